Context: an optimization exercise on an open-source flow, tuned for small area, a short achievable clock period and few clock cycles. The choices shown serve that exercise and are no tape-out recipe.
RTL that was checked went through simulation tests only; none was proved equivalent to the original.
Runs are listed by start time; runs that overlapped did not see each other's results, and the first one shown may already differ from the original design.
Not every run is shown, and edits may drop behaviour that the tests do not exercise.
Function not checked in runs 4 to 12, 18, 22 to 25, 29, 30 and 32: the RTL went through the layout flow alone.

==> flow/design.v <==
module grayscale(
  input clk,
  input rst,
  input en,
  input [23:0] d,
  output reg [7:0] q
  );
wire [11:0] r;
wire [11:0] g;
wire [11:0] b;
assign r = { 4'b0000, d[7:0] };
assign g = { 4'b0000, d[15:8] };
assign b = { 4'b0000, d[23:16]};
wire [11:0] y_r;
wire [11:0] y_g;
wire [11:0] y_b;
assign y_r=(r<<2)+r;
assign y_g = (g<<3) + g;
assign y_b = (b << 1);
wire [11:0] total;
assign total = y_r + y_g + y_b;
always @(posedge rst or posedge clk)begin
  if(rst) q <= 8'b0;
  else begin
    if(en)
      q <= total[11:4];
  end
end
endmodule
module err_dif(clk, rst, ld, en, addr, d, q);
input                             clk;
input                             rst;
input                             ld;      
input                             en;
input  [2:0]                      addr;
input  [8-1:0]      d;
output   [8-1:0]    q;
reg [8+4-1:0] error1, error3, error5, error7;
reg addsub;
reg [8-1:0] q;
reg [8-1:0]   Out_C_pixel,Out_R_pixel,Out_LL_pixel,Out_LC_pixel,Out_LR_pixel;
always @(posedge clk or posedge rst) begin
        if(rst)begin
                Out_C_pixel <= 8'b0;
                Out_R_pixel <= 8'b0;
                Out_LL_pixel <= 8'b0;
                Out_LC_pixel <= 8'b0;
                Out_LR_pixel <= 8'b0;
                error1 <= 12'b0;
                error3 <= 12'b0;
                error5 <= 12'b0;
                error7 <= 12'b0;
                addsub <= 1'b0;
        end
        else if(ld && (en==0))begin
          case(addr)
            3'b000:begin
                   if(d[8-1]==1)begin
                     Out_C_pixel <= 8'd255;
                     error1 <= (12'b111111111111&(8'b11111111-d));
                     error3 <= (12'b111111111111&(8'b11111111-d)*3);
                     error5 <= (12'b111111111111&(8'b11111111-d)*5);
                     error7 <= (12'b111111111111&(8'b11111111-d)*7);
                     addsub <= 1'b1;
                   end
                   else begin
                     Out_C_pixel <= 8'b0;
                     error1 <= (12'b111111111111&d);
                     error3 <= (12'b111111111111&(d*3));
                     error5 <= (12'b111111111111&(d*5));
                     error7 <= (12'b111111111111&(d*7));
                     addsub <= 1'b0;
                   end
                   end
            3'b001:begin
                   if(addsub)begin
                     if(d>error7[11:4])Out_R_pixel<=d-error7[11:4];
                     else Out_R_pixel<=8'b00000000;
                   end
                   else begin
                     if({1'b0,d}+{1'b0,error7[11:4]}<255)Out_R_pixel<=d+error7[11:4];
                     else Out_R_pixel<=8'b11111111;
                   end
                   end
            3'b010:begin
                   if(addsub)begin
                     if(d>error3[11:4])Out_LL_pixel<=d-error3[11:4];
                     else Out_LL_pixel<=8'b00000000;
                   end
                   else begin
                     if({1'b0,d}+{1'b0,error3[11:4]}<255)Out_LL_pixel<=d+error3[11:4];
                     else Out_LL_pixel<=8'b11111111;
                   end
                   end
            3'b011:begin
                   if(addsub)begin
                     if(d>error5[11:4])Out_LC_pixel<=d-error5[11:4];
                     else Out_LC_pixel<=8'b00000000;
                   end
                   else begin
                     if({1'b0,d}+{1'b0,error5[11:4]}<255)Out_LC_pixel<=d+error5[11:4];
                     else Out_LC_pixel<=8'b11111111;
                   end
                   end
            3'b100:begin
                   if(addsub)begin
                     if(d>error1[11:4])Out_LR_pixel<=d-error1[11:4];
                     else Out_LR_pixel<=8'b00000000;
                   end
                   else begin
                     if({1'b0,d}+{1'b0,error1[11:4]}<255)Out_LR_pixel<=d+error1[11:4];
                     else Out_LR_pixel<=8'b11111111;
                   end
                   end
            default:begin
                   end
          endcase
        end
end
always @(*) begin
  case(addr)
    3'b000:q = Out_C_pixel;
    3'b001:q = Out_R_pixel;
    3'b010:q = Out_LL_pixel;
    3'b011:q = Out_LC_pixel;
    3'b100:q = Out_LR_pixel;
    default:q = 8'b0;
  endcase
end
endmodule
module controller(clk,
                  rst,
                  en_in_mem,
                  in_mem_addr,
                  en_gray,
                  mux_sel,
                  en_out_mem,
                  out_mem_read,
                  out_mem_write,
                  out_mem_addr,
                  en_err_dif,
                  ld_err_dif,
                  err_dif_addr,
                  done
                  );
  input         clk;
  input         rst;
  output        en_in_mem;
  output [31:0] in_mem_addr;
  output        en_gray;
  output        mux_sel;
  output        en_out_mem;
  output        out_mem_read;
  output        out_mem_write;
  output [31:0] out_mem_addr;
  output        en_err_dif;
  output        ld_err_dif;
  output [2:0]  err_dif_addr;
  output        done;
  reg           en_in_mem;
  reg [31:0]    in_mem_addr;
  reg           en_gray;
  reg           mux_sel;
  reg           en_out_mem;
  reg           out_mem_read;
  reg           out_mem_write;
  reg [31:0]    out_mem_addr;
  reg           en_err_dif;
  reg           ld_err_dif;
  reg [2:0]     err_dif_addr;
  reg           done;
  reg [3:0] cstate;
  reg [3:0] nstate;
  reg [31:0]  in_mem_addr_next;  
  parameter S_reset = 4'b0000,
          S_in_mem = 4'b0001,
          S_grayscale = 4'b0010,
          S_writeback = 4'b0011,
          S_branch1 = 4'b0100,
          S_FS_read = 4'b0101,
          S_err_dif = 4'b0110,
          S_FS_writeback = 4'b0111,
          S_branch2 = 4'b1000,
          S_done = 4'b1001;
  reg [31:0] Center;
  reg [31:0]  errdif5[4:0];      
  reg [4:0]   inside5;           
  reg [31:0]    dirty;   
  wire          at_right;
  wire          at_left;
  wire          at_top;
always @(posedge clk or posedge rst) begin
    if (rst)
      cstate <= S_reset;
    else
      cstate <= nstate;
end
always @(posedge clk or posedge rst)begin
        if(rst)begin
        in_mem_addr <= 0;
        in_mem_addr_next <= 0;
        end
        else if (cstate == S_writeback)begin
        in_mem_addr_next <= in_mem_addr;
        end
        else if (cstate == S_branch1)begin
        in_mem_addr <= in_mem_addr_next + 1;
        end
end
always @(posedge clk or posedge rst)begin
        if(rst)begin
        err_dif_addr <= 0;
        end
        else if (cstate == S_FS_read)begin
        err_dif_addr <=(err_dif_addr < 4)?(err_dif_addr + 1):0;
        end
        else if (cstate == S_FS_writeback)begin
        err_dif_addr <=(err_dif_addr < 4)?(err_dif_addr + 1):0;
        end
end
always @(posedge clk or posedge rst)begin
        if(rst)begin
        Center <= 479200;  
        end
        else if(cstate == S_branch2)begin
        Center <= ((Center % 800) == 799)?(Center - 1599): Center + 1;   
        end
end
assign at_right = ((Center % 800) == 799);
assign at_left  = ((Center % 800) == 0);
assign at_top   = (Center < 800);
always @(*)begin
        dirty = 799;
        errdif5[0] = Center;
        errdif5[1] = at_right?dirty:(Center+1);
        errdif5[2] = (at_top || at_left)?dirty:(Center - 800 -1) ;
        errdif5[3] = at_top? dirty:(Center -800);
        errdif5[4] = (at_top || at_right)?dirty:(Center -800 +1);
        inside5[0] = 1'b1;
        inside5[1] = !at_right;
        inside5[2] = !(at_top || at_left);
        inside5[3] = !at_top;
        inside5[4] = !(at_top || at_right);
end
always @(*) begin
    en_in_mem = 0;
    en_gray = 0;
    en_out_mem = 0;
    out_mem_read = 0;
    out_mem_write = 0;
    en_err_dif = 0;
    ld_err_dif = 0;
    mux_sel = 0;
    done = 0;
    out_mem_addr = 0;
    nstate = cstate;
    case (cstate)
      S_reset:
      begin
        nstate = S_in_mem;
      end
      S_in_mem:
      begin
        en_in_mem = 1;
        nstate = S_grayscale;
      end
      S_grayscale:
      begin
        en_gray = 1;
        nstate = S_writeback;
      end
      S_writeback:
      begin
        en_out_mem = 1;
        out_mem_write = 1;
        nstate = S_branch1;
        out_mem_addr = in_mem_addr;
      end
      S_branch1:
      begin
        nstate = (in_mem_addr>= 32'd479999)?S_FS_read:S_in_mem;
      end
      S_FS_read:
      begin
        en_in_mem = 1;
        en_out_mem = 1;
        out_mem_read = 1;
        ld_err_dif = 1;
        mux_sel = 1;
        out_mem_addr = errdif5[err_dif_addr];
        nstate = (err_dif_addr == 4)?S_FS_writeback:S_FS_read;
      end
      S_FS_writeback:
      begin
        en_out_mem = inside5[err_dif_addr];
        out_mem_write = inside5[err_dif_addr];
        en_err_dif = 1;
        mux_sel = 1;
        out_mem_addr = errdif5[err_dif_addr];
        nstate = (err_dif_addr ==4)?S_branch2:S_FS_writeback;
      end
      S_branch2:
      begin
        mux_sel = 1;
        nstate = (Center==799)?S_done:S_FS_read;
      end
      S_done:
      begin
        mux_sel = 1;
        done = 1;
        nstate = S_done;
      end
      default:
      begin
        nstate = S_reset;
      end
    endcase
end
endmodule
module top(clk,
           rst,
           done,
           in_mem_data,
           out_mem_data,
           mux_data,
           en_in_mem,
           in_mem_addr,
           en_out_mem,
           out_mem_addr,
           out_mem_read,
           out_mem_write
           );
  input  clk;
  input  rst;
  input  [23:0]  in_mem_data;
  input  [7:0]   out_mem_data;
  output [7:0]   mux_data;
  output         en_in_mem;
  output [31:0]  in_mem_addr;
  output         en_out_mem;
  output [31:0]  out_mem_addr;
  output         out_mem_read;
  output         out_mem_write;
  output done;
  wire [7:0]   gray_data;
  wire [7:0]   err_dif_data;
  wire         en_gray;
  wire         mux_sel;
  wire         en_err_dif;
  wire         ld_err_dif;
  wire [2:0]   err_dif_addr;
  wire         done;
assign mux_data=(mux_sel)?err_dif_data:gray_data;
  grayscale gray(.clk(clk),
                 .rst(rst),
                 .en(en_gray),
                 .d(in_mem_data),
                 .q(gray_data)
                 );
  err_dif ed(.clk(clk),
             .rst(rst),
             .ld(ld_err_dif),
             .en(en_err_dif),
             .addr(err_dif_addr),
             .d(out_mem_data),
             .q(err_dif_data)
             );
  controller ctrl(.clk(clk),
                  .rst(rst),
                  .en_in_mem(en_in_mem),
                  .in_mem_addr(in_mem_addr),
                  .en_gray(en_gray),
                  .mux_sel(mux_sel),
                  .en_out_mem(en_out_mem),
                  .out_mem_read(out_mem_read),
                  .out_mem_write(out_mem_write),
                  .out_mem_addr(out_mem_addr),
                  .en_err_dif(en_err_dif),
                  .ld_err_dif(ld_err_dif),
                  .err_dif_addr(err_dif_addr),
                  .done(done)
                  );
endmodule
==> flow/run.sh <==
#!/bin/bash
# synth_recipe.tcl (not shown) runs the flow's synth.tcl, then flattens the netlist and writes it again
# the make line also repeats each setting of config.mk as NAME=value (left out here)
make -C /OpenROAD-flow-scripts/flow DESIGN_CONFIG=/design/flow/config.mk WORK_HOME=/design/flow/orfs CLKGATE_MAP_FILE= SYNTH_SCRIPT=/design/flow/synth_recipe.tcl finish
==> flow/config.mk <==
export PLATFORM = sky130hd
export DESIGN_NAME = top
export DESIGN_NICKNAME = top
export VERILOG_FILES = /design/flow/design.v
export SDC_FILE = /design/flow/constraint.sdc
export NUM_CORES = 4
export LEC_CHECK = 0
export CAP_MARGIN = 20
export CORE_MARGIN = 2
export CORE_UTILIZATION = 40
export SLEW_MARGIN = 20
==> flow/constraint.sdc <==
create_clock -name core_clock -period 24.0 [get_ports {clk}]
set_input_delay 4.8000 -clock core_clock [delete_from_list [all_inputs] [get_ports {clk}]]
set_output_delay 4.8000 -clock core_clock [all_outputs]
set_load 0.01 [all_outputs]
==> flow_summary.json, run 1 <==
{
  "status": "complete, no violations",
  "final_core_util": 0.457,
  "die_w_um": 240,
  "start_util": 0.404,
  "synth_cell_types": 132,
  "grt_pass1_vias": 21500,
  "vias": 22600,
  "max_stage_delay_ns": 0.78,
  "fin_crit_sh": 0.972,
  "gp_congestion": 1.01,
  "fmax_mhz": 42.9,
  "cts_inserted_buffers": 17,
  "cap_violations": 0,
  "ys_ff_latch": 167,
  "hp-class": "register to register",
  "pin_count": 111,
  "dieHeight_um": 240,
  "ys.flop_type": "dfrtp_1",
  "synthArstFlopShare": 1.00,
  "cts_hold_buf": 0,
  "ys_seq_area_frac": 0.188,
  "crit_path_top_delay_cell": "nor4_1",
  "max_slew_margin": 0.229,
  "dr.pass1.iters": 6,
  "overflow": 0,
  "fp-row-count": 86,
  "drive_above_1_share": 0.0969,
  "crit_fanout": 22,
  "die_area_mm2": 0.0576,
  "hpwlAfterDp_um": 54400,
  "antenna_left": 0,
  "nNetsFinal": 3208,
  "grt_pass1_wl_um": 115000,
  "worstMarginPinSlew_ns": 1.15,
  "core_mm2": 0.0551,
  "crit_type": "register to output port",
  "insertion_delay_ns": 0.47,
  "finalClockSkew_ns": 0.0152,
  "crit_required_ns": 19.20,
  "finalSetupViolCount": 0,
  "grt_max_degree": 64,
  "worst_setup_path_start_kind": "register",
  "clkTransAtPathRegs_ns": 0.08,
  "syn_area_mm2": 0.0223,
  "fillers": 5570,
  "synth_warnings": 4,
  "cts_buffer_depth": 2,
  "synthCells": 2988,
  "clock_sinks": 167,
  "routed_wl_um": 72100,
  "endpoint_kind": "output port",
  "tritoncts": "yes",
  "drtIter0Drc": 1844,
  "antenna_found_initial": 0,
  "via_per_inst": 5.99,
  "grt_usage": 0.245,
  "hold_slack_ns": 0.485,
  "min_period_ns": 23.33,
  "worstPathArrival_ns": 18.53,
  "wl_per_cell_um": 19.1,
  "area_growth_pct": 13.1,
  "clockRootBuffer": "clkbuf_16",
  "port_buffers": 110,
  "avgSynthCellArea_um2": 7.45,
  "htreeDepth": 4,
  "drcViolationCount": 0,
  "slew_violations": 0,
  "synth_edf_count": 0,
  "final-hold-violation-count": 0
}
## layout by cell type, fill, tap and decap left out, types with 20 or more instances in the layout
master | Yosys | layout
buf_4 | 7 | 65
nand2_1 | 330 | 329
fa_1 | 33 | 33
inv_1 | 129 | 128
nor3_1 | 87 | 84
a31oi_1 | 36 | 36
nand2b_1 | 28 | 28
a211oi_1 | 35 | 31
nor2_1 | 278 | 274
nand4_1 | 27 | 27
nand3_1 | 93 | 93
and3_1 | 48 | 48
and2_1 | 21 | 21
o211ai_1 | 26 | 26
a21o_1 | 55 | 54
dfrtp_1 | 156 | 156
or2_2 | 23 | 23
nor4_1 | 38 | 34
a21oi_1 | 235 | 233
xnor2_1 | 169 | 167
nor2b_1 | 20 | 20
ha_1 | 130 | 130
o21ai_0 | 173 | 171
or3_1 | 24 | 21
clkdlybuf4s50_1 | 0 | 110
o21ai_1 | 73 | 72
xor2_1 | 75 | 74
## stage by stage
step                      instances  cell area (um2)  worst slack (ns)  TNS, ns
after floorplan                2988            22300              3.52        0
after global placement         3714            23900             0.910        0
after detailed placement       3714            23900             0.335        0
after CTS                      3746            24500            0.0996        0
after global routing           3772            25200            -0.200    -2.07
final                          3773            25200             0.672        0
## kinds of logic (layout without fill, tap and decap cells)
group,Yosys count,after routing,share of synthesized area
AND/OR/NAND/NOR,1103,1104,0.241
AO/OA/AOI/OAI,940,940,0.285
buffers and inverters,314,348,0.0565
XOR/XNOR,248,249,0.0992
flip-flops,167,167,0.188
adder cells (fa/ha/maj),166,166,0.104
multiplexers,50,50,0.0256
other,0,1,0
## critical path, delay by kind of cell, from the launching register on
family	cells	cell delay, ns
flops	1	0.53
compound gates	28	7.47
simple gates	19	6.82
mux	6	2.24
buf+inv	2	0.83
xor+xnor	1	0.16
## sequential cells by signal, indices dropped and copies added, names as in the netlist
name,count
ctrl.cstate,4
ed.Out_R_pixel,8
ed.error5,7
ed.Out_LL_pixel,8
ed.Out_LC_pixel,8
ctrl.Center,32
ed.error3,6
ctrl.err_dif_addr,3
ed.Out_LR_pixel,8
ctrl.in_mem_addr_next,32
gray.q,8
ed.Out_C_pixel,1
ed.error1,3
ctrl.in_mem_addr,32
ed.error7,7
## worst paths after layout
kind	from	endpoint	slack, ns	cells after the start
min reg2reg	ed.Out_LR_pixel[1]	ed.Out_LR_pixel[1]	0.48	2
max in group asynchronous	rst	ctrl.Center[12]	17.32	4
max reg2reg	ctrl.Center[8]	ctrl.Center[22]	6.03	57
min in group asynchronous	rst	ctrl.in_mem_addr[4]	4.78	2
max	ctrl.Center[8]	out_mem_addr[0]	0.67	56
min	ed.Out_LR_pixel[1]	ed.Out_LR_pixel[1]	0.48	2
## metal layers
metal  vias to the layer above  global-route usage  routed length, um
met2                       779               0.425              35100
met3                       164              0.0305               3510
met1                     10800               0.310              30900
met4                         0              0.0945               2620
li1                      10900                   -                  -
met5                         -                   0                  0
## layout make-up
| cell class | instances | area, um2 | area share |
|---|---|---|---|
| flip-flops and latches | 167 | 4190 | 0.166 |
| multi-input cells | 2509 | 17300 | 0.687 |
| well taps | 748 | 936 | 0.0371 |
| repair buffers | 177 | 1620 | 0.0643 |
| diodes | 1 | 2.50 | 0.0000993 |
| clock buffers | 19 | 453 | 0.0180 |
| inverters | 139 | 534 | 0.0212 |
| clock inverters | 13 | 154 | 0.00611 |
## what timing repair did
action / in CTS / in global routing
pin swaps: 0 / 13
setup endpoints to repair: 18 / 34
resized for setup: 3 / 75
buffers inserted: 0 / 24
hold endpoints to repair: 0 / 0
cloned: 0 / 2
## Yosys cell counts (9+ instances only)
cell      count  share of area
a31oi_1      36          0.010
o21ai_1      73          0.016
fa_1         33          0.030
or2_1         9         0.0025
o31a_1       10         0.0039
and2_1       21         0.0059
o21bai_1     14         0.0047
a22o_1       12         0.0047
nand4_1      27         0.0076
dfrtp_1     156           0.18
inv_1       129          0.022
nand2_1     330          0.056
a21oi_1     235          0.053
nor3_1       87          0.020
o22ai_1      19         0.0053
xnor2_1     169          0.066
a22oi_1      17         0.0057
o21a_1       18         0.0061
o221ai_1     20         0.0079
o311ai_0      9         0.0035
nand2b_1     28         0.0079
a211oi_1     35          0.012
or4_1        12         0.0040
and3_1       48          0.013
mux2_2       19         0.0096
ha_1        130          0.073
a211o_1       9         0.0035
or3_1        24         0.0067
or2_2        23         0.0065
nor4_1       38          0.011
o31ai_1      19         0.0064
buf_2        24         0.0054
clkbuf_1    132          0.022
dfstp_2      11          0.013
buf_1         9         0.0015
nor2_1      278          0.047
a32oi_1      11         0.0043
a21o_1       55          0.019
o211ai_1     26         0.0088
xor2_1       75          0.029
nand3_1      93          0.021
nor2b_1      20         0.0056
a221oi_1     14         0.0055
o21ai_0     173          0.039
mux2i_1      23          0.010
Testbench counts, summed over its fixed seeds: cycles 28,800,008.
Power of run 1 is not shown: the default activity estimate is doubtful for this run.
==> inputs of run 2 (changes only) <==
==> flow/design.v (replaced) <==
module grayscale(
  input  [23:0] d,
  output [7:0]  q
  );
wire [11:0] r = {4'b0000, d[7:0]};
wire [11:0] g = {4'b0000, d[15:8]};
wire [11:0] b = {4'b0000, d[23:16]};
wire [11:0] total = (r << 2) + r + (g << 3) + g + (b << 1);
assign q = total[11:4];
endmodule
module sat_add(
  input  [7:0] a,
  input  [7:0] m,
  input        neg,
  output [7:0] q
  );
wire [8:0] r = {1'b0, a} + {1'b0, m ^ {8{neg}}} + {8'b0, neg};
wire       ovf = r[8] ^ neg;
assign q = ovf ? {8{~neg}} : r[7:0];
endmodule
module err_dif(
  input  [7:0] a,
  input  [6:0] c7,
  input  [6:0] ep,
  input        sp,
  input        m3,
  output [7:0] v,
  output       s,
  output [6:0] e,
  output [5:0] d7
  );
wire [8:0] ep3 = {2'b00, ep} + {1'b0, ep, 1'b0};
wire [4:0] d3  = m3 ? ep3[8:4] : 5'd0;
wire [7:0] t;
sat_add u_t(.a(a), .m({3'b000, d3}), .neg(sp), .q(t));
sat_add u_v(.a(t), .m({2'b00, c7[5:0]}), .neg(c7[6]), .q(v));
assign s  = v[7];
assign e  = v[6:0] ^ {7{v[7]}};
wire [9:0] e7 = {e, 3'b000} - {3'b000, e};
assign d7 = e7[9:4];
endmodule
module controller #(
  parameter W  = 800,
  parameter H  = 600,
  parameter K  = 4,
  parameter AW = 19
  ) (
  input               clk,
  input               rst,
  output reg [CW-1:0] c,
  output reg [XW-1:0] xo,
  output reg [AW-1:0] oa,
  output reg [AW-1:0] ia,
  output reg          rd,
  output reg          wr,
  output reg          en_o,
  output reg          en_i,
  output reg          done
  );
function integer lg2;
  input integer n;
  integer i;
  begin
    lg2 = 0;
    for (i = n - 1; i > 0; i = i >> 1)
      lg2 = lg2 + 1;
  end
endfunction
localparam integer NB  = H / K;
localparam integer CW  = lg2(K + 2);
localparam integer XW  = lg2(W);
localparam integer BW  = lg2(NB + 2);
localparam integer WK1 = W * (K + 1);
localparam [AW-1:0] D_RD   = W * K + K + 2;
localparam [AW-1:0] D_RDW  = W * K + K + 2 - WK1;
localparam [AW-1:0] D_L0   = -1;
localparam [AW-1:0] D_L0W  = WK1 - 1;
localparam [AW-1:0] D_LN   = -W - 1;
localparam [AW-1:0] D_LNW  = WK1 - W - 1;
localparam [AW-1:0] I_L2   = -2 * W - 2;
localparam [AW-1:0] I_L2W  = WK1 - 2 * W - 2;
localparam [AW-1:0] I_L3   = -3 * W - 2;
localparam [AW-1:0] I_L3W  = WK1 - 3 * W - 2;
localparam [AW-1:0] I_L0   = W * (K - 1) + K + 1;
localparam [AW-1:0] I_L0W  = W * (K - 1) + K + 1 - WK1;
localparam [AW-1:0] OA0    = W * (H - 1) + W - 3 - K;
localparam [XW-1:0] XO0    = W - 3 - K;
reg [BW-1:0] bo;
reg [CW-1:0] c_n;
reg [XW-1:0] xo_n;
reg [BW-1:0] bo_n;
reg [AW-1:0] doa, dia;
reg [XW:0]   xs;
reg          rd_n, wr_n, done_n;
always @(*) begin
  c_n = (c == K + 1) ? {CW{1'b0}} : c + 1'b1;
  xs  = {1'b0, xo} + (K + 2);
  bo_n = bo;
  if (c == 0) begin
    if (xs >= W) begin
      xo_n = xs - W;
      doa  = D_RDW;
      bo_n = bo + 1'b1;
    end else begin
      xo_n = xs[XW-1:0];
      doa  = D_RD;
    end
  end else begin
    if (xo == 0) begin
      xo_n = W - 1;
      doa  = (c == 1) ? D_L0W : D_LNW;
      bo_n = bo - 1'b1;
    end else begin
      xo_n = xo - 1'b1;
      doa  = (c == 1) ? D_L0 : D_LN;
    end
  end
  if (c_n == 1)
    dia = (xo_n < 2) ? I_L2W : I_L2;
  else if (c_n == 0 || c_n == K + 1)
    dia = ({1'b0, xo_n} + (K + 1) >= W) ? I_L0W : I_L0;
  else
    dia = (xo_n < 2) ? I_L3W : I_L3;
  done_n = done || (c == K + 1 && bo == NB && xo == W - 1);
  rd_n = 1'b0;
  wr_n = 1'b0;
  if (c_n == 1)
    rd_n = (bo_n >= 2 && bo_n <= NB);
  else if (c_n == 0)
    wr_n = (bo_n >= 1 && bo_n <= NB - 1);
  else
    wr_n = (bo_n >= 1 && bo_n <= NB);
  rd_n = rd_n && !done_n;
  wr_n = wr_n && !done_n;
end
always @(posedge clk or posedge rst) begin
  if (rst) begin
    c    <= 0;
    xo   <= XO0;
    bo   <= 0;
    oa   <= OA0;
    ia   <= 0;
    rd   <= 1'b0;
    wr   <= 1'b0;
    en_o <= 1'b0;
    en_i <= 1'b0;
    done <= 1'b0;
  end else begin
    c    <= c_n;
    xo   <= xo_n;
    bo   <= bo_n;
    oa   <= oa + doa;
    ia   <= oa + doa + dia;
    rd   <= rd_n;
    wr   <= wr_n;
    en_o <= rd_n || wr_n;
    en_i <= !done_n;
    done <= done_n;
  end
end
endmodule
module sipu_core #(
  parameter W  = 800,
  parameter H  = 600,
  parameter K  = 4,
  parameter AW = 19
  ) (
  input           clk,
  input           rst,
  input  [23:0]   in_mem_data,
  input  [7:0]    out_mem_data,
  output reg [7:0] mux_data,
  output          en_in_mem,
  output [AW-1:0] in_mem_addr,
  output          en_out_mem,
  output [AW-1:0] out_mem_addr,
  output          out_mem_read,
  output          out_mem_write,
  output          done
  );
function integer lg2;
  input integer n;
  integer i;
  begin
    lg2 = 0;
    for (i = n - 1; i > 0; i = i >> 1)
      lg2 = lg2 + 1;
  end
endfunction
localparam integer CW = lg2(K + 2);
localparam integer XW = lg2(W);
localparam integer RW = 19;
wire [CW-1:0] c;
wire [XW-1:0] xo;
controller #(.W(W), .H(H), .K(K), .AW(AW)) ctrl(
  .clk(clk), .rst(rst), .c(c), .xo(xo), .oa(out_mem_addr), .ia(in_mem_addr),
  .rd(out_mem_read), .wr(out_mem_write), .en_o(en_out_mem), .en_i(en_in_mem),
  .done(done));
reg [RW*(K+2)-1:0] ring;
reg [23:0]         in_q;
reg [6:0]          e_q;
reg                s_q;
wire [RW-1:0] head = ring[RW-1:0];
wire [7:0]    a    = head[7:0];
wire [3:0]    d1   = head[11:8];
wire [6:0]    c7   = head[18:12];
wire lane0 = (c == 1);
wire laneK = (c == K + 1);
wire x_last = (xo == 0);        
wire x_next_last = (xo == W - 1);
wire [7:0] v;
wire       s;
wire [6:0] e;
wire [5:0] d7;
wire m3 = !lane0 && !x_last;
err_dif ed(.a(a), .c7(c7), .ep(e_q), .sp(s_q && m3), .m3(m3),
           .v(v), .s(s), .e(e), .d7(d7));
wire [9:0] ep5 = {3'b000, e_q} + {1'b0, e_q, 2'b00};
wire [5:0] d5  = lane0 ? 6'd0 : ep5[9:4];
wire [2:0] d1n = (lane0 || x_next_last) ? 3'd0 : e_q[6:4];
wire [7:0] g, g1, a_calc;
grayscale gray(.d(in_q), .q(g));
sat_add u_g1(.a(g), .m({5'b00000, d1[2:0]}), .neg(d1[3]), .q(g1));
sat_add u_g5(.a(g1), .m({2'b00, d5}), .neg(s_q && !lane0), .q(a_calc));
wire [7:0] a_n  = (lane0 && out_mem_read) ? out_mem_data : a_calc;
wire [6:0] c7_n = (x_last || laneK) ? 7'd0 : {s, d7};
wire [3:0] d1_n = {s_q && !lane0 && !x_next_last, d1n};
always @(posedge clk) begin
  ring     <= {c7_n, d1_n, a_n, ring[RW*(K+2)-1:RW]};
  in_q     <= in_mem_data;
  e_q      <= e;
  s_q      <= s;
  mux_data <= laneK ? v : {8{s}};
end
endmodule
module top(clk,
           rst,
           done,
           in_mem_data,
           out_mem_data,
           mux_data,
           en_in_mem,
           in_mem_addr,
           en_out_mem,
           out_mem_addr,
           out_mem_read,
           out_mem_write
           );
  input  clk;
  input  rst;
  input  [23:0]  in_mem_data;
  input  [7:0]   out_mem_data;
  output [7:0]   mux_data;
  output         en_in_mem;
  output [31:0]  in_mem_addr;
  output         en_out_mem;
  output [31:0]  out_mem_addr;
  output         out_mem_read;
  output         out_mem_write;
  output done;
  wire [18:0] in_addr;
  wire [18:0] out_addr;
  assign in_mem_addr  = {13'd0, in_addr};
  assign out_mem_addr = {13'd0, out_addr};
  sipu_core #(.W(800), .H(600), .K(4), .AW(19)) core(
    .clk(clk), .rst(rst),
    .in_mem_data(in_mem_data), .out_mem_data(out_mem_data),
    .mux_data(mux_data),
    .en_in_mem(en_in_mem), .in_mem_addr(in_addr),
    .en_out_mem(en_out_mem), .out_mem_addr(out_addr),
    .out_mem_read(out_mem_read), .out_mem_write(out_mem_write),
    .done(done));
endmodule
==> run 2 against run 1 <==
  * Still clean on timing, DRC and antenna
  * Flip-flop and latch count up 50
  * Cell area decreased by 46%
  * Register-to-register slack better by 10 ns
  * Worst hold slack worse by 0.17 ns
  * Maximum frequency rose to 3.1 times the previous value
  * Synthesized cell count decreased by 60%
  * Highest routed layer unchanged
==> flow_summary.json, run 2 <==
{
  "antenna_left": 0,
  "synth.top_cells.by_count": "dfxtp_1, ha_1, inv_1",
  "ys_ff_latch": 217,
  "max_stage_delay_ns": 0.84,
  "synth_top_area_frac": 0.264,
  "die_w_um": 174,
  "insertion_delay_ns": 0.52,
  "dr.pass1.iters": 5,
  "drtIter0Drc": 319,
  "synth_area_leaders": "dfxtp_1, ha_1, dfrtp_1",
  "fin_cells": 1675,
  "fp-row-count": 62,
  "area_growth_pct": 16.3,
  "finalClockSkew_ns": 0.0168,
  "synth_cell_types": 88,
  "antenna_found_initial": 0,
  "routed_wl_um": 23500,
  "clock_sinks": 217,
  "dieHeight_um": 174,
  "drive_above_1_share": 0.0720,
  "overflow": 0,
  "cts_hold_buf": 0,
  "worst_setup_path_start_kind": "register",
  "ys.flop_type": "dfxtp_1",
  "worstMarginPinSlew_ns": 0.947,
  "synth_edf_count": 0,
  "cts_buffer_depth": 3,
  "synthCells": 1192,
  "max_slew_margin": 0.364,
  "clkTransAtPathRegs_ns": 0.06,
  "nNetsFinal": 1433,
  "final-hold-violation-count": 0,
  "largest_reg_flops": 114,
  "avgSynthCellArea_um2": 9.73,
  "port_buffers": 84,
  "crit_path_top_delay_cell": "xnor2_1",
  "hp-class": "register to register",
  "yosysTopAreaCell": "dfxtp_1",
  "pin_count": 111,
  "final_common_cell": "dfxtp_1",
  "reg_top3": "core.ring (114), core.in_q (24)",
  "cap_violations": 0,
  "post-cts-setup-buffer-count": 0,
  "final_cell_mix": "dfxtp_1, ha_1, inv_1, nand2_1, nor2_1",
  "wl_per_cell_um": 14.0,
  "gp_congestion": 0.868,
  "crit_type": "register to register",
  "start_util": 0.405,
  "vias": 8241,
  "finalSetupViolCount": 0,
  "fin_crit_sh": 0.313,
  "synthMostInstantiatedCell": "dfxtp_1",
  "rsz0062_at_grt": "false",
  "endpoint_kind": "register",
  "fin_setup_tns_ns": 0,
  "htreeDepth": 1,
  "cts_inserted_buffers": 24,
  "crit_required_ns": 24.45,
  "cts_resized": 0,
  "finalInstanceArea_mm2": 0.0135,
  "grt_max_degree": 65,
  "regMostFlops": "core.ring",
  "drcViolationCount": 0,
  "n_antenna_cell": 0,
  "fmax_mhz": 133,
  "placed_area_mm2": 0.0127,
  "synth_warnings": 2,
  "core_mm2": 0.0286,
  "hpwlAfterDp_um": 17900,
  "via_per_inst": 4.92,
  "clockRootBuffer": "clkbuf_16",
  "dp_cells": 1633,
  "synthArstFlopShare": 0.295,
  "ys_seq_area_frac": 0.404,
  "grt_usage": 0.155,
  "tritoncts": "yes",
  "min_period_ns": 7.50,
  "crit_fanout": 12,
  "syn_area_mm2": 0.0116,
  "grt_pass1_vias": 8032,
  "slew_violations": 0,
  "grt_pass1_wl_um": 39200,
  "worstPathArrival_ns": 7.95,
  "status": "complete, no violations",
  "cpMostUsedCell": "nor2_1",
  "die_area_mm2": 0.0304
}
[run 2: worst paths after layout]
kind	start	endpoint	slack (ns)	cells after the start
min	core.ring[46]	core.ring[27]	0.32	0
min in group asynchronous	rst	core.ctrl.ia[5]	4.84	3
max in group asynchronous	rst	core.ctrl.bo[6]	18.61	3
max	core.ctrl.xo[1]	core.ring[112]	16.50	27
max reg2reg	core.ctrl.xo[1]	core.ring[112]	16.50	27
min reg2reg	core.ring[46]	core.ring[27]	0.32	0
[run 2: per-stage QoR]
| stage | util | worst slack [ns] | hold WS [ns] |
|---|---|---|---|
| after global routing | 0.471 | 15.80 | 0.327 |
| final | 0.471 | 16.50 | 0.319 |
| after global placement | 0.443 | 16.70 | 0.310 |
| after CTS | 0.471 | 16.54 | 0.320 |
| after detailed placement | 0.443 | 16.58 | 0.312 |
| after floorplan | - | 17.49 | 0.310 |
[run 2: layout make-up]
cell class | instances | area [um2]
timing repair buffer | 86 | 856
inverter | 101 | 379
clock buffer | 25 | 626
multi-input combinational | 845 | 6280
clock inverter | 17 | 169
fill | 2685 | 15100
sequential | 217 | 4690
tap | 384 | 480
[run 2: worst max-delay path: cells and delay by family, from the launching register on]
family / cells / cell delay [ns]
AO/OA/AOI/OAI: 9 / 2.06
AND/OR/NAND/NOR: 10 / 2.02
adder cells (fa/ha/maj): 5 / 1.71
buffers and inverters: 2 / 0.33
XOR/XNOR: 1 / 0.84
flip-flops: 1 / 0.47
[run 2: kinds of logic (layout without fill, tap and decap cells)]
kind of cell             Yosys count  in the layout  synth area share
AO/OA/AOI/OAI                    247            247             0.146
multiplexers                       6              6           0.00529
other                              1             26          0.000323
adder cells (fa/ha/maj)          137            137             0.162
buffers and inverters            155            229            0.0619
AND/OR/NAND/NOR                  314            314             0.130
XOR/XNOR                         115            115            0.0908
flip-flops                       217            217             0.404
[run 2: metal layers]
| metal | track usage | vias to the layer above | wire (um) |
|---|---|---|---|
| li1 | - | 4216 | - |
| met5 | 0 | - | 0 |
| met3 | 0.0308 | 41 | 1180 |
| met4 | 0.0483 | 0 | 554 |
| met1 | 0.209 | 3807 | 11000 |
| met2 | 0.249 | 177 | 10700 |
Testbench counts for the RTL of run 2, summed over its fixed seeds: cycles 2,880,124.
Power of run 2 is not shown: the default activity estimate is doubtful for this run.
==> inputs of run 3 (changes only) <==
--- a/flow/design.v
+++ b/flow/design.v
@@ -262,7 +262,7 @@
   wire [18:0] out_addr;
   assign in_mem_addr  = {13'd0, in_addr};
   assign out_mem_addr = {13'd0, out_addr};
-  sipu_core #(.W(800), .H(600), .K(4), .AW(19)) core(
+  sipu_core #(.W(800), .H(600), .K(6), .AW(19)) core(
     .clk(clk), .rst(rst),
     .in_mem_data(in_mem_data), .out_mem_data(out_mem_data),
     .mux_data(mux_data),
==> run 3 against run 2 <==
  * Clock skew decreased by 0.0027 ns
  * Still clean
  * Setup slack improved by 0.18 ns
  * Wire length decreased by 0.79%
  * Largest cell class unchanged
  * Die area increased by 5.2%
  * Flip-flop and latch count increased by 37
  * Maximum frequency increased by 2.5%
  * Critical path type unchanged
  * Core utilization increased by 0.90 points
  * Sequential share of layout area increased by 3.1 points
  * Critical endpoint is now core.ring[150]
  * Non-clock buffer count increased by 1
==> flow_summary.json, run 3 <==
{
  "yosysTopAreaCell": "dfxtp_1",
  "crit_required_ns": 24.47,
  "grt_pass1_wl_um": 38100,
  "hpwlAfterDp_um": 17500,
  "cts_inserted_buffers": 27,
  "finalClockSkew_ns": 0.0140,
  "vias": 8274,
  "fmax_mhz": 137,
  "dp_cells": 1660,
  "synth_area_leaders": "dfxtp_1, ha_1, dfrtp_1",
  "min_period_ns": 7.32,
  "worstPathArrival_ns": 7.79,
  "routed_wl_um": 23300,
  "clkTransAtPathRegs_ns": 0.07,
  "gp_congestion": 0.852,
  "antenna_found_initial": 0,
  "pin_count": 111,
  "dr.pass1.iters": 4,
  "avgSynthCellArea_um2": 10.1,
  "ys.flop_type": "dfxtp_1",
  "synth.top_cells.by_count": "dfxtp_1, inv_1, ha_1",
  "syn_area_mm2": 0.0122,
  "drcViolationCount": 0,
  "insertion_delay_ns": 0.54,
  "die_area_mm2": 0.0320,
  "pre_cts_ws_ns": 16.68,
  "crit_fanout": 13,
  "synth_warnings": 2,
  "synth_top_area_frac": 0.313,
  "antenna_left": 0,
  "port_buffers": 84,
  "cts_buffer_depth": 3,
  "finalSetupViolCount": 0,
  "post-cts-setup-buffer-count": 0,
  "crit_path_top_delay_cell": "a21boi_1",
  "final_cell_mix": "dfxtp_1, inv_1, ha_1, nor2_1, clkdlybuf4s50_1",
  "grt_usage": 0.147,
  "cts_hold_buf": 0,
  "synth_edf_count": 0,
  "worstMarginPinSlew_ns": 0.936,
  "clockRootBuffer": "clkbuf_16",
  "tritoncts": "yes",
  "n_antenna_cell": 0,
  "dieHeight_um": 179,
  "grt_max_degree": 64,
  "max_slew_margin": 0.374,
  "whs_path_depth": 0,
  "wl_per_cell_um": 13.6,
  "slew_violations": 0,
  "worst_setup_path_start_kind": "register",
  "synthCells": 1207,
  "cp_cell_sequence": "nor4_1 > and3_1 > clkinv_1 > ha_1 > inv_1 > nor2_1 > fa_1 > a211oi_2 > o211ai_1 > a21oi_4 > a21oi_1 > ha_1 > a21o_1 > a21oi_1 > nand2_1 > a21boi_1 > nor2_1 > o32ai_1 > o21ai_1 > o21bai_2 > o2111ai_2 > a2111oi_4 > mux2i_1",
  "fp-row-count": 63,
  "fin_ws_ns": 16.68,
  "fin_setup_tns_ns": 0,
  "start_util": 0.409,
  "final_common_cell": "dfxtp_1",
  "status": "complete, no violations",
  "fin_crit_sh": 0.305,
  "rsz0062_at_grt": "false",
  "endpoint_kind": "register",
  "fin_cells": 1709,
  "synthMostInstantiatedCell": "dfxtp_1",
  "regMostFlops": "core.ring",
  "hp-class": "register to register",
  "ys_seq_area_frac": 0.444,
  "nNetsFinal": 1460,
  "area_growth_pct": 17.4,
  "synth_cell_types": 92,
  "ys_ff_latch": 254,
  "synthArstFlopShare": 0.248,
  "htreeDepth": 1,
  "grt_pass1_vias": 8077,
  "crit_type": "register to register",
  "overflow": 0,
  "reg2regPathDepth": 23,
  "cap_violations": 0,
  "max_stage_delay_ns": 0.74,
  "via_per_inst": 4.84,
  "final-hold-violation-count": 0,
  "cts_resized": 0,
  "largest_reg_flops": 152,
  "clock_sinks": 254,
  "drive_above_1_share": 0.0766,
  "core_mm2": 0.0299,
  "hold_slack_ns": 0.316,
  "reg_top3": "core.ring (152), core.in_q (24)",
  "die_w_um": 179,
  "drtIter0Drc": 375
}
[run 3: worst paths after layout]
path	startpoint	endpoint	slack, ns
min	core.ring[103]	core.ring[84]	0.32
min reg2reg	core.ring[103]	core.ring[84]	0.32
max reg2reg	core.ctrl.xo[3]	core.ring[150]	16.68
max	core.ctrl.xo[3]	core.ring[150]	16.68
max in group asynchronous	rst	core.ctrl.ia[4]	18.66
min in group asynchronous	rst	core.ctrl.ia[17]	4.81
[run 3: cells by family (layout without fill, tap and decap cells)]
kind of cell / count (synthesis) / after routing / share of synthesized area
buffers and inverters: 157 / 244 / 0.0571
multiplexers: 4 / 4 / 0.00338
AND/OR/NAND/NOR: 303 / 303 / 0.122
AO/OA/AOI/OAI: 244 / 244 / 0.139
XOR/XNOR: 106 / 106 / 0.0783
flip-flops: 254 / 254 / 0.444
adder cells (fa/ha/maj): 138 / 138 / 0.155
other: 1 / 26 / 0.000307
[run 3: layer usage]
layer  up-vias  global-route usage  wire (um)
li1       4262                   -          -
met1      3846               0.191      10900
met2       133               0.244      10600
met3        33              0.0373       1320
met4         0              0.0403        463
met5         -                   0          0
[run 3: cell type report]
type / instances / area (um2)
Clock buffer: 34 / 752
Clock inverter: 15 / 216
Fill cell: 2743 / 15500
Inverter: 108 / 405
Multi-Input combinational cell: 821 / 6190
Sequential cell: 254 / 5420
Tap cell: 390 / 488
Timing Repair Buffer: 87 / 863
[run 3: stage by stage]
step | instance area [um2] | util
floorplan | 12300 | -
global placement | 13400 | 0.448
detailed placement | 13400 | 0.448
CTS | 14300 | 0.480
global route | 14300 | 0.480
finish | 14300 | 0.480
[run 3: worst max-delay path, delay by kind of cell, from the launching register on]
family                   cells  cell delay [ns]
AO/OA/AOI/OAI               12             3.42
buffers and inverters        2             0.49
AND/OR/NAND/NOR              5             1.46
adder cells (fa/ha/maj)      3             1.23
multiplexers                 1             0.21
flip-flops                   1             0.46
Testbench counts for the RTL of run 3, summed over its fixed seeds: cycles 2,560,228.
Power of run 3 is not shown: the default activity estimate is doubtful for this run.
==> inputs of run 4 (changes only) <==
--- a/flow/design.v
+++ b/flow/design.v
@@ -20,24 +20,22 @@
 endmodule
 module err_dif(
   input  [7:0] a,
-  input  [6:0] c7,
+  input  [7:0] c7,
   input  [6:0] ep,
   input        sp,
   input        m3,
   output [7:0] v,
   output       s,
-  output [6:0] e,
-  output [5:0] d7
+  output [6:0] e
   );
 wire [8:0] ep3 = {2'b00, ep} + {1'b0, ep, 1'b0};
 wire [4:0] d3  = m3 ? ep3[8:4] : 5'd0;
+wire [9:0] e7  = {c7[6:0], 3'b000} - {3'b000, c7[6:0]};
 wire [7:0] t;
 sat_add u_t(.a(a), .m({3'b000, d3}), .neg(sp), .q(t));
-sat_add u_v(.a(t), .m({2'b00, c7[5:0]}), .neg(c7[6]), .q(v));
+sat_add u_v(.a(t), .m({2'b00, e7[9:4]}), .neg(c7[7]), .q(v));
 assign s  = v[7];
 assign e  = v[6:0] ^ {7{v[7]}};
-wire [9:0] e7 = {e, 3'b000} - {3'b000, e};
-assign d7 = e7[9:4];
 endmodule
 module controller #(
   parameter W  = 800,
@@ -54,8 +52,11 @@
   output reg          rd,
   output reg          wr,
   output reg          en_o,
-  output reg          en_i,
-  output reg          done
+  output reg          done,
+  output reg          idle,      
+  output reg          lane_k,    
+  output reg          x_last,    
+  output reg          x_nlast    
   );
 function integer lg2;
   input integer n;
@@ -133,29 +134,35 @@
   rd_n = rd_n && !done_n;
   wr_n = wr_n && !done_n;
 end
+always @(posedge clk)
+  ia <= oa + doa + dia;
 always @(posedge clk or posedge rst) begin
   if (rst) begin
     c    <= 0;
     xo   <= XO0;
     bo   <= 0;
     oa   <= OA0;
-    ia   <= 0;
     rd   <= 1'b0;
     wr   <= 1'b0;
     en_o <= 1'b0;
-    en_i <= 1'b0;
     done <= 1'b0;
+    idle <= 1'b1;
+    lane_k <= 1'b0;
+    x_last <= 1'b0;
+    x_nlast <= 1'b0;
   end else begin
     c    <= c_n;
     xo   <= xo_n;
     bo   <= bo_n;
     oa   <= oa + doa;
-    ia   <= oa + doa + dia;
     rd   <= rd_n;
     wr   <= wr_n;
     en_o <= rd_n || wr_n;
-    en_i <= !done_n;
     done <= done_n;
+    idle <= (c_n == 0);
+    lane_k <= (c_n == K + 1);
+    x_last <= (xo_n == 0);
+    x_nlast <= (xo_n == W - 1);
   end
 end
 endmodule
@@ -178,59 +185,41 @@
   output          out_mem_write,
   output          done
   );
-function integer lg2;
-  input integer n;
-  integer i;
-  begin
-    lg2 = 0;
-    for (i = n - 1; i > 0; i = i >> 1)
-      lg2 = lg2 + 1;
-  end
-endfunction
-localparam integer CW = lg2(K + 2);
-localparam integer XW = lg2(W);
-localparam integer RW = 19;
-wire [CW-1:0] c;
-wire [XW-1:0] xo;
+localparam integer RW = 20;
+wire idle, lane_k, x_last, x_nlast;
 controller #(.W(W), .H(H), .K(K), .AW(AW)) ctrl(
-  .clk(clk), .rst(rst), .c(c), .xo(xo), .oa(out_mem_addr), .ia(in_mem_addr),
-  .rd(out_mem_read), .wr(out_mem_write), .en_o(en_out_mem), .en_i(en_in_mem),
-  .done(done));
+  .clk(clk), .rst(rst), .c(), .xo(), .oa(out_mem_addr), .ia(in_mem_addr),
+  .rd(out_mem_read), .wr(out_mem_write), .en_o(en_out_mem), .done(done),
+  .idle(idle), .lane_k(lane_k), .x_last(x_last), .x_nlast(x_nlast));
+assign en_in_mem = 1'b1;
 reg [RW*(K+2)-1:0] ring;
 reg [23:0]         in_q;
-reg [6:0]          e_q;
-reg                s_q;
+reg [6:0]          e_q;      
+reg                s_q;      
 wire [RW-1:0] head = ring[RW-1:0];
 wire [7:0]    a    = head[7:0];
 wire [3:0]    d1   = head[11:8];
-wire [6:0]    c7   = head[18:12];
-wire lane0 = (c == 1);
-wire laneK = (c == K + 1);
-wire x_last = (xo == 0);        
-wire x_next_last = (xo == W - 1);
+wire [7:0]    c7   = head[19:12];
 wire [7:0] v;
 wire       s;
 wire [6:0] e;
-wire [5:0] d7;
-wire m3 = !lane0 && !x_last;
-err_dif ed(.a(a), .c7(c7), .ep(e_q), .sp(s_q && m3), .m3(m3),
-           .v(v), .s(s), .e(e), .d7(d7));
+err_dif ed(.a(a), .c7(c7), .ep(e_q), .sp(s_q), .m3(!x_last),
+           .v(v), .s(s), .e(e));
 wire [9:0] ep5 = {3'b000, e_q} + {1'b0, e_q, 2'b00};
-wire [5:0] d5  = lane0 ? 6'd0 : ep5[9:4];
-wire [2:0] d1n = (lane0 || x_next_last) ? 3'd0 : e_q[6:4];
+wire [2:0] d1n = x_nlast ? 3'd0 : e_q[6:4];
 wire [7:0] g, g1, a_calc;
 grayscale gray(.d(in_q), .q(g));
 sat_add u_g1(.a(g), .m({5'b00000, d1[2:0]}), .neg(d1[3]), .q(g1));
-sat_add u_g5(.a(g1), .m({2'b00, d5}), .neg(s_q && !lane0), .q(a_calc));
-wire [7:0] a_n  = (lane0 && out_mem_read) ? out_mem_data : a_calc;
-wire [6:0] c7_n = (x_last || laneK) ? 7'd0 : {s, d7};
-wire [3:0] d1_n = {s_q && !lane0 && !x_next_last, d1n};
+sat_add u_g5(.a(g1), .m({2'b00, ep5[9:4]}), .neg(s_q), .q(a_calc));
+wire [7:0] a_n  = out_mem_read ? out_mem_data : a_calc;
+wire [7:0] c7_n = (x_last || lane_k) ? 8'd0 : {s, e};
+wire [3:0] d1_n = {s_q && !x_nlast, d1n};
 always @(posedge clk) begin
   ring     <= {c7_n, d1_n, a_n, ring[RW*(K+2)-1:RW]};
   in_q     <= in_mem_data;
-  e_q      <= e;
-  s_q      <= s;
-  mux_data <= laneK ? v : {8{s}};
+  e_q      <= idle ? 7'd0 : e;
+  s_q      <= s && !idle;
+  mux_data <= lane_k ? v : {8{s}};
 end
 endmodule
 module top(clk,
==> run 4 against run 3 <==
  * Still clean
  * Clock skew grew 0.031 ns
  * Non-clock buffer count rose by 1
  * Setup slack worse by 0.17 ns
  * Core utilization is 0.69 points lower
  * Synthesized cell count grew 0.17%
  * Cell count increased by 0.47%
  * Global-route usage shrank 0.11 points
  * Worst hold slack got worse by 0.028 ns
  * Critical path depth increased by 7
  * Largest cell class unchanged
==> flow_summary.json, run 4 <==
{
  "synth.top_cells.by_count": "dfxtp_1, inv_1, ha_1",
  "status": "complete, no violations",
  "insertion_delay_ns": 0.57,
  "grt_max_degree": 48,
  "synth_top_area_frac": 0.356,
  "tritoncts": "yes",
  "ys_seq_area_frac": 0.453,
  "largest_reg_flops": 160,
  "final_cell_mix": "dfxtp_1, inv_1, ha_1, nor2_1, clkdlybuf4s50_1",
  "finalClockSkew_ns": 0.0445,
  "die_area_mm2": 0.0322,
  "clockRootBuffer": "clkbuf_16",
  "wl_per_cell_um": 13.8,
  "via_per_inst": 4.83,
  "fillers": 2904,
  "synth_cell_types": 87,
  "overflow": 0,
  "fp-row-count": 64,
  "max_slew_margin": 0.578,
  "reg_top3": "core.ring (160), core.in_q (24)",
  "cts_buffer_depth": 3,
  "vias": 8300,
  "r2r_slack_ns": 16.51,
  "worstPathArrival_ns": 7.88,
  "crit_path_top_delay_cell": "fa_1",
  "worstMarginPinSlew_ns": 0.617,
  "ys.flop_type": "dfxtp_1",
  "drtIter0Drc": 344,
  "n_antenna_cell": 0,
  "clkTransAtPathRegs_ns": 0.06,
  "crit_fanout": 9,
  "cpMostUsedCell": "a21oi_1",
  "fin_cells": 1717,
  "avgSynthCellArea_um2": 10.2,
  "final-hold-violation-count": 0,
  "synthMostInstantiatedCell": "dfxtp_1",
  "grt_usage": 0.146,
  "drive_above_1_share": 0.0840,
  "antenna_left": 0,
  "slew_violations": 0,
  "cp_top_family": "adder cells",
  "die_w_um": 179,
  "nNetsFinal": 1462,
  "clock_sinks": 266,
  "endpoint_kind": "register",
  "final_common_cell": "dfxtp_1",
  "cts_hold_buf": 0,
  "cts_resized": 0,
  "synth_warnings": 2,
  "pre_cts_ws_ns": 16.47,
  "synth_edf_count": 0,
  "finalSetupViolCount": 0,
  "dieHeight_um": 179,
  "hpwlAfterDp_um": 17400,
  "htreeDepth": 1,
  "grt_pass1_vias": 8355,
  "synthCells": 1209,
  "area_growth_pct": 16.8,
  "fin_ws_ns": 16.51,
  "port_buffers": 83,
  "core_mm2": 0.0304,
  "routed_wl_um": 23600,
  "cts_inserted_buffers": 28,
  "gp_congestion": 0.812,
  "worst_setup_path_start_kind": "register",
  "drcViolationCount": 0,
  "synth_area_leaders": "dfxtp_1, ha_1, dfrtp_1",
  "syn_area_mm2": 0.0123,
  "cap_violations": 0,
  "fmax_mhz": 134,
  "synthArstFlopShare": 0.177,
  "cp_num_buf_inv": 3,
  "yosysTopAreaCell": "dfxtp_1",
  "antenna_found_initial": 0,
  "pin_count": 111,
  "fin_crit_sh": 0.312,
  "start_util": 0.405,
  "dp_cells": 1666,
  "fin_setup_tns_ns": 0,
  "rsz0062_at_grt": "false",
  "dr.pass1.iters": 4,
  "crit_required_ns": 24.39,
  "hp-class": "register to register",
  "regMostFlops": "core.ring",
  "ys_ff_latch": 266,
  "grt_pass1_wl_um": 39900,
  "min_period_ns": 7.49,
  "post-cts-setup-buffer-count": 0,
  "max_stage_delay_ns": 0.53,
  "crit_type": "register to register"
}
-- run 4: cells by family after synthesis --
group	Yosys count	synth area share
XOR/XNOR	107	0.0782
adder cells (fa/ha/maj)	138	0.154
multiplexers	5	0.00437
flip-flops	266	0.453
other	2	0.000610
buffers and inverters	161	0.0592
AND/OR/NAND/NOR	302	0.126
AO/OA/AOI/OAI	228	0.125
-- run 4: layer usage --
layer	GRT usage	vias to the layer above	routed length (um)
li1	-	4246	-
met1	0.195	3870	11100
met4	0.0413	0	563
met2	0.241	140	10900
met5	0	-	0
met3	0.0298	44	1050
-- run 4: path summary, 6_finish.rpt --
check / start / end / cells past startpoint
worst max-delay path: core.in_q[1] / core.ring[147] / 30
worst min-delay path: core.ring[102] / core.ring[82] / 0
worst max register to register: core.in_q[1] / core.ring[147] / 30
worst min register to register: core.ring[102] / core.ring[82] / 0
max in group asynchronous: rst / core.ctrl.xo[3] / 3
min in group asynchronous: rst / core.ctrl.wr / 3
-- run 4: cell type report --
type	count	area, um2	area share
clock buffers	37	795	0.0552
flip-flops and latches	266	5590	0.388
inverters	109	409	0.0284
multi-input cells	807	6100	0.424
clock inverters	14	144	0.0100
well taps	396	495	0.0344
repair buffers	88	868	0.0603
-- run 4: metrics by stage --
step                hold slack [ns]  area [um2]   util
detailed placement            0.312       13500  0.442
global placement              0.309       13500  0.442
global route                  0.310       14400  0.473
finish                        0.288       14400  0.473
CTS                           0.292       14400  0.473
floorplan                     0.310       12400      -
Power of run 4 is not shown: the default activity estimate is doubtful for this run.
==> inputs of run 5 (changes only) <==
--- a/flow/config.mk
+++ b/flow/config.mk
@@ -5,6 +5,7 @@
 export SDC_FILE = /design/flow/constraint.sdc
 export NUM_CORES = 4
 export LEC_CHECK = 0
+export ABC_AREA = 1
 export CAP_MARGIN = 20
 export CORE_MARGIN = 2
 export CORE_UTILIZATION = 40
==> run 5 against run 4 <==
  * Non-clock buffer count down 5
  * Cell area is 1.6% higher
  * Flip-flop and latch count is the same
  * Via count increased by 8.7%
  * Area after synthesis increased by 1.8%
  * Wire length grew 5.3%
  * Critical endpoint is now core.ring[146]
==> flow_summary.json, run 5 <==
{
  "status": "complete, no violations",
  "dieHeight_um": 181,
  "synth_top_area_frac": 0.350,
  "synthCells": 1416,
  "clockRootBuffer": "clkbuf_16",
  "port_buffers": 83,
  "htreeDepth": 1,
  "cp_top_family": "adder cells",
  "clkTransAtPathRegs_ns": 0.06,
  "antenna_found_initial": 0,
  "die_area_mm2": 0.0328,
  "grtUsageMet2": 0.261,
  "grt_usage": 0.149,
  "largest_reg_flops": 160,
  "cts_inserted_buffers": 27,
  "avgSynthCellArea_um2": 8.86,
  "synth_area_leaders": "dfxtp_1, ha_1, nand2_1",
  "final-hold-violation-count": 0,
  "routed_wl_um": 24900,
  "slew_violations": 0,
  "antenna_left": 0,
  "synth_warnings": 2,
  "rsz0062_at_grt": "false",
  "ys_ff_latch": 266,
  "grt_pass1_wl_um": 40600,
  "core_mm2": 0.0307,
  "reg_top3": "core.ring (160), core.in_q (24)",
  "synth_edf_count": 0,
  "fin_crit_sh": 0.278,
  "ys_seq_area_frac": 0.445,
  "hpwlAfterDp_um": 19000,
  "overflow": 0,
  "cts_resized": 0,
  "insertion_delay_ns": 0.54,
  "dr.pass1.iters": 5,
  "synthArstFlopShare": 0.177,
  "regMostFlops": "core.ring",
  "crit_required_ns": 24.43,
  "via_per_inst": 4.68,
  "worstMarginPinSlew_ns": 0.890,
  "met1_usage": 0.188,
  "synthMostInstantiatedCell": "nand2_1",
  "max_slew_margin": 0.405,
  "finalClockSkew_ns": 0.0105,
  "drcViolationCount": 0,
  "wl_per_cell_um": 12.9,
  "die_w_um": 181,
  "vias": 9019,
  "tritoncts": "yes",
  "cp_num_buf_inv": 6,
  "fin_setup_tns_ns": 0,
  "start_util": 0.408,
  "post-cts-setup-buffer-count": 0,
  "worst_setup_path_start_kind": "register",
  "syn_area_mm2": 0.0125,
  "cts_hold_buf": 0,
  "worstPathArrival_ns": 7.10,
  "hp-class": "register to register",
  "pin_count": 111,
  "yosysTopAreaCell": "dfxtp_1",
  "grt_max_degree": 48,
  "endpoint_kind": "register",
  "drive_above_1_share": 0.0737,
  "drtIter0Drc": 344,
  "final_cell_mix": "nand2_1, dfxtp_1, inv_1, ha_1, a21oi_1",
  "crit_fanout": 7,
  "crit_path_top_delay_cell": "fa_1",
  "synth_cell_types": 51,
  "ys.flop_type": "dfxtp_1",
  "synth.top_cells.by_count": "nand2_1, dfxtp_1, inv_1",
  "crit_type": "register to register",
  "finalSetupViolCount": 0,
  "clock_sinks": 266,
  "final_common_cell": "nand2_1",
  "gp_congestion": 0.908,
  "fmax_mhz": 150,
  "max_stage_delay_ns": 0.53,
  "grt_pass1_vias": 8769,
  "fp-row-count": 64,
  "area_growth_pct": 16.7,
  "nNetsFinal": 1675,
  "min_period_ns": 6.67,
  "cts_buffer_depth": 3,
  "met3_usage": 0.0294,
  "busiest_layer": "met2",
  "n_antenna_cell": 0,
  "cpMostUsedCell": "inv_1",
  "cap_violations": 0
}
-- run 5: cell types whose count changed in the layout (fill, tap and decap cells not counted), moves of 11 or more --
cell | before | now
a21o_1 | 21 | 10
nand2_1 | 58 | 231
nand4_1 | 6 | 17
inv_1 | 107 | 214
xnor2_1 | 57 | 24
nand3_1 | 20 | 54
o21a_1 | 15 | 2
nand2b_1 | 15 | 0
nor2b_1 | 15 | 0
nand2_2 | 1 | 12
xor2_1 | 48 | 72
nor3_1 | 31 | 12
a21oi_1 | 64 | 100
or3_1 | 11 | 0
-- run 5: cell type report --
class	instances	area (um2)
clock inverter	11	130
sequential	266	5590
clock buffer	38	810
fill	3006	16100
inverter	223	838
timing repair buffer	83	831
tap	396	495
multi-input combinational	912	5940
-- run 5: cell families (layout without fill, tap and decap cells) --
family | count (synthesis) | count (layout) | share of synthesized area
and+or+nand+nor | 450 | 450 | 0.160
DFF | 266 | 266 | 0.445
buffers and inverters | 263 | 355 | 0.0883
AOI/OAI and AO/OA | 210 | 210 | 0.0930
adders and majority gates | 128 | 128 | 0.143
xor gates and xnor gates | 97 | 97 | 0.0692
other | 2 | 27 | 0.000599
-- run 5: path summary, 6_finish.rpt --
check                                   start              end  slack [ns]  cells past startpoint
worst max register to register   core.in_q[1]   core.ring[146]       17.33                     35
max in group asynchronous                 rst  core.ctrl.oa[3]       18.74                      2
worst min-delay path            core.ring[60]    core.ring[40]        0.32                      0
min in group asynchronous                 rst     core.ctrl.wr        4.73                      2
worst max-delay path             core.in_q[1]   core.ring[146]       17.33                     35
worst min register to register  core.ring[60]    core.ring[40]        0.32                      0
-- run 5: metrics by stage --
stage          instances  hold slack (ns)  worst slack [ns]   util  instance area [um2]
6_report            1929            0.319             17.33  0.476                14600
5_1_grt             1929            0.326             16.73  0.476                14600
4_1_cts             1929            0.314             17.29  0.476                14600
3_5_place_dp        1880            0.312             17.32  0.445                13700
3_3_place_gp        1880            0.310             17.46  0.445                13700
2_1_floorplan       1441            0.310             17.96      -                12600
-- run 5: per-layer routing --
metal | wire length (um) | share of wire | vias to the layer above
met3 | 1010 | 0.041 | 46
met2 | 11800 | 0.47 | 133
met5 | 0 | 0 | -
li1 | - | - | 4668
met1 | 11500 | 0.46 | 4172
met4 | 595 | 0.024 | 0
Power of run 5 is not shown: the default activity estimate is doubtful for this run.
==> inputs of run 6 (changes only) <==
--- a/flow/design.v
+++ b/flow/design.v
@@ -2,10 +2,21 @@
   input  [23:0] d,
   output [7:0]  q
   );
-wire [11:0] r = {4'b0000, d[7:0]};
-wire [11:0] g = {4'b0000, d[15:8]};
-wire [11:0] b = {4'b0000, d[23:16]};
-wire [11:0] total = (r << 2) + r + (g << 3) + g + (b << 1);
+wire [11:0] r  = {4'b0000, d[7:0]};
+wire [11:0] g  = {4'b0000, d[15:8]};
+wire [11:0] b  = {4'b0000, d[23:16]};
+wire [11:0] t0 = r;
+wire [11:0] t1 = r << 2;
+wire [11:0] t2 = g;
+wire [11:0] t3 = g << 3;
+wire [11:0] t4 = b << 1;
+wire [11:0] s1 = t0 ^ t1 ^ t2;
+wire [11:0] c1 = ((t0 & t1) | (t0 & t2) | (t1 & t2)) << 1;
+wire [11:0] s2 = s1 ^ c1 ^ t3;
+wire [11:0] c2 = ((s1 & c1) | (s1 & t3) | (c1 & t3)) << 1;
+wire [11:0] s3 = s2 ^ c2 ^ t4;
+wire [11:0] c3 = ((s2 & c2) | (s2 & t4) | (c2 & t4)) << 1;
+wire [11:0] total = s3 + c3;
 assign q = total[11:4];
 endmodule
 module sat_add(
@@ -78,12 +89,12 @@
 localparam [AW-1:0] D_L0W  = WK1 - 1;
 localparam [AW-1:0] D_LN   = -W - 1;
 localparam [AW-1:0] D_LNW  = WK1 - W - 1;
-localparam [AW-1:0] I_L2   = -2 * W - 2;
-localparam [AW-1:0] I_L2W  = WK1 - 2 * W - 2;
-localparam [AW-1:0] I_L3   = -3 * W - 2;
-localparam [AW-1:0] I_L3W  = WK1 - 3 * W - 2;
-localparam [AW-1:0] I_L0   = W * (K - 1) + K + 1;
-localparam [AW-1:0] I_L0W  = W * (K - 1) + K + 1 - WK1;
+localparam [AW-1:0] I_L3   = -3 * W - 3;
+localparam [AW-1:0] I_L3W  = WK1 - 3 * W - 3;
+localparam [AW-1:0] I_L4   = -4 * W - 3;
+localparam [AW-1:0] I_L4W  = WK1 - 4 * W - 3;
+localparam [AW-1:0] I_L0   = W * (K - 2) + K;
+localparam [AW-1:0] I_L0W  = W * (K - 2) + K - WK1;
 localparam [AW-1:0] OA0    = W * (H - 1) + W - 3 - K;
 localparam [XW-1:0] XO0    = W - 3 - K;
 reg [BW-1:0] bo;
@@ -116,12 +127,12 @@
       doa  = (c == 1) ? D_L0 : D_LN;
     end
   end
-  if (c_n == 1)
-    dia = (xo_n < 2) ? I_L2W : I_L2;
-  else if (c_n == 0 || c_n == K + 1)
-    dia = ({1'b0, xo_n} + (K + 1) >= W) ? I_L0W : I_L0;
+  if (c_n == 0 || c_n == K || c_n == K + 1)
+    dia = ({1'b0, xo_n} + K >= W) ? I_L0W : I_L0;
+  else if (c_n == 1)
+    dia = (xo_n < 3) ? I_L3W : I_L3;
   else
-    dia = (xo_n < 2) ? I_L3W : I_L3;
+    dia = (xo_n < 3) ? I_L4W : I_L4;
   done_n = done || (c == K + 1 && bo == NB && xo == W - 1);
   rd_n = 1'b0;
   wr_n = 1'b0;
@@ -194,11 +205,11 @@
 assign en_in_mem = 1'b1;
 reg [RW*(K+2)-1:0] ring;
 reg [23:0]         in_q;
+reg [7:0]          g1_q;     
 reg [6:0]          e_q;      
 reg                s_q;      
 wire [RW-1:0] head = ring[RW-1:0];
 wire [7:0]    a    = head[7:0];
-wire [3:0]    d1   = head[11:8];
 wire [7:0]    c7   = head[19:12];
 wire [7:0] v;
 wire       s;
@@ -207,16 +218,18 @@
            .v(v), .s(s), .e(e));
 wire [9:0] ep5 = {3'b000, e_q} + {1'b0, e_q, 2'b00};
 wire [2:0] d1n = x_nlast ? 3'd0 : e_q[6:4];
+wire [3:0] d1_nx = ring[2*RW-9:2*RW-12];
 wire [7:0] g, g1, a_calc;
 grayscale gray(.d(in_q), .q(g));
-sat_add u_g1(.a(g), .m({5'b00000, d1[2:0]}), .neg(d1[3]), .q(g1));
-sat_add u_g5(.a(g1), .m({2'b00, ep5[9:4]}), .neg(s_q), .q(a_calc));
+sat_add u_g1(.a(g), .m({5'b00000, d1_nx[2:0]}), .neg(d1_nx[3]), .q(g1));
+sat_add u_g5(.a(g1_q), .m({2'b00, ep5[9:4]}), .neg(s_q), .q(a_calc));
 wire [7:0] a_n  = out_mem_read ? out_mem_data : a_calc;
 wire [7:0] c7_n = (x_last || lane_k) ? 8'd0 : {s, e};
 wire [3:0] d1_n = {s_q && !x_nlast, d1n};
 always @(posedge clk) begin
   ring     <= {c7_n, d1_n, a_n, ring[RW*(K+2)-1:RW]};
   in_q     <= in_mem_data;
+  g1_q     <= g1;
   e_q      <= idle ? 7'd0 : e;
   s_q      <= s && !idle;
   mux_data <= lane_k ? v : {8{s}};
--- a/flow/config.mk
+++ b/flow/config.mk
@@ -5,7 +5,6 @@
 export SDC_FILE = /design/flow/constraint.sdc
 export NUM_CORES = 4
 export LEC_CHECK = 0
-export ABC_AREA = 1
 export CAP_MARGIN = 20
 export CORE_MARGIN = 2
 export CORE_UTILIZATION = 40
==> run 6 against run 5 <==
  * First-iteration DRC count increased by 27%
  * Wire length shrank 7.8%
  * Clock skew grew 0.0060 ns
  * Register-to-register slack improved by 0.39 ns
  * Die area decreased by 3.0%
  * Cell count shrank 14%
  * Maximum frequency increased by 0.62%
  * Non-clock buffer count is 4 higher
  * Core utilization is 0.39 points higher
==> flow_summary.json, run 6 <==
{
  "status": "complete, no violations",
  "synth_area_leaders": "dfxtp_1, ha_1, dfrtp_1",
  "reg_top3": "core.ring (156), core.in_q (24)",
  "final_core_util": 0.480,
  "n_antenna_cell": 0,
  "worst_setup_path_start_kind": "register",
  "antenna_left": 0,
  "synth_cell_types": 78,
  "fin_crit_sh": 0.276,
  "die_w_um": 178,
  "hold_end": "core.ring[118]",
  "synthMostInstantiatedCell": "dfxtp_1",
  "whs_path_depth": 0,
  "cp_cell_sequence": "clkdlybuf4s50_1",
  "grt_usage": 0.148,
  "cts_buffer_depth": 3,
  "min_period_ns": 6.62,
  "routed_wl_um": 23000,
  "hold_slack_ns": 0.320,
  "reg2reg_to": "core.ring[152]",
  "finalSetupViolCount": 0,
  "post-cts-setup-buffer-count": 0,
  "cts_resized": 0,
  "vias": 8068,
  "finalInstanceArea_mm2": 0.0143,
  "core_mm2": 0.0298,
  "yosysTopAreaCell": "dfxtp_1",
  "endpoint_kind": "output port",
  "htreeDepth": 1,
  "drtIter0Drc": 438,
  "hpwlAfterDp_um": 17300,
  "via_per_inst": 4.85,
  "crit_fanout": 15,
  "hp-class": "register to register",
  "cp_top_family": "flip-flops",
  "drive_above_1_share": 0.0839,
  "slew_violations": 0,
  "cts_hold_buf": 0,
  "max_slew_margin": 0.424,
  "final-hold-violation-count": 0,
  "r2r-start": "core.e_q[2]",
  "grt_max_degree": 48,
  "clkTransAtPathRegs_ns": 0.06,
  "reg2regPathDepth": 28,
  "dieHeight_um": 178,
  "wl_per_cell_um": 13.8,
  "cts_inserted_buffers": 28,
  "synthArstFlopShare": 0.174,
  "syn_area_mm2": 0.0122,
  "grt_pass1_wl_um": 38600,
  "ys.flop_type": "dfxtp_1",
  "final_cell_mix": "dfxtp_1, ha_1, nor2_1, clkdlybuf4s50_1, xnor2_1",
  "clockRootBuffer": "clkbuf_16",
  "nNetsFinal": 1420,
  "placed_area_mm2": 0.0133,
  "overflow": 0,
  "synth_edf_count": 0,
  "fp-row-count": 63,
  "synth_warnings": 2,
  "worstMarginPinSlew_ns": 0.862,
  "gp_congestion": 0.833,
  "ys_ff_latch": 270,
  "cap_violations": 0,
  "regMostFlops": "core.ring",
  "fmax_mhz": 151,
  "start_util": 0.408,
  "r2r_slack_ns": 17.72,
  "worstPathArrival_ns": 1.82,
  "ys_seq_area_frac": 0.466,
  "die_area_mm2": 0.0318,
  "crit_required_ns": 19.20,
  "fillers": 2764,
  "crit_type": "register to output port",
  "final_common_cell": "dfxtp_1",
  "dr.pass1.iters": 5,
  "rsz0062_at_grt": "false",
  "tritoncts": "yes",
  "crit_path_top_delay_cell": "dfrtp_1",
  "synth_top_area_frac": 0.367,
  "synth.top_cells.by_count": "dfxtp_1, ha_1, nor2_1",
  "port_buffers": 83,
  "pin_count": 111,
  "antenna_found_initial": 0,
  "insertion_delay_ns": 0.54,
  "clock_sinks": 270,
  "drcViolationCount": 0,
  "hp-start": "core.ring[138]",
  "largest_reg_flops": 156,
  "fin_setup_tns_ns": 0,
  "max_stage_delay_ns": 0.65,
  "synthCells": 1158,
  "area_growth_pct": 17.6,
  "cp_num_buf_inv": 1,
  "avgSynthCellArea_um2": 10.5,
  "grt_pass1_vias": 8095,
  "finalClockSkew_ns": 0.0165
}
==> run 6: changes by cell type in the layout (fill, tap and decap cells not counted), moves of 21 or more <==
cell / previous run / this run
nand2_1: 231 / 60
nand3_1: 54 / 18
a21oi_1: 100 / 66
xnor2_1: 24 / 67
o21ai_0: 57 / 36
xor2_1: 72 / 36
inv_1: 214 / 62
==> run 6: worst max-delay path by stage <==
stage            startpoint              end  depth (start not counted)
2_1_floorplan           rst  core.ctrl.bo[0]                          1
3_3_place_gp    core.e_q[2]   core.ring[152]                         28
3_5_place_dp    core.e_q[2]   core.ring[152]                         28
4_1_cts        core.ctrl.rd     out_mem_read                          1
5_1_grt         core.e_q[2]   core.ring[152]                         28
6_report       core.ctrl.rd     out_mem_read                          1
==> run 6: cell families (layout without fill, tap and decap cells) <==
group	Yosys count	in the layout	share of synthesized area
AOI/OAI and AO/OA	226	226	0.124
xor gates and xnor gates	104	104	0.0761
adders and majority gates	146	146	0.163
buffers and inverters	112	204	0.0443
DFF	270	270	0.466
muxes	9	9	0.00772
other	2	27	0.000618
and+or+nand+nor	289	289	0.118
==> run 6: area by class of cell <==
type                            count  area (um2)  share of cell area
Inverter                           65         244              0.0171
Multi-Input combinational cell    801        6050               0.423
Timing Repair Buffer               87         861              0.0602
Tap cell                          390         488              0.0341
Sequential cell                   270        5670               0.396
Clock inverter                     19         250              0.0175
Clock buffer                       33         739              0.0517
==> run 6: per-layer routing <==
| metal | GRT usage | share of wire | vias to the layer above |
|---|---|---|---|
| li1 | - | - | 4148 |
| met1 | 0.203 | 0.48 | 3754 |
| met2 | 0.243 | 0.46 | 134 |
| met3 | 0.0239 | 0.037 | 32 |
| met4 | 0.0410 | 0.019 | 0 |
| met5 | 0 | 0 | - |
==> run 6: through the flow <==
| step | setup WS (ns) | std cells |
|---|---|---|
| after floorplan | 18.12 | 1183 |
| after global placement | 17.95 | 1613 |
| after detailed placement | 17.76 | 1613 |
| after CTS | 17.35 | 1665 |
| after global routing | 17.08 | 1665 |
| final | 17.38 | 1665 |
Power of run 6 is not shown: the default activity estimate is doubtful for this run.
==> inputs of run 7 (changes only) <==
--- a/flow/config.mk
+++ b/flow/config.mk
@@ -5,6 +5,7 @@
 export SDC_FILE = /design/flow/constraint.sdc
 export NUM_CORES = 4
 export LEC_CHECK = 0
+export ABC_AREA = 1
 export CAP_MARGIN = 20
 export CORE_MARGIN = 2
 export CORE_UTILIZATION = 40
==> run 7 against run 6 <==
  * Clock skew is 0.0034 ns lower
  * Via count is 11% higher
  * Wire length up 7.4%
  * Highest routed layer unchanged
  * Clock-buffer cell count stayed put
  * Flip-flop and latch count unchanged
  * Cell count is 13% higher
  * Setup slack improved by 0.084 ns
  * Register-to-register slack gained 0.46 ns
  * Critical path type unchanged
==> flow_summary.json, run 7 <==
{
  "status": "complete, no violations",
  "whs_path_depth": 0,
  "grt_max_degree": 48,
  "hold_slack_ns": 0.317,
  "ys_ff_latch": 270,
  "max_stage_delay_ns": 0.65,
  "antenna_left": 0,
  "reg_top3": "core.ring (156), core.in_q (24)",
  "routed_wl_um": 24700,
  "synthArstFlopShare": 0.174,
  "largest_reg_flops": 156,
  "finalClockSkew_ns": 0.0131,
  "crit_type": "register to output port",
  "reg2reg_to": "core.ring[157]",
  "crit_path_top_delay_cell": "clkdlybuf4s50_1",
  "cts_inserted_buffers": 29,
  "synth.top_cells.by_count": "nand2_1, dfxtp_1, inv_1",
  "overflow": 0,
  "clock_sinks": 270,
  "worstMarginPinSlew_ns": 0.841,
  "pin_count": 111,
  "synth_warnings": 2,
  "wl_per_cell_um": 13.1,
  "yosysTopAreaCell": "dfxtp_1",
  "synth_cell_types": 54,
  "endpoint_kind": "output port",
  "ys_seq_area_frac": 0.455,
  "cp_num_buf_inv": 1,
  "finalSetupViolCount": 0,
  "syn_area_mm2": 0.0125,
  "cp_cell_sequence": "clkdlybuf4s50_1",
  "crit_required_ns": 19.20,
  "hpwlAfterDp_um": 18700,
  "clkTransAtPathRegs_ns": 0.07,
  "r2r-start": "core.e_q[2]",
  "max_slew_margin": 0.434,
  "crit_fanout": 10,
  "start_util": 0.406,
  "rsz0062_at_grt": "false",
  "htreeDepth": 1,
  "via_per_inst": 4.72,
  "regMostFlops": "core.ring",
  "fp-row-count": 64,
  "cap_violations": 0,
  "final_common_cell": "nand2_1",
  "insertion_delay_ns": 0.55,
  "area_growth_pct": 17.4,
  "avgSynthCellArea_um2": 9.11,
  "hp-class": "register to register",
  "grt_pass1_wl_um": 41800,
  "vias": 8917,
  "r2r_slack_ns": 18.18,
  "synth_area_leaders": "dfxtp_1, ha_1, nand2_1",
  "hp-start": "core.ring[144]",
  "cp_top_family": "buffers and inverters",
  "clockRootBuffer": "clkbuf_16",
  "drive_above_1_share": 0.0851,
  "reg2regPathDepth": 37,
  "ys.flop_type": "dfxtp_1",
  "drtIter0Drc": 402,
  "cts_hold_buf": 0,
  "final_cell_mix": "nand2_1, dfxtp_1, inv_1, ha_1, nor2_1",
  "n_antenna_cell": 0,
  "synthMostInstantiatedCell": "nand2_1",
  "post-cts-setup-buffer-count": 0,
  "fin_setup_tns_ns": 0,
  "fin_crit_sh": 0.273,
  "nNetsFinal": 1636,
  "synth_top_area_frac": 0.358,
  "finalInstanceArea_mm2": 0.0146,
  "cts_resized": 0,
  "core_mm2": 0.0307,
  "antenna_found_initial": 1,
  "grt_pass1_vias": 8942,
  "die_w_um": 180,
  "min_period_ns": 6.54,
  "synthCells": 1367,
  "dr.pass1.iters": 5,
  "worst_setup_path_start_kind": "register",
  "die_area_mm2": 0.0326,
  "tritoncts": "yes",
  "hold_end": "core.ring[124]",
  "cts_buffer_depth": 3,
  "dieHeight_um": 180,
  "drcViolationCount": 0,
  "placed_area_mm2": 0.0136,
  "gp_congestion": 0.864,
  "grt_usage": 0.153,
  "worstPathArrival_ns": 1.74,
  "slew_violations": 0,
  "final-hold-violation-count": 0,
  "fmax_mhz": 153,
  "port_buffers": 83,
  "synth_edf_count": 0
}
run 7: cell count changes after synthesis, moves of 11 or more:
cell	delta
a21o_1	-13
inv_1	+115
maj3_1	-13
nand2_1	+172
nand2_2	+11
nand3_1	+44
nand4_1	+15
nor2b_1	-15
nor3_1	-21
o21a_1	-17
o21ai_0	+32
xnor2_1	-37
xor2_1	+24
run 7: how the worst max path moves through the flow:
stage | from | to | cells after the start
after floorplan | rst | core.ctrl.bo[0] | 1
after global placement | core.ctrl.rd | out_mem_read | 1
after detailed placement | core.ctrl.rd | out_mem_read | 1
after CTS | core.ctrl.rd | out_mem_read | 1
after global routing | core.ctrl.rd | out_mem_read | 1
final | core.ctrl.rd | out_mem_read | 1
run 7: kinds of logic (layout without fill, tap and decap cells):
logic type               after synthesis  in the layout  synth area share
AO/OA/AOI/OAI                        181            181            0.0823
adder cells (fa/ha/maj)              133            133             0.149
AND/OR/NAND/NOR                      465            465             0.169
other                                  2             27          0.000603
XOR/XNOR                              91             91            0.0646
flip-flops                           270            270             0.455
buffers and inverters                225            325            0.0805
run 7: per-layer routing:
| layer | part of all wire | routed length [um] | global-route usage |
|---|---|---|---|
| met4 | 0.022 | 544 | 0.0445 |
| met1 | 0.45 | 11100 | 0.188 |
| met3 | 0.053 | 1300 | 0.0354 |
| met2 | 0.47 | 11700 | 0.266 |
| met5 | 0 | 0 | 0 |
run 7: area by class of cell:
class	instances	area [um2]
clock buffer	33	751
clock inverter	21	262
fill	2879	16000
inverter	186	724
multi-input combinational	897	5880
sequential	270	5670
tap	396	495
timing repair buffer	85	846
run 7: metrics by stage:
step / worst slack [ns] / cells / util
floorplan: 18.12 / 1392 / -
global placement: 18.04 / 1834 / 0.444
detailed placement: 18.02 / 1834 / 0.444
CTS: 17.42 / 1888 / 0.477
global route: 17.37 / 1888 / 0.477
finish: 17.46 / 1888 / 0.477
Power of run 7 is not shown: the default activity estimate is doubtful for this run.
==> inputs of run 8 (changes only) <==
--- a/flow/design.v
+++ b/flow/design.v
@@ -39,12 +39,24 @@
   output       s,
   output [6:0] e
   );
-wire [8:0] ep3 = {2'b00, ep} + {1'b0, ep, 1'b0};
-wire [4:0] d3  = m3 ? ep3[8:4] : 5'd0;
-wire [9:0] e7  = {c7[6:0], 3'b000} - {3'b000, c7[6:0]};
-wire [7:0] t;
-sat_add u_t(.a(a), .m({3'b000, d3}), .neg(sp), .q(t));
-sat_add u_v(.a(t), .m({2'b00, e7[9:4]}), .neg(c7[7]), .q(v));
+wire [9:0]  e7  = {c7[6:0], 3'b000} - {3'b000, c7[6:0]};
+wire [5:0]  d7  = e7[9:4];
+wire        n7  = c7[7];
+wire [6:0]  epm = m3 ? ep : 7'd0;
+wire [13:0] sx  = {14{sp}};
+wire [13:0] nx  = {2'b00, a, 4'b0000} + ({7'b0, epm} ^ sx) + ({6'b0, epm, 1'b0} ^ sx)
+                  + (sp ? 14'd17 : 14'd0);
+wire [13:0] nz  = nx + ({4'b0000, d7, 4'b0000} ^ {14{n7}}) + {13'b0, n7};
+wire [9:0]  x   = nx[13:4];
+wire [9:0]  z   = nz[13:4];
+wire x_lo = x[9];
+wire x_hi = !x[9] && x[8];
+wire z_lo = z[9];
+wire z_hi = !z[9] && z[8];
+assign v = x_lo ? (n7 ? 8'd0 : {2'b00, d7}) :
+           x_hi ? (n7 ? ~{2'b00, d7} : 8'd255) :
+           z_lo ? 8'd0 :
+           z_hi ? 8'd255 : z[7:0];
 assign s  = v[7];
 assign e  = v[6:0] ^ {7{v[7]}};
 endmodule
==> flow/flow/run.sh (new file) <==
#!/bin/bash
set -o pipefail
export BUFFER_PORTS_ARGS="-buffer_cell sky130_fd_sc_hd__buf_2"
export CTS_ARGS="-sink_clustering_enable -repair_clock_nets -dont_use_dummy_load -buf_list {sky130_fd_sc_hd__clkbuf_4 sky130_fd_sc_hd__clkbuf_8}"
bash standard.sh > standard.log 2>&1
==> flow/standard.sh (new file) <==
#!/bin/bash
# synth_recipe.tcl (not shown) runs the flow's synth.tcl, then flattens the netlist and writes it again
# the make line also repeats each setting of config.mk as NAME=value (left out here)
make -C /OpenROAD-flow-scripts/flow DESIGN_CONFIG=/design/flow/config.mk WORK_HOME=/design/flow/orfs CLKGATE_MAP_FILE= SYNTH_SCRIPT=/design/flow/synth_recipe.tcl "${@:-finish}"
--- a/flow/config.mk
+++ b/flow/config.mk
@@ -5,7 +5,6 @@
 export SDC_FILE = /design/flow/constraint.sdc
 export NUM_CORES = 4
 export LEC_CHECK = 0
-export ABC_AREA = 1
 export CAP_MARGIN = 20
 export CORE_MARGIN = 2
 export CORE_UTILIZATION = 40
removed: flow/run.sh
==> run 8 against run 7 <==
  * Core utilization is 2.8 points lower
  * Area after synthesis grew 7.2%
  * Still clean on timing, DRC and antenna
  * Sequential share of layout area down 0.13 points
  * Non-clock buffer count up 2
  * Cell area increased by 0.33%
  * Flip-flop and latch count unchanged
  * Largest cell class unchanged
  * Wire length up 3.7%
  * Global-route usage decreased by 0.51 points
==> flow_summary.json, run 8 <==
{
  "regMostFlops": "core.ring",
  "worstPathArrival_ns": 1.38,
  "synth_edf_count": 0,
  "nNetsFinal": 1591,
  "dr_wl_met3_um": 1390,
  "dr_wl_met2_um": 11700,
  "finalInstanceArea_mm2": 0.0147,
  "ys_seq_area_frac": 0.424,
  "overflow": 0,
  "grt_pass1_wl_um": 43300,
  "cts_hold_buf": 0,
  "crit_required_ns": 19.20,
  "grt_max_degree": 48,
  "synth_area_leaders": "dfxtp_1, ha_1, dfrtp_1",
  "status": "complete, no violations",
  "cts_buffer_depth": 3,
  "gp_congestion": 0.855,
  "port_buffers": 83,
  "ys_ff_latch": 270,
  "cp_cell_sequence": "buf_2",
  "synth.top_cells.by_count": "dfxtp_1, ha_1, nor2_1",
  "wl_per_cell_um": 13.9,
  "synth_cell_types": 100,
  "rsz0062_at_grt": "false",
  "routed_wl_um": 25600,
  "via_per_inst": 4.98,
  "final_common_cell": "dfxtp_1",
  "r2r_slack_ns": 17.86,
  "top_layer_used": "met4",
  "placed_area_mm2": 0.0141,
  "insertion_delay_ns": 0.52,
  "fp-row-count": 66,
  "dieHeight_um": 187,
  "hpwlAfterDp_um": 19100,
  "antenna_left": 0,
  "grt_pass1_vias": 9083,
  "cp_num_buf_inv": 1,
  "clkTransAtPathRegs_ns": 0.05,
  "htreeDepth": 2,
  "worst_setup_path_start_kind": "register",
  "die_w_um": 187,
  "drtIter0Drc": 395,
  "cts_inserted_buffers": 43,
  "tritoncts": "yes",
  "crit_type": "register to output port",
  "n_antenna_cell": 0,
  "clock_sinks": 270,
  "endpoint_kind": "output port",
  "pin_count": 111,
  "post-cts-setup-buffer-count": 0,
  "cp_top_family": "flip-flops",
  "slew_violations": 0,
  "wl_met1_um": 11800,
  "antenna_found_initial": 0,
  "die_area_mm2": 0.0349,
  "avgSynthCellArea_um2": 10.3,
  "hold_slack_ns": 0.314,
  "synth_warnings": 2,
  "max_stage_delay_ns": 0.65,
  "grt_usage": 0.148,
  "synthArstFlopShare": 0.174,
  "fin_crit_sh": 0.258,
  "ys.flop_type": "dfxtp_1",
  "drcViolationCount": 0,
  "dr.pass1.iters": 5,
  "min_period_ns": 6.18,
  "final_core_util": 0.449,
  "syn_area_mm2": 0.0134,
  "area_growth_pct": 9.86,
  "yosysTopAreaCell": "dfxtp_1",
  "largest_reg_flops": 156,
  "vias": 9146,
  "synthMostInstantiatedCell": "dfxtp_1",
  "reg_top3": "core.ring (156), core.in_q (24)",
  "fmax_mhz": 162,
  "core_mm2": 0.0327,
  "finalSetupViolCount": 0,
  "final_cell_mix": "dfxtp_1, ha_1, nor2_1, buf_2, inv_1",
  "fin_setup_tns_ns": 0,
  "synth_top_area_frac": 0.334,
  "crit_fanout": 15,
  "max_slew_margin": 0.470,
  "finalClockSkew_ns": 0.0206,
  "hp-class": "register to register",
  "crit_path_top_delay_cell": "dfrtp_1",
  "synthCells": 1300,
  "cts_resized": 0,
  "final-hold-violation-count": 0,
  "cap_violations": 0,
  "clockRootBuffer": "clkbuf_8",
  "drive_above_1_share": 0.148,
  "start_util": 0.409,
  "worstMarginPinSlew_ns": 0.793
}
[run 8: cell types whose count changed in the layout (fill, tap and decap cells not counted), sizes merged, moves of 17 or more]
cell and change:
nor3 +33, and2 +21, o21a +17, nand3 -45, nor2b +18, o21ai -35, inv -110, nand2 -187
xnor2 +38, ha +26, clkdlybuf4s50 -83, xor2 -33, buf +85
[run 8: logic make-up (layout without fill, tap and decap cells)]
group,Yosys count,after routing,share of synthesized area
AO/OA/AOI/OAI,258,258,0.138
XOR/XNOR,96,96,0.0629
adder cells (fa/ha/maj),171,171,0.173
buffers and inverters,145,214,0.0511
flip-flops,270,270,0.424
multiplexers,11,11,0.00890
other,2,27,0.000562
AND/OR/NAND/NOR,347,347,0.141
[run 8: cell type report]
type                    instances  area (um2)
flip-flops and latches        270        5670
fillers                      3160       18000
inverters                      84         317
repair buffers                 87         445
multi-input cells             910        7100
well taps                     442         553
clock buffers                  43         592
[run 8: metrics by stage]
| step | setup slack [ns] | cells |
|---|---|---|
| final | 17.82 | 1836 |
| after global routing | 17.35 | 1836 |
| after CTS | 17.78 | 1836 |
| after detailed placement | 17.95 | 1793 |
| after global placement | 17.99 | 1793 |
| after floorplan | 18.07 | 1325 |
[run 8: layer usage]
layer	track usage	vias to the layer above
met5	0	-
met4	0.0595	0
met3	0.0333	50
met2	0.238	204
met1	0.192	4216
li1	-	4676
[run 8: final timing paths]
path | to | cells past startpoint | start
setup / recovery | out_mem_read | 1 | core.ctrl.rd
hold / removal | core.ring[50] | 0 | core.ring[70]
setup reg to reg | core.ctrl.ia[18] | 22 | core.ctrl.xo[3]
hold reg to reg | core.ring[50] | 0 | core.ring[70]
max in group asynchronous | core.ctrl.xo[7] | 2 | rst
min in group asynchronous | core.ctrl.oa[15] | 2 | rst
Power of run 8 is not shown: the default activity estimate is doubtful for this run.
==> inputs of run 9 (changes only) <==
--- a/flow/design.v
+++ b/flow/design.v
@@ -31,7 +31,7 @@
 endmodule
 module err_dif(
   input  [7:0] a,
-  input  [7:0] c7,
+  input  [6:0] c7,
   input  [6:0] ep,
   input        sp,
   input        m3,
@@ -39,24 +39,11 @@
   output       s,
   output [6:0] e
   );
-wire [9:0]  e7  = {c7[6:0], 3'b000} - {3'b000, c7[6:0]};
-wire [5:0]  d7  = e7[9:4];
-wire        n7  = c7[7];
-wire [6:0]  epm = m3 ? ep : 7'd0;
-wire [13:0] sx  = {14{sp}};
-wire [13:0] nx  = {2'b00, a, 4'b0000} + ({7'b0, epm} ^ sx) + ({6'b0, epm, 1'b0} ^ sx)
-                  + (sp ? 14'd17 : 14'd0);
-wire [13:0] nz  = nx + ({4'b0000, d7, 4'b0000} ^ {14{n7}}) + {13'b0, n7};
-wire [9:0]  x   = nx[13:4];
-wire [9:0]  z   = nz[13:4];
-wire x_lo = x[9];
-wire x_hi = !x[9] && x[8];
-wire z_lo = z[9];
-wire z_hi = !z[9] && z[8];
-assign v = x_lo ? (n7 ? 8'd0 : {2'b00, d7}) :
-           x_hi ? (n7 ? ~{2'b00, d7} : 8'd255) :
-           z_lo ? 8'd0 :
-           z_hi ? 8'd255 : z[7:0];
+wire [8:0] ep3 = {2'b00, ep} + {1'b0, ep, 1'b0};
+wire [4:0] d3  = m3 ? ep3[8:4] : 5'd0;
+wire [7:0] t;
+sat_add u_t(.a(a), .m({3'b000, d3}), .neg(sp), .q(t));
+sat_add u_v(.a(t), .m({2'b00, c7[5:0]}), .neg(c7[6]), .q(v));
 assign s  = v[7];
 assign e  = v[6:0] ^ {7{v[7]}};
 endmodule
@@ -93,7 +80,6 @@
 localparam integer NB  = H / K;
 localparam integer CW  = lg2(K + 2);
 localparam integer XW  = lg2(W);
-localparam integer BW  = lg2(NB + 2);
 localparam integer WK1 = W * (K + 1);
 localparam [AW-1:0] D_RD   = W * K + K + 2;
 localparam [AW-1:0] D_RDW  = W * K + K + 2 - WK1;
@@ -109,22 +95,21 @@
 localparam [AW-1:0] I_L0W  = W * (K - 2) + K - WK1;
 localparam [AW-1:0] OA0    = W * (H - 1) + W - 3 - K;
 localparam [XW-1:0] XO0    = W - 3 - K;
-reg [BW-1:0] bo;
+localparam [AW-1:0] N_PIX  = W * H;         
+localparam [AW-1:0] N_RD   = W * (H - K);   
+localparam [AW-1:0] LAST   = W - 1;         
 reg [CW-1:0] c_n;
 reg [XW-1:0] xo_n;
-reg [BW-1:0] bo_n;
-reg [AW-1:0] doa, dia;
+reg [AW-1:0] doa, dia, oa_n;
 reg [XW:0]   xs;
 reg          rd_n, wr_n, done_n;
 always @(*) begin
   c_n = (c == K + 1) ? {CW{1'b0}} : c + 1'b1;
   xs  = {1'b0, xo} + (K + 2);
-  bo_n = bo;
   if (c == 0) begin
     if (xs >= W) begin
       xo_n = xs - W;
       doa  = D_RDW;
-      bo_n = bo + 1'b1;
     end else begin
       xo_n = xs[XW-1:0];
       doa  = D_RD;
@@ -133,7 +118,6 @@
     if (xo == 0) begin
       xo_n = W - 1;
       doa  = (c == 1) ? D_L0W : D_LNW;
-      bo_n = bo - 1'b1;
     end else begin
       xo_n = xo - 1'b1;
       doa  = (c == 1) ? D_L0 : D_LN;
@@ -145,47 +129,35 @@
     dia = (xo_n < 3) ? I_L3W : I_L3;
   else
     dia = (xo_n < 3) ? I_L4W : I_L4;
-  done_n = done || (c == K + 1 && bo == NB && xo == W - 1);
-  rd_n = 1'b0;
-  wr_n = 1'b0;
-  if (c_n == 1)
-    rd_n = (bo_n >= 2 && bo_n <= NB);
-  else if (c_n == 0)
-    wr_n = (bo_n >= 1 && bo_n <= NB - 1);
-  else
-    wr_n = (bo_n >= 1 && bo_n <= NB);
-  rd_n = rd_n && !done_n;
-  wr_n = wr_n && !done_n;
-end
-always @(posedge clk)
-  ia <= oa + doa + dia;
+  oa_n = oa + doa;
+  done_n = done || (wr && oa == LAST);
+  rd_n = (c_n == 1) && (oa_n < N_RD) && !done_n;
+  wr_n = (c_n != 1) && (oa_n < N_PIX) && !done_n;
+end
+always @(posedge clk) begin
+  ia      <= oa_n + dia;
+  idle    <= (c_n == 0);
+  lane_k  <= (c_n == K + 1);
+  x_last  <= (xo_n == 0);
+  x_nlast <= (xo_n == W - 1);
+end
 always @(posedge clk or posedge rst) begin
   if (rst) begin
     c    <= 0;
     xo   <= XO0;
-    bo   <= 0;
     oa   <= OA0;
     rd   <= 1'b0;
     wr   <= 1'b0;
     en_o <= 1'b0;
     done <= 1'b0;
-    idle <= 1'b1;
-    lane_k <= 1'b0;
-    x_last <= 1'b0;
-    x_nlast <= 1'b0;
   end else begin
     c    <= c_n;
     xo   <= xo_n;
-    bo   <= bo_n;
-    oa   <= oa + doa;
+    oa   <= oa_n;
     rd   <= rd_n;
     wr   <= wr_n;
     en_o <= rd_n || wr_n;
     done <= done_n;
-    idle <= (c_n == 0);
-    lane_k <= (c_n == K + 1);
-    x_last <= (xo_n == 0);
-    x_nlast <= (xo_n == W - 1);
   end
 end
 endmodule
@@ -208,21 +180,22 @@
   output          out_mem_write,
   output          done
   );
-localparam integer RW = 20;
+localparam integer RW = 19;     
 wire idle, lane_k, x_last, x_nlast;
 controller #(.W(W), .H(H), .K(K), .AW(AW)) ctrl(
   .clk(clk), .rst(rst), .c(), .xo(), .oa(out_mem_addr), .ia(in_mem_addr),
   .rd(out_mem_read), .wr(out_mem_write), .en_o(en_out_mem), .done(done),
   .idle(idle), .lane_k(lane_k), .x_last(x_last), .x_nlast(x_nlast));
 assign en_in_mem = 1'b1;
-reg [RW*(K+2)-1:0] ring;
+reg [RW*(K+1)-1:0] ring;
+reg [RW:0]         tail;
 reg [23:0]         in_q;
 reg [7:0]          g1_q;     
 reg [6:0]          e_q;      
 reg                s_q;      
 wire [RW-1:0] head = ring[RW-1:0];
 wire [7:0]    a    = head[7:0];
-wire [7:0]    c7   = head[19:12];
+wire [6:0]    c7   = head[18:12];
 wire [7:0] v;
 wire       s;
 wire [6:0] e;
@@ -230,7 +203,7 @@
            .v(v), .s(s), .e(e));
 wire [9:0] ep5 = {3'b000, e_q} + {1'b0, e_q, 2'b00};
 wire [2:0] d1n = x_nlast ? 3'd0 : e_q[6:4];
-wire [3:0] d1_nx = ring[2*RW-9:2*RW-12];
+wire [3:0] d1_nx = ring[2*RW-8:2*RW-11];
 wire [7:0] g, g1, a_calc;
 grayscale gray(.d(in_q), .q(g));
 sat_add u_g1(.a(g), .m({5'b00000, d1_nx[2:0]}), .neg(d1_nx[3]), .q(g1));
@@ -238,8 +211,10 @@
 wire [7:0] a_n  = out_mem_read ? out_mem_data : a_calc;
 wire [7:0] c7_n = (x_last || lane_k) ? 8'd0 : {s, e};
 wire [3:0] d1_n = {s_q && !x_nlast, d1n};
+wire [9:0] t7 = {tail[18:12], 3'b000} - {3'b000, tail[18:12]};
 always @(posedge clk) begin
-  ring     <= {c7_n, d1_n, a_n, ring[RW*(K+2)-1:RW]};
+  tail     <= {c7_n, d1_n, a_n};
+  ring     <= {tail[19], t7[9:4], tail[11:0], ring[RW*(K+1)-1:RW]};
   in_q     <= in_mem_data;
   g1_q     <= g1;
   e_q      <= idle ? 7'd0 : e;
==> run 9 against run 8 <==
  * Register-to-register slack gained 0.04 ns
  * Cell area decreased by 11%
  * Via count shrank 14%
  * Area after synthesis decreased by 12%
  * Cell count down 13%
  * Synthesized cell count shrank 15%
  * Non-clock buffer count stayed put
  * Flip-flop and latch count is 14 lower
  * Sequential share of layout area grew 2.3 points
==> flow_summary.json, run 9 <==
{
  "status": "complete, no violations",
  "die_w_um": 175,
  "ys.flop_type": "dfxtp_1",
  "fp-row-count": 62,
  "tritoncts": "yes",
  "fillers": 2677,
  "final_cell_mix": "dfxtp_1, ha_1, buf_2, nor2_1, inv_1",
  "crit_fanout": 15,
  "nNetsFinal": 1390,
  "core_mm2": 0.0288,
  "cap_violations": 0,
  "finalClockSkew_ns": 0.0791,
  "finalSetupViolCount": 0,
  "overflow": 0,
  "cts_hold_buf": 0,
  "regMostFlops": "core.ring",
  "pin_count": 111,
  "grt_pass1_vias": 7777,
  "worst_setup_path_start_kind": "register",
  "worstMarginPinSlew_ns": 1.01,
  "synthMostInstantiatedCell": "dfxtp_1",
  "start_util": 0.407,
  "cts_resized": 0,
  "dr.pass1.iters": 5,
  "synth.top_cells.by_count": "dfxtp_1, ha_1, nor2_1",
  "grt_usage": 0.149,
  "syn_area_mm2": 0.0117,
  "fin_crit_sh": 0.259,
  "synthCells": 1111,
  "synthArstFlopShare": 0.141,
  "clockRootBuffer": "clkbuf_8",
  "via_per_inst": 4.88,
  "synth_cell_types": 76,
  "yosysTopAreaCell": "dfxtp_1",
  "max_slew_margin": 0.312,
  "die_area_mm2": 0.0306,
  "grt_pass1_wl_um": 37200,
  "antenna_left": 0,
  "ys_seq_area_frac": 0.455,
  "routed_wl_um": 22600,
  "htreeDepth": 2,
  "reg_top3": "core.ring (129), core.in_q (24), core.tail (20)",
  "max_stage_delay_ns": 0.68,
  "synth_area_leaders": "dfxtp_1, ha_1, xnor2_1",
  "synth_top_area_frac": 0.376,
  "fmax_mhz": 161,
  "avgSynthCellArea_um2": 10.5,
  "vias": 7841,
  "hpwlAfterDp_um": 16800,
  "clock_sinks": 256,
  "crit_path_top_delay_cell": "dfrtp_1",
  "cp_cell_sequence": "buf_2",
  "n_antenna_cell": 0,
  "drtIter0Drc": 351,
  "insertion_delay_ns": 0.57,
  "ys_ff_latch": 256,
  "endpoint_kind": "output port",
  "grt_max_degree": 37,
  "cts_inserted_buffers": 43,
  "synth_edf_count": 0,
  "min_period_ns": 6.21,
  "final_common_cell": "dfxtp_1",
  "slew_violations": 0,
  "largest_reg_flops": 129,
  "port_buffers": 83,
  "clkTransAtPathRegs_ns": 0.06,
  "final-hold-violation-count": 0,
  "synth_warnings": 2,
  "fin_setup_tns_ns": 0,
  "crit_required_ns": 19.20,
  "drcViolationCount": 0,
  "cp_num_buf_inv": 1,
  "hp-class": "register to register",
  "crit_type": "register to output port",
  "rsz0062_at_grt": "false",
  "worstPathArrival_ns": 1.41,
  "antenna_found_initial": 0,
  "gp_congestion": 0.819,
  "dieHeight_um": 175,
  "drive_above_1_share": 0.142,
  "cp_top_family": "flip-flops",
  "post-cts-setup-buffer-count": 0,
  "area_growth_pct": 11.2,
  "cts_buffer_depth": 3,
  "wl_per_cell_um": 14.1
}
==> run 9: layer usage <==
layer	wire length, um	vias to the layer above	GRT usage
met5	0	-	0
met4	542	0	0.0573
met1	10300	3644	0.187
li1	-	4005	-
met3	1020	43	0.0309
met2	10700	149	0.252
==> run 9: path summary, 6_finish.rpt <==
path                                      from                to  slack, ns  depth (start not counted)
worst max register to register  core.ctrl.c[0]  core.ctrl.ia[18]      17.90                         22
worst min-delay path             core.ring[95]     core.ring[76]       0.25                          0
min in group asynchronous                  rst    core.ctrl.en_o       4.36                          3
worst max-delay path              core.ctrl.rd      out_mem_read      17.79                          1
max in group asynchronous                  rst   core.ctrl.xo[8]      19.21                          3
worst min register to register   core.ring[95]     core.ring[76]       0.25                          0
==> run 9: kinds of logic (layout without fill, tap and decap cells) <==
logic type	Yosys count	in the layout	synth area share
and+or+nand+nor	245	245	0.107
DFF	256	256	0.455
adders and majority gates	151	151	0.173
other	2	27	0.000642
AOI/OAI and AO/OA	227	227	0.128
buffers and inverters	119	205	0.0498
muxes	12	12	0.0106
xor gates and xnor gates	99	99	0.0752
==> run 9: cell type report <==
type | count | area (um2) | area share
Timing Repair Buffer | 87 | 445 | 0.0342
Multi-Input combinational cell | 761 | 5890 | 0.452
Inverter | 75 | 287 | 0.0220
Tap cell | 384 | 480 | 0.0369
Sequential cell | 256 | 5330 | 0.409
Clock buffer | 43 | 592 | 0.0455
==> run 9: stage by stage <==
| stage | setup WS (ns) | util | hold slack [ns] | cells | instance area [um2] |
|---|---|---|---|---|---|
| 6_report | 17.79 | 0.452 | 0.249 | 1606 | 13000 |
| 3_5_place_dp | 17.80 | 0.432 | 0.312 | 1563 | 12400 |
| 2_1_floorplan | 18.43 | - | 0.310 | 1136 | 11800 |
| 5_1_grt | 17.28 | 0.452 | 0.250 | 1606 | 13000 |
| 4_1_cts | 17.72 | 0.452 | 0.241 | 1606 | 13000 |
| 3_3_place_gp | 18.05 | 0.432 | 0.310 | 1563 | 12400 |
Power of run 9 is not shown: the default activity estimate is doubtful for this run.
==> inputs of run 10 (changes only) <==
==> flow/flow/run.sh (replaced) <==
#!/bin/bash
set -o pipefail
export BUFFER_PORTS_ARGS="-buffer_cell sky130_fd_sc_hd__buf_2"
export CTS_ARGS="-sink_clustering_enable -repair_clock_nets -dont_use_dummy_load -buf_list {sky130_fd_sc_hd__clkbuf_4 sky130_fd_sc_hd__clkbuf_8}"
export SETUP_SLACK_MARGIN=17.5
bash standard.sh > standard.log 2>&1
==> run 10 against run 9 <==
  * Maximum frequency is essentially flat
  * Global-route usage is the same
  * Flip-flop and latch count is the same
  * Die area is the same
  * Critical endpoint unchanged
  * Highest routed layer unchanged
==> flow_summary.json, run 10 <==
{
  "status": "complete, no violations",
  "dr.pass1.iters": 4,
  "crit_path_top_delay_cell": "dfrtp_1",
  "cap_violations": 0,
  "avgSynthCellArea_um2": 10.5,
  "start_util": 0.407,
  "synthMostInstantiatedCell": "dfxtp_1",
  "finalClockSkew_ns": 0.0786,
  "clock_sinks": 256,
  "fp-row-count": 62,
  "finalInstanceArea_mm2": 0.0130,
  "via_per_inst": 4.88,
  "htreeDepth": 2,
  "rsz0062_at_grt": "true",
  "cp_top_family": "flip-flops",
  "crit_fanout": 15,
  "clockRootBuffer": "clkbuf_8",
  "overflow": 0,
  "ys_ff_latch": 256,
  "max_slew_margin": 0.459,
  "finalSetupViolCount": 0,
  "cp_cell_sequence": "buf_2",
  "antenna_found_initial": 0,
  "die_w_um": 175,
  "clkTransAtPathRegs_ns": 0.06,
  "final_cell_mix": "dfxtp_1, ha_1, buf_2, nor2_1, inv_1",
  "max_stage_delay_ns": 0.68,
  "regMostFlops": "core.ring",
  "ys_seq_area_frac": 0.455,
  "area_growth_pct": 11.3,
  "insertion_delay_ns": 0.57,
  "final_core_util": 0.453,
  "crit_required_ns": 19.20,
  "synth_warnings": 2,
  "antenna_left": 0,
  "slew_violations": 0,
  "register_area_mm2": 0.00533,
  "synthArstFlopShare": 0.141,
  "grt_pass1_wl_um": 37200,
  "tritoncts": "yes",
  "fmax_mhz": 161,
  "port_buffers": 83,
  "min_period_ns": 6.21,
  "synth.top_cells.by_count": "dfxtp_1, ha_1, nor2_1",
  "grt_pass1_vias": 7777,
  "n_antenna_cell": 0,
  "fin_crit_sh": 0.259,
  "worst_setup_path_start_kind": "register",
  "drive_above_1_share": 0.144,
  "gp_congestion": 0.819,
  "synth_edf_count": 0,
  "final-hold-violation-count": 0,
  "hp-class": "register to register",
  "cts_hold_buf": 0,
  "cts_buffer_depth": 3,
  "wl_per_cell_um": 14.0,
  "endpoint_kind": "output port",
  "cp_num_buf_inv": 1,
  "r2r_slack_ns": 17.99,
  "synthCells": 1111,
  "drcViolationCount": 0,
  "synth_area_leaders": "dfxtp_1, ha_1, xnor2_1",
  "crit_type": "register to output port",
  "placed_area_mm2": 0.0124,
  "fillers": 2678,
  "final_common_cell": "dfxtp_1",
  "synth_top_area_frac": 0.376,
  "nNetsFinal": 1390,
  "largest_reg_flops": 129,
  "multi_input_area_mm2": 0.00590,
  "dieHeight_um": 175,
  "cts_inserted_buffers": 43,
  "worstMarginPinSlew_ns": 0.805,
  "pin_count": 111,
  "synth_cell_types": 76,
  "reg_top3": "core.ring (129), core.in_q (24), core.tail (20)",
  "routed_wl_um": 22500,
  "core_mm2": 0.0288,
  "hpwlAfterDp_um": 16800,
  "drtIter0Drc": 314,
  "grt_max_degree": 37,
  "fin_setup_tns_ns": 0,
  "grt_usage": 0.149,
  "ys.flop_type": "dfxtp_1",
  "vias": 7843,
  "die_area_mm2": 0.0306,
  "syn_area_mm2": 0.0117,
  "yosysTopAreaCell": "dfxtp_1",
  "worstPathArrival_ns": 1.41
}
run 10: cell counts after synthesis:
No cell type changed its count.
run 10: worst paths after layout:
kind	from	to	depth (start not counted)
worst max-delay path	core.ctrl.rd	out_mem_read	1
worst min-delay path	core.ring[95]	core.ring[76]	0
worst max register to register	core.ctrl.c[0]	core.ctrl.ia[18]	23
worst min register to register	core.ring[95]	core.ring[76]	0
max in group asynchronous	rst	core.ctrl.xo[8]	3
min in group asynchronous	rst	core.ctrl.done	3
run 10: final cells by class:
| type | count | area share |
|---|---|---|
| Tap cell | 384 | 0.0369 |
| Sequential cell | 256 | 0.409 |
| Multi-Input combinational cell | 761 | 0.453 |
| Timing Repair Buffer | 87 | 0.0342 |
| Clock buffer | 43 | 0.0454 |
| Inverter | 75 | 0.0220 |
run 10: what timing repair did:
action / in CTS / in global routing
setup endpoints to repair: 0 / 5
resized for setup: 0 / 3
setup buffers: 0 / 0
run 10: per-stage QoR:
step                      setup WS [ns]  hold slack (ns)  cells
after floorplan                   18.43            0.310   1136
after global placement            18.05            0.310   1563
after detailed placement          17.80            0.312   1563
after CTS                         17.72            0.241   1606
after global routing              17.49            0.250   1606
final                             17.79            0.250   1606
run 10: routing by layer:
metal	routed length [um]	GRT usage	part of all wire	vias to the layer above
met2	10600	0.252	0.47	146
li1	-	-	-	4003
met1	10300	0.187	0.46	3647
met4	580	0.0573	0.026	0
met3	1030	0.0309	0.046	47
met5	0	0	0	-
run 10: logic make-up after synthesis:
group	after synthesis	share of synthesized area
other	2	0.000642
buffers and inverters	119	0.0498
flip-flops	256	0.455
AO/OA/AOI/OAI	227	0.128
adder cells (fa/ha/maj)	151	0.173
XOR/XNOR	99	0.0752
AND/OR/NAND/NOR	245	0.107
multiplexers	12	0.0106
Power of run 10 is not shown: the default activity estimate is doubtful for this run.
==> inputs of run 11 (changes only) <==
==> flow/flow/run.sh (replaced) <==
#!/bin/bash
set -o pipefail
export BUFFER_PORTS_ARGS="-buffer_cell sky130_fd_sc_hd__buf_2"
export CTS_ARGS="-sink_clustering_enable -repair_clock_nets -dont_use_dummy_load -buf_list {sky130_fd_sc_hd__clkbuf_4 sky130_fd_sc_hd__clkbuf_8}"
export SETUP_SLACK_MARGIN=18.2
bash standard.sh > standard.log 2>&1
==> run 11 against run 10 <==
  * Register-to-register slack gained 0.41 ns
  * Sequential share of layout area is 1.5 points lower
  * Worst hold slack is essentially flat
  * Clock-buffer cell count unchanged
  * Core utilization rose by 2.0 points
==> flow_summary.json, run 11 <==
{
  "clkTransAtPathRegs_ns": 0.06,
  "final-hold-violation-count": 0,
  "r2r-start": "core.ctrl.xo[4]",
  "hold_slack_ns": 0.250,
  "fillers": 2642,
  "drtIter0Drc": 390,
  "crit_type": "register to output port",
  "min_period_ns": 6.04,
  "register_area_mm2": 0.00535,
  "finalSetupViolCount": 0,
  "die_w_um": 175,
  "synthCells": 1111,
  "via_per_inst": 4.89,
  "cts_hold_buf": 0,
  "final_common_cell": "dfxtp_1",
  "ys_seq_area_frac": 0.455,
  "wl_per_cell_um": 14.4,
  "synthArstFlopShare": 0.141,
  "endpoint": "out_mem_addr[2]",
  "hp-class": "register to register",
  "crit_path_top_delay_cell": "dfstp_2",
  "core_mm2": 0.0288,
  "fin_cells": 1638,
  "fin_setup_tns_ns": 0,
  "pin_count": 111,
  "synth_edf_count": 0,
  "regMostFlops": "core.ring",
  "r2r_slack_ns": 18.40,
  "cp_top_family": "flip-flops",
  "endpoint_kind": "output port",
  "routed_wl_um": 23500,
  "dr.pass1.iters": 5,
  "synth_top_area_frac": 0.376,
  "fp-row-count": 62,
  "max_stage_delay_ns": 0.58,
  "max_slew_margin": 0.496,
  "cp_num_buf_inv": 1,
  "clock_sinks": 256,
  "reg2reg_to": "core.ctrl.ia[18]",
  "overflow": 0,
  "slew_violations": 0,
  "synth_warnings": 2,
  "vias": 8016,
  "synthMostInstantiatedCell": "dfxtp_1",
  "cts_inserted_buffers": 43,
  "port_buffers": 83,
  "ys_ff_latch": 256,
  "avgSynthCellArea_um2": 10.5,
  "die_area_mm2": 0.0306,
  "drive_above_1_share": 0.197,
  "reg_top3": "core.ring (129), core.in_q (24), core.tail (20)",
  "tritoncts": "yes",
  "insertion_delay_ns": 0.57,
  "hpwlAfterDp_um": 16800,
  "dieHeight_um": 175,
  "synth.top_cells.by_count": "dfxtp_1, ha_1, nor2_1",
  "synth_area_leaders": "dfxtp_1, ha_1, xnor2_1",
  "cap_violations": 0,
  "start_util": 0.407,
  "final_cell_mix": "dfxtp_1, ha_1, nor2_1, inv_1, xnor2_1",
  "crit_required_ns": 19.20,
  "gp_congestion": 0.819,
  "worstPathArrival_ns": 1.24,
  "nNetsFinal": 1422,
  "cp_cell_sequence": "buf_6",
  "syn_area_mm2": 0.0117,
  "dp_cells": 1563,
  "reg2regPathDepth": 21,
  "path_depth": 1,
  "grt_pass1_vias": 7933,
  "rsz0062_at_grt": "true",
  "yosysTopAreaCell": "dfxtp_1",
  "finalClockSkew_ns": 0.0793,
  "antenna_left": 0,
  "n_antenna_cell": 0,
  "grt_usage": 0.154,
  "fin_crit_sh": 0.252,
  "largest_reg_flops": 129,
  "multi_input_area_mm2": 0.00600,
  "drcViolationCount": 0,
  "synth_cell_types": 76,
  "startpoint": "core.ctrl.oa[2]",
  "crit_fanout": 2,
  "worstMarginPinSlew_ns": 0.754,
  "clockRootBuffer": "clkbuf_8",
  "htreeDepth": 2,
  "grt_max_degree": 37,
  "area_growth_pct": 16.2,
  "worst_setup_path_start_kind": "register",
  "grt_pass1_wl_um": 38300,
  "fmax_mhz": 166,
  "cts_buffer_depth": 3,
  "antenna_found_initial": 0,
  "status": "complete, no violations",
  "ys.flop_type": "dfxtp_1"
}
==> run 11: cell counts after synthesis <==
Identical to the previous run, type by type.
==> run 11: kinds of logic (layout without fill, tap and decap cells) <==
family | after synthesis | in the layout | synth area share
flops | 256 | 256 | 0.455
buf+inv | 119 | 237 | 0.0498
fa+ha+maj | 151 | 151 | 0.173
other cells | 2 | 27 | 0.000642
xor+xnor | 99 | 99 | 0.0752
simple gates | 245 | 245 | 0.107
mux | 12 | 12 | 0.0106
compound gates | 227 | 227 | 0.128
==> run 11: worst min-delay path by stage <==
stage,start,end,cells after the start
6_report,core.ring[95],core.ring[76],0
5_1_grt,core.ring[95],core.ring[76],0
4_1_cts,core.ring[95],core.ring[76],0
3_5_place_dp,core.ring[19],core.ring[0],0
3_3_place_gp,core.ring[132],core.ring[113],0
2_1_floorplan,core.ring[19],core.ring[0],0
==> run 11: metrics by stage <==
step                      cell area (um2)  setup WS [ns]   util
after floorplan                     11800          18.43      -
after global placement              12400          18.05  0.432
after detailed placement            12400          17.80  0.432
after CTS                           13300          17.93  0.462
after global routing                13600          17.91  0.472
final                               13600          17.96  0.472
==> run 11: timing repair <==
| item | 4_1_cts | 5_1_grt |
|---|---|---|
| pin swaps | 2 | 10 |
| gates resized for setup | 29 | 54 |
| setup buffers | 20 | 12 |
| setup endpoints to repair | 50 | 74 |
==> run 11: final cells by class <==
cell class | instances | share of cell area
inverters | 75 | 0.0212
flip-flops and latches | 256 | 0.393
clock buffers | 43 | 0.0435
well taps | 384 | 0.0353
repair buffers | 119 | 0.0650
multi-input cells | 761 | 0.442
==> run 11: per-layer routing <==
layer,global-route usage,wire [um],vias to the layer above,part of all wire
li1,-,-,4067,-
met1,0.194,10600,3730,0.45
met5,0,0,-,0
met2,0.259,11000,170,0.47
met3,0.0335,1270,49,0.054
met4,0.0583,601,0,0.026
Power of run 11 is not shown: the default activity estimate is doubtful for this run.
==> inputs of run 12 (changes only) <==
==> flow/flow/run.sh (replaced) <==
#!/bin/bash
set -o pipefail
export BUFFER_PORTS_ARGS="-buffer_cell sky130_fd_sc_hd__buf_2"
export CTS_ARGS="-sink_clustering_enable -repair_clock_nets -dont_use_dummy_load -buf_list {sky130_fd_sc_hd__clkbuf_4 sky130_fd_sc_hd__clkbuf_8}"
export SETUP_SLACK_MARGIN=18.6
bash standard.sh > standard.log 2>&1
==> run 12 against run 11 <==
  * Flip-flop and latch count unchanged
  * Synthesized cell count unchanged
  * Core utilization increased by 2.8 points
  * Cell area increased by 5.8%
  * Via count increased by 2.8%
  * Global-route usage increased by 0.39 points
  * Cell count increased by 2.0%
  * Sequential share of layout area decreased by 2.1 points
  * Critical path depth unchanged
==> flow_summary.json, run 12 <==
{
  "die_w_um": 175,
  "wl_per_cell_um": 14.7,
  "synth.top_cells.by_count": "dfxtp_1, ha_1, nor2_1",
  "core_mm2": 0.0288,
  "top_layer_used": "met4",
  "cap_violations": 0,
  "multi_input_area_mm2": 0.00645,
  "slew_violations": 0,
  "synth_area_leaders": "dfxtp_1, ha_1, xnor2_1",
  "final_cell_mix": "dfxtp_1, ha_1, nor2_1, inv_1, buf_4",
  "max_slew_margin": 0.429,
  "cp_cell_sequence": "buf_6",
  "wl_met1_um": 11300,
  "grt_pass1_wl_um": 39500,
  "finalClockSkew_ns": 0.0766,
  "cts_buffer_depth": 3,
  "die_area_mm2": 0.0306,
  "synth_cell_types": 76,
  "synth_top_area_frac": 0.376,
  "n_antenna_cell": 0,
  "area_growth_pct": 22.9,
  "dr.pass1.iters": 5,
  "cp_top_family": "flip-flops",
  "drtIter0Drc": 405,
  "hp-class": "register to register",
  "via_per_inst": 4.94,
  "path_depth": 1,
  "fin_crit_sh": 0.251,
  "grt_usage": 0.158,
  "cts_inserted_buffers": 43,
  "min_period_ns": 6.02,
  "whs_path_depth": 0,
  "synth_edf_count": 0,
  "hpwlAfterDp_um": 16800,
  "endpoint_kind": "output port",
  "final-hold-violation-count": 0,
  "synthCells": 1111,
  "ys_ff_latch": 256,
  "grt_max_degree": 37,
  "status": "complete, no violations",
  "yosysTopAreaCell": "dfxtp_1",
  "insertion_delay_ns": 0.54,
  "dieHeight_um": 175,
  "nNetsFinal": 1454,
  "finalSetupViolCount": 0,
  "reg_top3": "core.ring (129), core.in_q (24), core.tail (20)",
  "final_common_cell": "dfxtp_1",
  "cp_num_buf_inv": 1,
  "overflow": 0,
  "finalInstanceArea_mm2": 0.0144,
  "ys_seq_area_frac": 0.455,
  "fp-row-count": 62,
  "grt_pass1_vias": 8134,
  "clock_sinks": 256,
  "worst_setup_path_start_kind": "register",
  "clockRootBuffer": "clkbuf_8",
  "largest_reg_flops": 129,
  "antenna_found_initial": 0,
  "fmax_mhz": 166,
  "tritoncts": "yes",
  "synth_warnings": 2,
  "dr_wl_met3_um": 1050,
  "crit_type": "register to output port",
  "gp_congestion": 0.804,
  "worstPathArrival_ns": 1.22,
  "crit_path_top_delay_cell": "dfstp_2",
  "placed_area_mm2": 0.0124,
  "crit_required_ns": 19.20,
  "max_stage_delay_ns": 0.58,
  "routed_wl_um": 24600,
  "avgSynthCellArea_um2": 10.5,
  "synthMostInstantiatedCell": "dfxtp_1",
  "register_area_mm2": 0.00537,
  "drive_above_1_share": 0.274,
  "clkTransAtPathRegs_ns": 0.06,
  "syn_area_mm2": 0.0117,
  "cts_hold_buf": 0,
  "antenna_left": 0,
  "synthArstFlopShare": 0.141,
  "drcViolationCount": 0,
  "worstMarginPinSlew_ns": 0.855,
  "regMostFlops": "core.ring",
  "crit_fanout": 2,
  "fillers": 2582,
  "start_util": 0.407,
  "port_buffers": 83,
  "pin_count": 111,
  "ys.flop_type": "dfxtp_1",
  "rsz0062_at_grt": "true",
  "vias": 8243,
  "reg2regPathDepth": 25,
  "fin_setup_tns_ns": 0,
  "htreeDepth": 2,
  "dr_wl_met2_um": 11700
}
==> run 12: cell families (layout without fill, tap and decap cells) <==
logic type | Yosys count | in the layout | synth area share
AO/OA/AOI/OAI | 227 | 227 | 0.128
XOR/XNOR | 99 | 99 | 0.0752
adder cells (fa/ha/maj) | 151 | 151 | 0.173
buffers and inverters | 119 | 269 | 0.0498
flip-flops | 256 | 256 | 0.455
multiplexers | 12 | 12 | 0.0106
other | 2 | 27 | 0.000642
AND/OR/NAND/NOR | 245 | 245 | 0.107
==> run 12: area by class of cell <==
| type | count | share of cell area |
|---|---|---|
| clock buffers | 43 | 0.0411 |
| well taps | 384 | 0.0334 |
| inverters | 75 | 0.0205 |
| multi-input cells | 761 | 0.449 |
| repair buffers | 151 | 0.0836 |
| flip-flops and latches | 256 | 0.373 |
==> run 12: metal layers <==
| layer | vias up | global-route usage |
|---|---|---|
| met5 | - | 0 |
| met4 | 0 | 0.0392 |
| met3 | 37 | 0.0294 |
| met2 | 157 | 0.266 |
| met1 | 3930 | 0.209 |
| li1 | 4119 | - |
==> run 12: worst paths after layout <==
path | start | to | slack, ns
setup / recovery | core.ctrl.oa[4] | out_mem_addr[4] | 17.98
hold / removal | core.ring[76] | core.ring[57] | 0.25
setup reg to reg | core.e_q[2] | core.mux_data[6] | 18.58
hold reg to reg | core.ring[76] | core.ring[57] | 0.25
max in group asynchronous | rst | core.ctrl.xo[3] | 18.99
min in group asynchronous | rst | core.ctrl.oa[10] | 4.45
==> run 12: timing repair <==
action,CTS,global route
cloned,0,1
buffers inserted,33,32
resized for setup,80,118
pin swaps,11,59
setup endpoints to repair,85,85
==> run 12: through the flow <==
step	utilization	instances	worst slack (ns)	hold WS (ns)
after floorplan	-	1136	18.64	0.310
after global placement	0.432	1561	17.73	0.310
after detailed placement	0.432	1561	17.69	0.312
after CTS	0.472	1637	17.94	0.250
after global routing	0.500	1670	17.93	0.248
final	0.500	1670	17.98	0.252
Power of run 12 is not shown: the default activity estimate is doubtful for this run.
==> inputs of run 13 (changes only) <==
--- a/flow/design.v
+++ b/flow/design.v
@@ -55,14 +55,13 @@
   ) (
   input               clk,
   input               rst,
-  output reg [CW-1:0] c,
-  output reg [XW-1:0] xo,
   output reg [AW-1:0] oa,
   output reg [AW-1:0] ia,
   output reg          rd,
   output reg          wr,
   output reg          en_o,
   output reg          done,
+  output reg          a_sel,     
   output reg          idle,      
   output reg          lane_k,    
   output reg          x_last,    
@@ -77,7 +76,6 @@
       lg2 = lg2 + 1;
   end
 endfunction
-localparam integer NB  = H / K;
 localparam integer CW  = lg2(K + 2);
 localparam integer XW  = lg2(W);
 localparam integer WK1 = W * (K + 1);
@@ -94,57 +92,64 @@
 localparam [AW-1:0] I_L0   = W * (K - 2) + K;
 localparam [AW-1:0] I_L0W  = W * (K - 2) + K - WK1;
 localparam [AW-1:0] OA0    = W * (H - 1) + W - 3 - K;
-localparam [XW-1:0] XO0    = W - 3 - K;
 localparam [AW-1:0] N_PIX  = W * H;         
 localparam [AW-1:0] N_RD   = W * (H - K);   
 localparam [AW-1:0] LAST   = W - 1;         
+reg [CW-1:0] c;
+reg [XW-1:0] x0;
+wire         x0_s  = (x0 < 16);
+wire [3:0]   x0_l  = x0[3:0];
+wire         x0_e  = (x0 == W - 1);
 reg [CW-1:0] c_n;
-reg [XW-1:0] xo_n;
 reg [AW-1:0] doa, dia, oa_n;
-reg [XW:0]   xs;
-reg          rd_n, wr_n, done_n;
+reg [3:0]    dx;
+reg          wa, wi, rd_n, wr_n, done_n;
 always @(*) begin
   c_n = (c == K + 1) ? {CW{1'b0}} : c + 1'b1;
-  xs  = {1'b0, xo} + (K + 2);
   if (c == 0) begin
-    if (xs >= W) begin
-      xo_n = xs - W;
-      doa  = D_RDW;
-    end else begin
-      xo_n = xs[XW-1:0];
-      doa  = D_RD;
-    end
+    wa  = x0_s && x0_l < K + 2;
+    doa = wa ? D_RDW : D_RD;
   end else begin
-    if (xo == 0) begin
-      xo_n = W - 1;
-      doa  = (c == 1) ? D_L0W : D_LNW;
-    end else begin
-      xo_n = xo - 1'b1;
-      doa  = (c == 1) ? D_L0 : D_LN;
-    end
-  end
-  if (c_n == 0 || c_n == K || c_n == K + 1)
-    dia = ({1'b0, xo_n} + K >= W) ? I_L0W : I_L0;
-  else if (c_n == 1)
-    dia = (xo_n < 3) ? I_L3W : I_L3;
-  else
-    dia = (xo_n < 3) ? I_L4W : I_L4;
+    wa  = x0_s && x0_l == c - 1;
+    if (c == 1)
+      doa = wa ? D_L0W : D_L0;
+    else
+      doa = wa ? D_LNW : D_LN;
+  end
   oa_n = oa + doa;
+  dx = x0_l - c;
+  if (c_n == 0) begin
+    wi  = x0_s && x0_l >= 1 && x0_l <= K;
+    dia = wi ? I_L0W : I_L0;
+  end else if (c_n == K) begin
+    wi  = (x0_s && x0_l < K - 1) || x0_e;
+    dia = wi ? I_L0W : I_L0;
+  end else if (c_n == K + 1) begin
+    wi  = x0_s && x0_l < K;
+    dia = wi ? I_L0W : I_L0;
+  end else if (c_n == 1) begin
+    wi  = x0_s && x0_l < 3;
+    dia = wi ? I_L3W : I_L3;
+  end else begin
+    wi  = x0_s && x0_l >= c && dx <= 2;
+    dia = wi ? I_L4W : I_L4;
+  end
   done_n = done || (wr && oa == LAST);
   rd_n = (c_n == 1) && (oa_n < N_RD) && !done_n;
   wr_n = (c_n != 1) && (oa_n < N_PIX) && !done_n;
 end
 always @(posedge clk) begin
   ia      <= oa_n + dia;
+  a_sel   <= (c_n == 1) && (oa_n < N_RD);
   idle    <= (c_n == 0);
   lane_k  <= (c_n == K + 1);
-  x_last  <= (xo_n == 0);
-  x_nlast <= (xo_n == W - 1);
+  x_last  <= x0_s && x0_l == c;
+  x_nlast <= (c == 0) ? x0_e : (x0_s && x0_l == c - 1);
 end
 always @(posedge clk or posedge rst) begin
   if (rst) begin
     c    <= 0;
-    xo   <= XO0;
+    x0   <= W - 1;
     oa   <= OA0;
     rd   <= 1'b0;
     wr   <= 1'b0;
@@ -152,7 +157,8 @@
     done <= 1'b0;
   end else begin
     c    <= c_n;
-    xo   <= xo_n;
+    if (c == K + 1)
+      x0 <= x0_e ? {XW{1'b0}} : x0 + 1'b1;
     oa   <= oa_n;
     rd   <= rd_n;
     wr   <= wr_n;
@@ -181,11 +187,11 @@
   output          done
   );
 localparam integer RW = 19;     
-wire idle, lane_k, x_last, x_nlast;
+wire a_sel, idle, lane_k, x_last, x_nlast;
 controller #(.W(W), .H(H), .K(K), .AW(AW)) ctrl(
-  .clk(clk), .rst(rst), .c(), .xo(), .oa(out_mem_addr), .ia(in_mem_addr),
+  .clk(clk), .rst(rst), .oa(out_mem_addr), .ia(in_mem_addr),
   .rd(out_mem_read), .wr(out_mem_write), .en_o(en_out_mem), .done(done),
-  .idle(idle), .lane_k(lane_k), .x_last(x_last), .x_nlast(x_nlast));
+  .a_sel(a_sel), .idle(idle), .lane_k(lane_k), .x_last(x_last), .x_nlast(x_nlast));
 assign en_in_mem = 1'b1;
 reg [RW*(K+1)-1:0] ring;
 reg [RW:0]         tail;
@@ -208,7 +214,7 @@
 grayscale gray(.d(in_q), .q(g));
 sat_add u_g1(.a(g), .m({5'b00000, d1_nx[2:0]}), .neg(d1_nx[3]), .q(g1));
 sat_add u_g5(.a(g1_q), .m({2'b00, ep5[9:4]}), .neg(s_q), .q(a_calc));
-wire [7:0] a_n  = out_mem_read ? out_mem_data : a_calc;
+wire [7:0] a_n  = a_sel ? out_mem_data : a_calc;
 wire [7:0] c7_n = (x_last || lane_k) ? 8'd0 : {s, e};
 wire [3:0] d1_n = {s_q && !x_nlast, d1n};
 wire [9:0] t7 = {tail[18:12], 3'b000} - {3'b000, tail[18:12]};
==> flow/flow/run.sh (replaced) <==
#!/bin/bash
set -o pipefail
export BUFFER_PORTS_ARGS="-buffer_cell sky130_fd_sc_hd__buf_2"
export CTS_ARGS="-sink_clustering_enable -repair_clock_nets -dont_use_dummy_load -buf_list {sky130_fd_sc_hd__clkbuf_4 sky130_fd_sc_hd__clkbuf_8}"
bash standard.sh > standard.log 2>&1
==> run 13 against run 12 <==
  * Core utilization decreased by 4.9 points
  * Register-to-register slack got worse by 0.53 ns
  * Synthesized cell count fell by 0.99%
==> flow_summary.json, run 13 <==
{
  "status": "complete, no violations",
  "synth_top_area_frac": 0.381,
  "antenna_found_initial": 0,
  "final-hold-violation-count": 0,
  "clockRootBuffer": "clkbuf_8",
  "clock_sinks": 257,
  "grt_pass1_vias": 7642,
  "cap_violations": 0,
  "worst_setup_path_start_kind": "register",
  "avgSynthCellArea_um2": 10.6,
  "finalSetupViolCount": 0,
  "ys_seq_area_frac": 0.461,
  "synthCells": 1100,
  "post-cts-setup-buffer-count": 0,
  "crit_type": "register to output port",
  "nNetsFinal": 1370,
  "final_common_cell": "dfxtp_1",
  "r2r-start": "core.e_q[2]",
  "antenna_left": 0,
  "drtIter0Drc": 334,
  "grt_usage": 0.149,
  "core_mm2": 0.0286,
  "ys_ff_latch": 257,
  "n_antenna_cell": 0,
  "cts_resized": 0,
  "cts_inserted_buffers": 43,
  "max_slew_margin": 0.424,
  "die_w_um": 174,
  "clkTransAtPathRegs_ns": 0.05,
  "tritoncts": "yes",
  "placed_area_mm2": 0.0123,
  "cp_cell_sequence": "buf_2",
  "routed_wl_um": 22100,
  "cp_num_buf_inv": 1,
  "crit_required_ns": 19.20,
  "dieHeight_um": 174,
  "slew_violations": 0,
  "htreeDepth": 2,
  "startpoint": "core.ctrl.oa[7]",
  "reg_top3": "core.ring (129), core.in_q (24), core.tail (20)",
  "grt_max_degree": 37,
  "synth_area_leaders": "dfxtp_1, ha_1, xnor2_1",
  "die_area_mm2": 0.0304,
  "crit_path_top_delay_cell": "dfstp_2",
  "final_cell_mix": "dfxtp_1, ha_1, buf_2, a21oi_1, inv_1",
  "hp-start": "core.ring[49]",
  "start_util": 0.405,
  "pin_count": 111,
  "synth_edf_count": 0,
  "overflow": 0,
  "worstMarginPinSlew_ns": 0.858,
  "port_buffers": 83,
  "hp-class": "register to register",
  "crit_fanout": 8,
  "wl_per_cell_um": 13.9,
  "final_core_util": 0.451,
  "synthArstFlopShare": 0.140,
  "finalClockSkew_ns": 0.0453,
  "worstPathArrival_ns": 1.31,
  "cp_top_family": "flip-flops",
  "fmax_mhz": 164,
  "hpwlAfterDp_um": 16900,
  "ys.flop_type": "dfxtp_1",
  "max_stage_delay_ns": 0.63,
  "fillers": 2700,
  "endpoint_kind": "output port",
  "insertion_delay_ns": 0.53,
  "fin_setup_tns_ns": 0,
  "regMostFlops": "core.ring",
  "drcViolationCount": 0,
  "grt_pass1_wl_um": 36900,
  "synth_warnings": 2,
  "cts_hold_buf": 0,
  "rsz0062_at_grt": "false",
  "syn_area_mm2": 0.0116,
  "synth.top_cells.by_count": "dfxtp_1, ha_1, a21oi_1",
  "area_growth_pct": 11.3,
  "yosysTopAreaCell": "dfxtp_1",
  "gp_congestion": 0.853,
  "hold_slack_ns": 0.297,
  "fin_crit_sh": 0.255,
  "synthMostInstantiatedCell": "dfxtp_1",
  "vias": 7780,
  "dr.pass1.iters": 5,
  "cts_buffer_depth": 3,
  "via_per_inst": 4.88,
  "synth_cell_types": 88,
  "min_period_ns": 6.11,
  "finalInstanceArea_mm2": 0.0129,
  "drive_above_1_share": 0.155,
  "largest_reg_flops": 129,
  "fp-row-count": 62
}
[run 13: layer usage]
layer | GRT usage | vias to the layer above | part of all wire
met5 | 0 | - | 0
met4 | 0.0501 | 0 | 0.024
met3 | 0.0319 | 41 | 0.042
met2 | 0.247 | 145 | 0.46
met1 | 0.194 | 3616 | 0.47
li1 | - | 3978 | -
[run 13: kinds of logic after synthesis]
| kind of cell | count (synthesis) | synth area share |
|---|---|---|
| muxes | 9 | 0.00819 |
| xor gates and xnor gates | 95 | 0.0733 |
| other | 2 | 0.000647 |
| buffers and inverters | 117 | 0.0485 |
| DFF | 257 | 0.461 |
| AOI/OAI and AO/OA | 223 | 0.130 |
| and+or+nand+nor | 255 | 0.112 |
| adders and majority gates | 142 | 0.166 |
[run 13: path summary, 6_finish.rpt]
| path | endpoint | slack (ns) | cells after the start |
|---|---|---|---|
| worst max register to register | core.mux_data[6] | 18.05 | 21 |
| worst max-delay path | out_mem_addr[7] | 17.89 | 1 |
| min in group asynchronous | core.ctrl.oa[13] | 4.39 | 3 |
| worst min register to register | core.ring[30] | 0.30 | 0 |
| max in group asynchronous | core.ctrl.oa[1] | 19.22 | 3 |
| worst min-delay path | core.ring[30] | 0.30 | 0 |
[run 13: metrics by stage]
stage	setup WS (ns)	cells
after floorplan	18.43	1125
after detailed placement	18.14	1551
after global routing	17.61	1594
final	17.89	1594
after CTS	17.85	1594
after global placement	18.33	1551
[run 13: area by class of cell]
type / instances / area [um2] / area share
sequential: 257 / 5350 / 0.414
multi-input combinational: 751 / 5790 / 0.448
inverter: 73 / 274 / 0.0212
timing repair buffer: 86 / 438 / 0.0339
tap: 384 / 480 / 0.0372
clock buffer: 43 / 592 / 0.0458
Testbench counts for the RTL of run 13, summed over its fixed seeds: cycles 2,560,228.
Power of run 13 is not shown: the default activity estimate is doubtful for this run.
==> inputs of run 14 (changes only) <==
==> flow/flow/run.sh (replaced) <==
#!/bin/bash
set -o pipefail
export BUFFER_PORTS_ARGS="-buffer_cell sky130_fd_sc_hd__buf_2"
export CTS_ARGS="-sink_clustering_enable -repair_clock_nets -dont_use_dummy_load -sink_clustering_size 16 -sink_clustering_max_diameter 100 -buf_list {sky130_fd_sc_hd__clkbuf_8 sky130_fd_sc_hd__clkbuf_16}"
bash standard.sh > standard.log 2>&1
==> run 14 against run 13 <==
  * Critical path depth unchanged
  * Maximum frequency up 0.41%
  * Clock skew down 0.0076 ns
  * Global-route usage down 0.091 points
  * Sequential share of layout area up 0.29 points
  * Critical path type unchanged
  * Largest cell class unchanged
==> flow_summary.json, run 14 <==
{
  "status": "complete, no violations",
  "hpwlAfterDp_um": 16900,
  "synth_cell_types": 88,
  "fmax_mhz": 164,
  "max_slew_margin": 0.443,
  "final_common_cell": "dfxtp_1",
  "cts_hold_buf": 0,
  "synthMostInstantiatedCell": "dfxtp_1",
  "nNetsFinal": 1347,
  "crit_fanout": 8,
  "hp-start": "core.ring[49]",
  "cts_resized": 0,
  "final_cell_mix": "dfxtp_1, ha_1, buf_2, a21oi_1, inv_1",
  "pin_count": 111,
  "synthArstFlopShare": 0.140,
  "grt_pass1_vias": 7490,
  "synth_warnings": 2,
  "tritoncts": "yes",
  "die_area_mm2": 0.0304,
  "grt_max_degree": 37,
  "dieHeight_um": 174,
  "grt_pass1_wl_um": 36900,
  "post-cts-setup-buffer-count": 0,
  "htreeDepth": 1,
  "syn_area_mm2": 0.0116,
  "finalSetupViolCount": 0,
  "ys_ff_latch": 257,
  "crit_path_top_delay_cell": "dfstp_2",
  "clock_sinks": 257,
  "final_core_util": 0.448,
  "n_antenna_cell": 0,
  "ys.flop_type": "dfxtp_1",
  "ys_seq_area_frac": 0.461,
  "start_util": 0.405,
  "regMostFlops": "core.ring",
  "fp-row-count": 62,
  "crit_required_ns": 19.20,
  "final-hold-violation-count": 0,
  "synth_edf_count": 0,
  "fin_ws_ns": 17.91,
  "cts_inserted_buffers": 20,
  "r2r-start": "core.e_q[2]",
  "synth_area_leaders": "dfxtp_1, ha_1, xnor2_1",
  "die_w_um": 174,
  "core_mm2": 0.0286,
  "worstMarginPinSlew_ns": 0.829,
  "gp_congestion": 0.853,
  "finalClockSkew_ns": 0.0377,
  "fin_crit_sh": 0.254,
  "cp_num_buf_inv": 1,
  "avgSynthCellArea_um2": 10.6,
  "synth.top_cells.by_count": "dfxtp_1, ha_1, a21oi_1",
  "area_growth_pct": 10.5,
  "antenna_left": 0,
  "cp_cell_sequence": "buf_2",
  "synth_top_area_frac": 0.381,
  "overflow": 0,
  "min_period_ns": 6.09,
  "drive_above_1_share": 0.138,
  "hp-class": "register to register",
  "worstPathArrival_ns": 1.29,
  "insertion_delay_ns": 0.50,
  "placed_area_mm2": 0.0123,
  "endpoint_kind": "output port",
  "antenna_found_initial": 0,
  "max_stage_delay_ns": 0.64,
  "pre_cts_ws_ns": 18.14,
  "rsz0062_at_grt": "false",
  "wl_per_cell_um": 14.2,
  "finalInstanceArea_mm2": 0.0128,
  "clockRootBuffer": "clkbuf_16",
  "port_buffers": 83,
  "clkTransAtPathRegs_ns": 0.08,
  "yosysTopAreaCell": "dfxtp_1",
  "slew_violations": 0,
  "reg_top3": "core.ring (129), core.in_q (24), core.tail (20)",
  "grt_usage": 0.148,
  "startpoint": "core.ctrl.oa[7]",
  "worst_setup_path_start_kind": "register",
  "vias": 7644,
  "crit_type": "register to output port",
  "drtIter0Drc": 333,
  "cap_violations": 0,
  "largest_reg_flops": 129,
  "fin_setup_tns_ns": 0,
  "routed_wl_um": 22300,
  "via_per_inst": 4.87,
  "cts_buffer_depth": 3,
  "drcViolationCount": 0,
  "synthCells": 1100,
  "cp_top_family": "flip-flops",
  "dr.pass1.iters": 4
}
run 14: path summary, 6_finish.rpt:
kind,slack (ns),end,cells past startpoint
setup / recovery,17.91,out_mem_addr[7],1
hold / removal,0.30,core.ring[30],0
setup reg to reg,18.07,core.mux_data[6],21
hold reg to reg,0.30,core.ring[30],0
max in group asynchronous,19.19,core.ctrl.x0[4],3
min in group asynchronous,4.43,core.ctrl.oa[8],3
run 14: through the flow:
stage	hold WS [ns]	cells
finish	0.301	1571
global route	0.306	1571
CTS	0.307	1571
detailed placement	0.312	1551
global placement	0.310	1551
floorplan	0.310	1125
run 14: cell type report:
cell class	instances	area (um2)
multi-input combinational	751	5790
fill	2696	15800
inverter	73	274
tap	384	480
sequential	257	5350
clock buffer	20	500
timing repair buffer	86	438
run 14: worst reg2reg max path: stages (launching register included):
cell       delay [ns]
dfxtp_1          0.35
ha_1             0.32
a21oi_1          0.19
a21oi_1          0.16
nor3_1           0.45
mux2_2           0.42
fa_1             0.43
a211o_1          0.33
a21oi_2          0.15
a22oi_2          0.17
a2111oi_4        0.36
nand3_1          0.17
fa_1             0.44
a21o_1           0.20
a21oi_1          0.21
o21bai_1         0.09
a21oi_1          0.26
o21a_1           0.28
nor2_1           0.10
or3_4            0.44
a21oi_1          0.22
a21oi_1          0.07
run 14: cells by family after synthesis:
logic type      after synthesis  share of synthesized area
compound gates              223                      0.130
xor+xnor                     95                     0.0733
fa+ha+maj                   142                      0.166
buf+inv                     117                     0.0485
flops                       257                      0.461
mux                           9                    0.00819
other cells                   2                   0.000647
simple gates                255                      0.112
run 14: routing by layer:
layer | up-vias | part of all wire | global-route usage
met5 | - | 0 | 0
met4 | 0 | 0.020 | 0.0368
met3 | 29 | 0.035 | 0.0252
met2 | 103 | 0.47 | 0.250
met1 | 3590 | 0.48 | 0.198
li1 | 3922 | - | -
Power of run 14 is not shown: the default activity estimate is doubtful for this run.
==> inputs of run 15 (changes only) <==
==> flow/flow/run.sh (replaced) <==
#!/bin/bash
set -o pipefail
export BUFFER_PORTS_ARGS="-buffer_cell sky130_fd_sc_hd__buf_2"
export CTS_ARGS="-sink_clustering_enable -repair_clock_nets -dont_use_dummy_load -sink_clustering_size 22 -sink_clustering_max_diameter 80 -buf_list {sky130_fd_sc_hd__clkbuf_16}"
bash standard.sh > standard.log 2>&1
==> run 15 against run 14 <==
  * Worst hold slack gained 0.0039 ns
  * Clock skew hardly changed
  * Wire length shrank 1.2%
  * Cell area is 0.78% lower
  * Die area unchanged
  * Critical path depth is the same
  * Still clean on timing, DRC and antenna
  * Cell count fell by 0.25%
==> flow_summary.json, run 15 <==
{
  "routed_wl_um": 22000,
  "synthMostInstantiatedCell": "dfxtp_1",
  "worst_setup_path_start_kind": "register",
  "endpoint_kind": "output port",
  "drive_above_1_share": 0.135,
  "hp-start": "core.ring[34]",
  "final_common_cell": "dfxtp_1",
  "overflow": 0,
  "n_antenna_cell": 0,
  "dp_cells": 1551,
  "nNetsFinal": 1343,
  "tritoncts": "yes",
  "post-cts-setup-buffer-count": 0,
  "cp_top_family": "flip-flops",
  "fin_cells": 1567,
  "worstPathArrival_ns": 1.30,
  "ys_ff_latch": 257,
  "whs_path_depth": 0,
  "hold_end": "core.ring[15]",
  "clock_sinks": 257,
  "grt_max_degree": 37,
  "area_growth_pct": 9.68,
  "fin_crit_sh": 0.254,
  "ys.flop_type": "dfxtp_1",
  "drcViolationCount": 0,
  "fillers": 2700,
  "cts_buffer_depth": 3,
  "final-hold-violation-count": 0,
  "synth_cell_types": 88,
  "reg_top3": "core.ring (129), core.in_q (24), core.tail (20)",
  "min_period_ns": 6.10,
  "cts_inserted_buffers": 16,
  "synth.top_cells.by_count": "dfxtp_1, ha_1, a21oi_1",
  "vias": 7605,
  "synth_top_area_frac": 0.381,
  "multi_input_area_mm2": 0.00579,
  "die_area_mm2": 0.0304,
  "antenna_found_initial": 0,
  "cts_hold_buf": 0,
  "cts_resized": 0,
  "wl_per_cell_um": 14.0,
  "die_w_um": 174,
  "drtIter0Drc": 326,
  "finalClockSkew_ns": 0.0376,
  "cap_violations": 0,
  "r2r-start": "core.e_q[2]",
  "crit_required_ns": 19.20,
  "clockRootBuffer": "clkbuf_16",
  "via_per_inst": 4.85,
  "regMostFlops": "core.ring",
  "hpwlAfterDp_um": 16900,
  "port_buffers": 83,
  "hold_slack_ns": 0.305,
  "fin_setup_tns_ns": 0,
  "crit_fanout": 8,
  "max_slew_margin": 0.460,
  "reg2regPathDepth": 21,
  "gp_congestion": 0.853,
  "synthArstFlopShare": 0.140,
  "synth_edf_count": 0,
  "avgSynthCellArea_um2": 10.6,
  "synthCells": 1100,
  "cp_num_buf_inv": 1,
  "rsz0062_at_grt": "false",
  "worstMarginPinSlew_ns": 0.804,
  "syn_area_mm2": 0.0116,
  "pin_count": 111,
  "dieHeight_um": 174,
  "core_mm2": 0.0286,
  "clkTransAtPathRegs_ns": 0.08,
  "hp-class": "register to register",
  "start_util": 0.405,
  "register_area_mm2": 0.00535,
  "antenna_left": 0,
  "yosysTopAreaCell": "dfxtp_1",
  "htreeDepth": 1,
  "fp-row-count": 62,
  "cp_cell_sequence": "buf_2",
  "grt_pass1_vias": 7425,
  "r2r_slack_ns": 18.05,
  "final_cell_mix": "dfxtp_1, ha_1, buf_2, a21oi_1, inv_1",
  "grt_usage": 0.146,
  "reg2reg_to": "core.mux_data[6]",
  "crit_type": "register to output port",
  "largest_reg_flops": 129,
  "ys_seq_area_frac": 0.461,
  "crit_path_top_delay_cell": "dfstp_2",
  "max_stage_delay_ns": 0.64,
  "grt_pass1_wl_um": 36400,
  "synth_area_leaders": "dfxtp_1, ha_1, xnor2_1",
  "slew_violations": 0,
  "dr.pass1.iters": 4,
  "synth_warnings": 2,
  "status": "complete, no violations",
  "insertion_delay_ns": 0.49,
  "finalSetupViolCount": 0,
  "fmax_mhz": 164
}
[run 15: cell counts after synthesis]
Identical to the previous run, type by type.
[run 15: kinds of logic (layout without fill, tap and decap cells)]
kind of cell,count (synthesis),in the layout,share of synthesized area
multiplexers,9,9,0.00819
AND/OR/NAND/NOR,255,255,0.112
XOR/XNOR,95,95,0.0733
AO/OA/AOI/OAI,223,223,0.130
other,2,27,0.000647
adder cells (fa/ha/maj),142,142,0.166
flip-flops,257,257,0.461
buffers and inverters,117,175,0.0485
[run 15: worst register-to-register path: cells and delay by family, from the launching register on]
family / cells / cell delay, ns
AOI/OAI and AO/OA: 13 / 2.71
adders and majority gates: 3 / 1.20
and+or+nand+nor: 4 / 1.16
muxes: 1 / 0.41
DFF: 1 / 0.35
[run 15: worst max-delay path by stage]
stage | start | to | slack, ns | cells past startpoint
final | core.ctrl.oa[7] | out_mem_addr[7] | 17.90 | 1
after global routing | core.e_q[3] | core.tail[18] | 17.56 | 21
after CTS | core.ctrl.oa[7] | out_mem_addr[7] | 17.89 | 1
after detailed placement | core.e_q[3] | core.mux_data[6] | 18.14 | 21
after global placement | core.e_q[2] | core.mux_data[6] | 18.33 | 21
after floorplan | rst | core.ctrl.c[0] | 18.43 | 1
[run 15: layer usage]
metal / global-route usage / vias up / routed length (um)
met5: 0 / - / 0
met4: 0.0333 / 0 / 354
met3: 0.0241 / 23 / 794
met2: 0.246 / 105 / 10200
met1: 0.196 / 3562 / 10700
li1: - / 3915 / -
[run 15: cell type report]
| cell class | count | area share |
|---|---|---|
| timing repair buffer | 86 | 0.0344 |
| clock buffer | 16 | 0.0314 |
| sequential | 257 | 0.420 |
| inverter | 73 | 0.0215 |
| multi-input combinational | 751 | 0.455 |
| tap | 384 | 0.0377 |
[run 15: through the flow]
stage | utilization | area (um2) | worst slack (ns)
global route | 0.445 | 12700 | 17.56
finish | 0.445 | 12700 | 17.90
floorplan | - | 11700 | 18.43
CTS | 0.445 | 12700 | 17.89
detailed placement | 0.431 | 12300 | 18.14
global placement | 0.431 | 12300 | 18.33
Power of run 15 is not shown: the default activity estimate is doubtful for this run.
==> inputs of run 16 (changes only) <==
==> flow/flow/run.sh (replaced) <==
#!/bin/bash
set -o pipefail
export BUFFER_PORTS_ARGS="-buffer_cell sky130_fd_sc_hd__buf_2"
export CTS_ARGS="-sink_clustering_enable -repair_clock_nets -dont_use_dummy_load -sink_clustering_size 30 -sink_clustering_max_diameter 100 -buf_list {sky130_fd_sc_hd__clkbuf_16}"
bash standard.sh > standard.log 2>&1
==> run 16 against run 15 <==
  * Still clean on timing, DRC and antenna
  * Sequential share of layout area is 0.25 points higher
  * Flip-flop and latch count is the same
  * Die area unchanged
  * Critical path depth unchanged
  * Synthesized cell count stayed put
  * Area after synthesis is the same
  * Worst hold slack gained 0.0011 ns
  * Largest cell class unchanged
==> flow_summary.json, run 16 <==
{
  "status": "complete, no violations",
  "regMostFlops": "core.ring",
  "syn_area_mm2": 0.0116,
  "die_area_mm2": 0.0304,
  "cts_hold_buf": 0,
  "ys_ff_latch": 257,
  "dr.pass1.iters": 5,
  "final-hold-violation-count": 0,
  "max_slew_margin": 0.477,
  "hp-class": "register to register",
  "final_cell_mix": "dfxtp_1, ha_1, buf_2, a21oi_1, inv_1",
  "gp_congestion": 0.853,
  "worstPathArrival_ns": 1.25,
  "cap_violations": 0,
  "die_w_um": 174,
  "synthArstFlopShare": 0.140,
  "worstMarginPinSlew_ns": 0.779,
  "area_growth_pct": 9.03,
  "htreeDepth": 1,
  "vias": 7658,
  "slew_violations": 0,
  "drive_above_1_share": 0.133,
  "clkTransAtPathRegs_ns": 0.10,
  "finalClockSkew_ns": 0.0615,
  "min_period_ns": 6.05,
  "crit_required_ns": 19.20,
  "post-cts-setup-buffer-count": 0,
  "cts_inserted_buffers": 13,
  "cts_resized": 0,
  "ys_seq_area_frac": 0.461,
  "cp_top_family": "flip-flops",
  "antenna_found_initial": 0,
  "tritoncts": "yes",
  "worst_setup_path_start_kind": "register",
  "crit_path_top_delay_cell": "dfstp_2",
  "synth_top_area_frac": 0.381,
  "start_util": 0.405,
  "routed_wl_um": 21800,
  "avgSynthCellArea_um2": 10.6,
  "fp-row-count": 62,
  "fin_crit_sh": 0.252,
  "max_stage_delay_ns": 0.64,
  "drtIter0Drc": 382,
  "grt_pass1_wl_um": 36300,
  "synth_area_leaders": "dfxtp_1, ha_1, xnor2_1",
  "drcViolationCount": 0,
  "clockRootBuffer": "clkbuf_16",
  "ys.flop_type": "dfxtp_1",
  "pin_count": 111,
  "fin_setup_tns_ns": 0,
  "final_common_cell": "dfxtp_1",
  "synth_cell_types": 88,
  "endpoint_kind": "output port",
  "nNetsFinal": 1340,
  "synthMostInstantiatedCell": "dfxtp_1",
  "grt_usage": 0.145,
  "via_per_inst": 4.90,
  "insertion_delay_ns": 0.49,
  "largest_reg_flops": 129,
  "cp_num_buf_inv": 1,
  "grt_pass1_vias": 7409,
  "cts_buffer_depth": 3,
  "synth_warnings": 2,
  "reg_top3": "core.ring (129), core.in_q (24), core.tail (20)",
  "dieHeight_um": 174,
  "cp_cell_sequence": "buf_2",
  "synth.top_cells.by_count": "dfxtp_1, ha_1, a21oi_1",
  "clock_sinks": 257,
  "port_buffers": 83,
  "core_mm2": 0.0286,
  "finalSetupViolCount": 0,
  "crit_type": "register to output port",
  "overflow": 0,
  "fmax_mhz": 165,
  "grt_max_degree": 37,
  "rsz0062_at_grt": "false",
  "synthCells": 1100,
  "yosysTopAreaCell": "dfxtp_1",
  "antenna_left": 0,
  "hpwlAfterDp_um": 16900,
  "synth_edf_count": 0,
  "wl_per_cell_um": 14.0,
  "n_antenna_cell": 0,
  "crit_fanout": 8
}
-- run 16: final timing paths --
path	slack, ns	endpoint	cells past startpoint	startpoint
setup / recovery	17.95	out_mem_addr[7]	1	core.ctrl.oa[7]
hold / removal	0.31	core.ring[123]	0	core.tail[9]
setup reg to reg	18.05	core.mux_data[6]	21	core.e_q[3]
hold reg to reg	0.31	core.ring[123]	0	core.tail[9]
max in group asynchronous	19.17	core.ctrl.oa[1]	3	rst
min in group asynchronous	4.41	core.ctrl.x0[7]	3	rst
-- run 16: cell type report --
| cell class | instances | area [um2] |
|---|---|---|
| inverter | 73 | 274 |
| tap | 384 | 480 |
| fill | 2708 | 16000 |
| sequential | 257 | 5350 |
| multi-input combinational | 751 | 5790 |
| clock buffer | 13 | 325 |
| timing repair buffer | 86 | 438 |
-- run 16: kinds of logic after synthesis --
kind of cell / share of synthesized area
flip-flops: 0.461
AND/OR/NAND/NOR: 0.112
AO/OA/AOI/OAI: 0.130
adder cells (fa/ha/maj): 0.166
buffers and inverters: 0.0485
XOR/XNOR: 0.0733
multiplexers: 0.00819
other: 0.000647
-- run 16: metal layers --
layer	vias to the layer above	share of wire	GRT usage
met4	0	0.019	0.0340
met5	-	0	0
met3	30	0.030	0.0199
met2	118	0.46	0.245
li1	3909	-	-
met1	3601	0.49	0.198
-- run 16: stage by stage --
stage / utilization / std cells / hold WS [ns] / cell area (um2) / setup WS, ns
floorplan: - / 1125 / 0.310 / 11700 / 18.43
global placement: 0.431 / 1551 / 0.310 / 12300 / 18.33
detailed placement: 0.431 / 1551 / 0.312 / 12300 / 18.14
CTS: 0.442 / 1564 / 0.305 / 12700 / 17.94
global route: 0.442 / 1564 / 0.306 / 12700 / 17.59
finish: 0.442 / 1564 / 0.306 / 12700 / 17.95
Power of run 16 is not shown: the default activity estimate is doubtful for this run.
==> inputs of run 17 (changes only) <==
==> flow/flow/run.sh (replaced) <==
#!/bin/bash
set -o pipefail
export BUFFER_PORTS_ARGS="-buffer_cell sky130_fd_sc_hd__buf_2"
export CTS_ARGS="-sink_clustering_enable -repair_clock_nets -dont_use_dummy_load -sink_clustering_size 26 -sink_clustering_max_diameter 90 -buf_list {sky130_fd_sc_hd__clkbuf_16}"
bash standard.sh > standard.log 2>&1
--- a/flow/config.mk
+++ b/flow/config.mk
@@ -7,5 +7,6 @@
 export LEC_CHECK = 0
 export CAP_MARGIN = 20
 export CORE_MARGIN = 2
-export CORE_UTILIZATION = 40
+export CORE_UTILIZATION = 65
+export PLACE_DENSITY = 0.75
 export SLEW_MARGIN = 20
==> run 17 against run 16 <==
  * Still clean
  * Via count up 0.51%
  * Critical path depth unchanged
  * Core utilization up 28 points
  * Flip-flop and latch count unchanged
  * Synthesized cell count unchanged
  * Die area down 38%
  * Setup slack worse by 0.036 ns
  * Critical path type unchanged
  * Highest routed layer unchanged
==> flow_summary.json, run 17 <==
{
  "antenna_found_initial": 0,
  "vias": 7697,
  "status": "complete, no violations",
  "final_cell_mix": "dfxtp_1, ha_1, buf_2, a21oi_1, inv_1",
  "r2r_slack_ns": 18.15,
  "min_period_ns": 6.09,
  "dr_wl_met3_um": 819,
  "synthMostInstantiatedCell": "dfxtp_1",
  "clockRootBuffer": "clkbuf_16",
  "reg_top3": "core.ring (129), core.in_q (24), core.tail (20)",
  "worst_setup_path_start_kind": "register",
  "placed_area_mm2": 0.0121,
  "via_per_inst": 5.48,
  "final_common_cell": "dfxtp_1",
  "nNetsFinal": 1340,
  "slew_violations": 0,
  "post-cts-setup-buffer-count": 0,
  "finalClockSkew_ns": 0.0219,
  "insertion_delay_ns": 0.48,
  "ys_seq_area_frac": 0.461,
  "start_util": 0.669,
  "rsz0062_at_grt": "false",
  "synth.top_cells.by_count": "dfxtp_1, ha_1, a21oi_1",
  "cap_violations": 0,
  "endpoint_kind": "output port",
  "worstPathArrival_ns": 1.29,
  "crit_path_top_delay_cell": "dfstp_2",
  "hpwlAfterDp_um": 16300,
  "synth_edf_count": 0,
  "clock_sinks": 257,
  "synth_cell_types": 88,
  "synth_top_area_frac": 0.381,
  "cp_cell_sequence": "buf_2",
  "cp_num_buf_inv": 1,
  "ys_ff_latch": 257,
  "grt_pass1_wl_um": 35100,
  "drtIter0Drc": 252,
  "largest_reg_flops": 129,
  "fp-row-count": 48,
  "final-hold-violation-count": 0,
  "fmax_mhz": 164,
  "core_mm2": 0.0174,
  "clkTransAtPathRegs_ns": 0.10,
  "wl_met1_um": 10000,
  "overflow": 0,
  "drcViolationCount": 0,
  "wl_per_cell_um": 15.2,
  "die_area_mm2": 0.0189,
  "routed_wl_um": 21400,
  "hold_slack_ns": 0.323,
  "finalInstanceArea_mm2": 0.0125,
  "fin_setup_tns_ns": 0,
  "finalSetupViolCount": 0,
  "port_buffers": 83,
  "drive_above_1_share": 0.133,
  "htreeDepth": 1,
  "crit_required_ns": 19.20,
  "yosysTopAreaCell": "dfxtp_1",
  "gp_congestion": 0.871,
  "n_antenna_cell": 0,
  "grt_max_degree": 37,
  "antenna_left": 0,
  "tritoncts": "yes",
  "pin_count": 111,
  "area_growth_pct": 7.32,
  "synth_warnings": 2,
  "synthCells": 1100,
  "max_slew_margin": 0.432,
  "dr_wl_met2_um": 10200,
  "crit_fanout": 8,
  "grt_pass1_vias": 7438,
  "die_w_um": 138,
  "cts_inserted_buffers": 13,
  "synth_area_leaders": "dfxtp_1, ha_1, xnor2_1",
  "hp-class": "register to register",
  "crit_type": "register to output port",
  "grt_usage": 0.231,
  "dieHeight_um": 138,
  "ys.flop_type": "dfxtp_1",
  "cp_top_family": "flip-flops",
  "avgSynthCellArea_um2": 10.6,
  "max_stage_delay_ns": 0.64,
  "top_layer_used": "met4",
  "regMostFlops": "core.ring",
  "fin_crit_sh": 0.254,
  "syn_area_mm2": 0.0116,
  "cts_buffer_depth": 3,
  "worstMarginPinSlew_ns": 0.846,
  "cts_hold_buf": 0,
  "cts_resized": 0,
  "dr.pass1.iters": 5,
  "synthArstFlopShare": 0.140
}
-- run 17: cell counts in the layout (fill, tap and decap cells not counted) --
Identical to the previous run, type by type.
-- run 17: metal layers --
metal / GRT usage / vias up
li1: - / 3910
met1: 0.303 / 3620
met2: 0.407 / 138
met3: 0.0294 / 29
met4: 0.0556 / 0
met5: 0 / -
-- run 17: worst paths after layout --
| kind | start | end | depth (start not counted) |
|---|---|---|---|
| worst min register to register | core.ring[125] | core.ring[106] | 0 |
| min in group asynchronous | rst | core.ctrl.oa[8] | 3 |
| worst max-delay path | core.ctrl.oa[7] | out_mem_addr[7] | 1 |
| max in group asynchronous | rst | core.ctrl.oa[16] | 3 |
| worst max register to register | core.e_q[2] | core.e_q[5] | 21 |
| worst min-delay path | core.ring[125] | core.ring[106] | 0 |
-- run 17: per-stage QoR --
stage | setup slack, ns | instances | utilization
after floorplan | 18.43 | 1125 | -
after CTS | 17.91 | 1405 | 0.718
final | 17.92 | 1405 | 0.718
after global placement | 18.37 | 1392 | 0.699
after detailed placement | 18.22 | 1392 | 0.699
after global routing | 17.66 | 1405 | 0.718
-- run 17: layout make-up --
type                    instances  area (um2)
fillers                      1307        4900
multi-input cells             751        5790
repair buffers                 86         438
flip-flops and latches        257        5350
inverters                      73         274
clock buffers                  13         325
well taps                     225         282
-- run 17: logic make-up (layout without fill, tap and decap cells) --
| family | count (synthesis) | in the layout | synth area share |
|---|---|---|---|
| xor gates and xnor gates | 95 | 95 | 0.0733 |
| AOI/OAI and AO/OA | 223 | 223 | 0.130 |
| buffers and inverters | 117 | 172 | 0.0485 |
| DFF | 257 | 257 | 0.461 |
| and+or+nand+nor | 255 | 255 | 0.112 |
| adders and majority gates | 142 | 142 | 0.166 |
| other | 2 | 27 | 0.000647 |
| muxes | 9 | 9 | 0.00819 |
Power of run 17 is not shown: the default activity estimate is doubtful for this run.
==> inputs of run 18 (changes only) <==
--- a/flow/design.v
+++ b/flow/design.v
@@ -59,7 +59,6 @@
   output reg [AW-1:0] ia,
   output reg          rd,
   output reg          wr,
-  output reg          en_o,
   output reg          done,
   output reg          a_sel,     
   output reg          idle,      
@@ -153,7 +152,6 @@
     oa   <= OA0;
     rd   <= 1'b0;
     wr   <= 1'b0;
-    en_o <= 1'b0;
     done <= 1'b0;
   end else begin
     c    <= c_n;
@@ -162,7 +160,6 @@
     oa   <= oa_n;
     rd   <= rd_n;
     wr   <= wr_n;
-    en_o <= rd_n || wr_n;
     done <= done_n;
   end
 end
@@ -190,9 +187,10 @@
 wire a_sel, idle, lane_k, x_last, x_nlast;
 controller #(.W(W), .H(H), .K(K), .AW(AW)) ctrl(
   .clk(clk), .rst(rst), .oa(out_mem_addr), .ia(in_mem_addr),
-  .rd(out_mem_read), .wr(out_mem_write), .en_o(en_out_mem), .done(done),
+  .rd(out_mem_read), .wr(out_mem_write), .done(done),
   .a_sel(a_sel), .idle(idle), .lane_k(lane_k), .x_last(x_last), .x_nlast(x_nlast));
-assign en_in_mem = 1'b1;
+assign en_in_mem  = 1'b1;
+assign en_out_mem = 1'b1;
 reg [RW*(K+1)-1:0] ring;
 reg [RW:0]         tail;
 reg [23:0]         in_q;
@@ -257,7 +255,7 @@
   wire [18:0] out_addr;
   assign in_mem_addr  = {13'd0, in_addr};
   assign out_mem_addr = {13'd0, out_addr};
-  sipu_core #(.W(800), .H(600), .K(6), .AW(19)) core(
+  sipu_core #(.W(800), .H(600), .K(8), .AW(19)) core(
     .clk(clk), .rst(rst),
     .in_mem_data(in_mem_data), .out_mem_data(out_mem_data),
     .mux_data(mux_data),
--- a/flow/config.mk
+++ b/flow/config.mk
@@ -7,6 +7,5 @@
 export LEC_CHECK = 0
 export CAP_MARGIN = 20
 export CORE_MARGIN = 2
-export CORE_UTILIZATION = 65
-export PLACE_DENSITY = 0.75
+export CORE_UTILIZATION = 40
 export SLEW_MARGIN = 20
==> run 18 against run 17 <==
  * Global-route usage fell by 9.1 points
  * Worst hold slack got worse by 0.0062 ns
  * Via count rose by 3.9%
  * Maximum frequency fell by 0.36%
  * Critical path depth rose by 24
  * Highest routed layer unchanged
  * Area after synthesis rose by 7.6%
  * Setup slack got worse by 0.022 ns
  * Cell count rose by 17%
  * Die area rose by 72%
==> flow_summary.json, run 18 <==
{
  "max_slew_margin": 0.315,
  "worstMarginPinSlew_ns": 1.02,
  "antenna_found_initial": 0,
  "die_area_mm2": 0.0327,
  "final_common_cell": "dfxtp_1",
  "htreeDepth": 1,
  "grt_max_degree": 37,
  "crit_required_ns": 24.38,
  "grt_pass1_vias": 7853,
  "cts_hold_buf": 0,
  "avgSynthCellArea_um2": 10.7,
  "ys_ff_latch": 295,
  "synth_cell_types": 80,
  "clkTransAtPathRegs_ns": 0.09,
  "worst_setup_path_start_kind": "register",
  "vias": 7999,
  "largest_reg_flops": 167,
  "dr.pass1.iters": 5,
  "synth_edf_count": 0,
  "n_antenna_cell": 0,
  "status": "complete, no violations",
  "regMostFlops": "core.ring",
  "synthMostInstantiatedCell": "dfxtp_1",
  "hp-class": "register to register",
  "synthCells": 1163,
  "endpoint_kind": "register",
  "crit_fanout": 7,
  "fin_setup_tns_ns": 0,
  "routed_wl_um": 22800,
  "area_growth_pct": 9.05,
  "final_cell_mix": "dfxtp_1, ha_1, buf_2, nor2_1, xnor2_1",
  "overflow": 0,
  "tritoncts": "yes",
  "drcViolationCount": 0,
  "syn_area_mm2": 0.0125,
  "drive_above_1_share": 0.118,
  "final-hold-violation-count": 0,
  "crit_type": "register to register",
  "slew_violations": 0,
  "port_buffers": 82,
  "grt_usage": 0.141,
  "grt_pass1_wl_um": 38400,
  "post-cts-setup-buffer-count": 0,
  "synth_warnings": 2,
  "min_period_ns": 6.11,
  "insertion_delay_ns": 0.49,
  "drtIter0Drc": 339,
  "cts_buffer_depth": 3,
  "core_mm2": 0.0307,
  "fmax_mhz": 164,
  "worstPathArrival_ns": 6.49,
  "synthArstFlopShare": 0.122,
  "ys.flop_type": "dfxtp_1",
  "ys_seq_area_frac": 0.489,
  "finalClockSkew_ns": 0.0296,
  "pin_count": 111,
  "cts_resized": 0,
  "fillers": 2918,
  "wl_per_cell_um": 14.0,
  "synth_area_leaders": "dfxtp_1, ha_1, xnor2_1",
  "synth_top_area_frac": 0.415,
  "nNetsFinal": 1401,
  "clock_sinks": 295,
  "clockRootBuffer": "clkbuf_16",
  "start_util": 0.407,
  "finalSetupViolCount": 0,
  "rsz0062_at_grt": "false",
  "reg_top3": "core.ring (167), core.in_q (24), core.tail (20)",
  "gp_congestion": 0.861,
  "cap_violations": 0,
  "fp-row-count": 64,
  "fin_crit_sh": 0.254,
  "hpwlAfterDp_um": 17400,
  "cts_inserted_buffers": 16,
  "die_w_um": 181,
  "synth.top_cells.by_count": "dfxtp_1, ha_1, nor2_1",
  "antenna_left": 0,
  "yosysTopAreaCell": "dfxtp_1",
  "dieHeight_um": 181,
  "via_per_inst": 4.89
}
==> run 18: cell count changes after synthesis, sizes merged, moves of 7 or more <==
cell,previous run,this run
mux2i,5,15
nand2,57,64
nor3,40,32
and2,5,13
a21oi,74,59
o21ai,33,43
dfxtp,221,259
a21o,24,15
inv,72,63
nor2,63,79
==> run 18: stage by stage <==
stage               worst slack, ns  instances  hold WS [ns]   util  instance area (um2)
finish                        17.89       1637         0.317  0.444                13600
global route                  16.95       1637         0.320  0.444                13600
CTS                           17.90       1637         0.321  0.444                13600
detailed placement            17.97       1621         0.312  0.431                13200
global placement              18.02       1621         0.311  0.431                13200
floorplan                     18.41       1189         0.310      -                12600
==> run 18: layer usage <==
layer / track usage / vias up / part of all wire
met2: 0.233 / 133 / 0.46
li1: - / 4104 / -
met4: 0.0326 / 0 / 0.016
met1: 0.194 / 3733 / 0.48
met3: 0.0216 / 29 / 0.038
met5: 0 / - / 0
==> run 18: cells by family after synthesis <==
family,synth area share
XOR/XNOR,0.0726
AND/OR/NAND/NOR,0.112
AO/OA/AOI/OAI,0.113
flip-flops,0.489
buffers and inverters,0.0430
other,0.000601
adder cells (fa/ha/maj),0.151
multiplexers,0.0189
==> run 18: worst max-delay path, stage by stage (launching register included) <==
cell and delay [ns]:
dfxtp_1 0.36, ha_1 0.31, nand4_1 0.10, a21boi_0 0.48, o21ai_0 0.19, nand2b_1 0.16
xnor2_1 0.13, nor2_1 0.06, xnor2_1 0.15, ha_1 0.34, a21oi_1 0.24, o2111ai_1 0.18
o221ai_1 0.14, a31oi_1 0.14, o21ai_0 0.24, o21ai_0 0.16, fa_1 0.42, a21o_1 0.17
a21oi_1 0.22, o21bai_1 0.11, a2111oi_0 0.48, or2_1 0.25, nor2_1 0.13, o21ai_0 0.51
nor2_1 0.08, mux2_2 0.27
==> run 18: path summary, 6_finish.rpt <==
| kind | startpoint | end | slack (ns) | depth (start not counted) |
|---|---|---|---|---|
| setup / recovery | core.e_q[3] | core.e_q[3] | 17.89 | 25 |
| hold / removal | core.ring[76] | core.ring[57] | 0.32 | 0 |
| setup reg to reg | core.e_q[3] | core.e_q[3] | 17.89 | 25 |
| hold reg to reg | core.ring[76] | core.ring[57] | 0.32 | 0 |
| max in group asynchronous | rst | core.ctrl.x0[2] | 19.20 | 3 |
| min in group asynchronous | rst | core.ctrl.x0[6] | 4.42 | 3 |
==> run 18: area by class of cell <==
class | count | area (um2) | share of cell area
clock buffer | 16 | 400 | 0.0294
multi-input combinational | 781 | 5940 | 0.436
sequential | 295 | 6110 | 0.449
tap | 396 | 495 | 0.0364
inverter | 64 | 240 | 0.0176
timing repair buffer | 85 | 433 | 0.0318
Power of run 18 is not shown: the default activity estimate is doubtful for this run.
==> inputs of run 19 (changes only) <==
--- a/flow/design.v
+++ b/flow/design.v
@@ -255,7 +255,7 @@
   wire [18:0] out_addr;
   assign in_mem_addr  = {13'd0, in_addr};
   assign out_mem_addr = {13'd0, out_addr};
-  sipu_core #(.W(800), .H(600), .K(8), .AW(19)) core(
+  sipu_core #(.W(800), .H(600), .K(6), .AW(19)) core(
     .clk(clk), .rst(rst),
     .in_mem_data(in_mem_data), .out_mem_data(out_mem_data),
     .mux_data(mux_data),
==> run 19 against run 18 <==
  * Wire length down 7.4%
  * Setup slack better by 0.094 ns
  * Sequential share of layout area down 2.5 points
  * Critical path type is now register to output port
  * Via count down 8.2%
  * Global-route usage up 0.11 points
  * Clock-buffer cell count down 1
  * Area after synthesis down 8.0%
  * Die area down 7.8%
  * Flip-flop and latch count down 39
  * Highest routed layer unchanged
  * First-iteration DRC count down 5.6%
  * Cell count down 6.0%
  * Clock skew up 0.0056 ns
==> flow_summary.json, run 19 <==
{
  "dp_cells": 1523,
  "ys.flop_type": "dfxtp_1",
  "hpwlAfterDp_um": 16100,
  "regMostFlops": "core.ring",
  "worstMarginPinSlew_ns": 1.07,
  "cap_violations": 0,
  "routed_wl_um": 21100,
  "dr.pass1.iters": 4,
  "antenna_left": 0,
  "max_slew_margin": 0.277,
  "synth_area_leaders": "dfxtp_1, ha_1, xnor2_1",
  "core_mm2": 0.0285,
  "avgSynthCellArea_um2": 10.7,
  "drtIter0Drc": 320,
  "clockRootBuffer": "clkbuf_16",
  "cp_num_buf_inv": 1,
  "synth_warnings": 2,
  "synthArstFlopShare": 0.137,
  "ys_seq_area_frac": 0.463,
  "drcViolationCount": 0,
  "synthCells": 1077,
  "rsz0062_at_grt": "false",
  "fin_cells": 1538,
  "crit_fanout": 6,
  "via_per_inst": 4.78,
  "wl_per_cell_um": 13.7,
  "syn_area_mm2": 0.0115,
  "start_util": 0.404,
  "port_buffers": 82,
  "crit_required_ns": 19.20,
  "status": "complete, no violations",
  "grt_max_degree": 36,
  "fp-row-count": 62,
  "crit_path_top_delay_cell": "dfrtp_1",
  "hp-class": "register to register",
  "overflow": 0,
  "finalClockSkew_ns": 0.0351,
  "clkTransAtPathRegs_ns": 0.09,
  "final_common_cell": "dfxtp_1",
  "n_antenna_cell": 0,
  "reg_top3": "core.ring (129), core.in_q (24), core.tail (20)",
  "grt_pass1_wl_um": 35400,
  "die_w_um": 174,
  "grt_usage": 0.142,
  "synth_edf_count": 0,
  "tritoncts": "yes",
  "gp_congestion": 0.817,
  "largest_reg_flops": 129,
  "crit_type": "register to output port",
  "dieHeight_um": 174,
  "cts_resized": 0,
  "die_area_mm2": 0.0301,
  "final_cell_mix": "dfxtp_1, ha_1, buf_2, xnor2_1, inv_1",
  "worstPathArrival_ns": 1.21,
  "nNetsFinal": 1314,
  "grt_pass1_vias": 7162,
  "fin_setup_tns_ns": 0,
  "final-hold-violation-count": 0,
  "cts_buffer_depth": 3,
  "slew_violations": 0,
  "pin_count": 111,
  "finalSetupViolCount": 0,
  "max_stage_delay_ns": 0.54,
  "cp_top_family": "flip-flops",
  "vias": 7347,
  "endpoint_kind": "output port",
  "insertion_delay_ns": 0.50,
  "synth_top_area_frac": 0.385,
  "clock_sinks": 256,
  "synthMostInstantiatedCell": "dfxtp_1",
  "cts_inserted_buffers": 15,
  "worst_setup_path_start_kind": "register",
  "htreeDepth": 1,
  "post-cts-setup-buffer-count": 0,
  "drive_above_1_share": 0.134,
  "fmax_mhz": 166,
  "synth_cell_types": 73,
  "min_period_ns": 6.01,
  "cp_cell_sequence": "buf_2",
  "yosysTopAreaCell": "dfxtp_1",
  "cts_hold_buf": 0,
  "area_growth_pct": 9.25,
  "synth.top_cells.by_count": "dfxtp_1, ha_1, xnor2_1",
  "antenna_found_initial": 0,
  "ys_ff_latch": 256,
  "fin_crit_sh": 0.251
}
==> run 19: cell types whose count changed after synthesis, sizes merged, moves of 6 or more <==
cell	before	now
nor2	79	63
buf	31	42
dfxtp	259	221
or3	10	4
a21o	15	27
nor3	32	25
mux2i	15	6
and3	2	13
clkbuf	18	5
==> run 19: path summary, 6_finish.rpt <==
path	start	slack (ns)	end	cells after the start
hold reg to reg	core.ring[105]	0.30	core.ring[86]	0
setup / recovery	core.ctrl.oa[3]	17.99	out_mem_addr[3]	1
setup reg to reg	core.e_q[2]	18.09	core.mux_data[1]	25
min in group asynchronous	rst	4.43	core.ctrl.x0[5]	3
max in group asynchronous	rst	19.18	core.ctrl.x0[0]	3
hold / removal	core.ring[105]	0.30	core.ring[86]	0
==> run 19: cell type report <==
| cell class | count | area (um2) |
|---|---|---|
| flip-flops and latches | 256 | 5330 |
| inverters | 65 | 244 |
| fillers | 2705 | 15900 |
| well taps | 384 | 480 |
| multi-input cells | 735 | 5720 |
| repair buffers | 83 | 418 |
| clock buffers | 15 | 375 |
==> run 19: cells by family after synthesis <==
group	Yosys count	share of synthesized area
flops	256	0.463
simple gates	248	0.109
compound gates	206	0.126
fa+ha+maj	139	0.165
buf+inv	112	0.0480
xor+xnor	105	0.0800
mux	9	0.00816
other cells	2	0.000653
==> run 19: stage by stage <==
step / area, um2 / hold WS [ns] / util / worst slack [ns]
after floorplan: 11600 / 0.310 / - / 18.46
after detailed placement: 12200 / 0.312 / 0.428 / 18.09
after global routing: 12600 / 0.314 / 0.441 / 17.54
after CTS: 12600 / 0.309 / 0.441 / 17.98
final: 12600 / 0.300 / 0.441 / 17.99
after global placement: 12200 / 0.310 / 0.428 / 18.23
==> run 19: per-layer routing <==
| layer | part of all wire | track usage | routed length (um) |
|---|---|---|---|
| met4 | 0.019 | 0.0286 | 399 |
| met2 | 0.46 | 0.241 | 9790 |
| met5 | 0 | 0 | 0 |
| met1 | 0.49 | 0.193 | 10300 |
| met3 | 0.031 | 0.0206 | 652 |
Testbench counts for the RTL of run 19, summed over its fixed seeds: cycles 2,560,228.
Power of run 19 is not shown: the default activity estimate is doubtful for this run.
==> inputs of run 20 (changes only) <==
--- a/flow/config.mk
+++ b/flow/config.mk
@@ -5,6 +5,7 @@
 export SDC_FILE = /design/flow/constraint.sdc
 export NUM_CORES = 4
 export LEC_CHECK = 0
+export ABC_AREA = 1
 export CAP_MARGIN = 20
 export CORE_MARGIN = 2
 export CORE_UTILIZATION = 40
==> run 20 against run 19 <==
  * Still clean
  * Flip-flop and latch count unchanged
  * Sequential share of layout area decreased by 0.73 points
  * Area after synthesis is 1.5% higher
  * Setup slack worse by 0.043 ns
  * Wire length grew 2.4%
  * Critical path depth is the same
  * First-iteration DRC count grew 36%
  * Core utilization increased by 0.41 points
==> flow_summary.json, run 20 <==
{
  "grt_pass1_vias": 7826,
  "finalClockSkew_ns": 0.0399,
  "max_stage_delay_ns": 0.63,
  "fp-row-count": 62,
  "largest_reg_flops": 129,
  "post-cts-setup-buffer-count": 0,
  "min_period_ns": 6.06,
  "synthArstFlopShare": 0.137,
  "grt_max_degree": 36,
  "avgSynthCellArea_um2": 9.19,
  "dp_cells": 1725,
  "fillers": 2807,
  "worst_setup_path_start_kind": "register",
  "antenna_left": 0,
  "ys_seq_area_frac": 0.456,
  "yosysTopAreaCell": "dfxtp_1",
  "final-hold-violation-count": 0,
  "core_mm2": 0.0287,
  "port_buffers": 82,
  "finalSetupViolCount": 0,
  "cts_hold_buf": 0,
  "multi_input_area_mm2": 0.00552,
  "crit_fanout": 9,
  "final_common_cell": "dfxtp_1",
  "htreeDepth": 1,
  "routed_wl_um": 21700,
  "fin_cells": 1740,
  "insertion_delay_ns": 0.49,
  "area_growth_pct": 9.52,
  "synth_cell_types": 56,
  "rsz0062_at_grt": "false",
  "nNetsFinal": 1516,
  "drtIter0Drc": 434,
  "clkTransAtPathRegs_ns": 0.10,
  "vias": 8009,
  "tritoncts": "yes",
  "drive_above_1_share": 0.135,
  "grt_usage": 0.144,
  "fin_setup_tns_ns": 0,
  "synth_top_area_frac": 0.379,
  "reg_top3": "core.ring (129), core.in_q (24), core.tail (20)",
  "grt_pass1_wl_um": 36700,
  "crit_required_ns": 19.20,
  "start_util": 0.406,
  "gp_congestion": 0.927,
  "max_slew_margin": 0.517,
  "synthMostInstantiatedCell": "dfxtp_1",
  "fmax_mhz": 165,
  "ys.flop_type": "dfxtp_1",
  "hpwlAfterDp_um": 17000,
  "syn_area_mm2": 0.0117,
  "cts_resized": 0,
  "register_area_mm2": 0.00533,
  "clock_sinks": 256,
  "worstPathArrival_ns": 1.26,
  "clockRootBuffer": "clkbuf_16",
  "endpoint_kind": "output port",
  "dieHeight_um": 175,
  "final_cell_mix": "dfxtp_1, nand2_1, inv_1, ha_1, nor2_1",
  "cp_cell_sequence": "buf_2",
  "ys_ff_latch": 256,
  "hp-class": "register to register",
  "slew_violations": 0,
  "n_antenna_cell": 0,
  "die_area_mm2": 0.0306,
  "synth.top_cells.by_count": "dfxtp_1, nand2_1, inv_1",
  "cap_violations": 0,
  "regMostFlops": "core.ring",
  "synth_edf_count": 0,
  "overflow": 0,
  "cts_buffer_depth": 3,
  "cp_top_family": "flip-flops",
  "via_per_inst": 4.60,
  "wl_per_cell_um": 12.4,
  "antenna_found_initial": 0,
  "pin_count": 111,
  "dr.pass1.iters": 5,
  "synth_warnings": 2,
  "cts_inserted_buffers": 15,
  "cp_num_buf_inv": 1,
  "synthCells": 1270,
  "fin_crit_sh": 0.252,
  "crit_type": "register to output port",
  "die_w_um": 175,
  "worstMarginPinSlew_ns": 0.723,
  "synth_area_leaders": "dfxtp_1, ha_1, nand2_1",
  "crit_path_top_delay_cell": "dfstp_2",
  "status": "complete, no violations",
  "drcViolationCount": 0
}
-- run 20: cell types whose count changed after synthesis, moves of 14 or more --
cell,previous run,this run
nor2_1,62,88
xor2_1,37,58
o21a_1,16,2
nand2_2,0,16
inv_1,65,164
xnor2_1,68,19
nand2_1,59,199
a21o_1,26,6
nand3_1,16,58
maj3_1,15,0
-- run 20: worst paths after layout --
check | start | end | slack, ns | depth (start not counted)
max in group asynchronous | rst | core.ctrl.oa[18] | 19.19 | 3
hold / removal | core.ring[116] | core.ring[97] | 0.31 | 0
setup / recovery | core.ctrl.oa[12] | out_mem_addr[12] | 17.94 | 1
min in group asynchronous | rst | core.ctrl.x0[6] | 4.41 | 3
setup reg to reg | core.e_q[2] | core.tail[12] | 18.59 | 36
hold reg to reg | core.ring[116] | core.ring[97] | 0.31 | 0
-- run 20: logic make-up (layout without fill, tap and decap cells) --
family | after synthesis | after routing | synth area share
simple gates | 435 | 435 | 0.175
flops | 256 | 256 | 0.456
buf+inv | 213 | 273 | 0.0786
compound gates | 161 | 161 | 0.0790
fa+ha+maj | 124 | 124 | 0.150
xor+xnor | 79 | 79 | 0.0606
other cells | 2 | 28 | 0.000644
-- run 20: cell type report --
class / count / share of cell area
multi-input cells: 827 / 0.432
flip-flops and latches: 256 / 0.417
inverters: 175 / 0.0514
well taps: 384 / 0.0376
repair buffers: 83 / 0.0327
clock buffers: 15 / 0.0294
-- run 20: metal layers --
metal | up-vias | part of all wire | GRT usage
met5 | - | 0 | 0
met4 | 0 | 0.019 | 0.0347
met3 | 30 | 0.040 | 0.0220
met2 | 132 | 0.47 | 0.246
met1 | 3662 | 0.47 | 0.192
li1 | 4185 | - | -
-- run 20: stage by stage --
step	hold WS [ns]	instance area (um2)	worst slack [ns]	utilization
after floorplan	0.310	11800	18.46	-
after global placement	0.310	12400	18.45	0.432
after detailed placement	0.312	12400	18.43	0.432
after CTS	0.311	12800	17.92	0.445
after global routing	0.317	12800	17.89	0.445
final	0.306	12800	17.94	0.445
Power of run 20 is not shown: the default activity estimate is doubtful for this run.
==> inputs of run 21 (changes only) <==
==> flow/flow/run.sh (replaced) <==
#!/bin/bash
set -o pipefail
export BUFFER_PORTS_ARGS="-buffer_cell sky130_fd_sc_hd__buf_1"
export CTS_ARGS="-sink_clustering_enable -repair_clock_nets -dont_use_dummy_load -sink_clustering_size 26 -sink_clustering_max_diameter 90 -buf_list {sky130_fd_sc_hd__clkbuf_16}"
bash standard.sh > standard.log 2>&1
--- a/flow/config.mk
+++ b/flow/config.mk
@@ -5,7 +5,6 @@
 export SDC_FILE = /design/flow/constraint.sdc
 export NUM_CORES = 4
 export LEC_CHECK = 0
-export ABC_AREA = 1
 export CAP_MARGIN = 20
 export CORE_MARGIN = 2
 export CORE_UTILIZATION = 40
==> run 21 against run 20 <==
  * Setup slack gained 0.024 ns
  * Sequential share of layout area grew 0.99 points
  * Via count shrank 7.8%
  * Core utilization fell by 0.68 points
  * Cell area down 2.3%
  * Largest cell class unchanged
==> flow_summary.json, run 21 <==
{
  "status": "complete, no violations",
  "synthCells": 1077,
  "crit_fanout": 3,
  "cap_violations": 0,
  "synthMostInstantiatedCell": "dfxtp_1",
  "wl_per_cell_um": 13.8,
  "synth_cell_types": 73,
  "ys_ff_latch": 256,
  "endpoint_kind": "output port",
  "grt_usage": 0.145,
  "fillers": 2738,
  "gp_congestion": 0.817,
  "rsz0062_at_grt": "false",
  "r2r_slack_ns": 18.04,
  "clkTransAtPathRegs_ns": 0.09,
  "grt_pass1_wl_um": 35800,
  "worstPathArrival_ns": 1.23,
  "worstMarginPinSlew_ns": 1.00,
  "tritoncts": "yes",
  "cts_hold_buf": 0,
  "max_stage_delay_ns": 0.55,
  "grt_pass1_vias": 7261,
  "synth_warnings": 2,
  "routed_wl_um": 21300,
  "clock_sinks": 256,
  "synthArstFlopShare": 0.137,
  "crit_path_top_delay_cell": "dfstp_2",
  "fmax_mhz": 166,
  "synth.top_cells.by_count": "dfxtp_1, ha_1, xnor2_1",
  "area_growth_pct": 8.58,
  "hp-class": "register to register",
  "cts_resized": 0,
  "antenna_found_initial": 0,
  "start_util": 0.404,
  "insertion_delay_ns": 0.50,
  "drcViolationCount": 0,
  "slew_violations": 0,
  "finalClockSkew_ns": 0.0574,
  "htreeDepth": 1,
  "cts_inserted_buffers": 16,
  "post-cts-setup-buffer-count": 0,
  "clockRootBuffer": "clkbuf_16",
  "max_slew_margin": 0.325,
  "worst_setup_path_start_kind": "register",
  "core_mm2": 0.0285,
  "synth_top_area_frac": 0.385,
  "port_buffers": 82,
  "grt_max_degree": 36,
  "fp-row-count": 62,
  "final_cell_mix": "dfxtp_1, ha_1, buf_1, xnor2_1, inv_1",
  "drtIter0Drc": 281,
  "cts_buffer_depth": 3,
  "hpwlAfterDp_um": 16100,
  "cp_num_buf_inv": 1,
  "cp_cell_sequence": "buf_1",
  "fin_crit_sh": 0.251,
  "crit_type": "register to output port",
  "pin_count": 111,
  "top_layer_used": "met4",
  "dr_wl_met3_um": 667,
  "ys.flop_type": "dfxtp_1",
  "ys_seq_area_frac": 0.463,
  "vias": 7384,
  "wl_met1_um": 10500,
  "antenna_left": 0,
  "overflow": 0,
  "reg_top3": "core.ring (129), core.in_q (24), core.tail (20)",
  "finalSetupViolCount": 0,
  "min_period_ns": 6.03,
  "crit_required_ns": 19.20,
  "nNetsFinal": 1315,
  "yosysTopAreaCell": "dfxtp_1",
  "n_antenna_cell": 0,
  "final_common_cell": "dfxtp_1",
  "synth_area_leaders": "dfxtp_1, ha_1, xnor2_1",
  "drive_above_1_share": 0.0641,
  "via_per_inst": 4.80,
  "avgSynthCellArea_um2": 10.7,
  "largest_reg_flops": 129,
  "regMostFlops": "core.ring",
  "die_area_mm2": 0.0301,
  "syn_area_mm2": 0.0115,
  "dr.pass1.iters": 4,
  "dr_wl_met2_um": 9640,
  "synth_edf_count": 0,
  "final-hold-violation-count": 0,
  "cp_top_family": "flip-flops",
  "fin_setup_tns_ns": 0,
  "dieHeight_um": 174,
  "die_w_um": 174
}
run 21: changes by cell type after synthesis, sizes merged, moves of 15 or more:
cell	before	now
a21o	6	27
nand2	217	59
inv	175	65
xnor2	20	68
maj3	0	15
nand3	70	16
xor2	59	37
nor2	97	63
run 21: logic make-up after synthesis:
group,Yosys count,synth area share
DFF,256,0.463
and+or+nand+nor,248,0.109
AOI/OAI and AO/OA,206,0.126
adders and majority gates,139,0.165
buffers and inverters,112,0.0480
xor gates and xnor gates,105,0.0800
muxes,9,0.00816
other,2,0.000653
run 21: per-layer routing:
metal  up-vias  global-route usage
met4         0              0.0374
li1       3793                   -
met3        29              0.0208
met2        99               0.238
met5         -                   0
met1      3463               0.200
run 21: worst register-to-register path, stage by stage, from the launching register on:
cell and delay (ns):
dfxtp_1 0.35, ha_1 0.34, a21oi_2 0.23, a21oi_2 0.12, nor3_2 0.31, mux2_2 0.40
fa_1 0.43, a211oi_1 0.34, o21ai_1 0.14, a21oi_1 0.32, maj3_1 0.26, o21bai_1 0.09
fa_1 0.40, a21o_1 0.20, a21oi_1 0.21, o21bai_1 0.08, a21oi_1 0.26, a211o_1 0.35
o21a_1 0.15, mux2i_1 0.10, a22oi_4 0.36, and2b_4 0.30, a31oi_2 0.05
run 21: layout make-up:
type,instances,area (um2),share of cell area
Multi-Input combinational cell,735,5720,0.458
Sequential cell,256,5330,0.427
Tap cell,384,480,0.0385
Clock buffer,16,400,0.0321
Timing Repair Buffer,83,315,0.0253
Inverter,65,244,0.0195
run 21: per-stage QoR:
stage           util  worst slack (ns)  hold WS (ns)  cells  area, um2
2_1_floorplan      -             18.46         0.310   1103      11600
3_3_place_gp   0.424             18.20         0.310   1523      12100
3_5_place_dp   0.424             18.09         0.312   1523      12100
4_1_cts        0.438             17.92         0.298   1539      12500
5_1_grt        0.438             17.65         0.294   1539      12500
6_report       0.438             17.97         0.301   1539      12500
run 21: path summary, 6_finish.rpt:
kind | startpoint | to | cells past startpoint
max reg2reg | core.e_q[2] | core.mux_data[2] | 22
max | core.ctrl.oa[1] | out_mem_addr[1] | 1
min in group asynchronous | rst | core.ctrl.x0[5] | 3
max in group asynchronous | rst | core.ctrl.oa[9] | 3
min | core.ring[105] | core.ring[86] | 0
min reg2reg | core.ring[105] | core.ring[86] | 0
Power of run 21 is not shown: the default activity estimate is doubtful for this run.
==> inputs of run 22 (changes only) <==
--- a/flow/design.v
+++ b/flow/design.v
@@ -61,10 +61,12 @@
   output reg          wr,
   output reg          done,
   output reg          a_sel,     
-  output reg          idle,      
+  output reg          lane_0,    
   output reg          lane_k,    
+  output reg          m3,        
   output reg          x_last,    
-  output reg          x_nlast    
+  output reg          x_nlast,   
+  output reg          c7_0       
   );
 function integer lg2;
   input integer n;
@@ -140,9 +142,11 @@
 always @(posedge clk) begin
   ia      <= oa_n + dia;
   a_sel   <= (c_n == 1) && (oa_n < N_RD);
-  idle    <= (c_n == 0);
+  lane_0  <= (c_n == 1);
   lane_k  <= (c_n == K + 1);
   x_last  <= x0_s && x0_l == c;
+  m3      <= !(x0_s && x0_l == c) && (c_n != 1);
+  c7_0    <= x_last || lane_k;
   x_nlast <= (c == 0) ? x0_e : (x0_s && x0_l == c - 1);
 end
 always @(posedge clk or posedge rst) begin
@@ -184,45 +188,45 @@
   output          done
   );
 localparam integer RW = 19;     
-wire a_sel, idle, lane_k, x_last, x_nlast;
+wire a_sel, lane_0, lane_k, m3, x_last, x_nlast, c7_0;
 controller #(.W(W), .H(H), .K(K), .AW(AW)) ctrl(
   .clk(clk), .rst(rst), .oa(out_mem_addr), .ia(in_mem_addr),
   .rd(out_mem_read), .wr(out_mem_write), .done(done),
-  .a_sel(a_sel), .idle(idle), .lane_k(lane_k), .x_last(x_last), .x_nlast(x_nlast));
+  .a_sel(a_sel), .lane_0(lane_0), .lane_k(lane_k), .m3(m3), .x_last(x_last),
+  .x_nlast(x_nlast), .c7_0(c7_0));
 assign en_in_mem  = 1'b1;
 assign en_out_mem = 1'b1;
 reg [RW*(K+1)-1:0] ring;
 reg [RW:0]         tail;
 reg [23:0]         in_q;
 reg [7:0]          g1_q;     
-reg [6:0]          e_q;      
-reg                s_q;      
 wire [RW-1:0] head = ring[RW-1:0];
 wire [7:0]    a    = head[7:0];
 wire [6:0]    c7   = head[18:12];
 wire [7:0] v;
 wire       s;
 wire [6:0] e;
-err_dif ed(.a(a), .c7(c7), .ep(e_q), .sp(s_q), .m3(!x_last),
+wire [6:0] e_q = tail[18:12];
+wire       s_q = tail[19];
+err_dif ed(.a(a), .c7(c7), .ep(e_q), .sp(s_q && m3), .m3(m3),
            .v(v), .s(s), .e(e));
 wire [9:0] ep5 = {3'b000, e_q} + {1'b0, e_q, 2'b00};
-wire [2:0] d1n = x_nlast ? 3'd0 : e_q[6:4];
+wire [5:0] d5  = lane_0 ? 6'd0 : ep5[9:4];
+wire [2:0] d1n = (x_nlast || lane_0) ? 3'd0 : e_q[6:4];
 wire [3:0] d1_nx = ring[2*RW-8:2*RW-11];
 wire [7:0] g, g1, a_calc;
 grayscale gray(.d(in_q), .q(g));
 sat_add u_g1(.a(g), .m({5'b00000, d1_nx[2:0]}), .neg(d1_nx[3]), .q(g1));
-sat_add u_g5(.a(g1_q), .m({2'b00, ep5[9:4]}), .neg(s_q), .q(a_calc));
+sat_add u_g5(.a(g1_q), .m({2'b00, d5}), .neg(s_q && !lane_0), .q(a_calc));
 wire [7:0] a_n  = a_sel ? out_mem_data : a_calc;
-wire [7:0] c7_n = (x_last || lane_k) ? 8'd0 : {s, e};
-wire [3:0] d1_n = {s_q && !x_nlast, d1n};
+wire [3:0] d1_n = {s_q && !x_nlast && !lane_0, d1n};
 wire [9:0] t7 = {tail[18:12], 3'b000} - {3'b000, tail[18:12]};
 always @(posedge clk) begin
-  tail     <= {c7_n, d1_n, a_n};
-  ring     <= {tail[19], t7[9:4], tail[11:0], ring[RW*(K+1)-1:RW]};
+  tail     <= {s, e, d1_n, a_n};
+  ring     <= {tail[19] && !c7_0, c7_0 ? 6'd0 : t7[9:4], tail[11:0],
+               ring[RW*(K+1)-1:RW]};
   in_q     <= in_mem_data;
   g1_q     <= g1;
-  e_q      <= idle ? 7'd0 : e;
-  s_q      <= s && !idle;
   mux_data <= lane_k ? v : {8{s}};
 end
 endmodule
==> flow/flow/run.sh (replaced) <==
#!/bin/bash
set -o pipefail
export BUFFER_PORTS_ARGS="-buffer_cell sky130_fd_sc_hd__buf_2"
export CTS_ARGS="-sink_clustering_enable -repair_clock_nets -dont_use_dummy_load -sink_clustering_size 26 -sink_clustering_max_diameter 90 -buf_list {sky130_fd_sc_hd__clkbuf_16}"
bash standard.sh > standard.log 2>&1
==> run 22 against run 21 <==
  * Still clean
  * Core utilization rose by 0.85 points
  * Clock-buffer cell count decreased by 2
  * Wire length down 0.72%
  * Clock skew fell by 0.028 ns
  * Critical path depth unchanged
  * Synthesized cell count rose by 1.4%
  * Cell count up 0.65%
  * Sequential share of layout area fell by 1.1 points
  * Area after synthesis down 0.63%
  * Register-to-register slack gained 0.12 ns
  * Largest cell class unchanged
  * Highest routed layer unchanged
==> flow_summary.json, run 22 <==
{
  "status": "complete, no violations",
  "avgSynthCellArea_um2": 10.5,
  "slew_violations": 0,
  "fmax_mhz": 161,
  "hp-class": "register to register",
  "final_common_cell": "dfxtp_1",
  "min_period_ns": 6.21,
  "die_w_um": 173,
  "worstPathArrival_ns": 1.41,
  "crit_fanout": 11,
  "grt_max_degree": 36,
  "synth.top_cells.by_count": "dfxtp_1, ha_1, inv_1",
  "clkTransAtPathRegs_ns": 0.09,
  "gp_congestion": 0.849,
  "crit_path_top_delay_cell": "dfxtp_1",
  "endpoint_kind": "output port",
  "cp_cell_sequence": "buf_2",
  "final_cell_mix": "dfxtp_1, ha_1, buf_2, inv_1, nor2_1",
  "port_buffers": 82,
  "overflow": 0,
  "start_util": 0.409,
  "ys.flop_type": "dfxtp_1",
  "largest_reg_flops": 129,
  "fp-row-count": 61,
  "cts_hold_buf": 0,
  "dr.pass1.iters": 4,
  "grt_usage": 0.141,
  "max_slew_margin": 0.522,
  "synthCells": 1092,
  "drtIter0Drc": 416,
  "insertion_delay_ns": 0.48,
  "worst_setup_path_start_kind": "register",
  "nNetsFinal": 1336,
  "hold_end": "core.ring[31]",
  "cts_buffer_depth": 3,
  "placed_area_mm2": 0.0121,
  "yosysTopAreaCell": "dfxtp_1",
  "r2r_slack_ns": 18.16,
  "cp_num_buf_inv": 1,
  "drcViolationCount": 0,
  "cts_resized": 0,
  "core_mm2": 0.0279,
  "hp-start": "core.ring[50]",
  "finalSetupViolCount": 0,
  "area_growth_pct": 9.30,
  "cp_top_family": "flip-flops",
  "cts_inserted_buffers": 14,
  "tritoncts": "yes",
  "htreeDepth": 1,
  "finalClockSkew_ns": 0.0293,
  "synthMostInstantiatedCell": "dfxtp_1",
  "fin_setup_tns_ns": 0,
  "synth_cell_types": 79,
  "synth_warnings": 2,
  "post-cts-setup-buffer-count": 0,
  "reg2regPathDepth": 23,
  "rsz0062_at_grt": "false",
  "worstMarginPinSlew_ns": 0.712,
  "synthArstFlopShare": 0.141,
  "fin_crit_sh": 0.259,
  "fillers": 2677,
  "crit_required_ns": 19.20,
  "pin_count": 111,
  "n_antenna_cell": 0,
  "syn_area_mm2": 0.0114,
  "vias": 7523,
  "synth_top_area_frac": 0.375,
  "fin_cells": 1549,
  "grt_pass1_vias": 7377,
  "clockRootBuffer": "clkbuf_16",
  "final-hold-violation-count": 0,
  "antenna_left": 0,
  "whs_path_depth": 0,
  "reg_top3": "core.ring (129), core.in_q (24), core.tail (20)",
  "dp_cells": 1535,
  "hpwlAfterDp_um": 16200,
  "max_stage_delay_ns": 0.70,
  "die_area_mm2": 0.0299,
  "synth_area_leaders": "dfxtp_1, ha_1, xnor2_1",
  "synth_edf_count": 0,
  "drive_above_1_share": 0.126,
  "ys_seq_area_frac": 0.454,
  "crit_type": "register to output port",
  "cap_violations": 0,
  "routed_wl_um": 21100,
  "wl_per_cell_um": 13.7,
  "clock_sinks": 249,
  "reg2reg_to": "core.tail[17]",
  "regMostFlops": "core.ring",
  "finalInstanceArea_mm2": 0.0125,
  "dieHeight_um": 173,
  "r2r-start": "core.tail[15]",
  "grt_pass1_wl_um": 35300,
  "ys_ff_latch": 249,
  "via_per_inst": 4.86,
  "antenna_found_initial": 0
}
## run 22: worst max-delay path by stage
| stage | startpoint | endpoint | slack (ns) | depth (start not counted) |
|---|---|---|---|---|
| 2_1_floorplan | rst | core.ctrl.c[0] | 18.46 | 1 |
| 3_3_place_gp | core.tail[19] | mux_data[7] | 18.31 | 1 |
| 3_5_place_dp | core.tail[15] | core.tail[14] | 18.22 | 23 |
| 4_1_cts | core.tail[19] | mux_data[7] | 17.75 | 1 |
| 5_1_grt | core.tail[15] | core.tail[16] | 17.69 | 23 |
| 6_report | core.tail[19] | mux_data[7] | 17.79 | 1 |
## run 22: logic make-up (layout without fill, tap and decap cells)
kind of cell,after synthesis,count (layout),synth area share
simple gates,248,248,0.105
mux,8,8,0.00723
xor+xnor,101,101,0.0788
buf+inv,124,177,0.0507
flops,249,249,0.454
fa+ha+maj,144,144,0.172
compound gates,216,216,0.131
other cells,2,28,0.000657
## run 22: through the flow
step                hold slack (ns)  setup WS, ns   util
floorplan                     0.310         18.46      -
global placement              0.310         18.31  0.434
detailed placement            0.312         18.22  0.434
CTS                           0.311         17.75  0.447
global route                  0.314         17.69  0.447
finish                        0.312         17.79  0.447
## run 22: cell type report
cell class | instances | area [um2] | area share
Clock buffer | 14 | 350 | 0.0281
Tap cell | 378 | 473 | 0.0379
Timing Repair Buffer | 83 | 418 | 0.0335
Sequential cell | 249 | 5180 | 0.415
Inverter | 80 | 303 | 0.0243
Multi-Input combinational cell | 745 | 5760 | 0.461
## run 22: per-layer routing
metal  vias up  track usage  part of all wire
met5         -            0                 0
met4         0       0.0459             0.029
met3        34       0.0207             0.036
met2       132        0.236              0.45
met1      3492        0.188              0.48
li1       3865            -                 -
Power of run 22 is not shown: the default activity estimate is doubtful for this run.
==> inputs of run 23 (changes only) <==
--- a/flow/design.v
+++ b/flow/design.v
@@ -61,9 +61,8 @@
   output reg          wr,
   output reg          done,
   output reg          a_sel,     
-  output reg          lane_0,    
+  output reg          idle,      
   output reg          lane_k,    
-  output reg          m3,        
   output reg          x_last,    
   output reg          x_nlast,   
   output reg          c7_0       
@@ -142,10 +141,9 @@
 always @(posedge clk) begin
   ia      <= oa_n + dia;
   a_sel   <= (c_n == 1) && (oa_n < N_RD);
-  lane_0  <= (c_n == 1);
+  idle    <= (c_n == 0);
   lane_k  <= (c_n == K + 1);
   x_last  <= x0_s && x0_l == c;
-  m3      <= !(x0_s && x0_l == c) && (c_n != 1);
   c7_0    <= x_last || lane_k;
   x_nlast <= (c == 0) ? x0_e : (x0_s && x0_l == c - 1);
 end
@@ -188,11 +186,11 @@
   output          done
   );
 localparam integer RW = 19;     
-wire a_sel, lane_0, lane_k, m3, x_last, x_nlast, c7_0;
+wire a_sel, idle, lane_k, x_last, x_nlast, c7_0;
 controller #(.W(W), .H(H), .K(K), .AW(AW)) ctrl(
   .clk(clk), .rst(rst), .oa(out_mem_addr), .ia(in_mem_addr),
   .rd(out_mem_read), .wr(out_mem_write), .done(done),
-  .a_sel(a_sel), .lane_0(lane_0), .lane_k(lane_k), .m3(m3), .x_last(x_last),
+  .a_sel(a_sel), .idle(idle), .lane_k(lane_k), .x_last(x_last),
   .x_nlast(x_nlast), .c7_0(c7_0));
 assign en_in_mem  = 1'b1;
 assign en_out_mem = 1'b1;
@@ -208,21 +206,20 @@
 wire [6:0] e;
 wire [6:0] e_q = tail[18:12];
 wire       s_q = tail[19];
-err_dif ed(.a(a), .c7(c7), .ep(e_q), .sp(s_q && m3), .m3(m3),
+err_dif ed(.a(a), .c7(c7), .ep(e_q), .sp(s_q && !x_last), .m3(!x_last),
            .v(v), .s(s), .e(e));
 wire [9:0] ep5 = {3'b000, e_q} + {1'b0, e_q, 2'b00};
-wire [5:0] d5  = lane_0 ? 6'd0 : ep5[9:4];
-wire [2:0] d1n = (x_nlast || lane_0) ? 3'd0 : e_q[6:4];
+wire [2:0] d1n = x_nlast ? 3'd0 : e_q[6:4];
 wire [3:0] d1_nx = ring[2*RW-8:2*RW-11];
 wire [7:0] g, g1, a_calc;
 grayscale gray(.d(in_q), .q(g));
 sat_add u_g1(.a(g), .m({5'b00000, d1_nx[2:0]}), .neg(d1_nx[3]), .q(g1));
-sat_add u_g5(.a(g1_q), .m({2'b00, d5}), .neg(s_q && !lane_0), .q(a_calc));
+sat_add u_g5(.a(g1_q), .m({2'b00, ep5[9:4]}), .neg(s_q), .q(a_calc));
 wire [7:0] a_n  = a_sel ? out_mem_data : a_calc;
-wire [3:0] d1_n = {s_q && !x_nlast && !lane_0, d1n};
+wire [3:0] d1_n = {s_q && !x_nlast, d1n};
 wire [9:0] t7 = {tail[18:12], 3'b000} - {3'b000, tail[18:12]};
 always @(posedge clk) begin
-  tail     <= {s, e, d1_n, a_n};
+  tail     <= {s && !idle, idle ? 7'd0 : e, d1_n, a_n};
   ring     <= {tail[19] && !c7_0, c7_0 ? 6'd0 : t7[9:4], tail[11:0],
                ring[RW*(K+1)-1:RW]};
   in_q     <= in_mem_data;
==> run 23 against run 22 <==
  * Still clean
  * Global-route usage is 0.14 points higher
  * Clock skew is 0.017 ns higher
  * Non-clock buffer count is 1 higher
  * Wire length is 1.6% higher
  * Synthesized cell count is 0.82% higher
  * Area after synthesis is 1.3% higher
  * Critical path type is now register to register
==> flow_summary.json, run 23 <==
{
  "synth_top_area_frac": 0.370,
  "area_growth_pct": 9.33,
  "overflow": 0,
  "rsz0062_at_grt": "false",
  "reg2reg_to": "core.tail[17]",
  "die_area_mm2": 0.0303,
  "worstMarginPinSlew_ns": 0.885,
  "hpwlAfterDp_um": 16500,
  "grt_pass1_wl_um": 35900,
  "fillers": 2725,
  "crit_required_ns": 24.39,
  "start_util": 0.404,
  "min_period_ns": 6.36,
  "final-hold-violation-count": 0,
  "syn_area_mm2": 0.0116,
  "synth_warnings": 2,
  "yosysTopAreaCell": "dfxtp_1",
  "drcViolationCount": 0,
  "drive_above_1_share": 0.133,
  "fp-row-count": 62,
  "synthArstFlopShare": 0.141,
  "nNetsFinal": 1347,
  "status": "complete, no violations",
  "reg2regPathDepth": 24,
  "ys_seq_area_frac": 0.448,
  "antenna_found_initial": 0,
  "regMostFlops": "core.ring",
  "worstPathArrival_ns": 6.75,
  "cts_resized": 0,
  "via_per_inst": 4.86,
  "fin_setup_tns_ns": 0,
  "grt_pass1_vias": 7395,
  "slew_violations": 0,
  "synthMostInstantiatedCell": "dfxtp_1",
  "cts_hold_buf": 0,
  "pin_count": 111,
  "cts_buffer_depth": 3,
  "cap_violations": 0,
  "whs_path_depth": 0,
  "r2r_slack_ns": 17.64,
  "antenna_left": 0,
  "vias": 7623,
  "pre_cts_ws_ns": 17.73,
  "largest_reg_flops": 129,
  "post-cts-setup-buffer-count": 0,
  "drtIter0Drc": 384,
  "grt_usage": 0.142,
  "endpoint_kind": "register",
  "tritoncts": "yes",
  "hp-start": "core.ring[47]",
  "clockRootBuffer": "clkbuf_16",
  "synth_area_leaders": "dfxtp_1, ha_1, dfstp_2",
  "finalSetupViolCount": 0,
  "r2r-start": "core.tail[15]",
  "fin_ws_ns": 17.64,
  "synth_edf_count": 0,
  "reg_top3": "core.ring (129), core.in_q (24), core.tail (20)",
  "worst_setup_path_start_kind": "register",
  "synth_cell_types": 88,
  "dr.pass1.iters": 5,
  "hp-class": "register to register",
  "avgSynthCellArea_um2": 10.5,
  "routed_wl_um": 21500,
  "ys.flop_type": "dfxtp_1",
  "cts_inserted_buffers": 14,
  "die_w_um": 174,
  "synthCells": 1101,
  "gp_congestion": 0.866,
  "grt_max_degree": 36,
  "crit_type": "register to register",
  "insertion_delay_ns": 0.48,
  "wl_per_cell_um": 13.7,
  "crit_fanout": 10,
  "final_common_cell": "dfxtp_1",
  "clkTransAtPathRegs_ns": 0.10,
  "port_buffers": 82,
  "max_slew_margin": 0.405,
  "finalClockSkew_ns": 0.0463,
  "fmax_mhz": 157,
  "dieHeight_um": 174,
  "final_cell_mix": "dfxtp_1, ha_1, buf_2, inv_1, nor2_1",
  "hold_slack_ns": 0.322,
  "synth.top_cells.by_count": "dfxtp_1, ha_1, inv_1, nor2_1, nand2_1",
  "startpoint": "core.tail[15]",
  "clock_sinks": 249,
  "ys_ff_latch": 249,
  "n_antenna_cell": 0,
  "hold_end": "core.ring[28]",
  "fin_crit_sh": 0.265,
  "core_mm2": 0.0286,
  "final_core_util": 0.442,
  "htreeDepth": 1
}
==> run 23: cell count changes after synthesis, sizes merged, moves of 5 or more <==
| cell | delta |
|---|---|
| and3 | +6 |
| nand2 | +9 |
| xor2 | +11 |
| o21ai | +10 |
| a21oi | -5 |
| xnor2 | -9 |
| nand4 | -6 |
| maj3 | +5 |
| nor3 | -9 |
| a211oi | -8 |
==> run 23: worst max path at each step <==
stage,to,slack [ns],cells past startpoint
4_1_cts,core.tail[17],17.67,24
3_3_place_gp,core.tail[17],17.91,24
3_5_place_dp,core.tail[17],17.73,24
6_report,core.tail[17],17.64,24
5_1_grt,core.tail[17],17.18,24
2_1_floorplan,core.ctrl.c[0],18.46,1
==> run 23: kinds of logic (layout without fill, tap and decap cells) <==
logic type,after synthesis,after routing,synth area share
compound gates,221,221,0.133
buf+inv,116,173,0.0486
simple gates,254,254,0.108
flops,249,249,0.448
other cells,2,28,0.000649
fa+ha+maj,147,147,0.172
mux,9,9,0.00800
xor+xnor,103,103,0.0816
==> run 23: area by class of cell <==
cell class	count	area (um2)	share of cell area
inverter	75	282	0.0223
clock buffer	14	350	0.0277
tap	384	480	0.0380
multi-input combinational	762	5930	0.468
sequential	249	5180	0.410
timing repair buffer	84	425	0.0336
==> run 23: routing by layer <==
metal  global-route usage  wire length [um]  share of wire  vias to the layer above
met5                    0                 0              0                        -
met4               0.0378               483          0.022                        0
met3               0.0192               761          0.035                       30
met2                0.237              9760           0.45                      141
met1                0.195             10500           0.49                     3548
li1                     -                 -              -                     3904
==> run 23: stage by stage <==
| step | instances | cell area (um2) |
|---|---|---|
| 2_1_floorplan | 1127 | 11700 |
| 3_3_place_gp | 1554 | 12300 |
| 3_5_place_dp | 1554 | 12300 |
| 5_1_grt | 1568 | 12600 |
| 4_1_cts | 1568 | 12600 |
| 6_report | 1568 | 12600 |
==> run 23: critical path, stage by stage, from the launching register on <==
cell and delay [ns]:
dfxtp_1 0.49, ha_1 0.31, a21oi_1 0.18, a21boi_1 0.15, or2_2 0.32, a21o_1 0.22, a21oi_1 0.17, xnor2_1 0.09
and2_1 0.17, ha_1 0.34, o21ai_0 0.25, o21ai_1 0.15, a311o_1 0.38, nor2_1 0.29, o21ai_0 0.15, ha_1 0.39
a21o_1 0.14, a21oi_1 0.09, o21bai_1 0.16, a21oi_1 0.13, o21ai_1 0.65, o221ai_1 0.19, nor3b_1 0.44, o211ai_1 0.17
a222oi_1 0.26
Power of run 23 is not shown: the default activity estimate is doubtful for this run.
==> inputs of run 24 (changes only) <==
--- a/flow/design.v
+++ b/flow/design.v
@@ -29,6 +29,34 @@
 wire       ovf = r[8] ^ neg;
 assign q = ovf ? {8{~neg}} : r[7:0];
 endmodule
+module err_terms(
+  input  [6:0] e,
+  output [4:0] d3,
+  output [5:0] d5,
+  output [5:0] d7
+  );
+wire [2:0] h = e[6:4];
+wire [3:0] l = e[3:0];
+wire [1:0] k3 = (l >= 11) ? 2'd2 : (l >= 6) ? 2'd1 : 2'd0;
+reg  [2:0] k5, k7;
+always @(*) begin
+  if (l >= 13)      k5 = 3'd4;
+  else if (l >= 10) k5 = 3'd3;
+  else if (l >= 7)  k5 = 3'd2;
+  else if (l >= 4)  k5 = 3'd1;
+  else              k5 = 3'd0;
+  if (l >= 14)      k7 = 3'd6;
+  else if (l >= 12) k7 = 3'd5;
+  else if (l >= 10) k7 = 3'd4;
+  else if (l >= 7)  k7 = 3'd3;
+  else if (l >= 5)  k7 = 3'd2;
+  else if (l >= 3)  k7 = 3'd1;
+  else              k7 = 3'd0;
+end
+assign d3 = {1'b0, h, 1'b0} + {2'b00, h} + {3'b000, k3};
+assign d5 = {1'b0, h, 2'b00} + {3'b000, h} + {3'b000, k5};
+assign d7 = {h, 3'b000} - {3'b000, h} + {3'b000, k7};
+endmodule
 module err_dif(
   input  [7:0] a,
   input  [6:0] c7,
@@ -39,8 +67,9 @@
   output       s,
   output [6:0] e
   );
-wire [8:0] ep3 = {2'b00, ep} + {1'b0, ep, 1'b0};
-wire [4:0] d3  = m3 ? ep3[8:4] : 5'd0;
+wire [4:0] ep3;
+err_terms et(.e(ep), .d3(ep3), .d5(), .d7());
+wire [4:0] d3  = m3 ? ep3 : 5'd0;
 wire [7:0] t;
 sat_add u_t(.a(a), .m({3'b000, d3}), .neg(sp), .q(t));
 sat_add u_v(.a(t), .m({2'b00, c7[5:0]}), .neg(c7[6]), .q(v));
@@ -64,8 +93,7 @@
   output reg          idle,      
   output reg          lane_k,    
   output reg          x_last,    
-  output reg          x_nlast,   
-  output reg          c7_0       
+  output reg          x_nlast    
   );
 function integer lg2;
   input integer n;
@@ -144,7 +172,6 @@
   idle    <= (c_n == 0);
   lane_k  <= (c_n == K + 1);
   x_last  <= x0_s && x0_l == c;
-  c7_0    <= x_last || lane_k;
   x_nlast <= (c == 0) ? x0_e : (x0_s && x0_l == c - 1);
 end
 always @(posedge clk or posedge rst) begin
@@ -186,44 +213,47 @@
   output          done
   );
 localparam integer RW = 19;     
-wire a_sel, idle, lane_k, x_last, x_nlast, c7_0;
+wire a_sel, idle, lane_k, x_last, x_nlast;
 controller #(.W(W), .H(H), .K(K), .AW(AW)) ctrl(
   .clk(clk), .rst(rst), .oa(out_mem_addr), .ia(in_mem_addr),
   .rd(out_mem_read), .wr(out_mem_write), .done(done),
-  .a_sel(a_sel), .idle(idle), .lane_k(lane_k), .x_last(x_last),
-  .x_nlast(x_nlast), .c7_0(c7_0));
+  .a_sel(a_sel), .idle(idle), .lane_k(lane_k), .x_last(x_last), .x_nlast(x_nlast));
 assign en_in_mem  = 1'b1;
 assign en_out_mem = 1'b1;
 reg [RW*(K+1)-1:0] ring;
 reg [RW:0]         tail;
 reg [23:0]         in_q;
 reg [7:0]          g1_q;     
+reg [6:0]          e_q;      
+reg                s_q;      
 wire [RW-1:0] head = ring[RW-1:0];
 wire [7:0]    a    = head[7:0];
 wire [6:0]    c7   = head[18:12];
 wire [7:0] v;
 wire       s;
 wire [6:0] e;
-wire [6:0] e_q = tail[18:12];
-wire       s_q = tail[19];
-err_dif ed(.a(a), .c7(c7), .ep(e_q), .sp(s_q && !x_last), .m3(!x_last),
+err_dif ed(.a(a), .c7(c7), .ep(e_q), .sp(s_q), .m3(!x_last),
            .v(v), .s(s), .e(e));
-wire [9:0] ep5 = {3'b000, e_q} + {1'b0, e_q, 2'b00};
+wire [5:0] ep5;
+err_terms et5(.e(e_q), .d3(), .d5(ep5), .d7());
 wire [2:0] d1n = x_nlast ? 3'd0 : e_q[6:4];
 wire [3:0] d1_nx = ring[2*RW-8:2*RW-11];
 wire [7:0] g, g1, a_calc;
 grayscale gray(.d(in_q), .q(g));
 sat_add u_g1(.a(g), .m({5'b00000, d1_nx[2:0]}), .neg(d1_nx[3]), .q(g1));
-sat_add u_g5(.a(g1_q), .m({2'b00, ep5[9:4]}), .neg(s_q), .q(a_calc));
+sat_add u_g5(.a(g1_q), .m({2'b00, ep5}), .neg(s_q), .q(a_calc));
 wire [7:0] a_n  = a_sel ? out_mem_data : a_calc;
+wire [7:0] c7_n = (x_last || lane_k) ? 8'd0 : {s, e};
 wire [3:0] d1_n = {s_q && !x_nlast, d1n};
-wire [9:0] t7 = {tail[18:12], 3'b000} - {3'b000, tail[18:12]};
+wire [5:0] t7;
+err_terms et7(.e(tail[18:12]), .d3(), .d5(), .d7(t7));
 always @(posedge clk) begin
-  tail     <= {s && !idle, idle ? 7'd0 : e, d1_n, a_n};
-  ring     <= {tail[19] && !c7_0, c7_0 ? 6'd0 : t7[9:4], tail[11:0],
-               ring[RW*(K+1)-1:RW]};
+  tail     <= {c7_n, d1_n, a_n};
+  ring     <= {tail[19], t7, tail[11:0], ring[RW*(K+1)-1:RW]};
   in_q     <= in_mem_data;
   g1_q     <= g1;
+  e_q      <= idle ? 7'd0 : e;
+  s_q      <= s && !idle;
   mux_data <= lane_k ? v : {8{s}};
 end
 endmodule
==> run 24 against run 23 <==
  * Highest routed layer unchanged
  * First-iteration DRC count is 27% higher
  * Die area increased by 0.49%
  * Register-to-register slack about the same
  * Area after synthesis grew 0.51%
  * Global-route usage rose by 0.36 points
  * Still clean on timing, DRC and antenna
  * Clock-buffer cell count rose by 1
  * Worst hold slack worse by 0.034 ns
  * Cell count is 1.2% higher
  * Non-clock buffer count unchanged
==> flow_summary.json, run 24 <==
{
  "syn_area_mm2": 0.0116,
  "yosysTopAreaCell": "dfxtp_1",
  "grt_max_degree": 36,
  "largest_reg_flops": 129,
  "final_common_cell": "dfxtp_1",
  "insertion_delay_ns": 0.49,
  "final_cell_mix": "dfxtp_1, ha_1, nor2_1, inv_1, buf_2",
  "drtIter0Drc": 488,
  "clock_sinks": 256,
  "die_area_mm2": 0.0304,
  "grt_pass1_vias": 7639,
  "start_util": 0.406,
  "drive_above_1_share": 0.111,
  "r2r-start": "core.e_q[1]",
  "vias": 7757,
  "dieHeight_um": 174,
  "ys.flop_type": "dfxtp_1",
  "cp_top_family": "adder cells",
  "crit_required_ns": 24.44,
  "regMostFlops": "core.ring",
  "cp_num_buf_inv": 2,
  "reg_top3": "core.ring (129), core.in_q (24), core.tail (20)",
  "htreeDepth": 1,
  "post-cts-setup-buffer-count": 0,
  "min_period_ns": 6.36,
  "endpoint_kind": "register",
  "worstMarginPinSlew_ns": 1.02,
  "endpoint": "core.mux_data[5]",
  "reg2regPathDepth": 23,
  "hp-class": "register to register",
  "fin_cells": 1587,
  "cts_resized": 0,
  "tritoncts": "yes",
  "drcViolationCount": 0,
  "rsz0062_at_grt": "false",
  "max_slew_margin": 0.300,
  "n_antenna_cell": 0,
  "clkTransAtPathRegs_ns": 0.10,
  "fin_crit_sh": 0.265,
  "status": "complete, no violations",
  "gp_congestion": 0.890,
  "fillers": 2704,
  "fmax_mhz": 157,
  "pin_count": 111,
  "cts_buffer_depth": 3,
  "worst_setup_path_start_kind": "register",
  "final-hold-violation-count": 0,
  "crit_type": "register to register",
  "reg2reg_to": "core.mux_data[5]",
  "antenna_found_initial": 0,
  "fp-row-count": 62,
  "ys_ff_latch": 256,
  "worstPathArrival_ns": 6.80,
  "startpoint": "core.e_q[1]",
  "synthArstFlopShare": 0.137,
  "hpwlAfterDp_um": 16700,
  "synth.top_cells.by_count": "dfxtp_1, ha_1, nor2_1",
  "overflow": 0,
  "wl_per_cell_um": 13.8,
  "cts_inserted_buffers": 15,
  "die_w_um": 174,
  "nNetsFinal": 1369,
  "crit_path_top_delay_cell": "xnor2_1",
  "dr.pass1.iters": 6,
  "synth_top_area_frac": 0.381,
  "synth_area_leaders": "dfxtp_1, ha_1, fa_1",
  "r2r_slack_ns": 17.64,
  "slew_violations": 0,
  "cap_violations": 0,
  "clockRootBuffer": "clkbuf_16",
  "core_mm2": 0.0286,
  "avgSynthCellArea_um2": 10.3,
  "synth_warnings": 3,
  "grt_pass1_wl_um": 36800,
  "dp_cells": 1572,
  "synth_cell_types": 70,
  "crit_fanout": 11,
  "area_growth_pct": 9.44,
  "fin_setup_tns_ns": 0,
  "max_stage_delay_ns": 0.82,
  "register_area_mm2": 0.00533,
  "path_depth": 23,
  "synthCells": 1124,
  "finalClockSkew_ns": 0.0402,
  "ys_seq_area_frac": 0.458,
  "synthMostInstantiatedCell": "dfxtp_1",
  "via_per_inst": 4.89,
  "routed_wl_um": 22000,
  "multi_input_area_mm2": 0.00581,
  "grt_usage": 0.146,
  "synth_edf_count": 0,
  "cp_cell_sequence": "a21oi_1 > nand2b_1 > fa_1 > inv_1 > ha_1 > fa_1 > nor2b_1 > xnor2_1 > ha_1 > a211oi_2 > o21ai_1 > a21oi_1 > inv_1 > maj3_1 > ha_1 > nand2_1 > a21oi_1 > nand2_1 > o311ai_2 > a31oi_4 > xnor2_1 > mux2_2 > maj3_2",
  "antenna_left": 0,
  "port_buffers": 82,
  "finalSetupViolCount": 0,
  "cts_hold_buf": 0
}
[run 24: changes by cell type after synthesis, moves of 6 or more]
| cell | previous run | this run |
|---|---|---|
| a211oi_1 | 3 | 17 |
| a21oi_1 | 51 | 68 |
| clkbuf_1 | 7 | 14 |
| dfxtp_1 | 214 | 221 |
| inv_1 | 75 | 82 |
| nand3_1 | 18 | 10 |
| nor2_1 | 75 | 85 |
| nor3_1 | 21 | 27 |
| o21ai_0 | 40 | 49 |
| xor2_1 | 40 | 31 |
[run 24: cell families (layout without fill, tap and decap cells)]
logic type,count (synthesis),count (layout),synth area share
DFF,256,256,0.458
and+or+nand+nor,247,247,0.0982
other,2,28,0.000646
buffers and inverters,128,181,0.0507
xor gates and xnor gates,94,94,0.0715
muxes,9,9,0.00829
adders and majority gates,147,147,0.175
AOI/OAI and AO/OA,241,241,0.138
[run 24: layout make-up]
class,instances,share of cell area
timing repair buffer,84,0.0334
tap,384,0.0378
clock buffer,15,0.0295
multi-input combinational,766,0.457
sequential,256,0.418
inverter,82,0.0242
[run 24: through the flow]
stage	hold WS, ns	utilization	instance area (um2)	setup slack [ns]
floorplan	0.310	-	11700	18.16
global placement	0.310	0.431	12300	17.77
detailed placement	0.312	0.431	12300	17.70
CTS	0.290	0.445	12700	17.66
global route	0.283	0.445	12700	17.14
finish	0.289	0.445	12700	17.64
[run 24: layer usage]
metal,track usage,vias up,wire length [um]
met5,0,-,0
met4,0.0344,0,334
met3,0.0221,23,811
met2,0.247,133,10100
met1,0.197,3629,10700
li1,-,3972,-
[run 24: worst min-delay path by stage]
stage | start | to | slack [ns] | depth (start not counted)
2_1_floorplan | core.ring[19] | core.ring[0] | 0.31 | 0
3_3_place_gp | core.ring[55] | core.ring[36] | 0.31 | 0
3_5_place_dp | core.ring[113] | core.ring[94] | 0.31 | 0
4_1_cts | core.ring[109] | core.ring[90] | 0.29 | 0
5_1_grt | core.ring[109] | core.ring[90] | 0.28 | 0
6_report | core.ring[109] | core.ring[90] | 0.29 | 0
Power of run 24 is not shown: the default activity estimate is doubtful for this run.
==> inputs of run 25 (changes only) <==
--- a/flow/design.v
+++ b/flow/design.v
@@ -29,34 +29,6 @@
 wire       ovf = r[8] ^ neg;
 assign q = ovf ? {8{~neg}} : r[7:0];
 endmodule
-module err_terms(
-  input  [6:0] e,
-  output [4:0] d3,
-  output [5:0] d5,
-  output [5:0] d7
-  );
-wire [2:0] h = e[6:4];
-wire [3:0] l = e[3:0];
-wire [1:0] k3 = (l >= 11) ? 2'd2 : (l >= 6) ? 2'd1 : 2'd0;
-reg  [2:0] k5, k7;
-always @(*) begin
-  if (l >= 13)      k5 = 3'd4;
-  else if (l >= 10) k5 = 3'd3;
-  else if (l >= 7)  k5 = 3'd2;
-  else if (l >= 4)  k5 = 3'd1;
-  else              k5 = 3'd0;
-  if (l >= 14)      k7 = 3'd6;
-  else if (l >= 12) k7 = 3'd5;
-  else if (l >= 10) k7 = 3'd4;
-  else if (l >= 7)  k7 = 3'd3;
-  else if (l >= 5)  k7 = 3'd2;
-  else if (l >= 3)  k7 = 3'd1;
-  else              k7 = 3'd0;
-end
-assign d3 = {1'b0, h, 1'b0} + {2'b00, h} + {3'b000, k3};
-assign d5 = {1'b0, h, 2'b00} + {3'b000, h} + {3'b000, k5};
-assign d7 = {h, 3'b000} - {3'b000, h} + {3'b000, k7};
-endmodule
 module err_dif(
   input  [7:0] a,
   input  [6:0] c7,
@@ -67,9 +39,8 @@
   output       s,
   output [6:0] e
   );
-wire [4:0] ep3;
-err_terms et(.e(ep), .d3(ep3), .d5(), .d7());
-wire [4:0] d3  = m3 ? ep3 : 5'd0;
+wire [8:0] ep3 = {2'b00, ep} + {1'b0, ep, 1'b0};
+wire [4:0] d3  = m3 ? ep3[8:4] : 5'd0;
 wire [7:0] t;
 sat_add u_t(.a(a), .m({3'b000, d3}), .neg(sp), .q(t));
 sat_add u_v(.a(t), .m({2'b00, c7[5:0]}), .neg(c7[6]), .q(v));
@@ -234,22 +205,20 @@
 wire [6:0] e;
 err_dif ed(.a(a), .c7(c7), .ep(e_q), .sp(s_q), .m3(!x_last),
            .v(v), .s(s), .e(e));
-wire [5:0] ep5;
-err_terms et5(.e(e_q), .d3(), .d5(ep5), .d7());
+wire [9:0] ep5 = {3'b000, e_q} + {1'b0, e_q, 2'b00};
 wire [2:0] d1n = x_nlast ? 3'd0 : e_q[6:4];
 wire [3:0] d1_nx = ring[2*RW-8:2*RW-11];
 wire [7:0] g, g1, a_calc;
 grayscale gray(.d(in_q), .q(g));
 sat_add u_g1(.a(g), .m({5'b00000, d1_nx[2:0]}), .neg(d1_nx[3]), .q(g1));
-sat_add u_g5(.a(g1_q), .m({2'b00, ep5}), .neg(s_q), .q(a_calc));
+sat_add u_g5(.a(g1_q), .m({2'b00, ep5[9:4]}), .neg(s_q), .q(a_calc));
 wire [7:0] a_n  = a_sel ? out_mem_data : a_calc;
 wire [7:0] c7_n = (x_last || lane_k) ? 8'd0 : {s, e};
 wire [3:0] d1_n = {s_q && !x_nlast, d1n};
-wire [5:0] t7;
-err_terms et7(.e(tail[18:12]), .d3(), .d5(), .d7(t7));
+wire [9:0] t7 = {tail[18:12], 3'b000} - {3'b000, tail[18:12]};
 always @(posedge clk) begin
   tail     <= {c7_n, d1_n, a_n};
-  ring     <= {tail[19], t7, tail[11:0], ring[RW*(K+1)-1:RW]};
+  ring     <= {tail[19], t7[9:4], tail[11:0], ring[RW*(K+1)-1:RW]};
   in_q     <= in_mem_data;
   g1_q     <= g1;
   e_q      <= idle ? 7'd0 : e;
@@ -286,7 +255,7 @@
   wire [18:0] out_addr;
   assign in_mem_addr  = {13'd0, in_addr};
   assign out_mem_addr = {13'd0, out_addr};
-  sipu_core #(.W(800), .H(600), .K(6), .AW(19)) core(
+  sipu_core #(.W(800), .H(600), .K(7), .AW(19)) core(
     .clk(clk), .rst(rst),
     .in_mem_data(in_mem_data), .out_mem_data(out_mem_data),
     .mux_data(mux_data),
==> run 25 against run 24 <==
  * Wire length is 4.6% higher
  * Critical endpoint is now out_mem_addr[0]
  * Still clean on timing, DRC and antenna
  * Maximum frequency is 5.5% higher
  * Core utilization is 0.16 points higher
  * Cell count is 3.7% higher
  * Global-route usage hardly changed
  * Setup slack better by 0.33 ns
  * Clock skew is 0.0056 ns lower
  * Sequential share of layout area is 1.1 points higher
==> flow_summary.json, run 25 <==
{
  "status": "complete, no violations",
  "dieHeight_um": 179,
  "cts_resized": 0,
  "fmax_mhz": 166,
  "finalClockSkew_ns": 0.0346,
  "antenna_left": 0,
  "cts_buffer_depth": 3,
  "htreeDepth": 1,
  "worst_setup_path_start_kind": "register",
  "synth_edf_count": 0,
  "final_common_cell": "dfxtp_1",
  "rsz0062_at_grt": "false",
  "start_util": 0.409,
  "ys_seq_area_frac": 0.469,
  "final_cell_mix": "dfxtp_1, ha_1, buf_2, inv_1, nor2_1",
  "port_buffers": 82,
  "worstPathArrival_ns": 1.23,
  "hold_end": "core.ring[122]",
  "endpoint_kind": "output port",
  "dp_cells": 1629,
  "synth.top_cells.by_count": "dfxtp_1, ha_1, inv_1",
  "synthMostInstantiatedCell": "dfxtp_1",
  "final_core_util": 0.446,
  "largest_reg_flops": 148,
  "r2r-start": "core.e_q[3]",
  "slew_violations": 0,
  "drive_above_1_share": 0.111,
  "fin_setup_tns_ns": 0,
  "die_area_mm2": 0.0320,
  "fillers": 2843,
  "synth_warnings": 2,
  "wl_per_cell_um": 14.0,
  "via_per_inst": 4.93,
  "synth_cell_types": 74,
  "grt_usage": 0.146,
  "synthCells": 1179,
  "avgSynthCellArea_um2": 10.4,
  "reg2regPathDepth": 21,
  "syn_area_mm2": 0.0122,
  "overflow": 0,
  "regMostFlops": "core.ring",
  "yosysTopAreaCell": "dfxtp_1",
  "antenna_found_initial": 0,
  "grt_max_degree": 37,
  "r2r_slack_ns": 18.04,
  "ys_ff_latch": 276,
  "crit_required_ns": 19.20,
  "cts_inserted_buffers": 16,
  "max_stage_delay_ns": 0.54,
  "drtIter0Drc": 477,
  "vias": 8112,
  "clock_sinks": 276,
  "ys.flop_type": "dfxtp_1",
  "max_slew_margin": 0.363,
  "hpwlAfterDp_um": 17500,
  "area_growth_pct": 9.08,
  "pre_cts_ws_ns": 17.94,
  "fin_cells": 1645,
  "n_antenna_cell": 0,
  "clockRootBuffer": "clkbuf_16",
  "routed_wl_um": 23000,
  "nNetsFinal": 1416,
  "post-cts-setup-buffer-count": 0,
  "cts_hold_buf": 0,
  "die_w_um": 179,
  "dr.pass1.iters": 5,
  "cp_top_family": "flip-flops",
  "grt_pass1_vias": 7853,
  "insertion_delay_ns": 0.50,
  "clkTransAtPathRegs_ns": 0.10,
  "fin_crit_sh": 0.251,
  "cp_num_buf_inv": 1,
  "finalSetupViolCount": 0,
  "worstMarginPinSlew_ns": 0.952,
  "pin_count": 111,
  "hp-start": "core.ring[141]",
  "hp-class": "register to register",
  "drcViolationCount": 0,
  "core_mm2": 0.0299,
  "tritoncts": "yes",
  "final-hold-violation-count": 0,
  "min_period_ns": 6.03,
  "synth_area_leaders": "dfxtp_1, ha_1, xnor2_1",
  "reg_top3": "core.ring (148), core.in_q (24), core.tail (20)",
  "synthArstFlopShare": 0.130,
  "whs_path_depth": 0,
  "cp_cell_sequence": "buf_2",
  "cap_violations": 0,
  "gp_congestion": 0.834,
  "reg2reg_to": "core.tail[15]",
  "crit_type": "register to output port",
  "grt_pass1_wl_um": 37900,
  "crit_path_top_delay_cell": "dfrtp_1",
  "fin_ws_ns": 17.97,
  "synth_top_area_frac": 0.393,
  "crit_fanout": 8,
  "fp-row-count": 63
}
==> run 25: logic make-up after synthesis <==
logic type,synth area share
AOI/OAI and AO/OA,0.133
xor gates and xnor gates,0.0681
adders and majority gates,0.156
buffers and inverters,0.0505
DFF,0.469
muxes,0.00768
other,0.000615
and+or+nand+nor,0.115
==> run 25: how the worst max path moves through the flow <==
stage / from / end / slack, ns / cells after the start
final: core.ctrl.oa[0] / out_mem_addr[0] / 17.97 / 1
after global routing: core.e_q[3] / core.e_q[3] / 17.51 / 23
after CTS: core.e_q[3] / core.mux_data[5] / 17.86 / 19
after detailed placement: core.e_q[3] / core.mux_data[5] / 17.94 / 19
after global placement: core.e_q[3] / core.e_q[3] / 18.13 / 19
after floorplan: rst / core.ctrl.c[0] / 18.43 / 1
==> run 25: layout make-up <==
class	instances	area [um2]	share of cell area
inverter	82	308	0.0231
sequential	276	5730	0.430
timing repair buffer	84	425	0.0319
multi-input combinational	797	5980	0.448
clock buffer	16	400	0.0300
tap	390	488	0.0366
==> run 25: layer usage <==
layer / global-route usage / routed length [um] / share of wire
met1: 0.199 / 11200 / 0.49
met2: 0.239 / 10400 / 0.45
met3: 0.0201 / 724 / 0.032
met4: 0.0481 / 688 / 0.030
met5: 0 / 0 / 0
==> run 25: per-stage QoR <==
| stage | hold slack (ns) | instance area, um2 |
|---|---|---|
| after global routing | 0.297 | 13300 |
| after floorplan | 0.310 | 12300 |
| after CTS | 0.299 | 13300 |
| after global placement | 0.310 | 12900 |
| final | 0.296 | 13300 |
| after detailed placement | 0.312 | 12900 |
Power of run 25 is not shown: the default activity estimate is doubtful for this run.
==> inputs of run 26 (changes only) <==
--- a/flow/design.v
+++ b/flow/design.v
@@ -255,7 +255,7 @@
   wire [18:0] out_addr;
   assign in_mem_addr  = {13'd0, in_addr};
   assign out_mem_addr = {13'd0, out_addr};
-  sipu_core #(.W(800), .H(600), .K(7), .AW(19)) core(
+  sipu_core #(.W(800), .H(600), .K(6), .AW(19)) core(
     .clk(clk), .rst(rst),
     .in_mem_data(in_mem_data), .out_mem_data(out_mem_data),
     .mux_data(mux_data),
==> flow/flow/run.sh (replaced) <==
#!/bin/bash
set -o pipefail
export BUFFER_PORTS_ARGS="-buffer_cell sky130_fd_sc_hd__buf_2"
export CTS_ARGS="-sink_clustering_enable -repair_clock_nets -dont_use_dummy_load -sink_clustering_size 26 -sink_clustering_max_diameter 90 -buf_list {sky130_fd_sc_hd__clkbuf_16}"
export SETUP_SLACK_MARGIN=18.1
bash standard.sh > standard.log 2>&1
==> run 26 against run 25 <==
  * Setup slack gained 0.052 ns
  * Clock-buffer cell count shrank 1
  * Wire length shrank 5.2%
  * Still clean
  * Die area shrank 5.8%
  * Worst hold slack gained 0.0072 ns
==> flow_summary.json, run 26 <==
{
  "status": "complete, no violations",
  "start_util": 0.404,
  "regMostFlops": "core.ring",
  "crit_required_ns": 19.20,
  "synth_top_area_frac": 0.385,
  "tritoncts": "yes",
  "cts_buffer_depth": 3,
  "cp_cell_sequence": "buf_6",
  "reg_top3": "core.ring (129), core.in_q (24), core.tail (20)",
  "routed_wl_um": 21800,
  "worstPathArrival_ns": 1.17,
  "drcViolationCount": 0,
  "worst_setup_path_start_kind": "register",
  "grt_max_degree": 36,
  "synth_warnings": 2,
  "grt_pass1_wl_um": 36100,
  "fp-row-count": 62,
  "ys_seq_area_frac": 0.463,
  "crit_type": "register to output port",
  "insertion_delay_ns": 0.50,
  "clock_sinks": 256,
  "nNetsFinal": 1334,
  "grt_usage": 0.146,
  "dr.pass1.iters": 4,
  "htreeDepth": 1,
  "drtIter0Drc": 346,
  "synthArstFlopShare": 0.137,
  "max_slew_margin": 0.250,
  "synth_cell_types": 73,
  "slew_violations": 0,
  "port_buffers": 82,
  "min_period_ns": 5.97,
  "antenna_left": 0,
  "fmax_mhz": 167,
  "core_mm2": 0.0285,
  "ys.flop_type": "dfxtp_1",
  "cp_num_buf_inv": 1,
  "wl_per_cell_um": 14.0,
  "final_common_cell": "dfxtp_1",
  "final-hold-violation-count": 0,
  "synth.top_cells.by_count": "dfxtp_1, ha_1, xnor2_1",
  "clockRootBuffer": "clkbuf_16",
  "vias": 7432,
  "overflow": 0,
  "synth_area_leaders": "dfxtp_1, ha_1, xnor2_1",
  "hp-class": "register to register",
  "gp_congestion": 0.817,
  "placed_area_mm2": 0.0122,
  "avgSynthCellArea_um2": 10.7,
  "fillers": 2687,
  "syn_area_mm2": 0.0115,
  "finalInstanceArea_mm2": 0.0129,
  "final_cell_mix": "dfxtp_1, ha_1, xnor2_1, buf_2, inv_1",
  "via_per_inst": 4.77,
  "pin_count": 111,
  "hpwlAfterDp_um": 16100,
  "multi_input_area_mm2": 0.00576,
  "fin_setup_tns_ns": 0,
  "dieHeight_um": 174,
  "crit_fanout": 2,
  "synthCells": 1077,
  "cts_inserted_buffers": 15,
  "area_growth_pct": 11.8,
  "cap_violations": 0,
  "antenna_found_initial": 0,
  "rsz0062_at_grt": "true",
  "synthMostInstantiatedCell": "dfxtp_1",
  "endpoint_kind": "output port",
  "clkTransAtPathRegs_ns": 0.09,
  "die_area_mm2": 0.0301,
  "fin_crit_sh": 0.249,
  "ys_ff_latch": 256,
  "worstMarginPinSlew_ns": 1.11,
  "cp_top_family": "flip-flops",
  "largest_reg_flops": 129,
  "die_w_um": 174,
  "crit_path_top_delay_cell": "dfstp_2",
  "register_area_mm2": 0.00533,
  "synth_edf_count": 0,
  "grt_pass1_vias": 7277,
  "finalClockSkew_ns": 0.0327,
  "drive_above_1_share": 0.157,
  "yosysTopAreaCell": "dfxtp_1",
  "finalSetupViolCount": 0,
  "max_stage_delay_ns": 0.59,
  "n_antenna_cell": 0
}
==> run 26: per-layer routing <==
metal	global-route usage	up-vias	wire length [um]
li1	-	3828	-
met1	0.199	3460	10500
met2	0.247	113	10100
met3	0.0219	31	728
met4	0.0279	0	403
met5	0	-	0
==> run 26: path summary, 6_finish.rpt <==
kind,from,endpoint,slack [ns],cells past startpoint
min in group asynchronous,rst,core.ctrl.rd,4.43,3
setup / recovery,core.ctrl.oa[4],out_mem_addr[4],18.03,1
setup reg to reg,core.e_q[2],core.mux_data[1],18.51,24
hold reg to reg,core.ring[105],core.ring[86],0.30,0
hold / removal,core.ring[105],core.ring[86],0.30,0
max in group asynchronous,rst,core.ctrl.x0[0],19.18,3
==> run 26: what timing repair did <==
item | 4_1_cts | 5_1_grt
hold buffers | 0 | 0
resized for setup | 17 | 11
endpoints found under the setup margin | 20 | 35
endpoints found under the hold margin | 0 | 0
pin swaps | 0 | 3
buffers inserted | 13 | 7
==> run 26: cell families after synthesis <==
| kind of cell | share of synthesized area |
|---|---|
| other | 0.000653 |
| adders and majority gates | 0.165 |
| and+or+nand+nor | 0.109 |
| xor gates and xnor gates | 0.0800 |
| muxes | 0.00816 |
| AOI/OAI and AO/OA | 0.126 |
| DFF | 0.463 |
| buffers and inverters | 0.0480 |
==> run 26: cell type report <==
type | count | area share
Timing Repair Buffer | 103 | 0.0520
Clock buffer | 15 | 0.0292
Tap cell | 384 | 0.0374
Inverter | 65 | 0.0190
Multi-Input combinational cell | 735 | 0.448
Sequential cell | 256 | 0.414
==> run 26: per-stage QoR <==
stage	worst slack, ns	hold WS, ns	utilization	instances
final	18.03	0.303	0.452	1558
after global routing	17.99	0.314	0.452	1558
after CTS	18.01	0.309	0.448	1551
after detailed placement	18.09	0.312	0.428	1523
after global placement	18.23	0.310	0.428	1523
after floorplan	18.46	0.310	-	1103
Testbench counts for the RTL of run 26, summed over its fixed seeds: cycles 2,560,228.
Power of run 26 is not shown: the default activity estimate is doubtful for this run.
==> inputs of run 27 (changes only) <==
==> flow/flow/run.sh (replaced) <==
#!/bin/bash
set -o pipefail
export BUFFER_PORTS_ARGS="-buffer_cell sky130_fd_sc_hd__buf_2"
export CTS_ARGS="-sink_clustering_enable -repair_clock_nets -dont_use_dummy_load -sink_clustering_size 26 -sink_clustering_max_diameter 90 -buf_list {sky130_fd_sc_hd__clkbuf_16}"
bash standard.sh > standard.log 2>&1
--- a/flow/config.mk
+++ b/flow/config.mk
@@ -5,6 +5,7 @@
 export SDC_FILE = /design/flow/constraint.sdc
 export NUM_CORES = 4
 export LEC_CHECK = 0
+export ABC_CLOCK_PERIOD_IN_PS = 6000
 export CAP_MARGIN = 20
 export CORE_MARGIN = 2
 export CORE_UTILIZATION = 40
==> run 27 against run 26 <==
  * Non-clock buffer count shrank 20
  * Global-route usage is 0.37 points lower
  * Register-to-register slack got worse by 0.42 ns
  * Clock skew rose by 0.0025 ns
  * Cell count decreased by 1.3%
  * Maximum frequency is 0.64% lower
  * Clock-buffer cell count unchanged
  * Synthesized cell count stayed put
  * Core utilization decreased by 1.0 points
  * Via count fell by 1.1%
  * Flip-flop and latch count unchanged
==> flow_summary.json, run 27 <==
{
  "finalSetupViolCount": 0,
  "crit_required_ns": 19.20,
  "max_slew_margin": 0.277,
  "clkTransAtPathRegs_ns": 0.09,
  "dieHeight_um": 174,
  "synth_edf_count": 0,
  "routed_wl_um": 21100,
  "clock_sinks": 256,
  "final_common_cell": "dfxtp_1",
  "wl_per_cell_um": 13.7,
  "core_mm2": 0.0285,
  "slew_violations": 0,
  "min_period_ns": 6.01,
  "cp_cell_sequence": "buf_2",
  "dr.pass1.iters": 4,
  "grt_pass1_vias": 7162,
  "post-cts-setup-buffer-count": 0,
  "synth_xor_area_frac": 0.0800,
  "area_growth_pct": 9.25,
  "synth_warnings": 2,
  "synthAdderAreaFrac": 0.165,
  "reg_top3": "core.ring (129), core.in_q (24), core.tail (20)",
  "crit_fanout": 6,
  "hp-class": "register to register",
  "fin_crit_sh": 0.251,
  "gp_congestion": 0.817,
  "cp_top_family": "flip-flops",
  "vias": 7347,
  "n_antenna_cell": 0,
  "worstMarginPinSlew_ns": 1.07,
  "ys_ff_latch": 256,
  "worstPathArrival_ns": 1.21,
  "cts_buffer_depth": 3,
  "pin_count": 111,
  "drtIter0Drc": 320,
  "finalInstanceArea_mm2": 0.0126,
  "nNetsFinal": 1314,
  "synth_mux_area_frac": 0.00816,
  "yosysTopAreaCell": "dfxtp_1",
  "placed_area_mm2": 0.0122,
  "ys_seq_area_frac": 0.463,
  "rsz0062_at_grt": "false",
  "insertion_delay_ns": 0.50,
  "tritoncts": "yes",
  "cap_violations": 0,
  "crit_path_top_delay_cell": "dfrtp_1",
  "synthSimpleGateAreaFrac": 0.109,
  "drcViolationCount": 0,
  "hold_slack_ns": 0.300,
  "final_cell_mix": "dfxtp_1, ha_1, buf_2, xnor2_1, inv_1",
  "regMostFlops": "core.ring",
  "synth_top_family_by_area": "adder cells",
  "cts_inserted_buffers": 15,
  "whs_path_depth": 0,
  "synth_top_area_frac": 0.385,
  "antenna_found_initial": 0,
  "clockRootBuffer": "clkbuf_16",
  "final_core_util": 0.441,
  "synth.top_cells.by_count": "dfxtp_1, ha_1, xnor2_1",
  "cts_hold_buf": 0,
  "via_per_inst": 4.78,
  "reg2regPathDepth": 25,
  "synthArstFlopShare": 0.137,
  "grt_max_degree": 36,
  "htreeDepth": 1,
  "die_area_mm2": 0.0301,
  "worst_setup_path_start_kind": "register",
  "fmax_mhz": 166,
  "grtUsageMet2": 0.241,
  "endpoint_kind": "output port",
  "antenna_left": 0,
  "grt_pass1_wl_um": 35400,
  "ys.flop_type": "dfxtp_1",
  "met3_usage": 0.0206,
  "path_depth": 1,
  "synth_compound_area_frac": 0.126,
  "finalClockSkew_ns": 0.0351,
  "busiest_layer": "met2",
  "avgSynthCellArea_um2": 10.7,
  "start_util": 0.404,
  "synth_area_leaders": "dfxtp_1, ha_1, xnor2_1",
  "synth_cell_types": 73,
  "status": "complete, no violations",
  "die_w_um": 174,
  "largest_reg_flops": 129,
  "syn_area_mm2": 0.0115,
  "port_buffers": 82,
  "met1_usage": 0.193,
  "fin_setup_tns_ns": 0,
  "synthCells": 1077,
  "overflow": 0,
  "max_stage_delay_ns": 0.54,
  "cp_num_buf_inv": 1,
  "crit_type": "register to output port",
  "synthMostInstantiatedCell": "dfxtp_1",
  "grt_usage": 0.142,
  "cts_resized": 0,
  "drive_above_1_share": 0.134,
  "hpwlAfterDp_um": 16100,
  "fillers": 2705,
  "final-hold-violation-count": 0,
  "fp-row-count": 62
}
run 27: cell types whose count changed in the layout (fill, tap and decap cells not counted), sizes merged:
cell | previous run | this run
buf | 103 | 83
run 27: area by class of cell:
class                   instances  area, um2  share of cell area
repair buffers                 83        418              0.0333
clock buffers                  15        375              0.0299
inverters                      65        244              0.0194
flip-flops and latches        256       5330               0.424
well taps                     384        480              0.0383
multi-input cells             735       5720               0.455
run 27: layer usage:
layer | vias to the layer above | share of wire
li1 | 3790 | -
met5 | - | 0
met4 | 0 | 0.019
met3 | 29 | 0.031
met1 | 3426 | 0.49
met2 | 102 | 0.46
run 27: stage by stage:
step / instances / setup slack, ns
finish: 1538 / 17.99
global route: 1538 / 17.54
CTS: 1538 / 17.98
detailed placement: 1523 / 18.09
global placement: 1523 / 18.23
floorplan: 1103 / 18.46
run 27: kinds of logic after synthesis:
group / count (synthesis)
xor gates and xnor gates: 105
AOI/OAI and AO/OA: 206
and+or+nand+nor: 248
buffers and inverters: 112
adders and majority gates: 139
muxes: 9
DFF: 256
other: 2
run 27: worst paths after layout:
kind	slack [ns]	to	startpoint
min in group asynchronous	4.43	core.ctrl.x0[5]	rst
setup / recovery	17.99	out_mem_addr[3]	core.ctrl.oa[3]
hold reg to reg	0.30	core.ring[86]	core.ring[105]
hold / removal	0.30	core.ring[86]	core.ring[105]
max in group asynchronous	19.18	core.ctrl.x0[0]	rst
setup reg to reg	18.09	core.mux_data[1]	core.e_q[2]
Power of run 27 is not shown: the default activity estimate is doubtful for this run.
==> inputs of run 28 (changes only) <==
--- a/flow/config.mk
+++ b/flow/config.mk
@@ -5,7 +5,7 @@
 export SDC_FILE = /design/flow/constraint.sdc
 export NUM_CORES = 4
 export LEC_CHECK = 0
-export ABC_CLOCK_PERIOD_IN_PS = 6000
+export ABC_CLOCK_PERIOD_IN_PS = 4500
 export CAP_MARGIN = 20
 export CORE_MARGIN = 2
 export CORE_UTILIZATION = 40
==> run 28 against run 27 <==
  * Critical path type unchanged
  * Largest cell class unchanged
  * Critical path depth is the same
  * Register-to-register slack is essentially flat
  * Critical endpoint unchanged
  * Still clean
  * Maximum frequency is the same
==> flow_summary.json, run 28 <==
{
  "status": "complete, no violations",
  "crit_type": "register to output port",
  "grt_max_degree": 36,
  "core_mm2": 0.0285,
  "hpwlAfterDp_um": 16100,
  "path_depth": 1,
  "avgSynthCellArea_um2": 10.7,
  "start_util": 0.404,
  "max_slew_margin": 0.277,
  "cts_resized": 0,
  "overflow": 0,
  "r2r-start": "core.e_q[2]",
  "cp_cell_sequence": "buf_2",
  "largest_reg_flops": 129,
  "finalSetupViolCount": 0,
  "worstPathArrival_ns": 1.21,
  "pin_count": 111,
  "vias": 7347,
  "cap_violations": 0,
  "nNetsFinal": 1314,
  "fin_crit_sh": 0.251,
  "rsz0062_at_grt": "false",
  "crit_path_top_delay_cell": "dfrtp_1",
  "grt_pass1_vias": 7162,
  "cp_top_family": "flip-flops",
  "cts_hold_buf": 0,
  "cts_inserted_buffers": 15,
  "final_common_cell": "dfxtp_1",
  "synthArstFlopShare": 0.137,
  "synth_cell_types": 73,
  "synthCells": 1077,
  "cp_num_buf_inv": 1,
  "regMostFlops": "core.ring",
  "fmax_mhz": 166,
  "die_area_mm2": 0.0301,
  "crit_fanout": 6,
  "final-hold-violation-count": 0,
  "endpoint_kind": "output port",
  "worstMarginPinSlew_ns": 1.07,
  "ys_ff_latch": 256,
  "synth.top_cells.by_count": "dfxtp_1, ha_1, xnor2_1",
  "crit_required_ns": 19.20,
  "dp_cells": 1523,
  "htreeDepth": 1,
  "hold_slack_ns": 0.300,
  "ys.flop_type": "dfxtp_1",
  "fp-row-count": 62,
  "yosysTopAreaCell": "dfxtp_1",
  "tritoncts": "yes",
  "antenna_found_initial": 0,
  "max_stage_delay_ns": 0.54,
  "grt_pass1_wl_um": 35400,
  "syn_area_mm2": 0.0115,
  "drtIter0Drc": 320,
  "fin_cells": 1538,
  "area_growth_pct": 9.25,
  "min_period_ns": 6.01,
  "endpoint": "out_mem_addr[3]",
  "cts_buffer_depth": 3,
  "clock_sinks": 256,
  "via_per_inst": 4.78,
  "slew_violations": 0,
  "reg2reg_to": "core.mux_data[1]",
  "grt_usage": 0.142,
  "synthMostInstantiatedCell": "dfxtp_1",
  "synth_warnings": 2,
  "antenna_left": 0,
  "drcViolationCount": 0,
  "insertion_delay_ns": 0.50,
  "reg2regPathDepth": 25,
  "ys_seq_area_frac": 0.463,
  "synth_area_leaders": "dfxtp_1, ha_1, xnor2_1",
  "reg_top3": "core.ring (129), core.in_q (24), core.tail (20)",
  "clkTransAtPathRegs_ns": 0.09,
  "hp-class": "register to register",
  "synth_edf_count": 0,
  "routed_wl_um": 21100,
  "final_core_util": 0.441,
  "finalClockSkew_ns": 0.0351,
  "dr.pass1.iters": 4,
  "die_w_um": 174,
  "gp_congestion": 0.817,
  "port_buffers": 82,
  "n_antenna_cell": 0,
  "wl_per_cell_um": 13.7,
  "synth_top_area_frac": 0.385,
  "worst_setup_path_start_kind": "register",
  "r2r_slack_ns": 18.09,
  "fin_setup_tns_ns": 0,
  "startpoint": "core.ctrl.oa[3]",
  "final_cell_mix": "dfxtp_1, ha_1, buf_2, xnor2_1, inv_1",
  "dieHeight_um": 174,
  "post-cts-setup-buffer-count": 0,
  "drive_above_1_share": 0.134,
  "clockRootBuffer": "clkbuf_16"
}
==> run 28: layout make-up <==
class	count	area, um2
Timing Repair Buffer	83	418
Multi-Input combinational cell	735	5720
Tap cell	384	480
Clock buffer	15	375
Fill cell	2705	15900
Inverter	65	244
Sequential cell	256	5330
==> run 28: through the flow <==
| step | area (um2) | setup WS [ns] |
|---|---|---|
| floorplan | 11600 | 18.46 |
| global placement | 12200 | 18.23 |
| detailed placement | 12200 | 18.09 |
| CTS | 12600 | 17.98 |
| global route | 12600 | 17.54 |
| finish | 12600 | 17.99 |
==> run 28: kinds of logic (layout without fill, tap and decap cells) <==
| kind of cell | after synthesis | after routing | synth area share |
|---|---|---|---|
| xor gates and xnor gates | 105 | 105 | 0.0800 |
| muxes | 9 | 9 | 0.00816 |
| and+or+nand+nor | 248 | 248 | 0.109 |
| buffers and inverters | 112 | 163 | 0.0480 |
| DFF | 256 | 256 | 0.463 |
| AOI/OAI and AO/OA | 206 | 206 | 0.126 |
| adders and majority gates | 139 | 139 | 0.165 |
| other | 2 | 28 | 0.000653 |
==> run 28: metal layers <==
layer	track usage	wire length, um	vias up
met5	0	0	-
met4	0.0286	399	0
met3	0.0206	652	29
met2	0.241	9790	102
met1	0.193	10300	3426
li1	-	-	3790
==> run 28: worst reg2reg max path, delay by kind of cell (launching register included) <==
family          cells  cell delay, ns
fa+ha+maj           4            1.56
xor+xnor            2            0.30
mux                 1            0.10
flops               1            0.35
simple gates        3            0.51
compound gates     15            2.97
==> run 28: how the worst min path moves through the flow <==
stage,cells past startpoint,end,slack (ns),startpoint
3_5_place_dp,0,core.ring[101],0.31,core.ring[120]
6_report,0,core.ring[86],0.30,core.ring[105]
2_1_floorplan,0,core.ring[0],0.31,core.ring[19]
4_1_cts,0,core.ring[86],0.31,core.ring[105]
3_3_place_gp,0,core.ring[93],0.31,core.ring[112]
5_1_grt,0,core.ring[86],0.31,core.ring[105]
Power of run 28 is not shown: the default activity estimate is doubtful for this run.
==> inputs of run 29 (changes only) <==
--- a/flow/design.v
+++ b/flow/design.v
@@ -41,9 +41,20 @@
   );
 wire [8:0] ep3 = {2'b00, ep} + {1'b0, ep, 1'b0};
 wire [4:0] d3  = m3 ? ep3[8:4] : 5'd0;
-wire [7:0] t;
-sat_add u_t(.a(a), .m({3'b000, d3}), .neg(sp), .q(t));
-sat_add u_v(.a(t), .m({2'b00, c7[5:0]}), .neg(c7[6]), .q(v));
+wire [5:0] d7  = c7[5:0];
+wire       n7  = c7[6];
+wire [9:0] p   = {2'b00, a} + ({4'b0000, d7} ^ {10{n7}}) + {9'd0, n7};
+wire [9:0] m   = {5'b00000, d3} ^ {10{sp}};
+wire [9:0] x   = {2'b00, a} + m + {9'd0, sp};
+wire [9:0] y   = p + m + {9'd0, sp};
+wire x_lo = x[9];
+wire x_hi = !x[9] && x[8];
+wire y_lo = y[9];
+wire y_hi = !y[9] && y[8];
+assign v = x_lo ? (n7 ? 8'd0 : {2'b00, d7}) :
+           x_hi ? (n7 ? ~{2'b00, d7} : 8'd255) :
+           y_lo ? 8'd0 :
+           y_hi ? 8'd255 : y[7:0];
 assign s  = v[7];
 assign e  = v[6:0] ^ {7{v[7]}};
 endmodule
--- a/flow/config.mk
+++ b/flow/config.mk
@@ -5,7 +5,6 @@
 export SDC_FILE = /design/flow/constraint.sdc
 export NUM_CORES = 4
 export LEC_CHECK = 0
-export ABC_CLOCK_PERIOD_IN_PS = 4500
 export CAP_MARGIN = 20
 export CORE_MARGIN = 2
 export CORE_UTILIZATION = 40
==> run 29 against run 28 <==
  * Still clean
  * Synthesized cell count increased by 7.9%
  * Flip-flop and latch count unchanged
  * Core utilization increased by 0.13 points
  * Worst hold slack improved by 0.013 ns
  * Die area increased by 4.5%
  * First-iteration DRC count increased by 42%
  * Global-route usage increased by 0.37 points
  * Via count increased by 8.9%
  * Clock-buffer cell count decreased by 1
  * Critical path type unchanged
  * Largest cell class unchanged
  * Highest routed layer unchanged
==> flow_summary.json, run 29 <==
{
  "status": "complete, no violations",
  "synthMostInstantiatedCell": "dfxtp_1",
  "crit_fanout": 7,
  "fmax_mhz": 165,
  "clock_sinks": 256,
  "startpoint": "core.ctrl.oa[7]",
  "r2r-start": "core.ctrl.x0[4]",
  "grtUsageMet2": 0.241,
  "fin_setup_tns_ns": 0,
  "synth.top_cells.by_count": "dfxtp_1, ha_1, inv_1",
  "start_util": 0.406,
  "fillers": 2878,
  "routed_wl_um": 22600,
  "ys_seq_area_frac": 0.443,
  "vias": 7998,
  "dp_cells": 1616,
  "endpoint_kind": "output port",
  "die_w_um": 177,
  "synth_top_area_frac": 0.368,
  "wl_per_cell_um": 13.8,
  "yosysTopAreaCell": "dfxtp_1",
  "port_buffers": 82,
  "synth_cell_types": 80,
  "finalClockSkew_ns": 0.0538,
  "cp_num_buf_inv": 1,
  "antenna_left": 0,
  "synthArstFlopShare": 0.137,
  "tritoncts": "yes",
  "synth_warnings": 2,
  "dieHeight_um": 177,
  "worstPathArrival_ns": 1.25,
  "regMostFlops": "core.ring",
  "path_depth": 1,
  "cp_cell_sequence": "buf_2",
  "drive_above_1_share": 0.122,
  "hp-start": "core.tail[9]",
  "worstMarginPinSlew_ns": 0.869,
  "clkTransAtPathRegs_ns": 0.10,
  "min_period_ns": 6.05,
  "crit_type": "register to output port",
  "cts_resized": 0,
  "synth_area_leaders": "dfxtp_1, ha_1, fa_1",
  "final-hold-violation-count": 0,
  "max_stage_delay_ns": 0.62,
  "hpwlAfterDp_um": 17300,
  "cap_violations": 0,
  "gp_congestion": 0.855,
  "insertion_delay_ns": 0.48,
  "ys_ff_latch": 256,
  "core_mm2": 0.0296,
  "antenna_found_initial": 0,
  "via_per_inst": 4.91,
  "dr.pass1.iters": 5,
  "ys.flop_type": "dfxtp_1",
  "die_area_mm2": 0.0315,
  "met1_usage": 0.202,
  "crit_path_top_delay_cell": "dfstp_2",
  "cts_hold_buf": 0,
  "synth_edf_count": 0,
  "grt_usage": 0.145,
  "fin_crit_sh": 0.252,
  "slew_violations": 0,
  "fin_cells": 1630,
  "final_core_util": 0.442,
  "nNetsFinal": 1426,
  "reg2regPathDepth": 19,
  "whs_path_depth": 0,
  "cp_top_family": "flip-flops",
  "n_antenna_cell": 0,
  "largest_reg_flops": 129,
  "grt_pass1_wl_um": 37700,
  "fp-row-count": 63,
  "clockRootBuffer": "clkbuf_16",
  "grt_max_degree": 36,
  "finalSetupViolCount": 0,
  "crit_required_ns": 19.20,
  "worst_setup_path_start_kind": "register",
  "area_growth_pct": 9.06,
  "avgSynthCellArea_um2": 10.3,
  "final_cell_mix": "dfxtp_1, ha_1, inv_1, buf_2, nor2_1",
  "grt_pass1_vias": 7774,
  "rsz0062_at_grt": "false",
  "reg_top3": "core.ring (129), core.in_q (24), core.tail (20)",
  "cts_buffer_depth": 3,
  "htreeDepth": 1,
  "hp-class": "register to register",
  "overflow": 0,
  "synthCells": 1162,
  "drtIter0Drc": 453,
  "pin_count": 111,
  "syn_area_mm2": 0.0120,
  "final_common_cell": "dfxtp_1",
  "drcViolationCount": 0,
  "busiest_layer": "met2",
  "met3_usage": 0.0221,
  "post-cts-setup-buffer-count": 0,
  "max_slew_margin": 0.417,
  "cts_inserted_buffers": 14
}
run 29: cell types whose count changed in the layout (fill, tap and decap cells not counted), moves of 8 or more:
| cell | change |
|---|---|
| or2_2 | +8 |
| o21ai_0 | +12 |
| a21o_1 | -14 |
| inv_1 | +25 |
| ha_1 | +17 |
| fa_1 | +9 |
| nor2_1 | +13 |
| nor2b_1 | +8 |
| xor2_1 | -20 |
run 29: per-layer routing:
metal | wire length, um | part of all wire
met1 | 11000 | 0.49
met2 | 10300 | 0.45
met3 | 921 | 0.041
met4 | 375 | 0.017
met5 | 0 | 0
run 29: cells by family after synthesis:
logic type,synth area share
and+or+nand+nor,0.117
AOI/OAI and AO/OA,0.131
DFF,0.443
adders and majority gates,0.191
other,0.000625
buffers and inverters,0.0531
muxes,0.00708
xor gates and xnor gates,0.0583
run 29: layout make-up:
| type | count | area, um2 | share of cell area |
|---|---|---|---|
| Timing Repair Buffer | 86 | 440 | 0.0336 |
| Multi-Input combinational cell | 791 | 6160 | 0.470 |
| Tap cell | 390 | 488 | 0.0372 |
| Sequential cell | 256 | 5330 | 0.406 |
| Clock buffer | 14 | 350 | 0.0267 |
| Inverter | 93 | 352 | 0.0268 |
run 29: path summary, 6_finish.rpt:
path                                     to  slack [ns]
setup / recovery            out_mem_addr[7]       17.95
hold reg to reg              core.ring[123]        0.31
setup reg to reg           core.ctrl.ia[17]       18.11
hold / removal               core.ring[123]        0.31
min in group asynchronous    core.ctrl.c[0]        4.43
max in group asynchronous  core.ctrl.oa[16]       19.16
run 29: stage by stage:
step	hold WS (ns)	setup WS, ns	area, um2
2_1_floorplan	0.310	18.46	12100
3_3_place_gp	0.310	18.33	12800
3_5_place_dp	0.312	18.17	12800
4_1_cts	0.315	17.93	13100
5_1_grt	0.321	17.55	13100
6_report	0.314	17.95	13100
Power of run 29 is not shown: the default activity estimate is doubtful for this run.
==> inputs of run 30 (changes only) <==
--- a/flow/design.v
+++ b/flow/design.v
@@ -41,20 +41,9 @@
   );
 wire [8:0] ep3 = {2'b00, ep} + {1'b0, ep, 1'b0};
 wire [4:0] d3  = m3 ? ep3[8:4] : 5'd0;
-wire [5:0] d7  = c7[5:0];
-wire       n7  = c7[6];
-wire [9:0] p   = {2'b00, a} + ({4'b0000, d7} ^ {10{n7}}) + {9'd0, n7};
-wire [9:0] m   = {5'b00000, d3} ^ {10{sp}};
-wire [9:0] x   = {2'b00, a} + m + {9'd0, sp};
-wire [9:0] y   = p + m + {9'd0, sp};
-wire x_lo = x[9];
-wire x_hi = !x[9] && x[8];
-wire y_lo = y[9];
-wire y_hi = !y[9] && y[8];
-assign v = x_lo ? (n7 ? 8'd0 : {2'b00, d7}) :
-           x_hi ? (n7 ? ~{2'b00, d7} : 8'd255) :
-           y_lo ? 8'd0 :
-           y_hi ? 8'd255 : y[7:0];
+wire [7:0] t;
+sat_add u_t(.a(a), .m({3'b000, d3}), .neg(sp), .q(t));
+sat_add u_v(.a(t), .m({2'b00, c7[5:0]}), .neg(c7[6]), .q(v));
 assign s  = v[7];
 assign e  = v[6:0] ^ {7{v[7]}};
 endmodule
@@ -266,7 +255,7 @@
   wire [18:0] out_addr;
   assign in_mem_addr  = {13'd0, in_addr};
   assign out_mem_addr = {13'd0, out_addr};
-  sipu_core #(.W(800), .H(600), .K(6), .AW(19)) core(
+  sipu_core #(.W(800), .H(600), .K(5), .AW(19)) core(
     .clk(clk), .rst(rst),
     .in_mem_data(in_mem_data), .out_mem_data(out_mem_data),
     .mux_data(mux_data),
==> run 30 against run 29 <==
  * Clock skew down 0.0079 ns
  * Via count down 9.4%
  * Critical path depth up 22
  * Cell count down 7.4%
  * Synthesized cell count down 9.0%
  * Setup slack worse by 0.39 ns
  * Non-clock buffer count down 2
  * Global-route usage about the same
  * Still clean on timing, DRC and antenna
  * Wire length down 8.9%
==> flow_summary.json, run 30 <==
{
  "cts_buffer_depth": 3,
  "synth_area_leaders": "dfxtp_1, ha_1, xnor2_1",
  "syn_area_mm2": 0.0111,
  "gp_congestion": 0.810,
  "synthMostInstantiatedCell": "dfxtp_1",
  "port_buffers": 82,
  "cap_violations": 0,
  "drive_above_1_share": 0.124,
  "worstMarginPinSlew_ns": 0.689,
  "cpMostUsedCell": "a21oi_1",
  "grt_usage": 0.146,
  "max_stage_delay_ns": 0.57,
  "cts_hold_buf": 0,
  "nNetsFinal": 1297,
  "routed_wl_um": 20500,
  "crit_fanout": 12,
  "fin_crit_sh": 0.268,
  "synthArstFlopShare": 0.148,
  "status": "complete, no violations",
  "hp-class": "register to register",
  "synth_top_area_frac": 0.365,
  "cts_inserted_buffers": 13,
  "dr.pass1.iters": 4,
  "crit_path_top_delay_cell": "o21ai_2",
  "worstPathArrival_ns": 6.75,
  "antenna_left": 0,
  "rsz0062_at_grt": "false",
  "ys_seq_area_frac": 0.446,
  "startpoint": "core.e_q[2]",
  "min_period_ns": 6.43,
  "wl_per_cell_um": 13.6,
  "reg_top3": "core.ring (110), core.in_q (24), core.tail (20)",
  "max_slew_margin": 0.541,
  "final_core_util": 0.447,
  "finalInstanceArea_mm2": 0.0121,
  "synth_edf_count": 0,
  "fin_setup_tns_ns": 0,
  "core_mm2": 0.0271,
  "die_area_mm2": 0.0290,
  "fin_cells": 1510,
  "synthCells": 1058,
  "fp-row-count": 60,
  "area_growth_pct": 9.39,
  "clock_sinks": 237,
  "dr_wl_met3_um": 771,
  "grt_max_degree": 36,
  "final-hold-violation-count": 0,
  "clockRootBuffer": "clkbuf_16",
  "crit_type": "register to register",
  "n_antenna_cell": 0,
  "cp_cell_sequence": "ha_1 > a21oi_1 > a21oi_1 > nor3_1 > mux2_2 > fa_1 > a211oi_1 > o21ai_1 > o31ai_2 > o2111ai_1 > nor3_1 > inv_1 > fa_1 > a21o_1 > a21oi_1 > o21bai_1 > a21oi_1 > o21ai_0 > nand3_1 > nor2_1 > o21ai_2 > nand2b_1 > a21boi_0",
  "wl_met1_um": 10000,
  "synth_cell_types": 80,
  "dr_wl_met2_um": 9340,
  "start_util": 0.409,
  "cts_resized": 0,
  "tritoncts": "yes",
  "clkTransAtPathRegs_ns": 0.09,
  "drcViolationCount": 0,
  "synth.top_cells.by_count": "dfxtp_1, ha_1, nor2_1",
  "crit_required_ns": 24.32,
  "htreeDepth": 1,
  "finalSetupViolCount": 0,
  "pin_count": 111,
  "yosysTopAreaCell": "dfxtp_1",
  "ys_ff_latch": 237,
  "post-cts-setup-buffer-count": 0,
  "avgSynthCellArea_um2": 10.5,
  "fmax_mhz": 155,
  "final_cell_mix": "dfxtp_1, ha_1, buf_2, nor2_1, a21oi_1",
  "endpoint_kind": "register",
  "insertion_delay_ns": 0.48,
  "die_w_um": 170,
  "placed_area_mm2": 0.0118,
  "top_layer_used": "met5",
  "regMostFlops": "core.ring",
  "dp_cells": 1497,
  "worst_setup_path_start_kind": "register",
  "slew_violations": 0,
  "antenna_found_initial": 1,
  "overflow": 0,
  "hpwlAfterDp_um": 16000,
  "vias": 7247,
  "final_common_cell": "dfxtp_1",
  "grt_pass1_wl_um": 34500,
  "grt_pass1_vias": 7021,
  "via_per_inst": 4.80,
  "largest_reg_flops": 110,
  "hp-start": "core.ring[106]",
  "synth_warnings": 2,
  "finalClockSkew_ns": 0.0459,
  "drtIter0Drc": 245,
  "dieHeight_um": 170,
  "r2r-start": "core.e_q[2]",
  "ys.flop_type": "dfxtp_1"
}
run 30: cell types whose count changed after synthesis, moves of 11 or more:
cell,before,now
a21o_1,12,25
nand2_1,63,46
dfxtp_1,221,202
xor2_1,17,41
fa_1,35,24
inv_1,90,67
ha_1,115,99
run 30: worst paths after layout:
| path | cells past startpoint | endpoint | slack (ns) |
|---|---|---|---|
| setup / recovery | 23 | core.mux_data[3] | 17.57 |
| hold / removal | 0 | core.ring[87] | 0.30 |
| setup reg to reg | 23 | core.mux_data[3] | 17.57 |
| hold reg to reg | 0 | core.ring[87] | 0.30 |
| max in group asynchronous | 3 | core.ctrl.oa[4] | 19.19 |
| min in group asynchronous | 3 | core.ctrl.x0[6] | 4.44 |
run 30: layer usage:
layer / GRT usage / vias up
li1: - / 3737
met1: 0.202 / 3370
met2: 0.237 / 108
met3: 0.0249 / 30
met4: 0.0342 / 2
met5: 0 / -
run 30: worst max-delay path, delay by kind of cell (launching register included):
kind                     cells  cell delay, ns
flip-flops                   1            0.36
adder cells (fa/ha/maj)      3            1.16
AO/OA/AOI/OAI               13            3.04
buffers and inverters        1            0.10
multiplexers                 1            0.41
AND/OR/NAND/NOR              5            1.21
run 30: final cells by class:
type                            count  area [um2]
Clock buffer                       13         325
Fill cell                        2560       15000
Inverter                           68         255
Multi-Input combinational cell    736        5710
Sequential cell                   237        4940
Tap cell                          372         465
Timing Repair Buffer               84         425
run 30: metrics by stage:
step,hold slack (ns),worst slack [ns]
6_report,0.296,17.57
5_1_grt,0.308,17.04
4_1_cts,0.296,17.60
3_5_place_dp,0.312,17.65
3_3_place_gp,0.310,17.42
2_1_floorplan,0.310,18.45
run 30: kinds of logic after synthesis:
kind of cell               count (synthesis)  synth area share
other                                      2          0.000678
buffers and inverters                    111            0.0480
muxes                                      7           0.00666
xor gates and xnor gates                 106            0.0845
DFF                                      237             0.446
and+or+nand+nor                          238             0.111
AOI/OAI and AO/OA                        216             0.132
adders and majority gates                141             0.171
Power of run 30 is not shown: the default activity estimate is doubtful for this run.
==> inputs of run 31 (changes only) <==
--- a/flow/design.v
+++ b/flow/design.v
@@ -255,7 +255,7 @@
   wire [18:0] out_addr;
   assign in_mem_addr  = {13'd0, in_addr};
   assign out_mem_addr = {13'd0, out_addr};
-  sipu_core #(.W(800), .H(600), .K(5), .AW(19)) core(
+  sipu_core #(.W(800), .H(600), .K(6), .AW(19)) core(
     .clk(clk), .rst(rst),
     .in_mem_data(in_mem_data), .out_mem_data(out_mem_data),
     .mux_data(mux_data),
--- a/flow/config.mk
+++ b/flow/config.mk
@@ -8,4 +8,5 @@
 export CAP_MARGIN = 20
 export CORE_MARGIN = 2
 export CORE_UTILIZATION = 40
+export PLACE_DENSITY = 0.85
 export SLEW_MARGIN = 20
==> run 31 against run 30 <==
  * Clock-buffer cell count rose by 1
  * Cell count rose by 1.8%
  * Wire length grew 7.1%
  * Die area up 3.7%
  * Area after synthesis up 3.7%
  * Non-clock buffer count down 1
  * Sequential share of layout area grew 1.7 points
  * Still clean on timing, DRC and antenna
  * Flip-flop and latch count rose by 19
  * Maximum frequency increased by 6.6%
  * First-iteration DRC count up 87%
  * Setup slack better by 0.40 ns
  * Highest routed layer is now met4
  * Critical path depth is the same
==> flow_summary.json, run 31 <==
{
  "finalClockSkew_ns": 0.0591,
  "dp_cells": 1523,
  "grt_usage": 0.146,
  "wl_per_cell_um": 14.3,
  "r2r-start": "core.e_q[2]",
  "placed_area_mm2": 0.0122,
  "clockRootBuffer": "clkbuf_16",
  "fin_cells": 1537,
  "worst_setup_path_start_kind": "register",
  "final-hold-violation-count": 0,
  "max_slew_margin": 0.392,
  "finalInstanceArea_mm2": 0.0125,
  "drive_above_1_share": 0.134,
  "final_cell_mix": "dfxtp_1, ha_1, buf_2, xnor2_1, inv_1",
  "fin_setup_tns_ns": 0,
  "vias": 7729,
  "ys.flop_type": "dfxtp_1",
  "cts_inserted_buffers": 14,
  "worstPathArrival_ns": 6.39,
  "pin_count": 111,
  "n_antenna_cell": 0,
  "synthArstFlopShare": 0.137,
  "hpwlAfterDp_um": 16800,
  "die_area_mm2": 0.0301,
  "drcViolationCount": 0,
  "synth_area_leaders": "dfxtp_1, ha_1, xnor2_1",
  "endpoint_kind": "register",
  "cap_violations": 0,
  "grt_pass1_vias": 7784,
  "grt_pass1_wl_um": 36900,
  "nNetsFinal": 1313,
  "status": "complete, no violations",
  "synthMostInstantiatedCell": "dfxtp_1",
  "reg2reg_to": "core.mux_data[2]",
  "die_w_um": 174,
  "largest_reg_flops": 129,
  "antenna_found_initial": 0,
  "clock_sinks": 256,
  "synth.top_cells.by_count": "dfxtp_1, ha_1, xnor2_1",
  "cts_hold_buf": 0,
  "slew_violations": 0,
  "fp-row-count": 62,
  "synth_warnings": 2,
  "post-cts-setup-buffer-count": 0,
  "start_util": 0.404,
  "r2r_slack_ns": 17.96,
  "overflow": 0,
  "synthCells": 1077,
  "yosysTopAreaCell": "dfxtp_1",
  "crit_required_ns": 24.35,
  "min_period_ns": 6.04,
  "via_per_inst": 5.03,
  "area_growth_pct": 9.09,
  "whs_path_depth": 0,
  "reg_top3": "core.ring (129), core.in_q (24), core.tail (20)",
  "ys_seq_area_frac": 0.463,
  "routed_wl_um": 22000,
  "regMostFlops": "core.ring",
  "crit_fanout": 9,
  "endpoint": "core.mux_data[2]",
  "finalSetupViolCount": 0,
  "cts_buffer_depth": 3,
  "synth_edf_count": 0,
  "gp_congestion": 0.882,
  "cts_resized": 0,
  "dr.pass1.iters": 5,
  "hp-class": "register to register",
  "crit_type": "register to register",
  "reg2regPathDepth": 23,
  "fmax_mhz": 166,
  "core_mm2": 0.0285,
  "fin_crit_sh": 0.252,
  "rsz0062_at_grt": "false",
  "drtIter0Drc": 459,
  "clkTransAtPathRegs_ns": 0.09,
  "hold_slack_ns": 0.320,
  "insertion_delay_ns": 0.49,
  "synth_cell_types": 73,
  "syn_area_mm2": 0.0115,
  "htreeDepth": 1,
  "port_buffers": 82,
  "antenna_left": 0,
  "avgSynthCellArea_um2": 10.7,
  "ys_ff_latch": 256,
  "startpoint": "core.e_q[2]",
  "worstMarginPinSlew_ns": 0.911,
  "synth_top_area_frac": 0.385,
  "grt_max_degree": 36,
  "tritoncts": "yes",
  "dieHeight_um": 174,
  "final_common_cell": "dfxtp_1"
}
## run 31: changes by cell type after synthesis, moves of 5 or more
| cell | before | now |
|---|---|---|
| a21oi_1 | 68 | 56 |
| a21oi_2 | 1 | 8 |
| buf_4 | 28 | 33 |
| dfxtp_1 | 202 | 221 |
| nand2_1 | 46 | 59 |
| nand3_1 | 10 | 16 |
| nor2_1 | 69 | 62 |
## run 31: cell type report
| cell class | count | area, um2 |
|---|---|---|
| multi-input cells | 735 | 5720 |
| inverters | 65 | 244 |
| repair buffers | 83 | 418 |
| flip-flops and latches | 256 | 5330 |
| fillers | 2592 | 15900 |
| well taps | 384 | 480 |
| clock buffers | 14 | 350 |
## run 31: per-stage QoR
step,setup slack [ns],util
final,17.96,0.440
after CTS,17.96,0.440
after floorplan,18.46,-
after global placement,18.28,0.428
after detailed placement,18.05,0.428
after global routing,17.37,0.440
## run 31: logic make-up after synthesis
group	synth area share
flip-flops	0.463
adder cells (fa/ha/maj)	0.165
buffers and inverters	0.0480
other	0.000653
AND/OR/NAND/NOR	0.109
XOR/XNOR	0.0800
multiplexers	0.00816
AO/OA/AOI/OAI	0.126
## run 31: worst max-delay path: stages (launching register included)
cell,delay [ns]
dfxtp_1,0.36
ha_1,0.35
a21oi_2,0.24
a21oi_2,0.12
or3_1,0.30
and3_1,0.19
xnor2_1,0.16
fa_1,0.48
a211oi_1,0.33
o21ai_1,0.14
a21oi_1,0.33
maj3_1,0.27
o21bai_1,0.10
fa_1,0.42
a21o_1,0.20
a21oi_1,0.22
o21bai_1,0.09
a21oi_1,0.27
a211o_1,0.35
o21a_1,0.15
mux2i_1,0.10
a22oi_4,0.39
and2b_4,0.30
a31oi_2,0.05
## run 31: worst min path at each step
stage                   start       endpoint  slack, ns
5_1_grt        core.ring[103]  core.ring[84]       0.34
4_1_cts         core.ring[32]  core.ring[13]       0.32
3_3_place_gp    core.ring[55]  core.ring[36]       0.31
6_report       core.ring[103]  core.ring[84]       0.32
2_1_floorplan   core.ring[19]   core.ring[0]       0.31
3_5_place_dp    core.ring[32]  core.ring[13]       0.31
## run 31: per-layer routing
layer,track usage,vias up,share of wire
met2,0.254,213,0.48
met5,0,-,0
met3,0.0274,35,0.059
li1,-,3787,-
met4,0.0346,0,0.020
met1,0.187,3694,0.44
Testbench counts for the RTL of run 31, summed over its fixed seeds: cycles 2,560,228.
Power of run 31 is not shown: the default activity estimate is doubtful for this run.
==> inputs of run 32 (changes only) <==
--- a/flow/design.v
+++ b/flow/design.v
@@ -55,7 +55,7 @@
   ) (
   input               clk,
   input               rst,
-  output reg [AW-1:0] oa,
+  output     [AW-1:0] oa,
   output reg [AW-1:0] ia,
   output reg          rd,
   output reg          wr,
@@ -95,6 +95,8 @@
 localparam [AW-1:0] N_RD   = W * (H - K);   
 localparam [AW-1:0] LAST   = W - 1;         
 reg [CW-1:0] c;
+reg [AW-1:0] oq;
+assign oa = oq ^ OA0;
 reg [XW-1:0] x0;
 wire         x0_s  = (x0 < 16);
 wire [3:0]   x0_l  = x0[3:0];
@@ -149,7 +151,7 @@
   if (rst) begin
     c    <= 0;
     x0   <= W - 1;
-    oa   <= OA0;
+    oq   <= {AW{1'b0}};
     rd   <= 1'b0;
     wr   <= 1'b0;
     done <= 1'b0;
@@ -157,7 +159,7 @@
     c    <= c_n;
     if (c == K + 1)
       x0 <= x0_e ? {XW{1'b0}} : x0 + 1'b1;
-    oa   <= oa_n;
+    oq   <= oa_n ^ OA0;
     rd   <= rd_n;
     wr   <= wr_n;
     done <= done_n;
--- a/flow/config.mk
+++ b/flow/config.mk
@@ -8,5 +8,4 @@
 export CAP_MARGIN = 20
 export CORE_MARGIN = 2
 export CORE_UTILIZATION = 40
-export PLACE_DENSITY = 0.85
 export SLEW_MARGIN = 20
==> run 32 against run 31 <==
  * Still clean on timing, DRC and antenna
  * Clock-buffer cell count is 1 higher
  * Sequential share of layout area increased by 0.43 points
  * First-iteration DRC count fell by 28%
  * Area after synthesis fell by 1.0%
  * Maximum frequency down 2.1%
  * Flip-flop and latch count did not move
  * Global-route usage down 0.95 points
  * Via count is 6.8% lower
  * Non-clock buffer count up 1
  * Register-to-register slack lost 0.13 ns
  * Critical path type unchanged
  * Critical endpoint is now core.mux_data[4]
  * Largest cell class unchanged
  * Highest routed layer unchanged
==> flow_summary.json, run 32 <==
{
  "crit_fanout": 11,
  "ys_seq_area_frac": 0.467,
  "cts_buffer_depth": 3,
  "pin_count": 111,
  "r2r-start": "core.e_q[3]",
  "start_util": 0.408,
  "r2r_slack_ns": 17.83,
  "wl_per_cell_um": 13.4,
  "yosysTopAreaCell": "dfxtp_1",
  "worst_setup_path_start_kind": "register",
  "finalSetupViolCount": 0,
  "grt_pass1_vias": 7034,
  "max_slew_margin": 0.398,
  "synth_top_area_frac": 0.389,
  "port_buffers": 82,
  "nNetsFinal": 1314,
  "worstPathArrival_ns": 6.53,
  "final-hold-violation-count": 0,
  "fin_crit_sh": 0.257,
  "synthArstFlopShare": 0.137,
  "grt_pass1_wl_um": 33900,
  "crit_type": "register to register",
  "gp_congestion": 0.833,
  "synth_cell_types": 84,
  "dr.pass1.iters": 4,
  "synth_warnings": 2,
  "via_per_inst": 4.70,
  "status": "complete, no violations",
  "insertion_delay_ns": 0.49,
  "rsz0062_at_grt": "false",
  "fp-row-count": 61,
  "core_mm2": 0.0279,
  "final_cell_mix": "dfxtp_1, ha_1, inv_1, buf_2, nor2_1",
  "vias": 7203,
  "endpoint": "core.mux_data[4]",
  "endpoint_kind": "register",
  "reg2reg_to": "core.mux_data[4]",
  "fin_setup_tns_ns": 0,
  "clock_sinks": 256,
  "reg_top3": "core.ring (129), core.in_q (24), core.tail (20)",
  "synth_edf_count": 0,
  "syn_area_mm2": 0.0114,
  "n_antenna_cell": 0,
  "largest_reg_flops": 129,
  "reg2regPathDepth": 26,
  "drive_above_1_share": 0.114,
  "crit_required_ns": 24.36,
  "synthCells": 1082,
  "clkTransAtPathRegs_ns": 0.10,
  "cap_violations": 0,
  "max_stage_delay_ns": 0.47,
  "grt_max_degree": 36,
  "ys_ff_latch": 256,
  "cts_resized": 0,
  "fillers": 2650,
  "fin_ws_ns": 17.83,
  "crit_path_top_delay_cell": "fa_1",
  "grt_usage": 0.136,
  "hpwlAfterDp_um": 15700,
  "htreeDepth": 1,
  "synth_area_leaders": "dfxtp_1, ha_1, dfrtp_1",
  "die_area_mm2": 0.0298,
  "finalClockSkew_ns": 0.0376,
  "cts_hold_buf": 0,
  "clockRootBuffer": "clkbuf_16",
  "hp-class": "register to register",
  "worstMarginPinSlew_ns": 0.902,
  "drtIter0Drc": 331,
  "cpMostUsedCell": "a21oi_1",
  "synthMostInstantiatedCell": "dfxtp_1",
  "min_period_ns": 6.17,
  "regMostFlops": "core.ring",
  "tritoncts": "yes",
  "slew_violations": 0,
  "antenna_found_initial": 0,
  "die_w_um": 173,
  "synth.top_cells.by_count": "dfxtp_1, ha_1, inv_1",
  "startpoint": "core.e_q[3]",
  "hold_slack_ns": 0.288,
  "drcViolationCount": 0,
  "avgSynthCellArea_um2": 10.5,
  "overflow": 0,
  "final_common_cell": "dfxtp_1",
  "cts_inserted_buffers": 15,
  "post-cts-setup-buffer-count": 0,
  "area_growth_pct": 8.79,
  "pre_cts_ws_ns": 17.89,
  "ys.flop_type": "dfxtp_1",
  "routed_wl_um": 20500,
  "fmax_mhz": 162,
  "dieHeight_um": 173,
  "antenna_left": 0
}
-- run 32: cell count changes after synthesis, sizes merged, moves of 7 or more --
cell,delta
a21oi,+8
and2,-8
clkbuf,+7
nand2b,-7
dfrtp,+13
nor2,+8
dfstp,-13
nand3,-7
inv,+22
-- run 32: layout make-up --
class	count	area (um2)	area share
inverter	88	330	0.0267
timing repair buffer	84	425	0.0344
tap	378	473	0.0382
clock buffer	15	375	0.0303
multi-input combinational	710	5460	0.441
sequential	256	5310	0.429
-- run 32: how the worst min path moves through the flow --
stage | endpoint | from | slack, ns | depth (start not counted)
final | core.ring[71] | core.ring[90] | 0.29 | 0
after global placement | core.ring[94] | core.ring[113] | 0.31 | 0
after detailed placement | core.ring[17] | core.ring[36] | 0.31 | 0
after floorplan | core.ring[0] | core.ring[19] | 0.31 | 0
after CTS | core.ring[71] | core.ring[90] | 0.29 | 0
after global routing | core.ring[71] | core.ring[90] | 0.31 | 0
-- run 32: per-stage QoR --
step / area [um2] / utilization / std cells
floorplan: 11500 / - / 1108
global placement: 12000 / 0.431 / 1516
detailed placement: 12000 / 0.431 / 1516
CTS: 12400 / 0.444 / 1531
global route: 12400 / 0.444 / 1531
finish: 12400 / 0.444 / 1531
-- run 32: cells by family after synthesis --
group	count (synthesis)	share of synthesized area
flops	256	0.467
other cells	2	0.000660
simple gates	215	0.0923
fa+ha+maj	140	0.168
buf+inv	142	0.0617
mux	7	0.00649
compound gates	214	0.122
xor+xnor	106	0.0823
-- run 32: metal layers --
| layer | part of all wire | track usage | vias to the layer above |
|---|---|---|---|
| met2 | 0.46 | 0.228 | 111 |
| met1 | 0.48 | 0.182 | 3320 |
| met5 | 0 | 0 | - |
| li1 | - | - | 3742 |
| met4 | 0.026 | 0.0406 | 0 |
| met3 | 0.034 | 0.0211 | 30 |
-- run 32: critical path: cells and delay by family (launching register included) --
kind            cells  cell delay [ns]
simple gates        5             0.75
fa+ha+maj           4             1.49
compound gates     13             2.77
buf+inv             2             0.33
xor+xnor            2             0.29
flops               1             0.41
Power of run 32 is not shown: the default activity estimate is doubtful for this run.

-- static timing again, ports no longer ideal --
In the flow no input, the clock included, has a driving cell. The finished layouts below were timed again as built, in two steps.
Step 1, drivers: a clkbuf_16 drives clk and a buf_2 each remaining input, both assumed.
Step 2 adds t to the input delays and takes it off the output delays; t is the mean of the earliest and latest rising clock arrival at the registers after step 1. Input paths then give back, and output paths get back, about the clock's delay inside the block.
Slacks: ideal / step 1 / step 2; pairs: ideal / step 1.
run	t, ns	setup WS [ns]	worst setup path after step 2
run 1	0.523	0.672 / 0.616 / 1.139	register to output
run 2	0.558	16.497 / 16.497 / 16.497	register to register
run 3	0.587	16.681 / 16.681 / 16.681	register to register
run 4	0.594	16.512 / 16.512 / 16.512	register to register
run 5	0.586	17.335 / 17.335 / 17.335	register to register
run 6	0.583	17.376 / 17.327 / 17.723	register to register
run 7	0.591	17.459 / 17.409 / 18.000	register to output
run 8	0.555	17.817 / 17.773 / 17.865	register to register
run 9	0.571	17.793 / 17.750 / 17.903	register to register
run 10	0.574	17.791 / 17.747 / 17.991	register to register
run 11	0.575	17.962 / 17.919 / 18.399	register to register
run 12	0.545	17.984 / 17.940 / 18.476	input, reset recovery
run 13	0.552	17.886 / 17.843 / 18.045	register to register
run 14	0.532	17.911 / 17.864 / 18.065	register to register
run 15	0.516	17.903 / 17.856 / 18.046	register to register
run 16	0.504	17.951 / 17.906 / 18.051	register to register
run 17	0.512	17.915 / 17.870 / 18.152	register to register
run 18	0.522	17.893 / 17.893 / 17.893	register to register
run 19	0.515	17.987 / 17.941 / 18.092	register to register
run 20	0.516	17.944 / 17.896 / 18.413	register to output
run 21	0.516	17.968 / 17.923 / 18.037	register to register
run 22	0.518	17.793 / 17.743 / 18.155	register to register
run 23	0.508	17.640 / 17.640 / 17.640	register to register
run 24	0.517	17.645 / 17.645 / 17.645	register to register
run 25	0.529	17.973 / 17.925 / 18.044	register to register
run 26	0.514	18.025 / 17.979 / 18.494	register to output
run 27	0.515	17.987 / 17.941 / 18.092	register to register
run 28	0.515	17.987 / 17.941 / 18.092	register to register
run 29	0.499	17.952 / 17.903 / 18.113	register to register
run 30	0.504	17.565 / 17.565 / 17.565	register to register
run 31	0.502	17.961 / 17.938 / 17.961	register to register
run 32	0.520	17.828 / 17.828 / 17.828	register to register
After both steps setup and hold are still met in every run listed. The worst setup slack also covers recovery checks on asynchronous resets.
